This is an optimization exercise on Yosys and OpenROAD, whose aim is small area, not a production implementation.
Where RTL was checked, it was by simulation tests only, not by an equivalence proof against the original.
Runs are listed by start time; runs that overlapped did not see each other's results, and the first one shown may already differ from the original design.
Not every run is shown, and edits may drop behaviour that the tests do not exercise.
No functional check of the RTL was part of runs 2 and 6.
Power and IR drop assume default switching activity.

[design/flow/config.mk]
export PLATFORM = sky130hd
export DESIGN_NAME = GraphicDriver
export DESIGN_NICKNAME = GraphicDriver
export VERILOG_FILES = /design/flow/design.v
export SDC_FILE = /design/flow/constraint.sdc
export NUM_CORES = 4
export LEC_CHECK = 0
export CAP_MARGIN = 20
export CORE_MARGIN = 2
export CORE_UTILIZATION = 25
export SLEW_MARGIN = 20
[design/flow/constraint.sdc]
create_clock -name core_clock -period 8.0 [get_ports {clk}]
set_input_delay 1.6000 -clock core_clock [delete_from_list [all_inputs] [get_ports {clk}]]
set_output_delay 1.6000 -clock core_clock [all_outputs]
set_load 0.01 [all_outputs]
[design/flow/design.v]
module altera_up_avalon_video_vga_timing (
	clk,
	reset,
	red_to_vga_display,
	green_to_vga_display,
	blue_to_vga_display,
	color_select,
	read_enable,
	end_of_active_frame,
	end_of_frame,
	vga_blank,					 
	vga_c_sync,					 
	vga_h_sync,					 
	vga_v_sync,					 
	vga_data_enable,			 
	vga_red,						 
	vga_green,	 				 
	vga_blue,	   			 
	vga_color_data	   		 
);
parameter CW								= 9;
parameter H_ACTIVE 						= 640;
parameter H_FRONT_PORCH					=  16;
parameter H_SYNC							=  96;
parameter H_BACK_PORCH 					=  48;
parameter H_TOTAL 						= 800;
parameter V_ACTIVE 						= 480;
parameter V_FRONT_PORCH					=  10;
parameter V_SYNC							=   2;
parameter V_BACK_PORCH 					=  33;
parameter V_TOTAL							= 525;
parameter PW								= 10;			 
parameter PIXEL_COUNTER_INCREMENT	= 10'h001;
parameter LW								= 10;			 
parameter LINE_COUNTER_INCREMENT		= 10'h001;
input						clk;
input						reset;
input			[CW: 0]	red_to_vga_display;
input			[CW: 0]	green_to_vga_display;
input			[CW: 0]	blue_to_vga_display;
input			[ 3: 0]	color_select;
output					read_enable;
output reg				end_of_active_frame;
output reg				end_of_frame;
output reg				vga_blank;			 
output reg				vga_c_sync;			 
output reg				vga_h_sync;			 
output reg				vga_v_sync;			 
output reg				vga_data_enable;	 
output reg	[CW: 0]	vga_red;				 
output reg	[CW: 0]	vga_green;			 
output reg	[CW: 0]	vga_blue;  	 		 
output reg	[CW: 0]	vga_color_data;	 
reg			[PW:1]	pixel_counter;
reg			[LW:1]	line_counter;
reg						early_hsync_pulse;
reg						early_vsync_pulse;
reg						hsync_pulse;
reg						vsync_pulse;
reg						csync_pulse;
reg						hblanking_pulse;
reg						vblanking_pulse;
reg						blanking_pulse;
always @ (posedge clk)
begin
	if (reset)
	begin
		vga_c_sync			<= 1'b1;
		vga_blank			<= 1'b1;
		vga_h_sync			<= 1'b1;
		vga_v_sync			<= 1'b1;
		vga_red				<= {(CW + 1){1'b0}};
		vga_green			<= {(CW + 1){1'b0}};
		vga_blue				<= {(CW + 1){1'b0}};
		vga_color_data		<= {(CW + 1){1'b0}};
	end
	else
	begin
		vga_blank			<= ~blanking_pulse;
		vga_c_sync			<= ~csync_pulse;
		vga_h_sync			<= ~hsync_pulse;
		vga_v_sync			<= ~vsync_pulse;
		vga_data_enable	<= ~blanking_pulse;
		if (blanking_pulse)
		begin
			vga_red			<= {(CW + 1){1'b0}};
			vga_green		<= {(CW + 1){1'b0}};
			vga_blue			<= {(CW + 1){1'b0}};
			vga_color_data	<= {(CW + 1){1'b0}};
		end
		else
		begin
			vga_red			<= red_to_vga_display;
			vga_green		<= green_to_vga_display;
			vga_blue			<= blue_to_vga_display;
			vga_color_data	<= ({(CW + 1){color_select[0]}} & red_to_vga_display) |
									({(CW + 1){color_select[1]}} & green_to_vga_display) |
									({(CW + 1){color_select[2]}} & blue_to_vga_display);
		end
	end
end
always @ (posedge clk)
begin
	if (reset)
	begin
		pixel_counter	<= H_TOTAL - 3;  
		line_counter	<= V_TOTAL - 1;  
	end
	else
	begin
		if (pixel_counter == (H_TOTAL - 1))
		begin
			pixel_counter <= {PW{1'b0}};
			if (line_counter == (V_TOTAL - 1))
				line_counter <= {LW{1'b0}};
			else
				line_counter <= line_counter + LINE_COUNTER_INCREMENT;
		end
		else 
			pixel_counter <= pixel_counter + PIXEL_COUNTER_INCREMENT;
	end
end
always @ (posedge clk) 
begin
	if (reset)
	begin
		end_of_active_frame <= 1'b0;
		end_of_frame		<= 1'b0;
	end
	else
	begin
		if ((line_counter == (V_ACTIVE - 1)) &&
			(pixel_counter == (H_ACTIVE - 2)))
			end_of_active_frame <= 1'b1;
		else
			end_of_active_frame <= 1'b0;
		if ((line_counter == (V_TOTAL - 1)) && 
			(pixel_counter == (H_TOTAL - 2)))
			end_of_frame <= 1'b1;
		else
			end_of_frame <= 1'b0;
	end
end
always @ (posedge clk) 
begin
	if (reset)
	begin
		early_hsync_pulse <= 1'b0;
		early_vsync_pulse <= 1'b0;
		hsync_pulse <= 1'b0;
		vsync_pulse <= 1'b0;
		csync_pulse	<= 1'b0;
	end
	else
	begin
		if (pixel_counter == (H_ACTIVE + H_FRONT_PORCH - 2))
			early_hsync_pulse <= 1'b1;	
		else if (pixel_counter == (H_TOTAL - H_BACK_PORCH - 2))
			early_hsync_pulse <= 1'b0;	
		if ((line_counter == (V_ACTIVE + V_FRONT_PORCH - 1)) && 
				(pixel_counter == (H_TOTAL - 2)))
			early_vsync_pulse <= 1'b1;
		else if ((line_counter == (V_TOTAL - V_BACK_PORCH - 1)) && 
				(pixel_counter == (H_TOTAL - 2)))
			early_vsync_pulse <= 1'b0;
		hsync_pulse <= early_hsync_pulse;
		vsync_pulse <= early_vsync_pulse;
		csync_pulse <= early_hsync_pulse ^ early_vsync_pulse;
	end
end
always @ (posedge clk) 
begin
	if (reset)
	begin
		hblanking_pulse	<= 1'b1;
		vblanking_pulse	<= 1'b1;
		blanking_pulse	<= 1'b1;
	end
	else
	begin
		if (pixel_counter == (H_ACTIVE - 2))
			hblanking_pulse	<= 1'b1;
		else if (pixel_counter == (H_TOTAL - 2))
			hblanking_pulse	<= 1'b0;
		if ((line_counter == (V_ACTIVE - 1)) &&
				(pixel_counter == (H_TOTAL - 2))) 
			vblanking_pulse	<= 1'b1;
		else if ((line_counter == (V_TOTAL - 1)) &&
				(pixel_counter == (H_TOTAL - 2))) 
			vblanking_pulse	<= 1'b0;
		blanking_pulse		<= hblanking_pulse | vblanking_pulse;
	end
end
assign read_enable = ~blanking_pulse;
endmodule
module video_driver
	#(parameter WIDTH = 640, parameter HEIGHT = 480)
	(CLOCK_50, reset, x, y, r, g, b, VGA_R, VGA_G, VGA_B, VGA_BLANK_N, VGA_CLK, VGA_HS, VGA_SYNC_N, VGA_VS); 
	input CLOCK_50;
	input reset;
	output reg [9:0] x;
	output reg [8:0] y;
	input [7:0] r, g, b;
	output [7:0] VGA_R;
	output [7:0] VGA_G;
	output [7:0] VGA_B;
	output VGA_BLANK_N;
	output VGA_CLK;
	output VGA_HS;
	output VGA_SYNC_N;
	output VGA_VS;
	localparam integer X_BLOCK = 640 / WIDTH;
	localparam integer Y_BLOCK = 480 / HEIGHT;
	localparam integer BLOCK = X_BLOCK < Y_BLOCK ? X_BLOCK : Y_BLOCK;
	localparam integer X_SPAN = WIDTH * BLOCK;
	localparam integer Y_SPAN = HEIGHT * BLOCK;
	localparam integer X_START = (640 - X_SPAN) / 2;
	localparam integer Y_START = (480 - Y_SPAN) / 2;
	localparam integer X_STOP = X_START + X_SPAN;
	localparam integer Y_STOP = Y_START + Y_SPAN;
	localparam integer BLOCK_STOP = BLOCK - 1;
	wire read_enable;
	wire end_of_active_frame;
	wire end_of_frame;
	wire vga_blank;
	wire vga_c_sync;
	wire vga_h_sync;
	wire vga_v_sync;
	wire vga_data_enable;
	reg read_enable_last;
	reg [9:0] xt;
	reg [8:0] yt;
	reg [9:0] xd;
	reg [8:0] yd;
	always @(posedge CLOCK_50) begin
		if(reset) begin
			xt <= 0;
			yt <= 0;
			xd <= 0;
			yd <= 0;
			x <= 0;
			y <= 0;
			read_enable_last <= 1'b0;
		end else begin
			read_enable_last <= read_enable;
			if(read_enable) begin
				xt <= xt + 1'b1;
				if(xt >= X_START && xt < X_STOP) begin
					if(xd == BLOCK_STOP) begin
						xd <= 10'b0;
						x <= x + 1'b1;
					end else begin
						xd <= xd + 1'b1;
					end
				end else begin
					xd <= 10'b0;
					x <= 10'b0;
				end
			end else begin
				xt <= 10'b0;
				xd <= 10'b0;
				x <= 10'b0;
			end
			if(end_of_active_frame) begin
				yt <= 9'b111111111;
				yd <= 9'b0;
				y <= 9'b0;
			end else begin
				if(read_enable_last & ~read_enable) begin
					yt <= yt + 1'b1;
					if(yt >= Y_START && yt < Y_STOP) begin
						if(yd == BLOCK_STOP) begin
							yd <= 9'b0;
							y <= y + 1'b1;
						end else begin
							yd <= yd + 1'b1;
						end
					end else begin
						yd <= 9'b0;
						y <= 9'b0;
					end
				end
			end
		end
	end
	assign VGA_BLANK_N = vga_blank;
	assign VGA_CLK = 1'b0;
	assign VGA_HS = vga_h_sync;
	assign VGA_SYNC_N = 1'b0;
	assign VGA_VS = vga_v_sync;
	reg [7:0] rout, gout, bout;
	always @(posedge CLOCK_50) begin
		if(xt >= X_START && xt < X_STOP && yt >= Y_START && yt < Y_STOP) begin
			rout <= r;
			gout <= g;
			bout <= b;
		end else begin
			rout <= 8'b0;
			gout <= 8'b0;
			bout <= 8'b0;
		end
	end
	altera_up_avalon_video_vga_timing video (
		.clk(CLOCK_50),
		.reset,
		.red_to_vga_display({rout,2'b00}),
		.green_to_vga_display({gout,2'b00}),
		.blue_to_vga_display({bout,2'b00}),
		.color_select(4'b1111),
		.read_enable,
		.end_of_active_frame,
		.end_of_frame,
		.vga_blank,					 
		.vga_c_sync,				 
		.vga_h_sync,				 
		.vga_v_sync,				 
		.vga_data_enable,			 
		.vga_red(VGA_R),			 
		.vga_green(VGA_G),	 	 
		.vga_blue(VGA_B),	   	 
		.vga_color_data()	   	 
	);
endmodule
module user_input(pressed, clk, button);
   output reg pressed;
	input clk, button;
   reg ps;
	reg ns;
	parameter off = 1'b0, on = 1'b1;
	always @(*)
	   case(ps)
		   off: if (button) ns = on;
			     else ns = off;
			on: if (button) ns = on;
			    else ns = off;
			default ns = off;
		endcase	
	always @(posedge clk) begin
	   pressed <= (~ps & button);
	   ps <= ns;
	end
endmodule
module pikachu(clk, rst, x, y, r, g, b, x0, y0, chosen);
	input clk, rst, chosen;
	input [9:0] x, x0;
	input [8:0] y, y0;
	output reg [7:0] r, g, b;
	parameter scale = 11;
	always @(posedge clk) begin
		if(chosen) begin
			if(x <= x0 + 10'b0011001000 & x > x0 & y <= y0 + 9'b011001000 & y > y0) begin
				if(y > y0 & y <= y0 + scale) begin
					if((x > x0 + scale*2 & x <= x0 + scale*4) | (x > x0 + 11*scale & x <= x0 + 13*scale)) begin
						r <= 8'b00001111;
						g <= 8'b00001111;
						b <= 8'b00001111;
					end else begin 
						r <= 8'b11111111;
						g <= 8'b11111111;
						b <= 8'b11111111;
					end
				end else if(y > y0 + scale & y <= y0 + scale*2) begin
					if((x > x0 + scale*2 & x <= x0 + 3*scale) | (x > x0 + scale*4 & x <= x0 + 5*scale) | 
							(x > x0 + 10*scale & x <= x0 + 11*scale) | (x > x0 + 12*scale & x <= x0 + 13*scale)) begin
						r <= 8'b00001111;  
						g <= 8'b00001111;
						b <= 8'b00001111;
					end else if((x > x0 + 3*scale & x <= x0 + scale*4) | (x > x0 + 11*scale & x <= x0 + 12*scale)) begin
						r <= 8'b11111111;  
						g <= 8'b11111111;
						b <= 8'b00000000;
					end else begin 
						r <= 8'b11111111;
						g <= 8'b11111111;
						b <= 8'b11111111;
					end 
				end else if(y > y0 + scale*2 & y <= y0 + 3*scale) begin
					if((x <= x0 + 3*scale) | (x > x0 + 5*scale & x <= x0 + 10*scale) | (x > x0 + 12*scale & x <= x0 + 13*scale)) begin
						r <= 8'b00001111;  
						g <= 8'b00001111;
						b <= 8'b00001111;
					end else if((x > x0 + 3*scale & x <= x0 + 5*scale) | (x > x0 + 10*scale & x <= x0 + 12*scale)) begin
						r <= 8'b11111111;  
						g <= 8'b11111111;
						b <= 8'b00000000;
					end else begin 
						r <= 8'b11111111;
						g <= 8'b11111111;
						b <= 8'b11111111;
					end
				end else if(y > y0 + 3*scale & y <= y0 + scale*4) begin
					if((x <= x0 + scale) | (x > x0 + scale*2 & x <= x0+ scale*4) | (x > x0 + 11*scale & x <= x0 + 12*scale)) begin
						r <= 8'b00001111;  
						g <= 8'b00001111;
						b <= 8'b00001111;
					end else if((x > x0 + scale & x <= x0 + scale*2) | (x > x0 + scale*4 & x <= x0 + 11*scale)) begin 
						r <= 8'b11111111;  
						g <= 8'b11111111;
						b <= 8'b00000000;
					end else begin 
						r <= 8'b11111111;
						g <= 8'b11111111;
						b <= 8'b11111111;
					end
				end else if(y > y0 + scale*4 & y <= y0 + 5*scale) begin
					if((x <= x0 + scale) | (x > x0 + 3*scale & x <= x0 + scale*4) | (x > x0 + 5*scale & x <= x0 + 6*scale) | 
							(x > x0 + 9*scale & x <= x0 + 10*scale) | (x > x0 + 11*scale & x <= x0 + 12*scale)) begin
						r <= 8'b00001111;  
						g <= 8'b00001111;
						b <= 8'b00001111;
					end else if((x > x0 + scale & x <= x0 + 3*scale) | (x > x0 + scale*4 & x <= x0 + 5*scale) | (x > x0 + 6*scale & x <= x0 + 9*scale) |
										(x > x0 + 10*scale & x <= x0 + 11*scale)) begin
						r <= 8'b11111111;  
						g <= 8'b11111111;
						b <= 8'b00000000;		
					end else begin 
						r <= 8'b11111111;
						g <= 8'b11111111;
						b <= 8'b11111111;
					end 
				end else if(y > y0 + 5*scale & y <= y0 + 6*scale) begin
					if((x > x0 + scale & x <= x0 + scale*4) | (x > x0 + 7*scale & x <= x0 + 8*scale) | (x > x0 + 11*scale & x <= x0 + 13*scale)) begin
						r <= 8'b00001111;
						g <= 8'b00001111;
						b <= 8'b00001111;
					end else if ((x > x0 + scale*4 & x <= x0 + 7*scale) | (x > x0 + 8*scale & x <= x0 + 11*scale)) begin
						r <= 8'b11111111;
						g <= 8'b11111111;
						b <= 8'b00000000;
					end else begin 
						r <= 8'b11111111;
						g <= 8'b11111111;
						b <= 8'b11111111;
					end
				end else if(y > y0 + 6*scale & y <= y0 + 7*scale) begin
					if((x > x0 + scale*2 & x <= x0 + 3*scale) | (x > x0 + 6*scale & x <= x0 + 9*scale) | (x > x0 + 12*scale & x <= x0 + 13*scale)) begin
						r <= 8'b00001111;
						g <= 8'b00001111;
						b <= 8'b00001111;
					end else if ((x > x0 + 3*scale & x <= x0 + scale*4) | (x > x0 + 5*scale & x <= x0 + 6*scale) | (x > x0 + 9*scale & x <= x0 + 10*scale) | (x > x0 + 11*scale & x <= x0 + 12*scale)) begin
						r <= 8'b11111111;
						g <= 8'b11111111;
						b <= 8'b00000000;
					end else if ((x > x0 + scale*4 & x <= x0 + 5*scale) | (x > x0 + 10*scale & x <= x0 + 11*scale)) begin
						r <= 8'b11111111;  
						g <= 8'b00000000;
						b <= 8'b00000000;
					end else begin 
						r <= 8'b11111111;
						g <= 8'b11111111;
						b <= 8'b11111111;
					end
				end else if(y > y0 + 7*scale & y <= y0 + 8*scale) begin
					if((x > x0 + scale*2 & x <= x0 + 3*scale) | (x > x0 + 12*scale & x <= x0 + 13*scale)) begin
						r <= 8'b00001111;
						g <= 8'b00001111;
						b <= 8'b00001111;
					end else if (x > x0 + 3*scale & x <= x0 + 12*scale) begin
						r <= 8'b11111111;
						g <= 8'b11111111;
						b <= 8'b00000000;
					end else begin 
						r <= 8'b11111111;
						g <= 8'b11111111;
						b <= 8'b11111111;
					end
				end else if(y > y0 + 8*scale & y <= y0 + 9*scale) begin
					if((x > x0 + scale*2 & x <= x0 + 3*scale) | (x > x0 + 5*scale & x <= x0 + 6*scale) | (x > x0 + 9*scale & x <= x0 + 10*scale) | (x > x0 + 12*scale & x <= x0 + 13*scale)) begin
						r <= 8'b00001111;
						g <= 8'b00001111;
						b <= 8'b00001111;
					end else if ((x > x0 + 3*scale & x <= x0 + 5*scale) | (x > x0 + 6*scale & x <= x0 + 9*scale) | (x > x0 + 10*scale & x <= x0 + 12*scale)) begin
						r <= 8'b11111111;
						g <= 8'b11111111;
						b <= 8'b00000000;
					end else begin 
						r <= 8'b11111111;
						g <= 8'b11111111;
						b <= 8'b11111111;
					end
				end else if(y > y0 + 9*scale & y <= y0 + 10*scale) begin
					if((x > x0 + scale*2 & x <= x0 + 3*scale) | (x > x0 + scale*4 & x <= x0 + 6*scale) | (x > x0 + 9*scale & x <= x0 + 11*scale) | (x > x0 + 12*scale & x <= x0 + 13*scale)) begin
						r <= 8'b00001111;
						g <= 8'b00001111;
						b <= 8'b00001111;
					end else if ((x > x0 + 3*scale & x <= x0 + scale*4) | (x > x0 + 6*scale & x <= x0 + 9*scale) | (x > x0 + 11*scale & x <= x0 + 12*scale)) begin
						r <= 8'b11111111;
						g <= 8'b11111111;
						b <= 8'b00000000;
					end else begin 
						r <= 8'b11111111;
						g <= 8'b11111111;
						b <= 8'b11111111;
					end
				end else if(y > y0 + 10*scale & y <= y0 + 11*scale) begin
					if((x > x0 + scale*2 & x <= x0 + 3*scale) | (x > x0 + 12*scale & x <= x0 + 13*scale)) begin
						r <= 8'b00001111;
						g <= 8'b00001111;
						b <= 8'b00001111;
					end else if (x > x0 + 3*scale & x <= x0 + 12*scale) begin
						r <= 8'b11111111;
						g <= 8'b11111111;
						b <= 8'b00000000;
					end else begin 
						r <= 8'b11111111;
						g <= 8'b11111111;
						b <= 8'b11111111;
					end
				end else if(y > y0 + 11*scale & y <= y0 + 12*scale) begin
					if((x > x0 + 3*scale & x <= x0 +scale*4) | (x > x0 + 6*scale & x <= x0 + 9*scale) | (x > x0 + 11*scale & x <= x0 + 12*scale)) begin
						r <= 8'b00001111;
						g <= 8'b00001111;
						b <= 8'b00001111;
					end else if ((x > x0 + scale*4 & x <= x0 + 6*scale) | (x > x0 + 9*scale & x <= x0 + 11*scale)) begin
						r <= 8'b11111111;
						g <= 8'b11111111;
						b <= 8'b00000000;
					end else begin 
						r <= 8'b11111111;
						g <= 8'b11111111;
						b <= 8'b11111111;
					end
				end else if(y > y0 + 12*scale & y <= y0 + 13*scale) begin
					if((x > x0 + scale*4 & x <= x0 + 6*scale) | (x > x0 + 9*scale & x <= x0 + 11*scale)) begin
						r <= 8'b00001111;
						g <= 8'b00001111;
						b <= 8'b00001111;
					end else begin 
						r <= 8'b11111111;
						g <= 8'b11111111;
						b <= 8'b11111111;
					end 
				end 
			end 
		end else begin 
			r <= 8'b11111111;
			g <= 8'b11111111;
			b <= 8'b11111111;
		end
	end 
endmodule 
module mushroom(clk, rst, x, y, r, g, b, x0, y0, chosen);
	input clk, rst, chosen;
	input [9:0] x, x0;
	input [8:0] y, y0;
	output reg [7:0] r, g, b;
	parameter scale = 8;
	always @(posedge clk) begin
		if(chosen) begin
			if(x <= x0 + 10'b0011001000 & x > x0 & y <= y0 + 9'b011001000 & y > y0) begin
				if(y > y0 & y <= y0 + scale) begin
					if(x > x0 + 5*scale & x <= x0 + 11*scale) begin
						r <= 8'b00001111;
						g <= 8'b00001111;
						b <= 8'b00001111;
					end else begin
						r <= 8'b11111111;
						g <= 8'b11111111;
						b <= 8'b11111111;
					end
				end else if (y > y0 + scale & y <= y0 + 2*scale) begin
					if((x > x0 + 3*scale & x <= x0 + 6*scale) | (x > x0 + 10*scale & x <= x0 + 13*scale)) begin
						r <= 8'b00001111;
						g <= 8'b00001111;
						b <= 8'b00001111;
					end else if (x > x0 + 7*scale & x <= x0 + 9*scale) begin
						r <= 8'b00001111;
						g <= 8'b10011001;
						b <= 8'b00001111;
					end else begin
						r <= 8'b11111111;
						g <= 8'b11111111;
						b <= 8'b11111111;
					end
				end else if (y > y0 + 2*scale & y <= y0 + 3*scale) begin
					if((x > x0 + 2*scale & x <= x0 + 4*scale) | (x > x0 + 12*scale & x <= x0 + 14*scale)) begin
						r <= 8'b00001111;
						g <= 8'b00001111;
						b <= 8'b00001111;
					end else if (x > x0 + 7*scale & x <= x0 + 9*scale) begin
						r <= 8'b00001111;
						g <= 8'b10011001;
						b <= 8'b00001111;
					end else begin
						r <= 8'b11111111;
						g <= 8'b11111111;
						b <= 8'b11111111;
					end
				end else if (y > y0 + 3*scale & y <= y0 + 4*scale) begin
					if((x > x0 + scale & x <= x0 + 3*scale) | (x > x0 + 13*scale & x <= x0 + 15*scale)) begin
						r <= 8'b00001111;
						g <= 8'b00001111;
						b <= 8'b00001111;
					end else if ((x > x0 + 3*scale & x <= x0 + 4*scale) | (x > x0 + 6*scale & x <= x0 + 10*scale) | (x > x0 + 12*scale & x <= x0 + 13*scale)) begin
						r <= 8'b00001111;
						g <= 8'b10011001;
						b <= 8'b00001111;
					end else begin
						r <= 8'b11111111;
						g <= 8'b11111111;
						b <= 8'b11111111;
					end
				end else if (y > y0 + 4*scale & y <= y0 + 5*scale) begin
					if((x > x0 + scale & x <= x0 + 2*scale) | (x > x0 + 14*scale & x <= x0 + 15*scale)) begin
						r <= 8'b00001111;
						g <= 8'b00001111;
						b <= 8'b00001111;
					end else if (x > x0 + 3*scale & x <= x0 + 13*scale) begin
						r <= 8'b00001111;
						g <= 8'b10011001;
						b <= 8'b00001111;
					end else begin
						r <= 8'b11111111;
						g <= 8'b11111111;
						b <= 8'b11111111;
					end
				end else if (y > y0 + 5*scale & y <= y0 + 6*scale) begin
					if((x > x0 & x <= x0 + 2*scale) | (x > x0 + 14*scale & x <= x0 + 16*scale)) begin
						r <= 8'b00001111;
						g <= 8'b00001111;
						b <= 8'b00001111;
					end else if ((x > x0 + 4*scale & x <= x0 + 6*scale) | (x > x0 + 10*scale & x <= x0 + 12*scale)) begin
						r <= 8'b00001111;
						g <= 8'b10011001;
						b <= 8'b00001111;
					end else begin
						r <= 8'b11111111;
						g <= 8'b11111111;
						b <= 8'b11111111;
					end
				end else if (y > y0 + 6*scale & y <= y0 + 9*scale) begin
					if((x > x0 & x <= x0 + 1*scale) | (x > x0 + 15*scale & x <= x0 + 16*scale)) begin
						r <= 8'b00001111;
						g <= 8'b00001111;
						b <= 8'b00001111;
					end else if ((x > x0 + 4*scale & x <= x0 + 5*scale) | (x > x0 + 11*scale & x <= x0 + 12*scale)) begin
						r <= 8'b00001111;
						g <= 8'b10011001;
						b <= 8'b00001111;
					end else begin
						r <= 8'b11111111;
						g <= 8'b11111111;
						b <= 8'b11111111;
					end
				end else if (y > y0 + 9*scale & y <= y0 + 10*scale) begin
					if((x > x0 & x <= x0 + 1*scale) | (x > x0 + 15*scale & x <= x0 + 16*scale)) begin
						r <= 8'b00001111;
						g <= 8'b00001111;
						b <= 8'b00001111;
					end else if ((x > x0 + scale & x <= x0 + 6*scale) | (x > x0 + 10*scale & x <= x0 + 15*scale)) begin
						r <= 8'b00001111;
						g <= 8'b10011001;
						b <= 8'b00001111;
					end else begin
						r <= 8'b11111111;
						g <= 8'b11111111;
						b <= 8'b11111111;
					end
				end else if (y > y0 + 10*scale & y <= y0 + 11*scale) begin
					if((x > x0 & x <= x0 + 1*scale) | (x > x0 + 3*scale & x <= x0 + 13*scale) | (x > x0 + 15*scale & x <= x0 + 16*scale)) begin
						r <= 8'b00001111;
						g <= 8'b00001111;
						b <= 8'b00001111;
					end else if ((x > x0 + scale & x <= x0 + 3*scale) | (x > x0 + 13*scale & x <= x0 + 15*scale)) begin
						r <= 8'b00001111;
						g <= 8'b10011001;
						b <= 8'b00001111;
					end else begin
						r <= 8'b11111111;
						g <= 8'b11111111;
						b <= 8'b11111111;
					end
				end else if (y > y0 + 11*scale & y <= y0 + 12*scale) begin
					if((x > x0 & x <= x0 + 4*scale) | (x > x0 + 6*scale & x <= x0 + 7*scale) | (x > x0 + 9*scale & x <= x0 + 10*scale) | (x > x0 + 12*scale & x <= x0 + 16*scale)) begin
						r <= 8'b00001111;
						g <= 8'b00001111;
						b <= 8'b00001111;
					end else if ((x > x0 + 4*scale & x <= x0 + 6*scale) | (x > x0 + 7*scale & x <= x0 + 9*scale) | (x > x0 + 10*scale & x <= x0 + 12*scale)) begin
						r <= 8'b11111111;  
						g <= 8'b11101101;
						b <= 8'b11001100;
					end else begin
						r <= 8'b11111111;
						g <= 8'b11111111;
						b <= 8'b11111111;
					end
				end else if (y > y0 + 12*scale & y <= y0 + 13*scale) begin
					if((x > x0 + scale & x <= x0 + 3*scale) | (x > x0 + 6*scale & x <= x0 + 7*scale) | (x > x0 + 9*scale & x <= x0 + 10*scale) | (x > x0 + 13*scale & x <= x0 + 15*scale)) begin
						r <= 8'b00001111;
						g <= 8'b00001111;
						b <= 8'b00001111;
					end else if ((x > x0 + 3*scale & x <= x0 + 6*scale) | (x > x0 + 7*scale & x <= x0 + 9*scale) | (x > x0 + 10*scale & x <= x0 + 13*scale)) begin
						r <= 8'b11111111;  
						g <= 8'b11101101;
						b <= 8'b11001100;
					end else begin
						r <= 8'b11111111;
						g <= 8'b11111111;
						b <= 8'b11111111;
					end
				end else if (y > y0 + 13*scale & y <= y0 + 14*scale) begin
					if((x > x0 + 2*scale & x <= x0 + 3*scale) | (x > x0 + 13*scale & x <= x0 + 14*scale)) begin
						r <= 8'b00001111;
						g <= 8'b00001111;
						b <= 8'b00001111;
					end else if (x > x0 + 3*scale & x <= x0 + 13*scale) begin
						r <= 8'b11111111;  
						g <= 8'b11101101;
						b <= 8'b11001100;
					end else begin
						r <= 8'b11111111;
						g <= 8'b11111111;
						b <= 8'b11111111;
					end
				end else if (y > y0 + 14*scale & y <= y0 + 15*scale) begin
					if((x > x0 + 2*scale & x <= x0 + 4*scale) | (x > x0 + 12*scale & x <= x0 + 14*scale)) begin
						r <= 8'b00001111;
						g <= 8'b00001111;
						b <= 8'b00001111;
					end else if (x > x0 + 4*scale & x <= x0 + 12*scale) begin
						r <= 8'b11111111;  
						g <= 8'b11101101;
						b <= 8'b11001100;
					end else begin
						r <= 8'b11111111;
						g <= 8'b11111111;
						b <= 8'b11111111;
					end
				end else if (y > y0 + 15*scale & y <= y0 + 16*scale) begin
					if(x > x0 + 3*scale & x <= x0 + 13*scale) begin
						r <= 8'b00001111;
						g <= 8'b00001111;
						b <= 8'b00001111;
					end else begin
						r <= 8'b11111111;
						g <= 8'b11111111;
						b <= 8'b11111111;
					end
				end
			end 
		end else begin
			r <= 8'b11111111;
			g <= 8'b11111111;
			b <= 8'b11111111;
		end
	end 
endmodule 
module kirby(clk, rst, x, y, r, g, b, x0, y0, chosen);
	input clk, rst, chosen;
	input [9:0] x, x0;
	input [8:0] y, y0;
	output reg [7:0] r, g, b;
	parameter scale = 8;
always @(posedge clk) begin
		if(chosen) begin
			if(x <= x0 + 10'b0011001000 & x > x0 & y <= y0 + 9'b011001000 & y > y0) begin
				if(y > y0 & y <= y0 + scale) begin
					if((x > x0 + 2*scale & x <= x0 + 4*scale) | (x > x0 + 5*scale & x <= x0 + 10*scale)) begin
						r <= 8'b00001111;
						g <= 8'b00001111;
						b <= 8'b00001111;
					end else begin
						r <= 8'b11111111;
						g <= 8'b11111111;
						b <= 8'b11111111;
					end
				end else if (y > y0 + scale & y <= y0 + 2*scale) begin
					if((x > x0 + 1*scale & x <= x0 + 2*scale) | (x > x0 + 4*scale & x <= x0 + 5*scale) | (x > x0 + 10*scale & x <= x0 + 12*scale)) begin
						r <= 8'b00001111;
						g <= 8'b00001111;
						b <= 8'b00001111;
					end else if ((x > x0 + 2*scale & x <= x0 + 4*scale) | (x > x0 + 5*scale & x <= x0 + 10*scale)) begin
						r <= 8'b11111111;
						g <= 8'b00110011;
						b <= 8'b00110011;
					end else begin
						r <= 8'b11111111;
						g <= 8'b11111111;
						b <= 8'b11111111;
					end
				end else if (y > y0 + 2*scale & y <= y0 + 3*scale) begin
					if((x > x0 & x <= x0 + scale) | (x > x0 + 3*scale & x <= x0 + 4*scale) | (x > x0 + 12*scale & x <= x0 + 13*scale)) begin
						r <= 8'b00001111;
						g <= 8'b00001111;
						b <= 8'b00001111;
					end else if ((x > x0 + scale & x <= x0 + 3*scale) | (x > x0 + 4*scale & x <= x0 + 12*scale)) begin
						r <= 8'b11111111;
						g <= 8'b00110011;
						b <= 8'b00110011;
					end else begin
						r <= 8'b11111111;
						g <= 8'b11111111;
						b <= 8'b11111111;
					end
				end else if (y > y0 + 3*scale & y <= y0 + 5*scale) begin
					if((x > x0 & x <= x0 + scale) | (x > x0 + 6*scale & x <= x0 + 7*scale) | (x > x0 + 8*scale & x <= x0 + 9*scale) | (x > x0 + 13*scale & x <= x0 + 14*scale)) begin
						r <= 8'b00001111;
						g <= 8'b00001111;
						b <= 8'b00001111;
					end else if ((x > x0 + scale & x <= x0 + 6*scale) | (x > x0 + 7*scale & x <= x0 + 8*scale) | (x > x0 + 9*scale & x <= x0 + 13*scale)) begin
						r <= 8'b11111111;
						g <= 8'b00110011;
						b <= 8'b00110011;
					end else begin
						r <= 8'b11111111;
						g <= 8'b11111111;
						b <= 8'b11111111;
					end
				end else if (y > y0 + 5*scale & y <= y0 + 6*scale) begin
					if((x > x0 & x <= x0 + scale) | (x > x0 + 6*scale & x <= x0 + 7*scale) | (x > x0 + 8*scale & x <= x0 + 9*scale) | (x > x0 + 14*scale & x <= x0 + 15*scale)) begin
						r <= 8'b00001111;
						g <= 8'b00001111;
						b <= 8'b00001111;
					end else if ((x > x0 + scale & x <= x0 + 6*scale) | (x > x0 + 7*scale & x <= x0 + 8*scale) | (x > x0 + 9*scale & x <= x0 + 14*scale)) begin
						r <= 8'b11111111;
						g <= 8'b00110011;
						b <= 8'b00110011;
					end else begin
						r <= 8'b11111111;
						g <= 8'b11111111;
						b <= 8'b11111111;
					end
				end else if (y > y0 + 6*scale & y <= y0 + 7*scale) begin
					if((x > x0 & x <= x0 + scale) | (x > x0 + 15*scale & x <= x0 + 16*scale)) begin
						r <= 8'b00001111;
						g <= 8'b00001111;
						b <= 8'b00001111;
					end else if ((x > x0 + scale & x <= x0 + 4*scale) | (x > x0 + 6*scale & x <= x0 + 9*scale) | (x > x0 + 11*scale & x <= x0 + 15*scale)) begin
						r <= 8'b11111111;
						g <= 8'b00110011;
						b <= 8'b00110011;
					end else if ((x > x0 + 4*scale & x <= x0 + 6*scale) | (x > x0 + 9*scale & x <= x0 + 11*scale)) begin
						r <= 8'b11111111;
						g <= 8'b00001111;
						b <= 8'b00001111;
					end else begin
						r <= 8'b11111111;
						g <= 8'b11111111;
						b <= 8'b11111111;
					end
				end else if (y > y0 + 7*scale & y <= y0 + 8*scale) begin
					if((x > x0 & x <= x0 + scale) | (x > x0 + 7*scale & x <= x0 + 8*scale) | (x > x0 + 15*scale & x <= x0 + 16*scale)) begin
						r <= 8'b00001111;
						g <= 8'b00001111;
						b <= 8'b00001111;
					end else if ((x > x0 + scale & x <= x0 + 7*scale) | (x > x0 + 8*scale & x <= x0 + 15*scale)) begin
						r <= 8'b11111111;
						g <= 8'b00110011;
						b <= 8'b00110011;
					end else begin
						r <= 8'b11111111;
						g <= 8'b11111111;
						b <= 8'b11111111;
					end
				end else if (y > y0 + 8*scale & y <= y0 + 9*scale) begin
					if((x > x0 + scale & x <= x0 + 2*scale) | (x > x0 + 7*scale & x <= x0 + 8*scale) | (x > x0 + 15*scale & x <= x0 + 16*scale)) begin
						r <= 8'b00001111;
						g <= 8'b00001111;
						b <= 8'b00001111;
					end else if ((x > x0 + 2*scale & x <= x0 + 7*scale) | (x > x0 + 8*scale & x <= x0 + 15*scale)) begin
						r <= 8'b11111111;
						g <= 8'b00110011;
						b <= 8'b00110011;
					end else begin
						r <= 8'b11111111;
						g <= 8'b11111111;
						b <= 8'b11111111;
					end
				end else if (y > y0 + 9*scale & y <= y0 + 10*scale) begin
					if((x > x0 + scale & x <= x0 + 2*scale) | (x > x0 + 12*scale & x <= x0 + 15*scale)) begin
						r <= 8'b00001111;
						g <= 8'b00001111;
						b <= 8'b00001111;
					end else if (x > x0 + 2*scale & x <= x0 + 12*scale) begin
						r <= 8'b11111111;
						g <= 8'b00110011;
						b <= 8'b00110011;
					end else begin
						r <= 8'b11111111;
						g <= 8'b11111111;
						b <= 8'b11111111;
					end	
				end else if (y > y0 + 10*scale & y <= y0 + 11*scale) begin
					if((x > x0 + scale & x <= x0 + 2*scale) | (x > x0 + 11*scale & x <= x0 + 12*scale) | (x > x0 + 15*scale & x <= x0 + 16*scale)) begin
						r <= 8'b00001111;
						g <= 8'b00001111;
						b <= 8'b00001111;
					end else if (x > x0 + 2*scale & x <= x0 + 11*scale) begin
						r <= 8'b11111111;
						g <= 8'b00110011;
						b <= 8'b00110011;
					end else if (x > x0 + 12*scale & x <= x0 + 15*scale) begin
						r <= 8'b11111111;
						g <= 8'b00001111;
						b <= 8'b00001111;
					end else begin
						r <= 8'b11111111;
						g <= 8'b11111111;
						b <= 8'b11111111;
					end	
				end else if (y > y0 + 11*scale & y <= y0 + 12*scale) begin
					if((x > x0 + 2*scale & x <= x0 + 3*scale) | (x > x0 + 10*scale & x <= x0 + 11*scale) | (x > x0 + 15*scale & x <= x0 + 16*scale)) begin
						r <= 8'b00001111;
						g <= 8'b00001111;
						b <= 8'b00001111;
					end else if (x > x0 + 3*scale & x <= x0 + 10*scale) begin
						r <= 8'b11111111;
						g <= 8'b00110011;
						b <= 8'b00110011;
					end else if (x > x0 + 11*scale & x <= x0 + 15*scale) begin
						r <= 8'b11111111;
						g <= 8'b00001111;
						b <= 8'b00001111;
					end else begin
						r <= 8'b11111111;
						g <= 8'b11111111;
						b <= 8'b11111111;
					end				
				end else if (y > y0 + 12*scale & y <= y0 + 13*scale) begin
					if((x > x0 + 2*scale & x <= x0 + 4*scale) | (x > x0 + 10*scale & x <= x0 + 11*scale) | (x > x0 + 15*scale & x <= x0 + 16*scale)) begin
						r <= 8'b00001111;
						g <= 8'b00001111;
						b <= 8'b00001111;
					end else if (x > x0 + 4*scale & x <= x0 + 10*scale) begin
						r <= 8'b11111111;
						g <= 8'b00110011;
						b <= 8'b00110011;
					end else if (x > x0 + 11*scale & x <= x0 + 15*scale) begin
						r <= 8'b11111111;
						g <= 8'b00001111;
						b <= 8'b00001111;
					end else begin
						r <= 8'b11111111;
						g <= 8'b11111111;
						b <= 8'b11111111;
					end		
				end else if (y > y0 + 13*scale & y <= y0 + 14*scale) begin
					if((x > x0 + scale & x <= x0 + 2*scale) | (x > x0 + 4*scale & x <= x0 + 6*scale) | (x > x0 + 9*scale & x <= x0 + 10*scale) | (x > x0 + 14*scale & x <= x0 + 15*scale)) begin
						r <= 8'b00001111;
						g <= 8'b00001111;
						b <= 8'b00001111;
					end else if (x > x0 + 6*scale & x <= x0 + 9*scale) begin
						r <= 8'b11111111;
						g <= 8'b00110011;
						b <= 8'b00110011;
					end else if ((x > x0 + 2*scale & x <= x0 + 4*scale) | (x > x0 + 10*scale & x <= x0 + 14*scale)) begin
						r <= 8'b11111111;
						g <= 8'b00001111;
						b <= 8'b00001111;
					end else begin
						r <= 8'b11111111;
						g <= 8'b11111111;
						b <= 8'b11111111;
					end	
				end else if (y > y0 + 14*scale & y <= y0 + 15*scale) begin
					if((x > x0 & x <= x0 + scale) | (x > x0 + 6*scale & x <= x0 + 11*scale) | (x > x0 + 13*scale & x <= x0 + 14*scale)) begin
						r <= 8'b00001111;
						g <= 8'b00001111;
						b <= 8'b00001111;
					end else if ((x > x0 + scale & x <= x0 + 6*scale) | (x > x0 + 11*scale & x <= x0 + 13*scale)) begin
						r <= 8'b11111111;
						g <= 8'b00001111;
						b <= 8'b00001111;
					end else begin
						r <= 8'b11111111;
						g <= 8'b11111111;
						b <= 8'b11111111;
					end	
				end else if (y > y0 + 15*scale & y <= y0 + 16*scale) begin
					if((x > x0 + scale & x <= x0 + 7*scale) | (x > x0 + 10*scale & x <= x0 + 13*scale)) begin
						r <= 8'b00001111;
						g <= 8'b00001111;
						b <= 8'b00001111;
					end else begin
						r <= 8'b11111111;
						g <= 8'b11111111;
						b <= 8'b11111111;
					end	
				end
			end 
		end else begin
			r <= 8'b11111111;
			g <= 8'b11111111;
			b <= 8'b11111111;
		end
	end 
endmodule 
module squirtle(clk, rst, x, y, r, g, b, x0, y0, chosen);
	input clk, rst, chosen;
	input [9:0] x, x0;
	input [8:0] y, y0;
	output reg [7:0] r, g, b;
	parameter scale = 6;
always @(posedge clk) begin
		if(chosen) begin
			if(x <= x0 + 10'b0011001000 & x > x0 & y <= y0 + 9'b011001000 & y > y0) begin
				if(y > y0 & y <= y0 + scale) begin
					if((x > x0 + 2*scale & x <= x0 + 5*scale) | (x > x0 + 14*scale & x <= x0 + 18*scale)) begin
						r <= 8'b00001111;
						g <= 8'b00001111;
						b <= 8'b00001111;
					end else begin
						r <= 8'b11111111;
						g <= 8'b11111111;
						b <= 8'b11111111;
					end
				end else if (y > y0 + scale & y <= y0 + 2*scale) begin
					if((x > x0 + 1*scale & x <= x0 + 2*scale) | (x > x0 + 5*scale & x <= x0 + 6*scale) | (x > x0 + 12*scale & x <= x0 + 14*scale) | (x > x0 + 18*scale & x <= x0 + 19*scale)) begin
						r <= 8'b00001111;
						g <= 8'b00001111;
						b <= 8'b00001111;
					end else if ((x > x0 + 2*scale & x <= x0 + 5*scale) | (x > x0 + 14*scale & x <= x0 + 18*scale)) begin
						r <= 8'b00000000;
						g <= 8'b11111111;
						b <= 8'b11111111;
					end else begin
						r <= 8'b11111111;
						g <= 8'b11111111;
						b <= 8'b11111111;
					end
				end else if (y > y0 + 2*scale & y <= y0 + 3*scale) begin
					if((x > x0 & x <= x0 + scale) | (x > x0 + 6*scale & x <= x0 + 7*scale) | (x > x0 + 10*scale & x <= x0 + 12*scale) | (x > x0 + 19*scale & x <= x0 + 20*scale)) begin
						r <= 8'b00001111;
						g <= 8'b00001111;
						b <= 8'b00001111;
					end else if ((x > x0 + scale & x <= x0 + 6*scale) | (x > x0 + 12*scale & x <= x0 + 19*scale)) begin
						r <= 8'b00000000;
						g <= 8'b11111111;
						b <= 8'b11111111;
					end else begin
						r <= 8'b11111111;
						g <= 8'b11111111;
						b <= 8'b11111111;
					end
				end else if (y > y0 + 3*scale & y <= y0 + 4*scale) begin
					if((x > x0 & x <= x0 + scale) | (x > x0 + 2*scale & x <= x0 + 3*scale) | (x > x0 + 6*scale & x <= x0 + 7*scale) | (x > x0 + 8*scale & x <= x0 + 10*scale) | (x > x0 + 11*scale & x <= x0 + 12*scale) | (x > x0 + 19*scale & x <= x0 + 20*scale)) begin
						r <= 8'b00001111;
						g <= 8'b00001111;
						b <= 8'b00001111;
					end else if ((x > x0 + scale & x <= x0 + 2*scale) | (x > x0 + 3*scale & x <= x0 + 6*scale) | (x > x0 + 12*scale & x <= x0 + 19*scale)) begin
						r <= 8'b00000000;
						g <= 8'b11111111;
						b <= 8'b11111111;
					end else if (x > x0 + 10*scale & x <= x0 + 11*scale) begin
						r <= 8'b11111111;  
						g <= 8'b11001100;
						b <= 8'b00000000;
					end else begin
						r <= 8'b11111111;
						g <= 8'b11111111;
						b <= 8'b11111111;
					end
				end else if (y > y0 + 4*scale & y <= y0 + 5*scale) begin
					if((x > x0 & x <= x0 + scale) | (x > x0 + 3*scale & x <= x0 + 4*scale) | (x > x0 + 7*scale & x <= x0 + 8*scale) | (x > x0 + 20*scale & x <= x0 + 21*scale)) begin
						r <= 8'b00001111;
						g <= 8'b00001111;
						b <= 8'b00001111;
					end else if ((x > x0 + scale & x <= x0 + 3*scale) | (x > x0 + 4*scale & x <= x0 + 7*scale) | (x > x0 + 11*scale & x <= x0 + 19*scale)) begin
						r <= 8'b00000000;
						g <= 8'b11111111;
						b <= 8'b11111111;
					end else if ((x > x0 + 8*scale & x <= x0 + 11*scale) | (x > x0 + 19*scale & x <= x0 + 20*scale)) begin
						r <= 8'b11111111;  
						g <= 8'b11001100;
						b <= 8'b00000000;
					end else begin
						r <= 8'b11111111;
						g <= 8'b11111111;
						b <= 8'b11111111;
					end
				end else if (y > y0 + 5*scale & y <= y0 + 6*scale) begin
					if((x > x0 + scale & x <= x0 + 2*scale) | (x > x0 + 3*scale & x <= x0 + 4*scale) | (x > x0 + 6*scale & x <= x0 + 7*scale) | (x > x0 + 20*scale & x <= x0 + 21*scale)) begin
						r <= 8'b00001111;
						g <= 8'b00001111;
						b <= 8'b00001111;
					end else if ((x > x0 + 2*scale & x <= x0 + 3*scale) | (x > x0 + 4*scale & x <= x0 + 6*scale) | (x > x0 + 10*scale & x <= x0 + 14*scale) | (x > x0 + 16*scale & x <= x0 + 20*scale)) begin
						r <= 8'b00000000;
						g <= 8'b11111111;
						b <= 8'b11111111;
					end else if ((x > x0 + 7*scale & x <= x0 + 10*scale) | (x > x0 + 14*scale & x <= x0 + 15*scale)) begin
						r <= 8'b11111111;  
						g <= 8'b11001100;
						b <= 8'b00000000;
					end else begin
						r <= 8'b11111111;
						g <= 8'b11111111;
						b <= 8'b11111111;
					end
				end else if (y > y0 + 6*scale & y <= y0 + 7*scale) begin
					if((x > x0 + 2*scale & x <= x0 + 5*scale) | (x > x0 + 6*scale & x <= x0 + 7*scale) | (x > x0 + 15*scale & x <= x0 + 16*scale) | (x > x0 + 20*scale & x <= x0 + 21*scale)) begin
						r <= 8'b00001111;
						g <= 8'b00001111;
						b <= 8'b00001111;
					end else if ((x > x0 + 5*scale & x <= x0 + 6*scale) | (x > x0 + 10*scale & x <= x0 + 14*scale) | (x > x0 + 16*scale & x <= x0 + 20*scale)) begin
						r <= 8'b00000000;
						g <= 8'b11111111;
						b <= 8'b11111111;
					end else if ((x > x0 + 7*scale & x <= x0 + 10*scale) | (x > x0 + 14*scale & x <= x0 + 15*scale)) begin
						r <= 8'b11111111;  
						g <= 8'b11001100;
						b <= 8'b00000000;
					end else begin
						r <= 8'b11111111;
						g <= 8'b11111111;
						b <= 8'b11111111;
					end
				end else if (y > y0 + 7*scale & y <= y0 + 8*scale) begin
					if((x > x0 + 4*scale & x <= x0 +6*scale) | (x > x0 + 10*scale & x <= x0 + 11*scale) | (x > x0 + 15*scale & x <= x0 + 16*scale) | (x > x0 + 19*scale & x <= x0 + 20*scale)) begin
						r <= 8'b00001111;
						g <= 8'b00001111;
						b <= 8'b00001111;
					end else if ((x > x0 + 9*scale & x <= x0 + 10*scale) | (x > x0 + 11*scale & x <= x0 + 14*scale) | (x > x0 + 16*scale & x <= x0 + 19*scale)) begin
						r <= 8'b00000000;
						g <= 8'b11111111;
						b <= 8'b11111111;
					end else if ((x > x0 + 6*scale & x <= x0 + 9*scale) | (x > x0 + 14*scale & x <= x0 + 15*scale)) begin
						r <= 8'b11111111;  
						g <= 8'b11001100;
						b <= 8'b00000000;
					end else begin
						r <= 8'b11111111;
						g <= 8'b11111111;
						b <= 8'b11111111;
					end
				end else if (y > y0 + 8*scale & y <= y0 + 9*scale) begin
					if((x > x0 + 5*scale & x <= x0 + 6*scale) | (x > x0 + 11*scale & x <= x0 + 13*scale) | (x > x0 + 17*scale & x <= x0 + 19*scale)) begin
						r <= 8'b00001111;
						g <= 8'b00001111;
						b <= 8'b00001111;
					end else if ((x > x0 + 8*scale & x <= x0 + 11*scale) | (x > x0 + 13*scale & x <= x0 +17*scale)) begin
						r <= 8'b00000000;
						g <= 8'b11111111;
						b <= 8'b11111111;
					end else if (x > x0 + 6*scale & x <= x0 + 8*scale) begin
						r <= 8'b11111111;  
						g <= 8'b11001100;
						b <= 8'b00000000;
					end else begin
						r <= 8'b11111111;
						g <= 8'b11111111;
						b <= 8'b11111111;
					end
				end else if (y > y0 + 9*scale & y <= y0 + 10*scale) begin
					if((x > x0 + 5*scale & x <= x0 + 6*scale) | (x > x0 + 13*scale & x <= x0 + 17*scale) | (x > x0 + 18*scale & x <= x0 + 19*scale)) begin
						r <= 8'b00001111;
						g <= 8'b00001111;
						b <= 8'b00001111;
					end else if ((x > x0 + 8*scale & x <= x0 + 13*scale) | (x > x0 + 17*scale & x <= x0 +18*scale)) begin
						r <= 8'b00000000;
						g <= 8'b11111111;
						b <= 8'b11111111;
					end else if (x > x0 + 6*scale & x <= x0 + 8*scale) begin
						r <= 8'b11111111;  
						g <= 8'b11001100;
						b <= 8'b00000000;
					end else begin
						r <= 8'b11111111;
						g <= 8'b11111111;
						b <= 8'b11111111;
					end
				end else if (y > y0 + 10*scale & y <= y0 + 11*scale) begin
					if((x > x0 + 5*scale & x <= x0 + 6*scale) | (x > x0 + 9*scale & x <= x0 + 10*scale) | (x > x0 + 13*scale & x <= x0 + 15*scale) | (x > x0 + 17*scale & x <= x0 + 18*scale)) begin
						r <= 8'b00001111;
						g <= 8'b00001111;
						b <= 8'b00001111;
					end else if ((x > x0 + 8*scale & x <= x0 + 9*scale) | (x > x0 + 10*scale & x <= x0 +13*scale)) begin
						r <= 8'b00000000;
						g <= 8'b11111111;
						b <= 8'b11111111;
					end else if (x > x0 + 6*scale & x <= x0 + 8*scale) begin
						r <= 8'b11111111;  
						g <= 8'b11001100;
						b <= 8'b00000000;
					end else if (x > x0 + 15*scale & x <= x0 + 17*scale) begin
						r <= 8'b11111111;
						g <= 8'b11111111;
						b <= 8'b00000000;
					end else begin
						r <= 8'b11111111;
						g <= 8'b11111111;
						b <= 8'b11111111;
					end
				end else if (y > y0 + 11*scale & y <= y0 + 12*scale) begin
					if((x > x0 + 5*scale & x <= x0 + 6*scale) | (x > x0 + 9*scale & x <= x0 + 13*scale) | (x > x0 + 16*scale & x <= x0 + 17*scale)) begin
						r <= 8'b00001111;
						g <= 8'b00001111;
						b <= 8'b00001111;
					end else if ((x > x0 + 8*scale & x <= x0 + 9*scale)) begin
						r <= 8'b00000000;
						g <= 8'b11111111;
						b <= 8'b11111111;
					end else if (x > x0 + 6*scale & x <= x0 + 8*scale) begin
						r <= 8'b11111111;  
						g <= 8'b11001100;
						b <= 8'b00000000;
					end else if (x > x0 + 13*scale & x <= x0 + 16*scale) begin
						r <= 8'b11111111;
						g <= 8'b11111111;
						b <= 8'b00000000;
					end else begin
						r <= 8'b11111111;
						g <= 8'b11111111;
						b <= 8'b11111111;
					end
				end else if (y > y0 + 12*scale & y <= y0 + 13*scale) begin
					if((x > x0 + 6*scale & x <= x0 + 7*scale) | (x > x0 + 8*scale & x <= x0 + 9*scale) | (x > x0 + 14*scale & x <= x0 + 16*scale) | (x > x0 + 17*scale & x <= x0 + 18*scale)) begin
						r <= 8'b00001111;
						g <= 8'b00001111;
						b <= 8'b00001111;
					end else if ((x > x0 + 7*scale & x <= x0 + 8*scale) | (x > x0 + 16*scale & x <= x0 + 17*scale)) begin
						r <= 8'b00000000;
						g <= 8'b11111111;
						b <= 8'b11111111;
					end else if (x > x0 + 9*scale & x <= x0 + 14*scale) begin
						r <= 8'b11111111;
						g <= 8'b11111111;
						b <= 8'b00000000;
					end else begin
						r <= 8'b11111111;
						g <= 8'b11111111;
						b <= 8'b11111111;
					end
				end else if (y > y0 + 13*scale & y <= y0 + 14*scale) begin
					if((x > x0 + 6*scale & x <= x0 + 7*scale) | (x > x0 + 8*scale & x <= x0 + 9*scale) | (x > x0 + 12*scale & x <= x0 + 17*scale)) begin
						r <= 8'b00001111;
						g <= 8'b00001111;
						b <= 8'b00001111;
					end else if ((x > x0 + 7*scale & x <= x0 + 8*scale) | (x > x0 + 9*scale & x <= x0 + 10*scale)) begin
						r <= 8'b00000000;
						g <= 8'b11111111;
						b <= 8'b11111111;
					end else if (x > x0 + 10*scale & x <= x0 + 12*scale) begin
						r <= 8'b11111111;
						g <= 8'b11111111;
						b <= 8'b00000000;
					end else begin
						r <= 8'b11111111;
						g <= 8'b11111111;
						b <= 8'b11111111;
					end
				end else if (y > y0 + 14*scale & y <= y0 + 15*scale) begin
					if((x > x0 + 7*scale & x <= x0 + 9*scale) | (x > x0 + 10*scale & x <= x0 + 13*scale)) begin
						r <= 8'b00001111;
						g <= 8'b00001111;
						b <= 8'b00001111;
					end else if (x > x0 + 9*scale & x <= x0 + 10*scale) begin
						r <= 8'b00000000;
						g <= 8'b11111111;
						b <= 8'b11111111;
					end else begin
						r <= 8'b11111111;
						g <= 8'b11111111;
						b <= 8'b11111111;
					end
				end else if (y > y0 + 15*scale & y <= y0 + 16*scale) begin
					if((x > x0 + 7*scale & x <= x0 + 8*scale) | (x > x0 + 11*scale & x <= x0 + 12*scale)) begin
						r <= 8'b00001111;
						g <= 8'b00001111;
						b <= 8'b00001111;
					end else if (x > x0 + 8*scale & x <= x0 + 11*scale) begin
						r <= 8'b00000000;
						g <= 8'b11111111;
						b <= 8'b11111111;
					end else begin
						r <= 8'b11111111;
						g <= 8'b11111111;
						b <= 8'b11111111;
					end
				end else if (y > y0 + 16*scale & y <= y0 + 17*scale) begin
					if(x > x0 + 7*scale & x <= x0 + 12*scale) begin
						r <= 8'b00001111;
						g <= 8'b00001111;
						b <= 8'b00001111;
					end else begin
						r <= 8'b11111111;
						g <= 8'b11111111;
						b <= 8'b11111111;
					end	
				end
			end 
		end else begin
			r <= 8'b11111111;
			g <= 8'b11111111;
			b <= 8'b11111111;
		end
	end 
endmodule 
module hulk(clk, rst, x, y, r, g, b, x0, y0, chosen);
	input clk, rst, chosen;
	input [9:0] x, x0;
	input [8:0] y, y0;
	output reg [7:0] r, g, b;
	parameter scale = 6;
always @(posedge clk) begin
		if(chosen) begin
			if(x <= x0 + 10'b0011001000 & x > x0 & y <= y0 + 9'b011001000 & y > y0) begin
				if(y > y0 & y <= y0 + scale) begin
					if((x > x0 + 4*scale & x <= x0 + 12*scale)) begin
						r <= 8'b00001111;
						g <= 8'b00001111;
						b <= 8'b00001111;
					end else begin
						r <= 8'b11111111;
						g <= 8'b11111111;
						b <= 8'b11111111;
					end
				end else if (y > y0 + scale & y <= y0 + 2*scale) begin
					if((x > x0 + 3*scale & x <= x0 + 4*scale) | (x > x0 + 12*scale & x <= x0 + 13*scale)) begin
						r <= 8'b00001111;
						g <= 8'b00001111;
						b <= 8'b00001111;
					end else if ((x > x0 + 4*scale & x <= x0 + 12*scale)) begin
						r <= 8'b01000000;
						g <= 8'b01000000;
						b <= 8'b01000000;
					end else begin
						r <= 8'b11111111;
						g <= 8'b11111111;
						b <= 8'b11111111;
					end
				end else if (y > y0 + 2*scale & y <= y0 + 4*scale) begin
					if((x > x0 + 2*scale & x <= x0 + 3*scale) | (x > x0 + 13*scale & x <= x0 + 14*scale)) begin
						r <= 8'b00001111;
						g <= 8'b00001111;
						b <= 8'b00001111;
					end else if ((x > x0 + 3*scale & x <= x0 + 13*scale)) begin
						r <= 8'b01000000;
						g <= 8'b01000000;
						b <= 8'b01000000;
					end else begin
						r <= 8'b11111111;
						g <= 8'b11111111;
						b <= 8'b11111111;
					end
				end else if (y > y0 + 4*scale & y <= y0 + 5*scale) begin
					if((x > x0 + 2*scale & x <= x0 + 3*scale) | (x > x0 + 13*scale & x <= x0 + 14*scale)) begin
						r <= 8'b00001111;
						g <= 8'b00001111;
						b <= 8'b00001111;
					end else if ((x > x0 + 3*scale & x <= x0 + 4*scale) | (x > x0 + 10*scale & x <= x0 + 13*scale)) begin
						r <= 8'b01000000;
						g <= 8'b01000000;
						b <= 8'b01000000;
					end else if ((x > x0 + 4*scale & x <= x0 + 10*scale)) begin
						r <= 8'b00000000;
						g <= 8'b01100110;
						b <= 8'b00000000;
					end else begin
						r <= 8'b11111111;
						g <= 8'b11111111;
						b <= 8'b11111111;
					end
				end else if (y > y0 + 5*scale & y <= y0 + 6*scale) begin
					if((x > x0 + 2*scale & x <= x0 + 3*scale) | (x > x0 + 13*scale & x <= x0 + 14*scale)) begin
						r <= 8'b00001111;
						g <= 8'b00001111;
						b <= 8'b00001111;
					end else if ((x > x0 + 3*scale & x <= x0 + 4*scale) | (x > x0 + 11*scale & x <= x0 + 13*scale)) begin
						r <= 8'b01000000;
						g <= 8'b01000000;
						b <= 8'b01000000;
					end else if ((x > x0 + 4*scale & x <= x0 + 11*scale)) begin
						r <= 8'b00000000;
						g <= 8'b01100110;
						b <= 8'b00000000;
					end else begin
						r <= 8'b11111111;
						g <= 8'b11111111;
						b <= 8'b11111111;
					end
				end else if (y > y0 + 6*scale & y <= y0 + 7*scale) begin
					if((x > x0 + 2*scale & x <= x0 + 3*scale) | (x > x0 + 5*scale & x <= x0 + 6*scale) | (x > x0 + 9*scale & x <= x0 + 10*scale) | (x > x0 + 13*scale & x <= x0 + 14*scale)) begin
						r <= 8'b00001111;
						g <= 8'b00001111;
						b <= 8'b00001111;
					end else if ((x > x0 + 3*scale & x <= x0 + 4*scale) | (x > x0 + 11*scale & x <= x0 + 12*scale)) begin
						r <= 8'b01000000;
						g <= 8'b01000000;
						b <= 8'b01000000;
					end else if ((x > x0 + 4*scale & x <= x0 + 5*scale) | (x > x0 + 6*scale & x <= x0 + 9*scale) | (x > x0 + 10*scale & x <= x0 + 11*scale) | (x > x0 + 12*scale & x <= x0 + 13*scale)) begin
						r <= 8'b00000000;
						g <= 8'b01100110;
						b <= 8'b00000000;
					end else begin
						r <= 8'b11111111;
						g <= 8'b11111111;
						b <= 8'b11111111;
					end
				end else if (y > y0 + 7*scale & y <= y0 + 8*scale) begin
					if((x > x0 + 2*scale & x <= x0 + 3*scale) | (x > x0 + 13*scale & x <= x0 + 14*scale)) begin
						r <= 8'b00001111;
						g <= 8'b00001111;
						b <= 8'b00001111;
					end else if ((x > x0 + 3*scale & x <= x0 + 13*scale)) begin
						r <= 8'b00000000;
						g <= 8'b01100110;
						b <= 8'b00000000;
					end else begin
						r <= 8'b11111111;
						g <= 8'b11111111;
						b <= 8'b11111111;
					end
				end else if (y > y0 + 8*scale & y <= y0 + 9*scale) begin
					if((x > x0 + 2*scale & x <= x0 + 3*scale) | (x > x0 + 5*scale & x <= x0 + 10*scale) | (x > x0 + 13*scale & x <= x0 + 14*scale)) begin
						r <= 8'b00001111;
						g <= 8'b00001111;
						b <= 8'b00001111;
					end else if ((x > x0 + 3*scale & x <= x0 + 5*scale) | (x > x0 + 10*scale & x <= x0 + 13*scale)) begin
						r <= 8'b00000000;
						g <= 8'b01100110;
						b <= 8'b00000000;
					end else begin
						r <= 8'b11111111;
						g <= 8'b11111111;
						b <= 8'b11111111;
					end
				end else if (y > y0 + 9*scale & y <= y0 + 10*scale) begin
					if((x > x0 + 2*scale & x <= x0 + 3*scale) | (x > x0 + 13*scale & x <= x0 + 14*scale)) begin
						r <= 8'b00001111;
						g <= 8'b00001111;
						b <= 8'b00001111;
					end else if ((x > x0 + 3*scale & x <= x0 + 13*scale)) begin
						r <= 8'b00000000;
						g <= 8'b01100110;
						b <= 8'b00000000;
					end else begin
						r <= 8'b11111111;
						g <= 8'b11111111;
						b <= 8'b11111111;
					end	
				end else if (y > y0 + 10*scale & y <= y0 + 11*scale) begin
					if((x > x0 + 2*scale & x <= x0 + 4*scale) | (x > x0 + 12*scale & x <= x0 + 14*scale)) begin
						r <= 8'b00001111;
						g <= 8'b00001111;
						b <= 8'b00001111;
					end else if ((x > x0 + 4*scale & x <= x0 + 12*scale)) begin
						r <= 8'b00000000;
						g <= 8'b01100110;
						b <= 8'b00000000;
					end else begin
						r <= 8'b11111111;
						g <= 8'b11111111;
						b <= 8'b11111111;
					end	
				end else if (y > y0 + 11*scale & y <= y0 + 12*scale) begin
					if((x > x0 + 2*scale & x <= x0 + 3*scale) | (x > x0 + 4*scale & x <= x0 + 12*scale) | (x > x0 + 13*scale & x <= x0 + 14*scale)) begin
						r <= 8'b00001111;
						g <= 8'b00001111;
						b <= 8'b00001111;
					end else if ((x > x0 + 3*scale & x <= x0 + 4*scale) | (x > x0 + 12*scale & x <= x0 + 13*scale)) begin
						r <= 8'b00000000;
						g <= 8'b01100110;
						b <= 8'b00000000;
					end else begin
						r <= 8'b11111111;
						g <= 8'b11111111;
						b <= 8'b11111111;
					end
				end else if (y > y0 + 12*scale & y <= y0 + 13*scale) begin
					if((x > x0 + 1*scale & x <= x0 + 2*scale) | (x > x0 + 14*scale & x <= x0 + 15*scale)) begin
						r <= 8'b00001111;
						g <= 8'b00001111;
						b <= 8'b00001111;
					end else if ((x > x0 + 2*scale & x <= x0 + 14*scale)) begin
						r <= 8'b00000000;
						g <= 8'b01100110;
						b <= 8'b00000000;
					end else begin
						r <= 8'b11111111;
						g <= 8'b11111111;
						b <= 8'b11111111;
					end
				end else if (y > y0 + 13*scale & y <= y0 + 14*scale) begin
					if((x > x0 & x <= x0 + scale) | (x > x0 + 11*scale & x <= x0 + 12*scale) | (x > x0 + 15*scale & x <= x0 + 16*scale)) begin
						r <= 8'b00001111;
						g <= 8'b00001111;
						b <= 8'b00001111;
					end else if ((x > x0 + scale & x <= x0 + 11*scale) | (x > x0 + 12*scale & x <= x0 + 15*scale)) begin
						r <= 8'b00000000;
						g <= 8'b01100110;
						b <= 8'b00000000;
					end else begin
						r <= 8'b11111111;
						g <= 8'b11111111;
						b <= 8'b11111111;
					end
				end else if (y > y0 + 14*scale & y <= y0 + 15*scale) begin
					if((x > x0 & x <= x0 + scale) | (x > x0 + 3*scale & x <= x0 + 5*scale) | (x > x0 + 11*scale & x <= x0 + 13*scale) | (x > x0 + 15*scale & x <= x0 + 16*scale)) begin
						r <= 8'b00001111;
						g <= 8'b00001111;
						b <= 8'b00001111;
					end else if ((x > x0 + scale & x <= x0 + 3*scale) | (x > x0 + 5*scale & x <= x0 + 11*scale) | (x > x0 + 13*scale & x <= x0 + 15*scale)) begin
						r <= 8'b00000000;
						g <= 8'b01100110;
						b <= 8'b00000000;
					end else begin
						r <= 8'b11111111;
						g <= 8'b11111111;
						b <= 8'b11111111;
					end
				end else if (y > y0 + 15*scale & y <= y0 + 16*scale) begin
					if((x > x0 & x <= x0 + scale) | (x > x0 + 4*scale & x <= x0 + 5*scale) | (x > x0 + 11*scale & x <= x0 + 12*scale) | (x > x0 + 15*scale & x <= x0 + 16*scale)) begin
						r <= 8'b00001111;
						g <= 8'b00001111;
						b <= 8'b00001111;
					end else if ((x > x0 + scale & x <= x0 + 4*scale) | (x > x0 + 5*scale & x <= x0 + 11*scale) | (x > x0 + 12*scale & x <= x0 + 15*scale)) begin
						r <= 8'b00000000;
						g <= 8'b01100110;
						b <= 8'b00000000;
					end else begin
						r <= 8'b11111111;
						g <= 8'b11111111;
						b <= 8'b11111111;
					end
				end else if (y > y0 + 16*scale & y <= y0 + 17*scale) begin
					if((x > x0 & x <= x0 + scale) | (x > x0 + 4*scale & x <= x0 + 5*scale) | (x > x0 + 11*scale & x <= x0 + 12*scale) | (x > x0 + 15*scale & x <= x0 + 16*scale)) begin
						r <= 8'b00001111;
						g <= 8'b00001111;
						b <= 8'b00001111;
					end else if ((x > x0 + scale & x <= x0 + 4*scale) | (x > x0 + 12*scale & x <= x0 + 15*scale)) begin
						r <= 8'b00000000;
						g <= 8'b01100110;
						b <= 8'b00000000;
					end else if ((x > x0 + 5*scale & x <= x0 + 11*scale)) begin
						r <= 8'b00110011;
						g <= 8'b00110011;
						b <= 8'b11111111;
					end else begin
						r <= 8'b11111111;
						g <= 8'b11111111;
						b <= 8'b11111111;
					end	
				end else if (y > y0 + 17*scale & y <= y0 + 18*scale) begin
					if((x > x0 + scale & x <= x0 + 5*scale) | (x > x0 + 11*scale & x <= x0 + 15*scale)) begin
						r <= 8'b00001111;
						g <= 8'b00001111;
						b <= 8'b00001111;
					end else if ((x > x0 + 5*scale & x <= x0 + 11*scale)) begin
						r <= 8'b00110011;
						g <= 8'b00110011;
						b <= 8'b11111111;
					end else begin
						r <= 8'b11111111;
						g <= 8'b11111111;
						b <= 8'b11111111;
					end	
				end else if (y > y0 + 18*scale & y <= y0 + 19*scale) begin
					if((x > x0 + 4*scale & x <= x0 + 5*scale) | (x > x0 + 7*scale & x <= x0 + 9*scale) | (x > x0 + 11*scale & x <= x0 + 12*scale)) begin
						r <= 8'b00001111;
						g <= 8'b00001111;
						b <= 8'b00001111;
					end else if ((x > x0 + 5*scale & x <= x0 + 7*scale) | (x > x0 + 9*scale & x <= x0 + 11*scale)) begin
						r <= 8'b00110011;
						g <= 8'b00110011;
						b <= 8'b11111111;
					end else begin
						r <= 8'b11111111;
						g <= 8'b11111111;
						b <= 8'b11111111;
					end		
				end else if (y > y0 + 19*scale & y <= y0 + 20*scale) begin
					if((x > x0 + 4*scale & x <= x0 + 7*scale) | (x > x0 + 9*scale & x <= x0 + 12*scale)) begin
						r <= 8'b00001111;
						g <= 8'b00001111;
						b <= 8'b00001111;
					end else begin
						r <= 8'b11111111;
						g <= 8'b11111111;
						b <= 8'b11111111;
					end	
				end
			end 
		end else begin
			r <= 8'b11111111;
			g <= 8'b11111111;
			b <= 8'b11111111;
		end
	end 
endmodule 
module ironman(clk, rst, x, y, r, g, b, x0, y0, chosen);
	input clk, rst, chosen;
	input [9:0] x, x0;
	input [8:0] y, y0;
	output reg [7:0] r, g, b;
	parameter scale = 6;
always @(posedge clk) begin
		if(chosen) begin
			if(x <= x0 + 10'b0011001000 & x > x0 & y <= y0 + 9'b011001000 & y > y0) begin
				if(y > y0 & y <= y0 + scale) begin
					if((x > x0 + 11*scale & x <= x0 + 17*scale)) begin
						r <= 8'b00001111;
						g <= 8'b00001111;
						b <= 8'b00001111;
					end else begin
						r <= 8'b11111111;
						g <= 8'b11111111;
						b <= 8'b11111111;
					end
				end else if (y > y0 + scale & y <= y0 + 2*scale) begin
					if((x > x0 + 10*scale & x <= x0 + 11*scale) | (x > x0 + 17*scale & x <= x0 + 18*scale)) begin
						r <= 8'b00001111;
						g <= 8'b00001111;
						b <= 8'b00001111;
					end else if ((x > x0 + 11*scale & x <= x0 + 17*scale)) begin
						r <= 8'b11111111;
						g <= 8'b00000000;
						b <= 8'b00000000;
					end else begin
						r <= 8'b11111111;
						g <= 8'b11111111;
						b <= 8'b11111111;
					end
				end else if (y > y0 + 2*scale & y <= y0 + 3*scale) begin
					if((x > x0 + 9*scale & x <= x0 + 10*scale) | (x > x0 + 18*scale & x <= x0 + 19*scale)) begin
						r <= 8'b00001111;
						g <= 8'b00001111;
						b <= 8'b00001111;
					end else if ((x > x0 + 10*scale & x <= x0 + 13*scale) | (x > x0 + 16*scale & x <= x0 + 18*scale)) begin
						r <= 8'b11111111;
						g <= 8'b00000000;
						b <= 8'b00000000;
					end else if ((x > x0 + 13*scale & x <= x0 + 16*scale)) begin
						r <= 8'b11111111;
						g <= 8'b11111111;
						b <= 8'b00000000;
					end else begin
						r <= 8'b11111111;
						g <= 8'b11111111;
						b <= 8'b11111111;
					end
				end else if (y > y0 + 3*scale & y <= y0 + 4*scale) begin
					if((x > x0 + 9*scale & x <= x0 + 10*scale) | (x > x0 + 19*scale & x <= x0 + 20*scale)) begin
						r <= 8'b00001111;
						g <= 8'b00001111;
						b <= 8'b00001111;
					end else if ((x > x0 + 10*scale & x <= x0 + 13*scale) | (x > x0 + 16*scale & x <= x0 + 18*scale)) begin
						r <= 8'b11111111;
						g <= 8'b00000000;
						b <= 8'b00000000;
					end else if ((x > x0 + 13*scale & x <= x0 + 16*scale) | (x > x0 + 18*scale & x <= x0 + 19*scale)) begin
						r <= 8'b11111111;
						g <= 8'b11111111;
						b <= 8'b00000000;
					end else begin
						r <= 8'b11111111;
						g <= 8'b11111111;
						b <= 8'b11111111;
					end
				end else if (y > y0 + 4*scale & y <= y0 + 5*scale) begin
					if((x > x0 + 8*scale & x <= x0 + 9*scale) | (x > x0 + 19*scale & x <= x0 + 20*scale)) begin
						r <= 8'b00001111;
						g <= 8'b00001111;
						b <= 8'b00001111;
					end else if ((x > x0 + 9*scale & x <= x0 + 13*scale) | (x > x0 + 16*scale & x <= x0 + 18*scale)) begin
						r <= 8'b11111111;
						g <= 8'b00000000;
						b <= 8'b00000000;
					end else if ((x > x0 + 13*scale & x <= x0 + 16*scale) | (x > x0 + 18*scale & x <= x0 + 19*scale)) begin
						r <= 8'b11111111;
						g <= 8'b11111111;
						b <= 8'b00000000;
					end else begin
						r <= 8'b11111111;
						g <= 8'b11111111;
						b <= 8'b11111111;
					end
				end else if (y > y0 + 5*scale & y <= y0 + 6*scale) begin
					if((x > x0 + 6*scale & x <= x0 + 9*scale) | (x > x0 + 19*scale & x <= x0 + 20*scale)) begin
						r <= 8'b00001111;
						g <= 8'b00001111;
						b <= 8'b00001111;
					end else if ((x > x0 + 9*scale & x <= x0 + 12*scale)) begin
						r <= 8'b11111111;
						g <= 8'b00000000;
						b <= 8'b00000000;
					end else if ((x > x0 + 12*scale & x <= x0 + 19*scale)) begin
						r <= 8'b11111111;
						g <= 8'b11111111;
						b <= 8'b00000000;
					end else begin
						r <= 8'b11111111;
						g <= 8'b11111111;
						b <= 8'b11111111;
					end
				end else if (y > y0 + 6*scale & y <= y0 + 7*scale) begin
					if((x > x0 + 4*scale & x <= x0 + 6*scale) | (x > x0 + 8*scale & x <= x0 + 9*scale) | (x > x0 + 14*scale & x <= x0 + 16*scale) | (x > x0 + 17*scale & x <= x0 + 18*scale) | (x > x0 + 19*scale & x <= x0 + 20*scale) | (x > x0 + 26*scale & x <= x0 + 28*scale)) begin
						r <= 8'b00001111;
						g <= 8'b00001111;
						b <= 8'b00001111;
					end else if ((x > x0 + 7*scale & x <= x0 + 8*scale) | (x > x0 + 9*scale & x <= x0 + 12*scale)) begin
						r <= 8'b11111111;
						g <= 8'b00000000;
						b <= 8'b00000000;
					end else if ((x > x0 + 6*scale & x <= x0 + 7*scale) | (x > x0 + 12*scale & x <= x0 + 14*scale) | (x > x0 + 16*scale & x <= x0 + 17*scale) | (x > x0 + 18*scale & x <= x0 + 19*scale)) begin
						r <= 8'b11111111;
						g <= 8'b11111111;
						b <= 8'b00000000;
					end else begin
						r <= 8'b11111111;
						g <= 8'b11111111;
						b <= 8'b11111111;
					end
				end else if (y > y0 + 7*scale & y <= y0 + 8*scale) begin
					if((x > x0 + 3*scale & x <= x0 + 4*scale) | (x > x0 + 9*scale & x <= x0 + 10*scale) | (x > x0 + 19*scale & x <= x0 + 20*scale) | (x > x0 + 25*scale & x <= x0 + 26*scale) | (x > x0 + 28*scale & x <= x0 + 29*scale)) begin
						r <= 8'b00001111;
						g <= 8'b00001111;
						b <= 8'b00001111;
					end else if ((x > x0 + 7*scale & x <= x0 + 9*scale) | (x > x0 + 10*scale & x <= x0 + 12*scale) | (x > x0 + 26*scale & x <= x0 + 28*scale)) begin
						r <= 8'b11111111;
						g <= 8'b00000000;
						b <= 8'b00000000;
					end else if ((x > x0 + 4*scale & x <= x0 + 7*scale) | (x > x0 + 12*scale & x <= x0 + 19*scale)) begin
						r <= 8'b11111111;
						g <= 8'b11111111;
						b <= 8'b00000000;
					end else begin
						r <= 8'b11111111;
						g <= 8'b11111111;
						b <= 8'b11111111;
					end
				end else if (y > y0 + 8*scale & y <= y0 + 9*scale) begin
					if((x > x0 + 2*scale & x <= x0 + 3*scale) | (x > x0 + 9*scale & x <= x0 + 10*scale) | (x > x0 + 19*scale & x <= x0 + 25*scale) | (x > x0 + 28*scale & x <= x0 + 29*scale)) begin
						r <= 8'b00001111;
						g <= 8'b00001111;
						b <= 8'b00001111;
					end else if ((x > x0 + 3*scale & x <= x0 + 4*scale) | (x > x0 + 6*scale & x <= x0 + 9*scale) | (x > x0 + 10*scale & x <= x0 + 13*scale) | (x > x0 + 18*scale & x <= x0 + 19*scale) | (x > x0 + 25*scale & x <= x0 + 26*scale)) begin
						r <= 8'b11111111;
						g <= 8'b00000000;
						b <= 8'b00000000;
					end else if ((x > x0 + 4*scale & x <= x0 + 6*scale) | (x > x0 + 13*scale & x <= x0 + 18*scale)) begin
						r <= 8'b11111111;
						g <= 8'b11111111;
						b <= 8'b00000000;
					end else begin
						r <= 8'b11111111;
						g <= 8'b11111111;
						b <= 8'b11111111;
					end
				end else if (y > y0 + 9*scale & y <= y0 + 10*scale) begin
					if((x > x0 + 2*scale & x <= x0 + 3*scale) | (x > x0 + 7*scale & x <= x0 + 8*scale) | (x > x0 + 10*scale & x <= x0 + 11*scale) | (x > x0 + 14*scale & x <= x0 + 17*scale) | (x > x0 + 18*scale & x <= x0 + 20*scale) | (x > x0 + 22*scale & x <= x0 + 23*scale) | (x > x0 + 28*scale & x <= x0 + 29*scale)) begin
						r <= 8'b00001111;
						g <= 8'b00001111;
						b <= 8'b00001111;
					end else if ((x > x0 + 3*scale & x <= x0 + 7*scale) | (x > x0 + 8*scale & x <= x0 + 10*scale) | (x > x0 + 11*scale & x <= x0 + 13*scale) | (x > x0 + 23*scale & x <= x0 + 26*scale)) begin
						r <= 8'b11111111;
						g <= 8'b00000000;
						b <= 8'b00000000;
					end else if ((x > x0 + 13*scale & x <= x0 + 14*scale) | (x > x0 + 17*scale & x <= x0 + 18*scale) | (x > x0 + 20*scale & x <= x0 + 22*scale)) begin
						r <= 8'b11111111;
						g <= 8'b11111111;
						b <= 8'b00000000;
					end else begin
						r <= 8'b11111111;
						g <= 8'b11111111;
						b <= 8'b11111111;
					end
				end else if (y > y0 + 10*scale & y <= y0 + 11*scale) begin
					if((x > x0 + 2*scale & x <= x0 + 3*scale) | (x > x0 + 6*scale & x <= x0 + 7*scale) | (x > x0 + 8*scale & x <= x0 + 9*scale) | (x > x0 + 11*scale & x <= x0 + 12*scale) | (x > x0 + 17*scale & x <= x0 + 18*scale) | (x > x0 + 22*scale & x <= x0 + 23*scale) | (x > x0 + 28*scale & x <= x0 + 29*scale)) begin
						r <= 8'b00001111;
						g <= 8'b00001111;
						b <= 8'b00001111;
					end else if ((x > x0 + 3*scale & x <= x0 + 6*scale) | (x > x0 + 7*scale & x <= x0 + 8*scale) | (x > x0 + 9*scale & x <= x0 + 11*scale) | (x > x0 + 12*scale & x <= x0 + 13*scale) | (x > x0 + 18*scale & x <= x0 + 20*scale) | (x > x0 + 23*scale & x <= x0 + 26*scale)) begin
						r <= 8'b11111111;
						g <= 8'b00000000;
						b <= 8'b00000000;
					end else if ((x > x0 + 13*scale & x <= x0 + 17*scale) | (x > x0 + 20*scale & x <= x0 + 22*scale)) begin
						r <= 8'b11111111;
						g <= 8'b11111111;
						b <= 8'b00000000;
					end else begin
						r <= 8'b11111111;
						g <= 8'b11111111;
						b <= 8'b11111111;
					end
				end else if (y > y0 + 11*scale & y <= y0 + 12*scale) begin
					if((x > x0 + 3*scale & x <= x0 + 4*scale) | (x > x0 + 6*scale & x <= x0 + 7*scale) | (x > x0 + 9*scale & x <= x0 + 10*scale) | (x > x0 + 12*scale & x <= x0 + 17*scale) | (x > x0 + 22*scale & x <= x0 + 23*scale) | (x > x0 + 28*scale & x <= x0 + 29*scale)) begin
						r <= 8'b00001111;
						g <= 8'b00001111;
						b <= 8'b00001111;
					end else if ((x > x0 + 4*scale & x <= x0 + 6*scale) | (x > x0 + 7*scale & x <= x0 + 9*scale) | (x > x0 + 10*scale & x <= x0 + 12*scale) | (x > x0 + 17*scale & x <= x0 + 22*scale) | (x > x0 + 23*scale & x <= x0 + 28*scale)) begin
						r <= 8'b11111111;
						g <= 8'b00000000;
						b <= 8'b00000000;
					end else begin
						r <= 8'b11111111;
						g <= 8'b11111111;
						b <= 8'b11111111;
					end
				end else if (y > y0 + 12*scale & y <= y0 + 13*scale) begin
					if((x > x0 + 4*scale & x <= x0 + 5*scale) | (x > x0 + 9*scale & x <= x0 + 10*scale) | (x > x0 + 17*scale & x <= x0 + 28*scale)) begin
						r <= 8'b00001111;
						g <= 8'b00001111;
						b <= 8'b00001111;
					end else if ((x > x0 + 5*scale & x <= x0 + 9*scale) | (x > x0 + 10*scale & x <= x0 + 13*scale) | (x > x0 + 16*scale & x <= x0 + 17*scale)) begin
						r <= 8'b11111111;
						g <= 8'b00000000;
						b <= 8'b00000000;
					end else begin
						r <= 8'b11111111;
						g <= 8'b11111111;
						b <= 8'b11111111;
					end
				end else if (y > y0 + 13*scale & y <= y0 + 14*scale) begin
					if((x > x0 + 5*scale & x <= x0 + 6*scale) | (x > x0 + 8*scale & x <= x0 + 9*scale) | (x > x0 + 17*scale & x <= x0 + 18*scale)) begin
						r <= 8'b00001111;
						g <= 8'b00001111;
						b <= 8'b00001111;
					end else if ((x > x0 + 6*scale & x <= x0 + 8*scale) | (x > x0 + 9*scale & x <= x0 + 14*scale) | (x > x0 + 15*scale & x <= x0 + 17*scale)) begin
						r <= 8'b11111111;
						g <= 8'b00000000;
						b <= 8'b00000000;
					end else begin
						r <= 8'b11111111;
						g <= 8'b11111111;
						b <= 8'b11111111;
					end
				end else if (y > y0 + 14*scale & y <= y0 + 15*scale) begin
					if((x > x0 + 6*scale & x <= x0 + 8*scale) | (x > x0 + 16*scale & x <= x0 + 17*scale)) begin
						r <= 8'b00001111;
						g <= 8'b00001111;
						b <= 8'b00001111;
					end else if ((x > x0 + 8*scale & x <= x0 + 16*scale)) begin
						r <= 8'b11111111;
						g <= 8'b00000000;
						b <= 8'b00000000;
					end else begin
						r <= 8'b11111111;
						g <= 8'b11111111;
						b <= 8'b11111111;
					end
				end else if (y > y0 + 15*scale & y <= y0 + 16*scale) begin
					if((x > x0 + 8*scale & x <= x0 + 9*scale) | (x > x0 + 16*scale & x <= x0 + 17*scale)) begin
						r <= 8'b00001111;
						g <= 8'b00001111;
						b <= 8'b00001111;
					end else if ((x > x0 + 9*scale & x <= x0 + 16*scale)) begin
						r <= 8'b11111111;
						g <= 8'b00000000;
						b <= 8'b00000000;
					end else begin
						r <= 8'b11111111;
						g <= 8'b11111111;
						b <= 8'b11111111;
					end
				end else if (y > y0 + 16*scale & y <= y0 + 17*scale) begin
					if((x > x0 + 7*scale & x <= x0 + 8*scale) | (x > x0 + 16*scale & x <= x0 + 17*scale)) begin
						r <= 8'b00001111;
						g <= 8'b00001111;
						b <= 8'b00001111;
					end else if ((x > x0 + 9*scale & x <= x0 + 15*scale)) begin
						r <= 8'b11111111;
						g <= 8'b00000000;
						b <= 8'b00000000;
					end else if ((x > x0 + 8*scale & x <= x0 + 9*scale) | (x > x0 + 15*scale & x <= x0 + 16*scale)) begin
						r <= 8'b11111111;
						g <= 8'b11111111;
						b <= 8'b00000000;
					end else begin
						r <= 8'b11111111;
						g <= 8'b11111111;
						b <= 8'b11111111;
					end
				end else if (y > y0 + 17*scale & y <= y0 + 18*scale) begin
					if((x > x0 + 6*scale & x <= x0 + 7*scale) | (x > x0 + 17*scale & x <= x0 + 18*scale)) begin
						r <= 8'b00001111;
						g <= 8'b00001111;
						b <= 8'b00001111;
					end else if ((x > x0 + 10*scale & x <= x0 + 14*scale)) begin
						r <= 8'b11111111;
						g <= 8'b00000000;
						b <= 8'b00000000;
					end else if ((x > x0 + 7*scale & x <= x0 + 10*scale) | (x > x0 + 14*scale & x <= x0 + 17*scale)) begin
						r <= 8'b11111111;
						g <= 8'b11111111;
						b <= 8'b00000000;
					end else begin
						r <= 8'b11111111;
						g <= 8'b11111111;
						b <= 8'b11111111;
					end
				end else if (y > y0 + 18*scale & y <= y0 + 19*scale) begin
					if((x > x0 + 5*scale & x <= x0 + 6*scale) | (x > x0 + 11*scale & x <= x0 + 13*scale) | (x > x0 + 18*scale & x <= x0 + 19*scale)) begin
						r <= 8'b00001111;
						g <= 8'b00001111;
						b <= 8'b00001111;
					end else if ((x > x0 + 6*scale & x <= x0 + 7*scale) | (x > x0 + 16*scale & x <= x0 + 18*scale)) begin
						r <= 8'b11111111;
						g <= 8'b00000000;
						b <= 8'b00000000;
					end else if ((x > x0 + 7*scale & x <= x0 + 11*scale) | (x > x0 + 13*scale & x <= x0 + 16*scale)) begin
						r <= 8'b11111111;
						g <= 8'b11111111;
						b <= 8'b00000000;
					end else begin
						r <= 8'b11111111;
						g <= 8'b11111111;
						b <= 8'b11111111;
					end
				end else if (y > y0 + 19*scale & y <= y0 + 20*scale) begin
					if((x > x0 + 3*scale & x <= x0 + 5*scale) | (x > x0 + 10*scale & x <= x0 + 11*scale) | (x > x0 + 13*scale & x <= x0 + 14*scale) | (x > x0 + 18*scale & x <= x0 + 19*scale)) begin
						r <= 8'b00001111;
						g <= 8'b00001111;
						b <= 8'b00001111;
					end else if ((x > x0 + 5*scale & x <= x0 + 8*scale) | (x > x0 + 14*scale & x <= x0 + 18*scale)) begin
						r <= 8'b11111111;
						g <= 8'b00000000;
						b <= 8'b00000000;
					end else if ((x > x0 + 8*scale & x <= x0 + 10*scale)) begin
						r <= 8'b11111111;
						g <= 8'b11111111;
						b <= 8'b00000000;
					end else begin
						r <= 8'b11111111;
						g <= 8'b11111111;
						b <= 8'b11111111;
					end
				end else if (y > y0 + 20*scale & y <= y0 + 21*scale) begin
					if((x > x0 + 1*scale & x <= x0 + 3*scale) | (x > x0 + 9*scale & x <= x0 + 10*scale) | (x > x0 + 13*scale & x <= x0 + 14*scale) | (x > x0 + 17*scale & x <= x0 + 20*scale)) begin
						r <= 8'b00001111;
						g <= 8'b00001111;
						b <= 8'b00001111;
					end else if ((x > x0 + 3*scale & x <= x0 + 9*scale) | (x > x0 + 14*scale & x <= x0 + 17*scale)) begin
						r <= 8'b11111111;
						g <= 8'b00000000;
						b <= 8'b00000000;
					end else begin
						r <= 8'b11111111;
						g <= 8'b11111111;
						b <= 8'b11111111;
					end
				end else if (y > y0 + 21*scale & y <= y0 + 22*scale) begin
					if((x > x0 & x <= x0 + scale) | (x > x0 + 8*scale & x <= x0 + 9*scale) | (x > x0 + 12*scale & x <= x0 + 13*scale) | (x > x0 + 20*scale & x <= x0 + 21*scale)) begin
						r <= 8'b00001111;
						g <= 8'b00001111;
						b <= 8'b00001111;
					end else if ((x > x0 + scale & x <= x0 + 8*scale) | (x > x0 + 13*scale & x <= x0 + 20*scale)) begin
						r <= 8'b11111111;
						g <= 8'b00000000;
						b <= 8'b00000000;
					end else begin
						r <= 8'b11111111;
						g <= 8'b11111111;
						b <= 8'b11111111;
					end
				end else if (y > y0 + 22*scale & y <= y0 + 23*scale) begin
					if((x > x0 & x <= x0 + 9*scale) | (x > x0 + 12*scale & x <= x0 + 21*scale)) begin
						r <= 8'b00001111;
						g <= 8'b00001111;
						b <= 8'b00001111;
					end else begin
						r <= 8'b11111111;
						g <= 8'b11111111;
						b <= 8'b11111111;
					end
				end
			end 
		end else begin
			r <= 8'b11111111;
			g <= 8'b11111111;
			b <= 8'b11111111;
		end
	end 
endmodule 
module mp(clk, rst, x, y, r, g, b, x0, y0, magic);
	input clk, rst;
	input [9:0] x, x0;
	input [8:0] y, y0;
	input [9:0] magic;
	output reg [7:0] r, g, b;
	always @(posedge clk) begin
		if(x <= x0 + 10'b0011001000 & x > x0 & y <= y0 + 9'b011001000 & y > y0) begin
			if(y > y0 & y <= y0 + 2) begin
				if((x > x0 & x <= x0 + 124)) begin
					r <= 8'b00001111;
					g <= 8'b00001111;
					b <= 8'b00001111;
				end else begin 
					r <= 8'b11111111;
					g <= 8'b11111111;
					b <= 8'b11111111;
				end
			end else if(y > y0 + 2 & y <= y0 + 12) begin
				if((x > x0 & x <= x0 + 2) | (x > x0 + 122 & x <= x0 + 124)) begin
					r <= 8'b00001111;
					g <= 8'b00001111;
					b <= 8'b00001111;
				end else if (x > x0 + 2 & x <= x0 + magic) begin
					r <= 8'b00000000;
					g <= 8'b00000000;
					b <= 8'b11111111;
				end else begin			
					r <= 8'b11111111;
					g <= 8'b11111111;
					b <= 8'b11111111;
				end
			end else if(y > y0 + 12 & y <= y0 + 14) begin
				if((x > x0 & x <= x0 + 124)) begin
					r <= 8'b00001111;
					g <= 8'b00001111;
					b <= 8'b00001111;
				end else begin 
					r <= 8'b11111111;
					g <= 8'b11111111;
					b <= 8'b11111111;
				end
			end	
		end else begin 
			r <= 8'b11111111;
			g <= 8'b11111111;
			b <= 8'b11111111;
		end
	end 
endmodule 
module blood_bar(clk, rst, x, y, r, g, b, x0, y0, blood);
	input clk, rst;
	input [9:0] x, x0;
	input [8:0] y, y0;
	input [9:0] blood;
	output reg [7:0] r, g, b;
	always @(posedge clk) begin
		if(x <= x0 + 10'b0011001000 & x > x0 & y <= y0 + 9'b011001000 & y > y0) begin
			if(y > y0 & y <= y0 + 2) begin
				if((x > x0 & x <= x0 + 124)) begin
					r <= 8'b00001111;
					g <= 8'b00001111;
					b <= 8'b00001111;
				end else begin 
					r <= 8'b11111111;
					g <= 8'b11111111;
					b <= 8'b11111111;
				end
			end else if(y > y0 + 2 & y <= y0 + 12) begin
				if((x > x0 & x <= x0 + 2) | (x > x0 + 122 & x <= x0 + 124)) begin
					r <= 8'b00001111;
					g <= 8'b00001111;
					b <= 8'b00001111;
				end else if (x > x0 + 2 & x <= x0 + blood) begin
					r <= 8'b11111111;
					g <= 8'b00000000;
					b <= 8'b00000000;
				end else begin			
					r <= 8'b11111111;
					g <= 8'b11111111;
					b <= 8'b11111111;
				end
			end else if(y > y0 + 12 & y <= y0 + 14) begin
				if((x > x0 & x <= x0 + 124)) begin
					r <= 8'b00001111;
					g <= 8'b00001111;
					b <= 8'b00001111;
				end else begin 
					r <= 8'b11111111;
					g <= 8'b11111111;
					b <= 8'b11111111;
				end
			end	
		end else begin 
			r <= 8'b11111111;
			g <= 8'b11111111;
			b <= 8'b11111111;
		end
	end 
endmodule 
module Menu(clk, rst, x, y, r, g, b, x0, y0);
	input clk, rst;
	input [9:0] x, x0;
	input [8:0] y, y0;
	output reg [7:0] r, g, b;
	always @(posedge clk) begin
		if(x <= x0 + 10'b0011001000 & x > x0 & y <= y0 + 9'b011001000 & y > y0) begin
			if(y > y0 & y <= y0 + 2) begin
				if((x > x0 & x <= x0 + 179)) begin
					r <= 8'b00000000;
					g <= 8'b00000000;
					b <= 8'b00000000;
				end else begin 
					r <= 8'b11111111;
					g <= 8'b11111111;
					b <= 8'b11111111;
				end
			end else if(y > y0 + 2 & y <= y0 + 17) begin
				if((x > x0 & x <= x0 + 2) | (x > x0 + 177 & x <= x0 + 179)) begin
					r <= 8'b00000000;
					g <= 8'b00000000;
					b <= 8'b00000000;
				end else begin			
					r <= 8'b11111111;
					g <= 8'b11111111;
					b <= 8'b11111111;
				end
			end else if(y > y0 + 17 & y <= y0 + 42) begin
				if((x > x0 & x <= x0 + 2) | (x > x0 + 177 & x <= x0 + 179)) begin
					r <= 8'b00000000;
					g <= 8'b00000000;
					b <= 8'b00000000;
				end else if((x > x0 + 97 & x <= x0 + 122)) begin
					r <= 8'b11111111;
					g <= 8'b00000000;
					b <= 8'b00000000;
				end else if (x > x0 + 137 & x <= x0 + 162) begin
					r <= 8'b00000000;
					g <= 8'b00000000;
					b <= 8'b11111111;
				end else begin			
					r <= 8'b11111111;
					g <= 8'b11111111;
					b <= 8'b11111111;
				end
			end else if(y > y0 + 42 & y <= y0 + 57) begin
				if((x > x0 & x <= x0 + 2) | (x > x0 + 177 & x <= x0 + 179)) begin
					r <= 8'b00000000;
					g <= 8'b00000000;
					b <= 8'b00000000;
				end else begin			
					r <= 8'b11111111;
					g <= 8'b11111111;
					b <= 8'b11111111;
				end
			end else if(y > y0 + 57 & y <= y0 + 82) begin
				if((x > x0 & x <= x0 + 2) | (x > x0 + 177 & x <= x0 + 179)) begin
					r <= 8'b00000000;
					g <= 8'b00000000;
					b <= 8'b00000000;
				end else if((x > x0 + 17 & x <= x0 + 42)) begin
					r <= 8'b00101111;
					g <= 8'b00101111;
					b <= 8'b00101111;
				end else if((x > x0 + 57 & x <= x0 + 82)) begin
					r <= 8'b00011111;
					g <= 8'b00011111;
					b <= 8'b00011111;
				end else if((x > x0 + 97 & x <= x0 + 122)) begin
					r <= 8'b00010011;
					g <= 8'b00010011;
					b <= 8'b00010011;
				end else if((x > x0 + 137 & x <= x0 + 162)) begin
					r <= 8'b00001100;
					g <= 8'b00001100;
					b <= 8'b00001100;
				end else begin 
					r <= 8'b11111111;
					g <= 8'b11111111;
					b <= 8'b11111111;
				end
			end else if(y > y0 + 82 & y <= y0 + 97) begin
				if((x > x0 & x <= x0 + 2) | (x > x0 + 177 & x <= x0 + 179)) begin
					r <= 8'b00000000;
					g <= 8'b00000000;
					b <= 8'b00000000;
				end else begin 
					r <= 8'b11111111;
					g <= 8'b11111111;
					b <= 8'b11111111;
				end
			end else if(y > y0 + 97 & y <= y0 + 99) begin
				if((x > x0 & x <= x0 + 179)) begin
					r <= 8'b00000000;
					g <= 8'b00000000;
					b <= 8'b00000000;
				end else begin 
					r <= 8'b11111111;
					g <= 8'b11111111;
					b <= 8'b11111111;
				end
			end
		end else begin 
			r <= 8'b11111111;
			g <= 8'b11111111;
			b <= 8'b11111111;
		end
	end 
endmodule 
module pointer_locat(clk, rst, toLeft, toRight, x, y, enter, command);
	input clk, rst;
	input toLeft, toRight;
	output reg [9:0] x;
	output reg [8:0] y;
	input enter;
	output reg [5:0] command;
	parameter case_blood = 3'b000, case_magic = 3'b001, case_1 = 3'b010, case_2 = 3'b011,
					case_3 = 3'b100, case_4 = 3'b101;
	reg [3:0] ps, ns;
	always @ (*)
		case (ps)
			case_blood: if(toLeft & ~toRight & ~enter) begin
								ns = case_4;
								command = 6'b000000;
							end else if (toRight & ~toLeft & ~enter) begin 
								ns = case_magic;
								command = 6'b000000;
							end else if (~toRight & ~toLeft & enter) begin
								ns = case_blood;
								command = 6'b010000;
							end else begin
								ns = ps;
								command = 6'b000000;
							end
			case_magic: if(toLeft & ~toRight & ~enter) begin
								ns = case_blood;
								command = 6'b000000;
							end else if (toRight & ~toLeft & ~enter) begin 
								ns = case_1;
								command = 6'b000000;
							end else if (~toRight & ~toLeft & enter) begin
								ns = case_magic;
								command = 6'b100000;
							end else begin
								ns = ps;
								command = 6'b000000;
							end
			case_1: if(toLeft & ~toRight & ~enter) begin
							ns = case_magic;
							command = 6'b000000;
						end else if (toRight & ~toLeft & ~enter) begin 
							ns = case_2;
							command = 6'b000000;
						end else if (~toRight & ~toLeft & enter) begin
							ns = case_1;
							command = 6'b000001;
						end else begin
								ns = ps;
								command = 6'b000000;
						end
			case_2: if(toLeft & ~toRight & ~enter) begin
							ns = case_1;
							command = 6'b000000;
						end else if (toRight & ~toLeft & ~enter) begin 
							ns = case_3;
							command = 6'b000000;
						end else if (~toRight & ~toLeft & enter) begin
							ns = case_2;
							command = 6'b000010;
						end else begin
								ns = ps;
								command = 6'b000000;
						end
			case_3: if(toLeft & ~toRight & ~enter) begin
							ns = case_2;
							command = 6'b000000;
						end else if (toRight & ~toLeft & ~enter) begin 
							ns = case_4;
							command = 6'b000000;
						end else if (~toRight & ~toLeft & enter) begin
							ns = case_3;
							command = 6'b000100;
						end else begin
								ns = ps;
								command = 6'b000000;
						end
			case_4: if(toLeft & ~toRight & ~enter) begin
							ns = case_3;
							command = 6'b000000;
						end else if (toRight & ~toLeft & ~enter) begin 
							ns = case_blood;
							command = 6'b000000;
						end else if (~toRight & ~toLeft & enter) begin
							ns = case_4;
							command = 6'b001000;
						end else begin
								ns = ps;
								command = 6'b000000;
						end
			default begin
						ns = case_blood;
						command = 6'b000000;
					end
		endcase
	always @ (*)
		case (ps)
			case_blood: begin 
							x = 88;
							y = 22;
							end
			case_magic: begin 
							x = 128;
							y = 22;
							end
			case_1: begin 
							x = 8;
							y = 62;
							end				
			case_2: begin 
							x = 48;
							y = 62;
							end	
			case_3: begin 
							x = 88;
							y = 62;
							end
			case_4: begin 
							x = 128;
							y = 62;
							end
			default begin 
							x = 88;
							y = 22;
					end
		endcase
		always @(posedge clk)
			if (rst)
				ps <= case_blood;
			else 
				ps <= ns;
endmodule
module pointer(clk, rst, x, y, r, g, b, x0, y0);
	input clk, rst;
	input [9:0] x, x0;
	input [8:0] y, y0;
	output reg [7:0] r, g, b;
	parameter scale = 2;
	always @(posedge clk) begin
		if(x <= x0 + 10'b0000001000 & x > x0 & y <= y0 + 9'b000001110 & y > y0) begin
			if(y > y0 & y <= y0 + scale) begin
				if((x > x0 & x <= x0 + scale)) begin
					r <= 8'b11111111;
					g <= 8'b10011001;
					b <= 8'b11001100;
				end else begin 
					r <= 8'b11111111;
					g <= 8'b11111111;
					b <= 8'b11111111;
				end
			end else if(y > y0 + scale & y <= y0 + 2*scale) begin
				if((x > x0 & x <= x0 + 2*scale)) begin
					r <= 8'b11111111;
					g <= 8'b10011001;
					b <= 8'b11001100;
				end else begin 
					r <= 8'b11111111;
					g <= 8'b11111111;
					b <= 8'b11111111;
				end
			end else if(y > y0 + 2*scale & y <= y0 + 3*scale) begin
				if((x > x0 & x <= x0 + 3*scale)) begin
					r <= 8'b11111111;
					g <= 8'b10011001;
					b <= 8'b11001100;
				end else begin 
					r <= 8'b11111111;
					g <= 8'b11111111;
					b <= 8'b11111111;
				end
			end else if(y > y0 + 3*scale & y <= y0 + 4*scale) begin
				if((x > x0 & x <= x0 + 4*scale)) begin
					r <= 8'b11111111;
					g <= 8'b10011001;
					b <= 8'b11001100;
				end else begin 
					r <= 8'b11111111;
					g <= 8'b11111111;
					b <= 8'b11111111;
				end
			end else if(y > y0 + 4*scale & y <= y0 + 5*scale) begin
				if((x > x0 & x <= x0 + 3*scale)) begin
					r <= 8'b11111111;
					g <= 8'b10011001;
					b <= 8'b11001100;
				end else begin 
					r <= 8'b11111111;
					g <= 8'b11111111;
					b <= 8'b11111111;
				end
			end else if(y > y0 + 5*scale & y <= y0 + 6*scale) begin
				if((x > x0 & x <= x0 + 2*scale)) begin
					r <= 8'b11111111;
					g <= 8'b10011001;
					b <= 8'b11001100;
				end else begin 
					r <= 8'b11111111;
					g <= 8'b11111111;
					b <= 8'b11111111;
				end	
			end else if(y > y0 + 6*scale & y <= y0 + 7*scale) begin
				if((x > x0 & x <= x0 + scale)) begin
					r <= 8'b11111111;
					g <= 8'b10011001;
					b <= 8'b11001100;
				end else begin 
					r <= 8'b11111111;
					g <= 8'b11111111;
					b <= 8'b11111111;
				end
			end
		end else begin 
			r <= 8'b11111111;
			g <= 8'b11111111;
			b <= 8'b11111111;
		end
	end 
endmodule 
module pokeball(clk, rst, x, y, r, g, b, x0, y0, enable);
	input clk, rst, enable;
	input [9:0] x, x0;
	input [8:0] y, y0;
	output reg [7:0] r, g, b;
	always @(posedge clk) begin
		if(enable) begin
			if(x <= x0 + 10'b0000001110 & x > x0 & y <= y0 + 9'b000001110 & y > y0) begin
				if(y > y0 & y <= y0 + 1) begin
					if(x > x0 + 5 & x <= x0 + 9) begin
						r <= 8'b00001111;
						g <= 8'b00001111;
						b <= 8'b00001111;
					end else begin
						r <= 8'b11111111;
						g <= 8'b11111111;
						b <= 8'b11111111;
					end
				end else if (y > y0 + 1 & y <= y0 + 2) begin
					if((x > x0 + 3 & x <= x0 + 5) | (x > x0 + 10 & x <= x0 + 11)) begin
						r <= 8'b00001111;
						g <= 8'b00001111;
						b <= 8'b00001111;
					end else if (x > x0 + 5 & x <= x0 + 10) begin
						r <= 8'b11111111;
						g <= 8'b00000000;
						b <= 8'b00000000;
					end else begin
						r <= 8'b11111111;
						g <= 8'b11111111;
						b <= 8'b11111111;
					end
				end else if (y > y0 + 2 & y <= y0 + 3) begin
					if((x > x0 + 2 & x <= x0 + 3) | (x > x0 + 11 & x <= x0 + 12)) begin
						r <= 8'b00001111;
						g <= 8'b00001111;
						b <= 8'b00001111;
					end else if (x > x0 + 3 & x <= x0 + 11) begin
						r <= 8'b11111111;
						g <= 8'b00000000;
						b <= 8'b00000000;
					end else begin
						r <= 8'b11111111;
						g <= 8'b11111111;
						b <= 8'b11111111;
					end
				end else if (y > y0 + 3 & y <= y0 + 5) begin
					if((x > x0 + 1 & x <= x0 + 2) | (x > x0 + 12 & x <= x0 + 13)) begin
						r <= 8'b00001111;
						g <= 8'b00001111;
						b <= 8'b00001111;
					end else if (x > x0 + 2 & x <= x0 + 12) begin
						r <= 8'b11111111;
						g <= 8'b00000000;
						b <= 8'b00000000;
					end else begin
						r <= 8'b11111111;
						g <= 8'b11111111;
						b <= 8'b11111111;
					end
				end else if (y > y0 + 5 & y <= y0 + 6) begin
					if((x > x0 & x <= x0 + 1) | (x > x0 + 6 & x <= x0 + 8) | (x > x0 + 13 & x <= x0 + 14)) begin
						r <= 8'b00001111;
						g <= 8'b00001111;
						b <= 8'b00001111;
					end else if ((x > x0 + 1 & x <= x0 + 6) |  (x > x0 + 8 & x <= x0 + 13))begin
						r <= 8'b11111111;
						g <= 8'b00000000;
						b <= 8'b00000000;
					end else begin
						r <= 8'b11111111;
						g <= 8'b11111111;
						b <= 8'b11111111;
					end
				end else if (y > y0 + 6 & y <= y0 + 7) begin
					if((x > x0 & x <= x0 + 1) | (x > x0 + 5 & x <= x0 + 6) | (x > x0 + 8 & x <= x0 + 9) | (x > x0 + 13 & x <= x0 + 14)) begin
						r <= 8'b00001111;
						g <= 8'b00001111;
						b <= 8'b00001111;
					end else if ((x > x0 + 1 & x <= x0 + 5) |  (x > x0 + 9 & x <= x0 + 13))begin
						r <= 8'b11111111;
						g <= 8'b00000000;
						b <= 8'b00000000;
					end else begin
						r <= 8'b11111111;
						g <= 8'b11111111;
						b <= 8'b11111111;
					end
				end else if (y > y0 + 7 & y <= y0 + 8) begin
					if((x > x0 & x <= x0 + 6) | (x > x0 + 9 & x <= x0 + 14)) begin
						r <= 8'b00001111;
						g <= 8'b00001111;
						b <= 8'b00001111;
					end else begin
						r <= 8'b11111111;
						g <= 8'b11111111;
						b <= 8'b11111111;
					end
				end else if (y > y0 + 8 & y <= y0 + 9) begin
					if((x > x0 & x <= x0 + 1) | (x > x0 + 6 & x <= x0 + 8) | (x > x0 + 13 & x <= x0 + 14)) begin
						r <= 8'b00001111;
						g <= 8'b00001111;
						b <= 8'b00001111;
					end else begin
						r <= 8'b11111111;
						g <= 8'b11111111;
						b <= 8'b11111111;
					end
				end else if (y > y0 + 9 & y <= y0 + 11) begin
					if((x > x0 + 1 & x <= x0 + 2) | (x > x0 + 12 & x <= x0 + 13)) begin
						r <= 8'b00001111;
						g <= 8'b00001111;
						b <= 8'b00001111;
					end else begin
						r <= 8'b11111111;
						g <= 8'b11111111;
						b <= 8'b11111111;
					end
				end else if (y > y0 + 11 & y <= y0 + 12) begin
					if((x > x0 + 2 & x <= x0 + 3) | (x > x0 + 11 & x <= x0 + 12)) begin
						r <= 8'b00001111;
						g <= 8'b00001111;
						b <= 8'b00001111;
					end else begin
						r <= 8'b11111111;
						g <= 8'b11111111;
						b <= 8'b11111111;
					end
				end else if (y > y0 + 12 & y <= y0 + 13) begin
					if((x > x0 + 3 & x <= x0 + 5) | (x > x0 + 9 & x <= x0 + 11)) begin
						r <= 8'b00001111;
						g <= 8'b00001111;
						b <= 8'b00001111;
					end else begin
						r <= 8'b11111111;
						g <= 8'b11111111;
						b <= 8'b11111111;
					end
				end else if(y > y0 + 13& y <= y0 + 14) begin
					if(x > x0 + 5 & x <= x0 + 9) begin
						r <= 8'b00001111;
						g <= 8'b00001111;
						b <= 8'b00001111;
					end else begin
						r <= 8'b11111111;
						g <= 8'b11111111;
						b <= 8'b11111111;
					end
				end
			end else begin
				r <= 8'b11111111;
				g <= 8'b11111111;
				b <= 8'b11111111;
			end
		end else begin
			r <= 8'b11111111;
			g <= 8'b11111111;
			b <= 8'b11111111;
		end
	end 
endmodule 
module GraphicDriver(clk, reset, VGA_HS, VGA_VS, VGA_R, VGA_G, VGA_B, VGA_SYNC_N, VGA_BLANK_N, KEY, enable, getAttack, blood1, blood2, magic, life, command);
	input clk, reset, getAttack;
	input [3:0] KEY;
	input [11:0] enable;
	input [9:0] blood1, blood2, magic;
	input [2:0] life;
	output VGA_HS, VGA_VS;
	output VGA_BLANK_N;
	output VGA_SYNC_N;
	output [7:0] VGA_R, VGA_G, VGA_B;
	output [5:0] command;
	wire VGA_CLK;
	wire [9:0] x;
	wire [8:0] y;
	wire [7:0] r1, g1, b1, r2, g2, b2, r3, g3, b3, r4, g4, b4, r5, g5, b5, r6, g6, b6, r7, g7, b7, r8, g8, b8, 
					r9, g9, b9, r10, g10, b10, r11, g11, b11, r12, g12, b12, r13, g13, b13, r14, g14, b14, r15, g15, b15,
					r16, g16, b16, r17, g17, b17, r18, g18, b18, r19, g19, b19, r20, g20, b20;
	reg [7:0] r, g, b;
	wire pressed1, pressed2, pressed3;
	wire [9:0] point_x;
	wire [8:0] point_y;
	wire [7:0] offset = 8'd0;
	video_driver vd(clk, reset, x, y, r, g, b, VGA_R, VGA_G, VGA_B, VGA_BLANK_N, VGA_CLK, VGA_HS, VGA_SYNC_N, VGA_VS);
	user_input u1 (pressed1, clk, KEY[2]);
	user_input u2 (pressed2, clk, KEY[3]);
	user_input u3 (pressed3, clk, KEY[0]);
	pikachu p1(clk, reset, x, y, r1, g1, b1, 60 + offset, 275 - offset, enable[0]);
	mushroom m1(clk, reset, x, y, r3, g3, b3, 60 + offset, 275 - offset, enable[1]);
	kirby k1(clk, reset, x, y, r5, g5, b5, 60 + offset, 275 - offset, enable[2]);
	squirtle s1(clk, reset, x, y, r7, g7, b7, 60 + offset, 275 - offset, enable[3]);
	hulk h1(clk, reset, x, y, r9, g9, b9, 60 + offset, 275 - offset, enable[4]);
	ironman i1(clk, reset, x, y, r11, g11, b11, 60 + offset, 275 - offset, enable[5]);
	pikachu p2(clk, reset, x, y, r2, g2, b2, 380, 75, enable[6]);
	mushroom m2(clk, reset, x, y, r4, g4, b4, 380, 75, enable[7]);
	kirby k2(clk, reset, x, y, r6, g6, b6, 380, 75, enable[8]);
	squirtle s2(clk, reset, x, y, r8, g8, b8, 380, 75, enable[9]);
	hulk h2(clk, reset, x, y, r10, g10, b10, 380, 75, enable[10]);
	ironman i2(clk, reset, x, y, r12, g12, b12, 380, 75, enable[11]);
	mp mp(clk, reset, x, y, r13, g13, b13, 60, 244, magic);
	blood_bar bb1(clk, reset, x, y, r14, g14, b14, 380, 30, blood1);
	blood_bar bb2(clk, reset, x, y, r15, g15, b15, 60, 230, blood2);
	Menu m(clk, reset, x, y, r16, g16, b16, 350, 300);
	pointer_locat pl(clk, reset, pressed2, pressed1, point_x, point_y, ~KEY[0], command);
	pointer p(clk, reset, x, y, r17, g17, b17, 350 + point_x, 300 + point_y);
	pokeball pb1(clk, reset, x, y, r18, g18, b18, 362, 317, life[0]);
	pokeball pb2(clk, reset, x, y, r19, g19, b19, 386, 317, life[1]);
	pokeball pb3(clk, reset, x, y, r20, g20, b20, 410, 317, life[2]);
	always @(*) 
		if(getAttack) 
			r = 8'b11111111;
		else begin
			if(r1 > r2 & r3 > r2 & r4 > r2 & r5 > r2 & r6 > r2 & r7 > r2 & r8 > r2 & r9 > r2 & r10 > r2 & r11 > r2 & r12 > r2 & r13 > r2 & r14 > r2 & r15 > r2 & r16 > r2 & r17 > r2 & r18 > r2 & r19 > r2 & r20 > r2) 
				r = r2;
			else if(r2 > r1 & r3 > r1 & r4 > r1 & r5 > r1 & r6 > r1 & r7 > r1 & r8 > r1 & r9 > r1 & r10 > r1 & r11 > r1 & r12 > r1 & r13 > r1 & r14 > r1 & r15 > r1 & r16 > r1 & r17 > r1 & r18 > r1 & r19 > r1 & r20 > r1)
				r = r1;
			else if(r1 > r3 & r2 > r3 & r4 > r3 & r5 > r3 & r6 > r3 & r7 > r3 & r8 > r3 & r9 > r3 & r10 > r3 & r11 > r3 & r12 > r3 & r13 > r3 & r14 > r3 & r15 > r3 & r16 > r3 & r17 > r3 & r18 > r3 & r19 > r3 & r20 > r3)
				r = r3;
			else if(r1 > r4 & r2 > r4 & r3 > r4 & r5 > r4 & r6 > r4 & r7 > r4 & r8 > r4 & r9 > r4 & r10 > r4 & r11 > r4 & r12 > r4 & r13 > r4 & r14 > r4 & r15 > r4 & r16 > r4 & r17 > r4 & r18 > r4 & r19 > r4 & r20 > r4)
				r = r4;
			else if(r1 > r5 & r2 > r5 & r3 > r5 & r4 > r5 & r6 > r5 & r7 > r5 & r8 > r5 & r9 > r5 & r10 > r5 & r11 > r5 & r12 > r5 & r13 > r5 & r14 > r5 & r15 > r5 & r16 > r5 & r17 > r5 & r18 > r5 & r19 > r5 & r20 > r5)
				r = r5;
			else if(r1 > r6 & r2 > r6 & r3 > r6 & r4 > r6 & r5 > r6 & r7 > r6 & r8 > r6 & r9 > r6 & r10 > r6 & r11 > r6 & r12 > r6 & r13 > r6 & r14 > r6 & r15 > r6 & r16 > r6 & r17 > r6 & r18 > r6 & r19 > r6 & r20 > r6)
				r = r6;
			else if(r1 > r7 & r2 > r7 & r3 > r7 & r4 > r7 & r5 > r7 & r6 > r7 & r8 > r7 & r9 > r7 & r10 > r7 & r11 > r7 & r12 > r7 & r13 > r7 & r14 > r7 & r15 > r7 & r16 > r7 & r17 > r7 & r18 > r7 & r19 > r7 & r20 > r7)
				r = r7;
			else if(r1 > r8 & r2 > r8 & r3 > r8 & r4 > r8 & r5 > r8 & r6 > r8 & r7 > r8 & r9 > r8 & r10 > r8 & r11 > r8 & r12 > r8 & r13 > r8 & r14 > r8 & r15 > r8 & r16 > r8 & r17 > r8 & r18 > r8 & r19 > r8 & r20 > r8)
				r = r8;
			else if(r1 > r9 & r2 > r9 & r3 > r9 & r4 > r9 & r5 > r9 & r6 > r9 & r7 > r9 & r8 > r9 & r10 > r9 & r11 > r9 & r12 > r9 & r13 > r9 & r14 > r9 & r15 > r9 & r16 > r9 & r17 > r9 & r18 > r9 & r19 > r9 & r20 > r9)
				r = r9;
			else if(r1 > r10 & r2 > r10 & r3 > r10 & r4 > r10 & r5 > r10 & r6 > r10 & r7 > r10 & r8 > r10 & r9 > r10 & r11 > r10 & r12 > r10 & r13 > r10 & r14 > r10 & r15 > r10 & r16 > r10 & r17 > r10 & r18 > r10 & r19 > r10 & r20 > r10)
				r = r10;
			else if(r1 > r11 & r2 > r11 & r3 > r11 & r4 > r11 & r5 > r11 & r6 > r11 & r7 > r11 & r8 > r11 & r9 > r11 & r10 > r11 & r12 > r11 & r13 > r11 & r14 > r11 & r15 > r11 & r16 > r11 & r17 > r11 & r18 > r11 & r19 > r11 & r20 > r11)
				r = r11;
			else if(r1 > r12 & r2 > r12 & r3 > r12 & r4 > r12 & r5 > r12 & r6 > r12 & r7 > r12 & r8 > r12 & r9 > r12 & r10 > r12 & r11 > r12 & r13 > r12 & r14 > r12 & r15 > r12 & r16 > r12 & r17 > r12 & r18 > r12 & r19 > r12 & r20 > r12)
				r = r12;
			else if(r1 > r13 & r2 > r13 & r3 > r13 & r4 > r13 & r5 > r13 & r6 > r13 & r7 > r13 & r8 > r13 & r9 > r13 & r10 > r13 & r11 > r13 & r12 > r13 & r14 > r13 & r15 > r13 & r16 > r13 & r17 > r13 & r18 > r13 & r19 > r13 & r20 > r13)
				r = r13;
			else if(r1 > r14 & r2 > r14 & r3 > r14 & r4 > r14 & r5 > r14 & r6 > r14 & r7 > r14 & r8 > r14 & r9 > r14 & r10 > r14 & r11 > r14 & r12 > r14 & r13 > r14 & r15 > r14 & r16 > r14 & r17 > r14 & r18 > r14 & r19 > r14 & r20 > r14)
				r = r14;
			else if(r1 > r15 & r2 > r15 & r3 > r15 & r4 > r15 & r5 > r15 & r6 > r15 & r7 > r15 & r8 > r15 & r9 > r15 & r10 > r15 & r11 > r15 & r12 > r15 & r13 > r15 & r14 > r15 & r16 > r15 & r17 > r15 & r18 > r15 & r19 > r15 & r20 > r15)
				r = r15;
			else if(r1 > r16 & r2 > r16 & r3 > r16 & r4 > r16 & r5 > r16 & r6 > r16 & r7 > r16 & r8 > r16 & r9 > r16 & r10 > r16 & r11 > r16 & r12 > r16 & r13 > r16 & r14 > r16 & r15 > r16 & r17 > r16 & r18 > r16 & r19 > r16 & r20 > r16)
				r = r16;
			else if(r1 > r17 & r2 > r17 & r3 > r17 & r4 > r17 & r5 > r17 & r6 > r17 & r7 > r17 & r8 > r17 & r9 > r17 & r10 > r17 & r11 > r17 & r12 > r17 & r13 > r17 & r14 > r17 & r15 > r17 & r16 > r17 & r18 > r17 & r19 > r17 & r20 > r17)
				r = r17;
			else if(r1 > r18 & r2 > r18 & r3 > r18 & r4 > r18 & r5 > r18 & r6 > r18 & r7 > r18 & r8 > r18 & r9 > r18 & r10 > r18 & r11 > r18 & r12 > r18 & r13 > r18 & r14 > r18 & r15 > r18 & r16 > r18 & r17 > r18 & r19 > r18 & r20 > r18)
				r = r18;
			else if(r1 > r19 & r2 > r19 & r3 > r19 & r4 > r19 & r5 > r19 & r6 > r19 & r7 > r19 & r8 > r19 & r9 > r19 & r10 > r19 & r11 > r19 & r12 > r19 & r13 > r19 & r14 > r19 & r15 > r19 & r16 > r19 & r17 > r19 & r18 > r19 & r20 > r19)
				r = r19;
			else 
				r = r20;
		end
	always @(*) 
		if(getAttack) 
			g = 8'b00001111;
		else begin
			if(g1 > g2 & g3 > g2 & g4 > g2 & g5 > g2 & g6 > g2 & g7 > g2 & g8 > g2 & g9 > g2 & g10 > g2 & g11 > g2 & g12 > g2 & g13 > g2 & g14 > g2 & g15 > g2 & g16 > g2 & g17 > g2 & g18 > g2 & g19 > g2 & g20 > g2) 
				g = g2;
			else if(g2 > g1 & g3 > g1 & g4 > g1 & g5 > g1 & g6 > g1 & g7 > g1 & g8 > g1 & g9 > g1 & g10 > g1 & g11 > g1 & g12 > g1 & g13 > g1 & g14 > g1 & g15 > g1 & g16 > g1 & g17 > g1 & g18 > g1 & g19 > g1 & g20 > g1)
				g = g1;
			else if(g1 > g3 & g2 > g3 & g4 > g3 & g5 > g3 & g6 > g3 & g7 > g3 & g8 > g3 & g9 > g3 & g10 > g3 & g11 > g3 & g12 > g3 & g13 > g3 & g14 > g3 & g15 > g3 & g16 > g3 & g17 > g3 & g18 > g3 & g19 > g3 & g20 > g3)
				g = g3;
			else if(g1 > g4 & g2 > g4 & g3 > g4 & g5 > g4 & g6 > g4 & g7 > g4 & g8 > g4 & g9 > g4 & g10 > g4 & g11 > g4 & g12 > g4 & g13 > g4 & g14 > g4 & g15 > g4 & g16 > g4 & g17 > g4 & g18 > g4 & g19 > g4 & g20 > g4)
				g = g4;
			else if(g1 > g5 & g2 > g5 & g3 > g5 & g4 > g5 & g6 > g5 & g7 > g5 & g8 > g5 & g9 > g5 & g10 > g5 & g11 > g5 & g12 > g5 & g13 > g5 & g14 > g5 & g15 > g5 & g16 > g5 & g17 > g5 & g18 > g5 & g19 > g5 & g20 > g5)
				g = g5;
			else if(g1 > g6 & g2 > g6 & g3 > g6 & g4 > g6 & g5 > g6 & g7 > g6 & g8 > g6 & g9 > g6 & g10 > g6 & g11 > g6 & g12 > g6 & g13 > g6 & g14 > g6 & g15 > g6 & g16 > g6 & g17 > g6 & g18 > g6 & g19 > g6 & g20 > g6)
				g = g6;
			else if(g1 > g7 & g2 > g7 & g3 > g7 & g4 > g7 & g5 > g7 & g6 > g7 & g8 > g7 & g9 > g7 & g10 > g7 & g11 > g7 & g12 > g7 & g13 > g7 & g14 > g7 & g15 > g7 & g16 > g7 & g17 > g7 & g18 > g7 & g19 > g7 & g20 > g7)
				g = g7;
			else if(g1 > g8 & g2 > g8 & g3 > g8 & g4 > g8 & g5 > g8 & g6 > g8 & g7 > g8 & g9 > g8 & g10 > g8 & g11 > g8 & g12 > g8 & g13 > g8 & g14 > g8 & g15 > g8 & g16 > g8 & g17 > g8 & g18 > g8 & g19 > g8 & g20 > g8)
				g = g8;
			else if(g1 > g9 & g2 > g9 & g3 > g9 & g4 > g9 & g5 > g9 & g6 > g9 & g7 > g9 & g8 > g9 & g10 > g9 & g11 > g9 & g12 > g9 & g13 > g9 & g14 > g9 & g15 > g9 & g16 > g9 & g17 > g9 & g18 > g9 & g19 > g9 & g20 > g9)
				g = g9;
			else if(g1 > g10 & g2 > g10 & g3 > g10 & g4 > g10 & g5 > g10 & g6 > g10 & g7 > g10 & g8 > g10 & g9 > g10 & g11 > g10 & g12 > g10 & g13 > g10 & g14 > g10 & g15 > g10 & g16 > g10 & g17 > g10 & g18 > g10 & g19 > g10 & g20 > g10)
				g = g10;
			else if(g1 > g11 & g2 > g11 & g3 > g11 & g4 > g11 & g5 > g11 & g6 > g11 & g7 > g11 & g8 > g11 & g9 > g11 & g10 > g11 & g12 > g11 & g13 > g11 & g14 > g11 & g15 > g11 & g16 > g11 & g17 > g11 & g18 > g11 & g19 > g11 & g20 > g11)
				g = g11;
			else if(g1 > g12 & g2 > g12 & g3 > g12 & g4 > g12 & g5 > g12 & g6 > g12 & g7 > g12 & g8 > g12 & g9 > g12 & g10 > g12 & g11 > g12 & g13 > g12 & g14 > g12 & g15 > g12 & g16 > g12 & g17 > g12 & g18 > g12 & g19 > g12 & g20 > g12)
				g = g12;
			else if(g1 > g13 & g2 > g13 & g3 > g13 & g4 > g13 & g5 > g13 & g6 > g13 & g7 > g13 & g8 > g13 & g9 > g13 & g10 > g13 & g11 > g13 & g12 > g13 & g14 > g13 & g15 > g13 & g16 > g13 & g17 > g13 & g18 > g13 & g19 > g13 & g20 > g13)
				g = g13;
			else if(g1 > g14 & g2 > g14 & g3 > g14 & g4 > g14 & g5 > g14 & g6 > g14 & g7 > g14 & g8 > g14 & g9 > g14 & g10 > g14 & g11 > g14 & g12 > g14 & g13 > g14 & g15 > g14 & g16 > g14 & g17 > g14 & g18 > g14 & g19 > g14 & g20 > g14)
				g = g14;
			else if(g1 > g15 & g2 > g15 & g3 > g15 & g4 > g15 & g5 > g15 & g6 > g15 & g7 > g15 & g8 > g15 & g9 > g15 & g10 > g15 & g11 > g15 & g12 > g15 & g13 > g15 & g14 > g15 & g16 > g15 & g17 > g15 & g18 > g15 & g19 > g15 & g20 > g15)
				g = g15;
			else if(g1 > g16 & g2 > g16 & g3 > g16 & g4 > g16 & g5 > g16 & g6 > g16 & g7 > g16 & g8 > g16 & g9 > g16 & g10 > g16 & g11 > g16 & g12 > g16 & g13 > g16 & g14 > g16 & g15 > g16 & g17 > g16 & g18 > g16 & g19 > g16 & g20 > g16)
				g = g16;
			else if(g1 > g17 & g2 > g17 & g3 > g17 & g4 > g17 & g5 > g17 & g6 > g17 & g7 > g17 & g8 > g17 & g9 > g17 & g10 > g17 & g11 > g17 & g12 > g17 & g13 > g17 & g14 > g17 & g15 > g17 & g16 > g17 & g18 > g17 & g19 > g17 & g20 > g17)
				g = g17;
			else if(g1 > g18 & g2 > g18 & g3 > g18 & g4 > g18 & g5 > g18 & g6 > g18 & g7 > g18 & g8 > g18 & g9 > g18 & g10 > g18 & g11 > g18 & g12 > g18 & g13 > g18 & g14 > g18 & g15 > g18 & g16 > g18 & g17 > g18 & g19 > g18 & g20 > g18)
				g = g18;
			else if(g1 > g19 & g2 > g19 & g3 > g19 & g4 > g19 & g5 > g19 & g6 > g19 & g7 > g19 & g8 > g19 & g9 > g19 & g10 > g19 & g11 > g19 & g12 > g19 & g13 > g19 & g14 > g19 & g15 > g19 & g16 > g19 & g17 > g19 & g18 > g19 & g20 > g19)
				g = g19;
			else 
				g = g20;
		end
	always @(*) 
		if(getAttack) 
			b = 8'b00001111;
		else begin
			if(b1 > b2 & b3 > b2 & b4 > b2 & b5 > b2 & b6 > b2 & b7 > b2 & b8 > b2 & b9 > b2 & b10 > b2 & b11 > b2 & b12 > b2 & b13 > b2 & b14 > b2 & b15 > b2 & b16 > b2 & b17 > b2 & b18 > b2 & b19 > b2 & b20 > b2) 
				b = b2;
			else if(b2 > b1 & b3 > b1 & b4 > b1 & b5 > b1 & b6 > b1 & b7 > b1 & b8 > b1 & b9 > b1 & b10 > b1 & b11 > b1 & b12 > b1 & b13 > b1 & b14 > b1 & b15 > b1 & b16 > b1 & b17 > b1 & b18 > b1 & b19 > b1 & b20 > b1)
				b = b1;
			else if(b1 > b3 & b2 > b3 & b4 > b3 & b5 > b3 & b6 > b3 & b7 > b3 & b8 > b3 & b9 > b3 & b10 > b3 & b11 > b3 & b12 > b3 & b13 > b3 & b14 > b3 & b15 > b3 & b16 > b3 & b17 > b3 & b18 > b3 & b19 > b3 & b20 > b3)
				b = b3;
			else if(b1 > b4 & b2 > b4 & b3 > b4 & b5 > b4 & b6 > b4 & b7 > b4 & b8 > b4 & b9 > b4 & b10 > b4 & b11 > b4 & b12 > b4 & b13 > b4 & b14 > b4 & b15 > b4 & b16 > b4 & b17 > b4 & b18 > b4 & b19 > b4 & b20 > b4)
				b = b4;
			else if(b1 > b5 & b2 > b5 & b3 > b5 & b4 > b5 & b6 > b5 & b7 > b5 & b8 > b5 & b9 > b5 & b10 > b5 & b11 > b5 & b12 > b5 & b13 > b5 & b14 > b5 & b15 > b5 & b16 > b5 & b17 > b5 & b18 > b5 & b19 > b5 & b20 > b5)
				b = b5;
			else if(b1 > b6 & b2 > b6 & b3 > b6 & b4 > b6 & b5 > b6 & b7 > b6 & b8 > b6 & b9 > b6 & b10 > b6 & b11 > b6 & b12 > b6 & b13 > b6 & b14 > b6 & b15 > b6 & b16 > b6 & b17 > b6 & b18 > b6 & b19 > b6 & b20 > b6)
				b = b6;
			else if(b1 > b7 & b2 > b7 & b3 > b7 & b4 > b7 & b5 > b7 & b6 > b7 & b8 > b7 & b9 > b7 & b10 > b7 & b11 > b7 & b12 > b7 & b13 > b7 & b14 > b7 & b15 > b7 & b16 > b7 & b17 > b7 & b18 > b7 & b19 > b7 & b20 > b7)
				b = b7;
			else if(b1 > b8 & b2 > b8 & b3 > b8 & b4 > b8 & b5 > b8 & b6 > b8 & b7 > b8 & b9 > b8 & b10 > b8 & b11 > b8 & b12 > b8 & b13 > b8 & b14 > b8 & b15 > b8 & b16 > b8 & b17 > b8 & b18 > b8 & b19 > b8 & b20 > b8)
				b = b8;
			else if(b1 > b9 & b2 > b9 & b3 > b9 & b4 > b9 & b5 > b9 & b6 > b9 & b7 > b9 & b8 > b9 & b10 > b9 & b11 > b9 & b12 > b9 & b13 > b9 & b14 > b9 & b15 > b9 & b16 > b9 & b17 > b9 & b18 > b9 & b19 > b9 & b20 > b9)
				b = b9;
			else if(b1 > b10 & b2 > b10 & b3 > b10 & b4 > b10 & b5 > b10 & b6 > b10 & b7 > b10 & b8 > b10 & b9 > b10 & b11 > b10 & b12 > b10 & b13 > b10 & b14 > b10 & b15 > b10 & b16 > b10 & b17 > b10 & b18 > b10 & b19 > b10 & b20 > b10)
				b = b10;
			else if(b1 > b11 & b2 > b11 & b3 > b11 & b4 > b11 & b5 > b11 & b6 > b11 & b7 > b11 & b8 > b11 & b9 > b11 & b10 > b11 & b12 > b11 & b13 > b11 & b14 > b11 & b15 > b11 & b16 > b11 & b17 > b11 & b18 > b11 & b19 > b11 & b20 > b11)
				b = b11;
			else if(b1 > b12 & b2 > b12 & b3 > b12 & b4 > b12 & b5 > b12 & b6 > b12 & b7 > b12 & b8 > b12 & b9 > b12 & b10 > b12 & b11 > b12 & b13 > b12 & b14 > b12 & b15 > b12 & b16 > b12 & b17 > b12 & b18 > b12 & b19 > b12 & b20 > b12)
				b = b12;
			else if(b1 > b13 & b2 > b13 & b3 > b13 & b4 > b13 & b5 > b13 & b6 > b13 & b7 > b13 & b8 > b13 & b9 > b13 & b10 > b13 & b11 > b13 & b12 > b13 & b14 > b13 & b15 > b13 & b16 > b13 & b17 > b13 & b18 > b13 & b19 > b13 & b20 > b13)
				b = b13;
			else if(b1 > b14 & b2 > b14 & b3 > b14 & b4 > b14 & b5 > b14 & b6 > b14 & b7 > b14 & b8 > b14 & b9 > b14 & b10 > b14 & b11 > b14 & b12 > b14 & b13 > b14 & b15 > b14 & b16 > b14 & b17 > b14 & b18 > b14 & b19 > b14 & b20 > b14)
				b = b14;
			else if(b1 > b15 & b2 > b15 & b3 > b15 & b4 > b15 & b5 > b15 & b6 > b15 & b7 > b15 & b8 > b15 & b9 > b15 & b10 > b15 & b11 > b15 & b12 > b15 & b13 > b15 & b14 > b15 & b16 > b15 & b17 > b15 & b18 > b15 & b19 > b15 & b20 > b15)
				b = b15;
			else if(b1 > b16 & b2 > b16 & b3 > b16 & b4 > b16 & b5 > b16 & b6 > b16 & b7 > b16 & b8 > b16 & b9 > b16 & b10 > b16 & b11 > b16 & b12 > b16 & b13 > b16 & b14 > b16 & b15 > b16 & b17 > b16 & b18 > b16 & b19 > b16 & b20 > b16)
				b = b16;
			else if(b1 > b17 & b2 > b17 & b3 > b17 & b4 > b17 & b5 > b17 & b6 > b17 & b7 > b17 & b8 > b17 & b9 > b17 & b10 > b17 & b11 > b17 & b12 > b17 & b13 > b17 & b14 > b17 & b15 > b17 & b16 > b17 & b18 > b17 & b19 > b17 & b20 > b17)
				b = b17;
			else if(b1 > b18 & b2 > b18 & b3 > b18 & b4 > b18 & b5 > b18 & b6 > b18 & b7 > b18 & b8 > b18 & b9 > b18 & b10 > b18 & b11 > b18 & b12 > b18 & b13 > b18 & b14 > b18 & b15 > b18 & b16 > b18 & b17 > b18 & b19 > b18 & b20 > b18)
				b = b18;
			else if(b1 > b19 & b2 > b19 & b3 > b19 & b4 > b19 & b5 > b19 & b6 > b19 & b7 > b19 & b8 > b19 & b9 > b19 & b10 > b19 & b11 > b19 & b12 > b19 & b13 > b19 & b14 > b19 & b15 > b19 & b16 > b19 & b17 > b19 & b18 > b19 & b20 > b19)
				b = b19;
			else 
				b = b20;
		end
endmodule
[design/flow/run.sh]
#!/bin/bash
# synth_recipe.tcl (not shown) runs the flow's synth.tcl, then flattens the netlist and writes it again
# the make line also repeats each setting of config.mk as NAME=value (left out here)
make -C /OpenROAD-flow-scripts/flow DESIGN_CONFIG=/design/flow/config.mk WORK_HOME=/design/flow/orfs CLKGATE_MAP_FILE= SYNTH_SCRIPT=/design/flow/synth_recipe.tcl finish
==> notes.md, run 1 <==
# TYPE chip_impl_metric gauge
chip_impl_info{name="outcome",value="finished clean"} 1
chip_impl_info{name="synth.top_cells.by_area",value="sky130_fd_sc_hd__ha_1, sky130_fd_sc_hd__dfxtp_1, sky130_fd_sc_hd__a21oi_1"} 1
chip_impl_info{name="worstHoldPathType",value="reg -> reg"} 1
chip_impl_metric{name="worst-slew-pin-transition",unit="ns"} 1.289
chip_impl_metric{name="worstPathRequired",unit="ns"} 8.44
chip_impl_metric{name="avgSynthCellArea",unit="µm²"} 7.389
chip_impl_metric{name="wl",unit="µm"} 362600
chip_impl_metric{name="clk_pin_slew_worst_paths",unit="ns"} 0.06
chip_impl_metric{name="synth_largest_type_area_fraction",unit=""} 0.2768
chip_impl_metric{name="global_route.usage.total",unit=""} 0.2670
chip_impl_metric{name="synth_edf_count",unit=""} 0
chip_impl_metric{name="hold_buffers",unit=""} 0
chip_impl_info{name="critical_path_class",value="reg -> reg"} 1
chip_impl_metric{name="max_cap_viol_count",unit=""} 0
chip_impl_metric{name="drcViolationCount",unit=""} 0
chip_impl_metric{name="vias",unit=""} 76672
chip_impl_metric{name="antenna_found_initial",unit=""} 18
chip_impl_metric{name="reg2regPathDepth",unit=""} 11
chip_impl_info{name="cts_tree",value="done"} 1
chip_impl_info{name="critPathSlowestCell",value="sky130_fd_sc_hd__o21ai_1"} 1
chip_impl_metric{name="hpwl",unit="µm"} 280200
chip_impl_metric{name="holdPathStages",unit=""} 1
chip_impl_metric{name="cpPeakStageDelay",unit="ns"} 1.14
chip_impl_metric{name="largest_net_degree_at_the_start_of_global_routing",unit=""} 51
chip_impl_info{name="yosys_most_used_dff",value="sky130_fd_sc_hd__dfxtp_1"} 1
chip_impl_metric{name="floorplan.io_pins",unit=""} 86
chip_impl_info{name="setup.worst_path.end_class",value="flop"} 1
chip_impl_metric{name="global_route.overflow_total",unit=""} 0
chip_impl_metric{name="final-max-slew-violation-count",unit=""} 0
chip_impl_metric{name="worst-path-buf-inv",unit=""} 1
chip_impl_metric{name="route.detailed.vias_per_inst",unit=""} 6.340
chip_impl_metric{name="numPortBuffers",unit=""} 77
chip_impl_metric{name="critical_path.max_fanout",unit=""} 32
chip_impl_metric{name="synthesis.instances",unit=""} 8606
chip_impl_metric{name="post_route_cells_drive_above_1_share",unit=""} 0.06767
chip_impl_metric{name="seq_area_frac_synth",unit=""} 0.07366
chip_impl_metric{name="syn_area",unit="mm²"} 0.06359
chip_impl_metric{name="clock-sinks",unit=""} 234
chip_impl_metric{name="setup_viol",unit=""} 0
chip_impl_info{name="timing.critical_path.max_delay_family",value="compound AO/OA/AOI/OAI gates"} 1
chip_impl_metric{name="yosys_warnings",unit=""} 59
chip_impl_info{name="grt_setup_unrepaired",value="no"} 1
chip_impl_metric{name="1st_iter_drt_viols",unit=""} 10575
chip_impl_metric{name="post_cts.resized_instances",unit=""} 0
chip_impl_metric{name="first_pass_iters",unit=""} 10
chip_impl_metric{name="initial_utilization",unit=""} 0.2509
chip_impl_metric{name="final_min_period_over_clock_period",unit=""} 0.7306
chip_impl_metric{name="worst_rel_slew_slack",unit=""} 0.1296
chip_impl_metric{name="insertion_delay",unit="ns"} 0.65
chip_impl_metric{name="first_global_vias",unit=""} 70271
chip_impl_metric{name="final.fill_count",unit=""} 27980
chip_impl_metric{name="clock_tree.htree_level_count",unit=""} 2
chip_impl_metric{name="fmax",unit="MHz"} 171.1
chip_impl_metric{name="coreArea",unit="mm²"} 0.2535
chip_impl_info{name="cts-root-buf",value="sky130_fd_sc_hd__clkbuf_16"} 1
chip_impl_metric{name="cts_inserted_buffers",unit=""} 35
chip_impl_metric{name="rows",unit=""} 185
chip_impl_metric{name="postSynthRegisterBits",unit=""} 234
chip_impl_info{name="worstSetupStartpointType",value="flop"} 1
chip_impl_metric{name="post_cts.repair.setup_buffers",unit=""} 0
chip_impl_metric{name="design.die.area",unit="mm²"} 0.2584
chip_impl_metric{name="first_pass_grt_wire_length",unit="µm"} 512100
chip_impl_metric{name="cts_buffer_depth",unit=""} 3
chip_impl_metric{name="synth_async_sr_flop_share",unit=""} 0
chip_impl_info{name="critical_path.most_common_cell",value="sky130_fd_sc_hd__o21ai_1"} 1
chip_impl_metric{name="die_y",unit="µm"} 508.4
chip_impl_metric{name="ant_nets",unit=""} 0
chip_impl_metric{name="fin_worst_skew",unit="ns"} 0.05697
chip_impl_metric{name="nets",unit=""} 10153
chip_impl_metric{name="die_w",unit="µm"} 508.4
chip_impl_info{name="cell_type_with_the_highest_aggregate_area_in_the_netlist",value="sky130_fd_sc_hd__ha_1"} 1
chip_impl_metric{name="wire_per_inst",unit="µm"} 29.98
chip_impl_metric{name="synth_cell_types",unit=""} 137
chip_impl_metric{name="cp.arrival",unit="ns"} 6.29
chip_impl_metric{name="report.final.hold_viol_count",unit=""} 0
chip_impl_metric{name="critical_path_depth",unit=""} 11
chip_impl_info{name="path_cells",value="buf_4 -> nand4bb_1 -> o21ai_1 -> nand2_1 -> o21ai_0 -> or4_1 -> nor4_2 -> nor3_1 -> o21ai_1 -> a2111oi_0 -> a311oi_1"} 1
chip_impl_metric{name="timing.final.crit_period",unit="ns"} 5.845
chip_impl_metric{name="routabilityCongestion",unit=""} 1.078
chip_impl_metric{name="setup_total_negative_slack",unit="ns"} 0
chip_impl_metric{name="area_growth_syn_to_layout",unit="%"} 10.46
-- through the flow --
| stage | area (µm²) | utilization | instances | hold slack, ns | setup WS, ns |
|---|---|---|---|---|---|
| 2_1_floorplan | 63630 | - | 8615 | 0.3559 | 3.534 |
| 3_3_place_gp | 69000 | 0.2722 | 12022 | 0.3607 | 2.581 |
| 3_5_place_dp | 69000 | 0.2722 | 12022 | 0.3639 | 2.670 |
| 4_1_cts | 70170 | 0.2769 | 12084 | 0.3783 | 2.593 |
| 5_1_grt | 70240 | 0.2771 | 12090 | 0.3836 | 2.149 |
| 6_report | 70240 | 0.2771 | 12093 | 0.3788 | 2.155 |
-- path summary, 6_finish.rpt --
path | start | end | slack (ns)
max | vd.x[7]$_SDFFE_PP0P_ | s2.r[6]$_SDFFE_PN1P_ | 2.16
min | u2.ps$_DFF_P_ | u2.pressed$_DFF_P_ | 0.38
max reg2reg | vd.x[7]$_SDFFE_PP0P_ | s2.r[6]$_SDFFE_PN1P_ | 2.16
min reg2reg | u2.ps$_DFF_P_ | u2.pressed$_DFF_P_ | 0.38
-- routing by layer --
layer  up-vias  global-route usage  part of all wire
met5         -                   0           0.00026
met4        12              0.1638             0.077
met3      1335             0.07529              0.12
met2      5266              0.3936              0.40
met1     36202              0.3412              0.40
li1      33857                   -                 -
-- cells in the final DEF (no fill, tap or decap), drive strengths merged, types with 36 or more instances in the layout --
cell type / n
or3: 59
a221oi: 57
inv: 335
o211ai: 109
nor4: 170
a31oi: 122
o31ai: 54
and4: 39
nor2b: 226
xor2: 36
nand2b: 167
nand3: 397
nand4: 319
a211o: 36
and3: 127
a21o: 207
clkdlybuf4s50: 77
xnor2: 41
or4: 69
dfxtp: 234
ha: 1407
buf: 256
nor4b: 42
and2: 91
o2111ai: 38
a21oi: 684
o21a: 62
a32oi: 36
o221ai: 58
clkbuf: 43
a2111oi: 42
o22ai: 149
nand2: 662
a22oi: 79
o21ai: 499
nor2: 666
nor3: 242
or2: 71
a211oi: 112
-- cell type report --
| class | instances | area [µm²] | area share |
|---|---|---|---|
| antenna | 8 | 20.02 | 0.0002850 |
| clock buffer | 43 | 915.9 | 0.01304 |
| clock inverter | 19 | 254.0 | 0.003616 |
| inverter | 336 | 1261 | 0.01795 |
| multi-input combinational | 7754 | 56150 | 0.7993 |
| sequential | 234 | 4725 | 0.06726 |
| tap | 3366 | 4212 | 0.05996 |
| timing repair buffer | 333 | 2709 | 0.03856 |
-- synthesized netlist by cell type (148+ instances only) --
master                     instances
sky130_fd_sc_hd__nand4_1         317
sky130_fd_sc_hd__a21o_1          207
sky130_fd_sc_hd__ha_1           1407
sky130_fd_sc_hd__nor2b_1         226
sky130_fd_sc_hd__nand3_1         397
sky130_fd_sc_hd__inv_1           329
sky130_fd_sc_hd__nand2_1         659
sky130_fd_sc_hd__nor4_1          164
sky130_fd_sc_hd__dfxtp_1         234
sky130_fd_sc_hd__nand2b_1        167
sky130_fd_sc_hd__a21oi_1         673
sky130_fd_sc_hd__o22ai_1         148
sky130_fd_sc_hd__o21ai_0         463
sky130_fd_sc_hd__nor2_1          657
sky130_fd_sc_hd__nor3_1          224
-- worst register-to-register path: stages (launching register included) --
cell	delay, ns
sky130_fd_sc_hd__dfxtp_2	0.87
sky130_fd_sc_hd__buf_4	0.43
sky130_fd_sc_hd__nand4bb_1	0.61
sky130_fd_sc_hd__o21ai_1	1.14
sky130_fd_sc_hd__nand2_1	0.76
sky130_fd_sc_hd__o21ai_0	0.42
sky130_fd_sc_hd__or4_1	0.33
sky130_fd_sc_hd__nor4_2	0.10
sky130_fd_sc_hd__nor3_1	0.21
sky130_fd_sc_hd__o21ai_1	0.10
sky130_fd_sc_hd__a2111oi_0	0.58
sky130_fd_sc_hd__a311oi_1	0.11
-- kinds of logic (layout without fill, tap and decap cells) --
family,Yosys count,in the layout,share of synthesized area
xor+xnor,77,77,0.01060
fa+ha+maj,1407,1407,0.2768
compound gates,2698,2698,0.2868
flops,234,234,0.07366
mux,16,16,0.002558
buf+inv,627,731,0.04517
simple gates,3545,3545,0.3042
other cells,2,19,0.0001181
Power of run 1 is not shown: the default activity estimate is doubtful for this run.
## Run 2: large edit since run 1, in outline
design/flow/design.v: 2734 -> 4695 lines; modules unchanged: 0
  GraphicDriver: edited, 183 -> 4695 lines, shown in part
  removed: altera_up_avalon_video_vga_timing, video_driver, user_input, pikachu, mushroom, kirby, squirtle, hulk, ironman, mp, blood_bar, Menu, pointer_locat, pointer, pokeball
==> module GraphicDriver as of run 2, first 98 of 4695 lines <==
module GraphicDriver(clk, reset, VGA_HS, VGA_VS, VGA_R, VGA_G, VGA_B, VGA_SYNC_N, VGA_BLANK_N, KEY, enable, getAttack, blood1, blood2, magic, life, command);
  input clk;
  wire clk;
  input reset;
  wire reset;
  output VGA_HS;
  wire VGA_HS;
  output VGA_VS;
  wire VGA_VS;
  output [7:0] VGA_R;
  wire [7:0] VGA_R;
  output [7:0] VGA_G;
  wire [7:0] VGA_G;
  output [7:0] VGA_B;
  wire [7:0] VGA_B;
  output VGA_SYNC_N;
  wire VGA_SYNC_N;
  output VGA_BLANK_N;
  reg VGA_BLANK_N;
  input [3:0] KEY;
  wire [3:0] KEY;
  input [11:0] enable;
  wire [11:0] enable;
  input getAttack;
  wire getAttack;
  input [9:0] blood1;
  wire [9:0] blood1;
  input [9:0] blood2;
  wire [9:0] blood2;
  input [9:0] magic;
  wire [9:0] magic;
  input [2:0] life;
  wire [2:0] life;
  output [5:0] command;
  wire [5:0] command;
  wire [5:0] _0000_;
  wire [5:0] _0001_;
  wire [5:0] _0002_;
  wire _0003_;
  wire _0004_;
  wire _0005_;
  wire [3:0] _0006_;
  wire [2:0] _0007_;
  wire [3:0] _0008_;
  wire _0009_;
  wire _0010_;
  wire _0011_;
  wire _0012_;
  wire _0013_;
  wire _0014_;
  wire _0015_;
  wire _0016_;
  wire _0017_;
  wire _0018_;
  wire _0019_;
  wire _0020_;
  wire _0021_;
  wire _0022_;
  wire _0023_;
  wire _0024_;
  wire _0025_;
  wire _0026_;
  wire _0027_;
  wire _0028_;
  wire _0029_;
  wire _0030_;
  wire _0031_;
  wire _0032_;
  wire _0033_;
  wire _0034_;
  wire _0035_;
  wire _0036_;
  wire _0037_;
  wire _0038_;
  wire _0039_;
  wire _0040_;
  wire _0041_;
  wire _0042_;
  wire _0043_;
  wire _0044_;
  wire _0045_;
  wire _0046_;
  wire _0047_;
  wire _0048_;
  wire _0049_;
  wire _0050_;
  wire _0051_;
  wire _0052_;
  wire _0053_;
  wire _0054_;
  wire _0055_;
  wire _0056_;
  wire _0057_;
  wire _0058_;
  wire _0059_;
  wire _0060_;
  wire _0061_;
  wire _0062_;
--- a/design/flow/config.mk
+++ b/design/flow/config.mk
@@ -6,6 +6,7 @@
 export NUM_CORES = 4
 export LEC_CHECK = 0
+export ABC_AREA = 1
 export CAP_MARGIN = 20
 export CORE_MARGIN = 2
-export CORE_UTILIZATION = 25
+export CORE_UTILIZATION = 50
 export SLEW_MARGIN = 20
==> run 2 against run 1 <==
Still clean. Sequential cell count fell by 144. Cell count fell by 79%. First-iteration DRC count fell by 81%. Largest cell class unchanged. Highest routed layer is now met4.
==> notes.md, run 2 <==
# TYPE chip_impl_metric gauge
chip_impl_info{name="synth_top_family_by_area",value="simple AND/OR/NAND/NOR gates"} 1
chip_impl_metric{name="critical_path.max_fanout",unit=""} 15
chip_impl_info{name="worstSetupStartpointType",value="flop"} 1
chip_impl_metric{name="coreArea",unit="mm²"} 0.02354
chip_impl_info{name="critPathSlowestCell",value="sky130_fd_sc_hd__dfxtp_1"} 1
chip_impl_metric{name="simple_gate_share_of_the_synthesized_area",unit=""} 0.4684
chip_impl_metric{name="design.die.area",unit="mm²"} 0.02532
chip_impl_metric{name="number_of_inserted_diodes",unit=""} 0
chip_impl_metric{name="initial_utilization",unit=""} 0.5111
chip_impl_metric{name="synth_xor_area_frac",unit=""} 0.007072
chip_impl_metric{name="die_y",unit="µm"} 159.1
chip_impl_metric{name="leakagePower",unit="µW"} 0.007183
chip_impl_metric{name="final.fill_count",unit=""} 2323
chip_impl_metric{name="fmax",unit="MHz"} 131.8
chip_impl_metric{name="wl",unit="µm"} 53000
chip_impl_info{name="cts_tree",value="done"} 1
chip_impl_info{name="commonest_cells_after_routing_fill_and_taps_aside",value="sky130_fd_sc_hd__nand2_1, sky130_fd_sc_hd__nor2_1, sky130_fd_sc_hd__inv_1"} 1
chip_impl_metric{name="global_route.overflow_total",unit=""} 0
chip_impl_metric{name="setup_viol",unit=""} 0
chip_impl_metric{name="synth_largest_type_area_fraction",unit=""} 0.1750
chip_impl_metric{name="vias",unit=""} 15357
chip_impl_metric{name="synth_async_sr_flop_share",unit=""} 0
chip_impl_metric{name="placement.cell_area",unit="mm²"} 0.01325
chip_impl_metric{name="max_cap_viol_count",unit=""} 0
chip_impl_info{name="grt_setup_unrepaired",value="no"} 1
chip_impl_metric{name="die_w",unit="µm"} 159.1
chip_impl_metric{name="largest_net_degree_at_the_start_of_global_routing",unit=""} 23
chip_impl_info{name="synth.top_cells.by_count",value="sky130_fd_sc_hd__nand2_1, sky130_fd_sc_hd__nor2_1, sky130_fd_sc_hd__inv_1, sky130_fd_sc_hd__nand3_1, sky130_fd_sc_hd__o21ai_0"} 1
chip_impl_info{name="cell_type_with_the_highest_aggregate_area_in_the_netlist",value="sky130_fd_sc_hd__nand2_1"} 1
chip_impl_metric{name="cts_buffer_depth",unit=""} 2
chip_impl_info{name="layout.cells.most_common",value="sky130_fd_sc_hd__nand2_1"} 1
chip_impl_metric{name="insertion_delay",unit="ns"} 0.36
chip_impl_metric{name="report.final.hold_viol_count",unit=""} 0
chip_impl_metric{name="final-max-slew-violation-count",unit=""} 0
chip_impl_metric{name="post_route_cells_drive_above_1_share",unit=""} 0.1108
chip_impl_info{name="cts-root-buf",value="sky130_fd_sc_hd__clkbuf_16"} 1
chip_impl_metric{name="finish.instance_area",unit="mm²"} 0.01360
chip_impl_metric{name="floorplan.io_pins",unit=""} 86
chip_impl_metric{name="synthesis.instances",unit=""} 2095
chip_impl_info{name="setup.worst_path.end_class",value="flop"} 1
chip_impl_info{name="worstHoldPathType",value="reg -> reg"} 1
chip_impl_metric{name="final_min_period_over_clock_period",unit=""} 0.9485
chip_impl_metric{name="first_pass_grt_wire_length",unit="µm"} 79870
chip_impl_metric{name="hold_buffers",unit=""} 0
chip_impl_metric{name="numPortBuffers",unit=""} 77
chip_impl_metric{name="post-place-ws",unit="ns"} 0.4401
chip_impl_metric{name="fin_util",unit=""} 0.5777
chip_impl_metric{name="synth_adder_area_share",unit=""} 0.08091
chip_impl_info{name="outcome",value="finished clean"} 1
chip_impl_info{name="critical_path.most_common_cell",value="sky130_fd_sc_hd__ha_1"} 1
chip_impl_metric{name="yosys-mux-area-fraction",unit=""} 0
chip_impl_metric{name="postSynthRegisterBits",unit=""} 90
chip_impl_metric{name="ant_nets",unit=""} 0
chip_impl_metric{name="clk_pin_slew_worst_paths",unit="ns"} 0.07
chip_impl_metric{name="first_global_vias",unit=""} 14291
chip_impl_metric{name="synth_cell_types",unit=""} 78
chip_impl_metric{name="seq_area_frac_synth",unit=""} 0.1498
chip_impl_metric{name="area_growth_syn_to_layout",unit="%"} 13.04
chip_impl_metric{name="1st_iter_drt_viols",unit=""} 2038
chip_impl_metric{name="fin_worst_skew",unit="ns"} 0.01018
chip_impl_info{name="critical_path_class",value="reg -> reg"} 1
chip_impl_metric{name="clock-sinks",unit=""} 90
chip_impl_metric{name="cts_inserted_buffers",unit=""} 9
chip_impl_metric{name="yosys_warnings",unit=""} 1
chip_impl_metric{name="cp.arrival",unit="ns"} 7.84
chip_impl_metric{name="routabilityCongestion",unit=""} 1.055
chip_impl_metric{name="worstPathRequired",unit="ns"} 8.25
chip_impl_metric{name="global_route.usage.total",unit=""} 0.4017
chip_impl_metric{name="setup_total_negative_slack",unit="ns"} 0
chip_impl_metric{name="rows",unit=""} 56
chip_impl_metric{name="ir_worst_vdd",unit="mV"} 0.1495
chip_impl_info{name="yosys_most_used_dff",value="sky130_fd_sc_hd__dfxtp_1"} 1
chip_impl_metric{name="hpwl",unit="µm"} 43190
chip_impl_metric{name="avgSynthCellArea",unit="µm²"} 5.743
chip_impl_metric{name="timing.final.crit_period",unit="ns"} 7.588
chip_impl_info{name="synth.top_cells.by_area",value="sky130_fd_sc_hd__nand2_1, sky130_fd_sc_hd__dfxtp_1, sky130_fd_sc_hd__nor2_1"} 1
chip_impl_metric{name="wire_per_inst",unit="µm"} 21.09
chip_impl_metric{name="worst-slew-pin-transition",unit="ns"} 0.9529
chip_impl_metric{name="nets",unit=""} 2318
chip_impl_metric{name="synth_compound_gate_area_share",unit=""} 0.1688
chip_impl_metric{name="cpPeakStageDelay",unit="ns"} 0.38
chip_impl_metric{name="first_pass_iters",unit=""} 6
chip_impl_metric{name="drcViolationCount",unit=""} 0
chip_impl_metric{name="synth_edf_count",unit=""} 0
chip_impl_metric{name="timing.final.ws_setup",unit="ns"} 0.4123
chip_impl_metric{name="antenna_found_initial",unit=""} 0
chip_impl_metric{name="route.detailed.vias_per_inst",unit=""} 6.111
chip_impl_metric{name="power-per-cell-area",unit="mW/mm²"} 258.6
chip_impl_metric{name="clock_tree.htree_level_count",unit=""} 3
chip_impl_metric{name="syn_area",unit="mm²"} 0.01203
chip_impl_metric{name="worst_rel_slew_slack",unit=""} 0.3483
chip_impl_info{name="post-synth-top-count-cell",value="sky130_fd_sc_hd__nand2_1"} 1
[run 2: power breakdown]
part	internal [µW]	leakage [µW]	switching, µW
registers	465	0.000731	25.7
logic	666	0.00630	1900
clock network	252	0.000157	206
[run 2: path summary, 6_finish.rpt]
path / startpoint / endpoint / slack, ns / cells past startpoint
worst max-delay path: Y[3]$_SDFFE_PP1P_ / s1[0]$_SDFF_PP1_ / 0.41 / 48
worst min-delay path: k3_ps$_DFF_P_ / pressed2$_SDFF_PP0_ / 0.39 / 1
worst max register to register: Y[3]$_SDFFE_PP1P_ / s1[0]$_SDFF_PP1_ / 0.41 / 48
worst min register to register: k3_ps$_DFF_P_ / pressed2$_SDFF_PP0_ / 0.39 / 1
[run 2: metrics by stage]
stage,power [µW],instances,hold slack [ns]
4_1_cts,3381,2512,0.4000
3_3_place_gp,2924,2496,0.3722
6_report,3517,2513,0.3929
5_1_grt,3679,2513,0.4038
2_1_floorplan,2131,2101,0.3661
3_5_place_dp,2924,2496,0.3900
[run 2: cell families after synthesis]
kind of cell	count (synthesis)
flops	90
compound gates	337
other cells	1
fa+ha+maj	78
simple gates	1227
xor+xnor	8
buf+inv	354
[run 2: routing by layer]
layer	up-vias	part of all wire	GRT usage
met5	-	0	0
met4	0	0.082	0.2773
met3	279	0.11	0.08544
met2	1078	0.43	0.6316
met1	6933	0.38	0.4916
li1	7067	-	-
[run 2: cell type report]
class                      count  area (µm²)  share of cell area
tap                          319       399.1             0.02935
sequential                    90        1802              0.1325
clock buffer                   9       225.2             0.01656
timing repair buffer         130        1169             0.08592
inverter                     300        1130             0.08307
clock inverter                 7       95.09            0.006992
multi-input combinational   1658        8781              0.6456
[run 2: critical path, delay by kind of cell, from the launching register on]
family	cells	cell delay [ns]
buf+inv	7	0.69
fa+ha+maj	6	1.32
simple gates	30	4.05
compound gates	5	1.04
flops	1	0.38
[run 2: repair_timing]
action                                 CTS  global route
buffers inserted                         0             0
endpoints found under the hold margin    0             0
setup endpoints to repair                0            10
resized for setup                        0             7
## Run 3: large edit since run 2, in outline
design/flow/design.v: 4695 -> 4771 lines; modules unchanged: 0
  GraphicDriver: edited, 4695 -> 4771 lines, shown in part
==> module GraphicDriver, changes in run 3, first 90 of 4773 lines <==
@@ -34,13 +34,13 @@
   output [5:0] command;
   wire [5:0] command;
-  wire [5:0] _0000_;
-  wire [5:0] _0001_;
-  wire [5:0] _0002_;
-  wire _0003_;
-  wire _0004_;
-  wire _0005_;
-  wire [3:0] _0006_;
-  wire [2:0] _0007_;
-  wire [3:0] _0008_;
+  wire _0000_;
+  wire _0001_;
+  wire _0002_;
+  wire [3:0] _0003_;
+  wire [2:0] _0004_;
+  wire [3:0] _0005_;
+  wire _0006_;
+  wire _0007_;
+  wire _0008_;
   wire _0009_;
   wire _0010_;
@@ -2190,4 +2190,54 @@
   wire _2154_;
   wire _2155_;
+  wire _2156_;
+  wire _2157_;
+  wire _2158_;
+  wire _2159_;
+  wire _2160_;
+  wire _2161_;
+  wire _2162_;
+  wire _2163_;
+  wire _2164_;
+  wire _2165_;
+  wire _2166_;
+  wire _2167_;
+  wire _2168_;
+  wire _2169_;
+  wire _2170_;
+  wire _2171_;
+  wire _2172_;
+  wire _2173_;
+  wire _2174_;
+  wire _2175_;
+  wire _2176_;
+  wire _2177_;
+  wire _2178_;
+  wire _2179_;
+  wire _2180_;
+  wire _2181_;
+  wire _2182_;
+  wire _2183_;
+  wire _2184_;
+  wire _2185_;
+  wire _2186_;
+  wire _2187_;
+  wire _2188_;
+  wire _2189_;
+  wire _2190_;
+  wire _2191_;
+  wire _2192_;
+  wire _2193_;
+  wire _2194_;
+  wire _2195_;
+  wire _2196_;
+  wire _2197_;
+  wire _2198_;
+  wire _2199_;
+  wire _2200_;
+  wire _2201_;
+  wire _2202_;
+  wire _2203_;
+  wire _2204_;
+  wire _2205_;
   reg [9:0] X;
   wire [9:0] Xp1;
@@ -2227,2241 +2277,2275 @@
   reg [9:0] s1;
   reg [9:0] s2;
-  assign _1096_ = 4'h1 >> { Y[8], Y[9] };
-  assign _1107_ = 4'h1 >> Y[3:2];
-  assign _1118_ = 4'h2 >> { _1107_, Y[4] };
-  assign _1129_ = 4'h1 >> { Y[6], Y[7] };
-  assign _1140_ = 4'h4 >> { _1129_, Y[5] };
-  assign _1151_ = 4'h4 >> { _1140_, Y[9] };
-  assign _1162_ = 4'h4 >> { _1151_, _1118_ };
-  assign _1173_ = 4'h1 >> { _1162_, _1096_ };
-  assign _1183_ = 4'h8 >> Y[3:2];
==> run 3 against run 2 <==
Sequential cell count is 4 lower. Count of clock-buffer cells in the layout stayed put. Power is 2.6% lower. Clock power is 5.2% lower. Fmax is 0.67% higher. First-iteration DRC count is 17% higher. Cell count is 4.0% higher. Non-clock buffer count is 16 lower.
==> notes.md, run 3 <==
# TYPE chip_impl_metric gauge
chip_impl_metric{name="power",unit="µW"} 3425
chip_impl_metric{name="first_global_vias",unit=""} 14841
chip_impl_metric{name="numPortBuffers",unit=""} 77
chip_impl_metric{name="final.fill_count",unit=""} 2411
chip_impl_metric{name="leakagePower",unit="µW"} 0.007355
chip_impl_metric{name="ir_worst_vdd",unit="mV"} 0.1363
chip_impl_info{name="synth.top_cells.by_count",value="sky130_fd_sc_hd__nand2_1, sky130_fd_sc_hd__nor2_1, sky130_fd_sc_hd__inv_1, sky130_fd_sc_hd__nand3_1, sky130_fd_sc_hd__o21ai_0"} 1
chip_impl_metric{name="postSynthRegisterBits",unit=""} 86
chip_impl_info{name="synth.top_cells.by_area",value="sky130_fd_sc_hd__nand2_1, sky130_fd_sc_hd__dfxtp_1, sky130_fd_sc_hd__nor2_1"} 1
chip_impl_metric{name="floorplan.io_pins",unit=""} 86
chip_impl_metric{name="worst-slew-pin-transition",unit="ns"} 0.9122
chip_impl_metric{name="sw_frac_of_total",unit=""} 0.6184
chip_impl_metric{name="synth_largest_type_area_fraction",unit=""} 0.1894
chip_impl_metric{name="ant_nets",unit=""} 0
chip_impl_metric{name="global_route.overflow_total",unit=""} 0
chip_impl_metric{name="critical_path.max_fanout",unit=""} 17
chip_impl_metric{name="cts_buffer_depth",unit=""} 2
chip_impl_metric{name="p_clk_frac",unit=""} 0.127
chip_impl_info{name="critical_path.most_common_cell",value="sky130_fd_sc_hd__nand2_1"} 1
chip_impl_metric{name="max_cap_viol_count",unit=""} 0
chip_impl_metric{name="setup_total_negative_slack",unit="ns"} 0
chip_impl_metric{name="cpPeakStageDelay",unit="ns"} 0.50
chip_impl_info{name="grt_setup_unrepaired",value="no"} 1
chip_impl_info{name="cell_type_with_the_highest_aggregate_area_in_the_netlist",value="sky130_fd_sc_hd__nand2_1"} 1
chip_impl_metric{name="die_y",unit="µm"} 159.5
chip_impl_metric{name="drcViolationCount",unit=""} 0
chip_impl_metric{name="synth_cell_types",unit=""} 66
chip_impl_info{name="outcome",value="finished clean"} 1
chip_impl_info{name="post-synth-top-count-cell",value="sky130_fd_sc_hd__nand2_1"} 1
chip_impl_info{name="cts-root-buf",value="sky130_fd_sc_hd__clkbuf_16"} 1
chip_impl_metric{name="synth_async_sr_flop_share",unit=""} 0
chip_impl_metric{name="hpwl",unit="µm"} 42480
chip_impl_metric{name="nets",unit=""} 2396
chip_impl_metric{name="vias",unit=""} 16146
chip_impl_metric{name="final-max-slew-violation-count",unit=""} 0
chip_impl_metric{name="1st_iter_drt_viols",unit=""} 2385
chip_impl_metric{name="worst_rel_slew_slack",unit=""} 0.3854
chip_impl_metric{name="fin_util",unit=""} 0.5769
chip_impl_metric{name="cp.arrival",unit="ns"} 7.80
chip_impl_metric{name="combinationalPowerShare",unit=""} 0.735
chip_impl_metric{name="post_route_cells_drive_above_1_share",unit=""} 0.09812
chip_impl_metric{name="power.sequential.fraction",unit=""} 0.138
chip_impl_metric{name="post_cts.repair.setup_buffers",unit=""} 0
chip_impl_metric{name="synthesis.instances",unit=""} 2197
chip_impl_metric{name="avgSynthCellArea",unit="µm²"} 5.503
chip_impl_metric{name="wire_per_inst",unit="µm"} 20.00
chip_impl_metric{name="final_min_period_over_clock_period",unit=""} 0.9421
chip_impl_metric{name="worstPathRequired",unit="ns"} 8.26
chip_impl_metric{name="setup_viol",unit=""} 0
chip_impl_info{name="critical_path_class",value="reg -> reg"} 1
chip_impl_metric{name="clock_tree.htree_level_count",unit=""} 3
chip_impl_metric{name="cts_inserted_buffers",unit=""} 9
chip_impl_info{name="commonest_cells_after_routing_fill_and_taps_aside",value="sky130_fd_sc_hd__nand2_1, sky130_fd_sc_hd__nor2_1, sky130_fd_sc_hd__inv_1"} 1
chip_impl_info{name="yosys_most_used_dff",value="sky130_fd_sc_hd__dfxtp_1"} 1
chip_impl_metric{name="syn_area",unit="mm²"} 0.01209
chip_impl_metric{name="power_report.internal_total",unit="µW"} 1307
chip_impl_metric{name="wl",unit="µm"} 52250
chip_impl_metric{name="first_pass_grt_wire_length",unit="µm"} 79320
chip_impl_metric{name="clk_pin_slew_worst_paths",unit="ns"} 0.08
chip_impl_metric{name="netSwitchingPower",unit="µW"} 2118
chip_impl_metric{name="fin_worst_skew",unit="ns"} 0.01032
chip_impl_metric{name="seq_area_frac_synth",unit=""} 0.1424
chip_impl_metric{name="yosys_warnings",unit=""} 1
chip_impl_metric{name="first_pass_iters",unit=""} 8
chip_impl_metric{name="coreArea",unit="mm²"} 0.02361
chip_impl_info{name="worstSetupStartpointType",value="flop"} 1
chip_impl_metric{name="area_growth_syn_to_layout",unit="%"} 12.67
chip_impl_metric{name="routabilityCongestion",unit=""} 1.111
chip_impl_info{name="setup.worst_path.end_class",value="flop"} 1
chip_impl_metric{name="global_route.usage.total",unit=""} 0.3930
chip_impl_metric{name="clock-sinks",unit=""} 86
chip_impl_metric{name="insertion_delay",unit="ns"} 0.36
chip_impl_metric{name="largest_net_degree_at_the_start_of_global_routing",unit=""} 19
chip_impl_metric{name="route.detailed.vias_per_inst",unit=""} 6.179
chip_impl_metric{name="timing.final.crit_period",unit="ns"} 7.537
chip_impl_metric{name="synth_edf_count",unit=""} 0
chip_impl_info{name="worstHoldPathType",value="reg -> reg"} 1
chip_impl_info{name="layout.cells.most_common",value="sky130_fd_sc_hd__nand2_1"} 1
chip_impl_info{name="critPathSlowestCell",value="sky130_fd_sc_hd__ha_1"} 1
chip_impl_metric{name="power-per-cell-area",unit="mW/mm²"} 251.4
chip_impl_metric{name="initial_utilization",unit=""} 0.5120
chip_impl_metric{name="design.die.area",unit="mm²"} 0.02544
chip_impl_metric{name="report.final.hold_viol_count",unit=""} 0
chip_impl_metric{name="fmax",unit="MHz"} 132.7
chip_impl_metric{name="antenna_found_initial",unit=""} 0
chip_impl_info{name="cts_tree",value="done"} 1
chip_impl_metric{name="rows",unit=""} 56
chip_impl_metric{name="die_w",unit="µm"} 159.5
==> run 3: cell types whose count changed after synthesis, moves of 6 or more <==
| cell | delta |
|---|---|
| sky130_fd_sc_hd__ha_1 | -21 |
| sky130_fd_sc_hd__nand3_1 | -14 |
| sky130_fd_sc_hd__buf_4 | -12 |
| sky130_fd_sc_hd__o21ai_1 | +8 |
| sky130_fd_sc_hd__nor2_1 | +61 |
| sky130_fd_sc_hd__nor3_1 | +6 |
| sky130_fd_sc_hd__nand2_1 | +49 |
| sky130_fd_sc_hd__inv_1 | +29 |
| sky130_fd_sc_hd__o22ai_1 | +11 |
| sky130_fd_sc_hd__a21oi_1 | -17 |
| sky130_fd_sc_hd__nor4_1 | +7 |
| sky130_fd_sc_hd__inv_2 | +8 |
==> run 3: cells by family (layout without fill, tap and decap cells) <==
family / after synthesis / after routing / share of synthesized area
adders and majority gates: 56 / 56 / 0.05795
buffers and inverters: 372 / 462 / 0.1238
xor gates and xnor gates: 5 / 5 / 0.003622
DFF: 86 / 86 / 0.1424
AOI/OAI and AO/OA: 336 / 336 / 0.1685
and+or+nand+nor: 1341 / 1341 / 0.5035
other: 1 / 8 / 0.0003102
==> run 3: final cells by class <==
type,instances,area [µm²],area share
Tap cell,319,399.1,0.02930
Timing Repair Buffer,114,1049,0.07697
Inverter,332,1249,0.09167
Multi-Input combinational cell,1745,8900,0.6533
Clock buffer,9,225.2,0.01653
Antenna cell,1,2.502,0.0001837
Sequential cell,86,1722,0.1264
Clock inverter,7,76.32,0.005603
==> run 3: power groups by stage <==
stage	sequential [µW]	combinational, µW	clock (µW)
detailed placement	481	2360	0
CTS	471	2380	433
finish	472	2520	434
floorplan	471	1600	0
global route	475	2640	453
global placement	481	2360	0
==> run 3: timing repair <==
item | 4_1_cts | 5_1_grt
endpoints found under the setup margin | 0 | 1
hold buffers | 0 | 0
gates resized for setup | 0 | 1
==> run 3: critical path, delay by kind of cell (launching register included) <==
| family | cells | cell delay, ns |
|---|---|---|
| AO/OA/AOI/OAI | 3 | 0.27 |
| XOR/XNOR | 1 | 0.21 |
| adder cells (fa/ha/maj) | 2 | 0.74 |
| buffers and inverters | 7 | 0.85 |
| flip-flops | 1 | 0.41 |
| AND/OR/NAND/NOR | 32 | 4.89 |
==> run 3: through the flow <==
| step | cell area [µm²] | cells | hold slack (ns) | setup WS, ns |
|---|---|---|---|---|
| finish | 13620 | 2613 | 0.3896 | 0.4630 |
| global route | 13620 | 2612 | 0.4015 | 0.02285 |
| CTS | 13610 | 2612 | 0.3895 | 0.7031 |
| detailed placement | 13310 | 2596 | 0.3772 | 0.8403 |
| global placement | 13310 | 2596 | 0.3693 | 0.9525 |
| floorplan | 12110 | 2203 | 0.3661 | 2.275 |
==> run 3: path summary, 6_finish.rpt <==
path | startpoint | end | slack (ns) | cells past startpoint
max reg2reg | Y[4]$_SDFFE_PP0P_ | s1[7]$_SDFF_PP1_ | 0.46 | 45
max | Y[4]$_SDFFE_PP0P_ | s1[7]$_SDFF_PP1_ | 0.46 | 45
min | k2_ps$_DFF_P_ | pressed1$_SDFF_PP0_ | 0.39 | 1
min reg2reg | k2_ps$_DFF_P_ | pressed1$_SDFF_PP0_ | 0.39 | 1
==> run 3: layer usage <==
layer  global-route usage  up-vias  wire length [µm]
met5                    0        -                 0
met4               0.2198        0              3511
met3              0.09898      283              7164
met2               0.6173     1302             22060
met1               0.4908     7231             19510
li1                     -     7330                 -
==> run 4: changes to the inputs <==
==> design/flow/flow/run.sh (new file) <==
#!/bin/bash
# Own layout flow: the standard synthesis, then the combinational logic of its
# netlist is re-mapped for area (flip-flop cells and their names are kept),
# then the standard ORFS flow from floorplan on, with 1x port buffers.
# Every tool's output goes to a log file of its own in this folder.
set -euo pipefail
W=$PWD
R=$W/orfs/results/sky130hd/GraphicDriver/base
LIB=$FLOW_HOME/platforms/sky130hd/lib/sky130_fd_sc_hd__tt_025C_1v80.lib

# 1. standard synthesis
bash standard.sh synth > $W/log_1_standard_synth.log 2>&1
cp $R/1_2_yosys.v $W/std_1_2_yosys.v

# 2. re-map the combinational logic for area
DU=$(sed -n '/DONT_USE_CELLS += /,/^#/p' $FLOW_HOME/platforms/sky130hd/config.mk | grep -o 'sky130_fd_sc_hd__[a-z0-9_]*' | sed 's/^/-dont_use /' | tr '\n' ' ')
echo "strash; dch -f; amap; topo" > $W/remap.abc
cat > $W/remap.ys <<EOS
read_liberty -ignore_miss_func $LIB
read_verilog $W/std_1_2_yosys.v
hierarchy -top GraphicDriver
setattr -mod -set keep_hierarchy 1 sky130_fd_sc_hd__dfxtp_1
flatten
opt_clean -purge
abc -script $W/remap.abc -liberty $LIB $DU
opt_clean -purge
hilomap -singleton -hicell sky130_fd_sc_hd__conb_1 HI -locell sky130_fd_sc_hd__conb_1 LO
insbuf -buf sky130_fd_sc_hd__buf_4 A X
opt_clean -purge
select GraphicDriver
write_verilog -noattr -noexpr -selected $W/remapped.v
EOS
yosys -s $W/remap.ys > $W/log_2_remap.log 2>&1
cp $W/remapped.v $R/1_2_yosys.v
rm -f $R/1_synth.odb $R/1_synth.sdc
bash standard.sh synth > $W/log_3_synth_odb.log 2>&1

# 3. floorplan to final layout
bash standard.sh BUFFER_PORTS_ARGS="-buffer_cell sky130_fd_sc_hd__buf_1" finish > $W/log_4_finish.log 2>&1
==> design/flow/standard.sh (new file) <==
#!/bin/bash
# synth_recipe.tcl (not shown) runs the flow's synth.tcl, then flattens the netlist and writes it again
# the make line also repeats each setting of config.mk as NAME=value (left out here)
make -C /OpenROAD-flow-scripts/flow DESIGN_CONFIG=/design/flow/config.mk WORK_HOME=/design/flow/orfs CLKGATE_MAP_FILE= SYNTH_SCRIPT=/design/flow/synth_recipe.tcl "${@:-finish}"
removed: design/flow/run.sh
==> run 4 against run 3 <==
Cell count fell by 13%. Highest routed layer is now met5. The layout now fails its checks (setup timing). First-iteration DRC count up 4.3%. Critical path type unchanged. Sequential power decreased by 1%. Clock skew increased by 0.0031 ns. Largest cell class unchanged.
==> notes.md, run 4 <==
# TYPE chip_impl_metric gauge
chip_impl_metric{name="cpPeakStageDelay",unit="ns"} 0.45
chip_impl_metric{name="leakagePower",unit="µW"} 0.004536
chip_impl_metric{name="p_clk_frac",unit=""} 0.124
chip_impl_metric{name="clock_tree.htree_level_count",unit=""} 3
chip_impl_info{name="reg2reg_to",value="s1[2]$_SDFF_PP1_"} 1
chip_impl_metric{name="nets",unit=""} 2050
chip_impl_metric{name="setup_viol",unit=""} 2
chip_impl_metric{name="final-max-slew-violation-count",unit=""} 0
chip_impl_metric{name="first_pass_grt_wire_length",unit="µm"} 74490
chip_impl_metric{name="worstPathRequired",unit="ns"} 8.24
chip_impl_metric{name="hold_buffers",unit=""} 0
chip_impl_info{name="worstHoldPathType",value="reg -> reg"} 1
chip_impl_metric{name="ir_worst_vdd",unit="mV"} 0.2227
chip_impl_metric{name="dpl.cell_count",unit=""} 2234
chip_impl_info{name="worstSetupStartpointType",value="flop"} 1
chip_impl_metric{name="syn_area",unit="mm²"} 0.009737
chip_impl_metric{name="clock-sinks",unit=""} 86
chip_impl_metric{name="power.sequential.fraction",unit=""} 0.127
chip_impl_metric{name="critical_path.max_fanout",unit=""} 10
chip_impl_metric{name="power_report.internal_total",unit="µW"} 1584
chip_impl_metric{name="reg2regPathDepth",unit=""} 45
chip_impl_metric{name="sw_frac_of_total",unit=""} 0.5671
chip_impl_metric{name="route.detailed.vias_per_inst",unit=""} 6.725
chip_impl_metric{name="worst_rel_slew_slack",unit=""} 0.4540
chip_impl_metric{name="floorplan.io_pins",unit=""} 86
chip_impl_metric{name="global_route.overflow_total",unit=""} 0
chip_impl_metric{name="wl",unit="µm"} 50340
chip_impl_metric{name="cp.arrival",unit="ns"} 8.28
chip_impl_metric{name="combinationalPowerShare",unit=""} 0.749
chip_impl_info{name="worstSetupStartpoint",value="Y[6]$_SDFFE_PP0P_"} 1
chip_impl_info{name="critical_path.reg2reg.startpoint",value="Y[6]$_SDFFE_PP0P_"} 1
chip_impl_info{name="critPathSlowestCell",value="sky130_fd_sc_hd__or3_1"} 1
chip_impl_metric{name="synthesis.instances",unit=""} 1722
chip_impl_metric{name="power-per-cell-area",unit="mW/mm²"} 286.6
chip_impl_info{name="setup.worst_path.end_class",value="flop"} 1
chip_impl_metric{name="first_pass_iters",unit=""} 12
chip_impl_metric{name="ant_nets",unit=""} 0
chip_impl_metric{name="timing.final.crit_period",unit="ns"} 8.039
chip_impl_metric{name="numPortBuffers",unit=""} 77
chip_impl_metric{name="worst-slew-pin-transition",unit="ns"} 0.8115
chip_impl_info{name="holdCritStartpoint",value="k3_ps$_DFF_P_"} 1
chip_impl_info{name="outcome",value="failed layout checks"} 1
chip_impl_metric{name="yosys_warnings",unit=""} 1
chip_impl_metric{name="fin_worst_skew",unit="ns"} 0.01344
chip_impl_metric{name="vias",unit=""} 15252
chip_impl_info{name="check-failures",value="setup timing"} 1
chip_impl_metric{name="insertion_delay",unit="ns"} 0.36
chip_impl_info{name="cts-root-buf",value="sky130_fd_sc_hd__clkbuf_16"} 1
chip_impl_info{name="critical_path_class",value="reg -> reg"} 1
chip_impl_metric{name="rows",unit=""} 51
chip_impl_metric{name="first_global_vias",unit=""} 13610
chip_impl_metric{name="cts_buffer_depth",unit=""} 2
chip_impl_metric{name="final.fill_count",unit=""} 1785
chip_impl_metric{name="wire_per_inst",unit="µm"} 22.20
chip_impl_metric{name="post-place-ws",unit="ns"} -0.3333
chip_impl_metric{name="number_of_inserted_diodes",unit=""} 0
chip_impl_metric{name="largest_net_degree_at_the_start_of_global_routing",unit=""} 18
chip_impl_info{name="critPathCapture",value="s1[2]$_SDFF_PP1_"} 1
chip_impl_metric{name="antenna_found_initial",unit=""} 2
chip_impl_metric{name="clk_pin_slew_worst_paths",unit="ns"} 0.07
chip_impl_metric{name="netSwitchingPower",unit="µW"} 2075
chip_impl_info{name="layout.cells.most_common",value="sky130_fd_sc_hd__nor2_1"} 1
chip_impl_metric{name="post_route_cells_drive_above_1_share",unit=""} 0.1802
chip_impl_metric{name="initial_utilization",unit=""} 0.5053
chip_impl_metric{name="max_cap_viol_count",unit=""} 0
chip_impl_metric{name="global_route.usage.total",unit=""} 0.4708
chip_impl_info{name="cts_tree",value="done"} 1
chip_impl_metric{name="timing.final.ws_setup",unit="ns"} -0.03916
chip_impl_metric{name="drcViolationCount",unit=""} 0
chip_impl_metric{name="layout.cells.non_filler",unit=""} 2268
chip_impl_metric{name="routabilityCongestion",unit=""} 1.213
chip_impl_metric{name="die_w",unit="µm"} 143.6
chip_impl_metric{name="rrSetupSlack",unit="ns"} -0.04
chip_impl_metric{name="avgSynthCellArea",unit="µm²"} 5.654
chip_impl_metric{name="fin_util",unit=""} 0.6624
chip_impl_metric{name="cts_inserted_buffers",unit=""} 9
chip_impl_metric{name="report.final.hold_viol_count",unit=""} 0
chip_impl_metric{name="final_min_period_over_clock_period",unit=""} 1.005
chip_impl_metric{name="1st_iter_drt_viols",unit=""} 2487
chip_impl_metric{name="hpwl",unit="µm"} 38340
chip_impl_metric{name="design.die.area",unit="mm²"} 0.02061
chip_impl_metric{name="fmax",unit="MHz"} 124.4
chip_impl_metric{name="hold_slack",unit="ns"} 0.3888
chip_impl_metric{name="area_growth_syn_to_layout",unit="%"} 31.11
chip_impl_metric{name="die_y",unit="µm"} 143.6
chip_impl_info{name="commonest_cells_after_routing_fill_and_taps_aside",value="sky130_fd_sc_hd__nor2_1, sky130_fd_sc_hd__clkinv_1, sky130_fd_sc_hd__buf_4"} 1
chip_impl_metric{name="coreArea",unit="mm²"} 0.01927
run 4: timing repair:
action | CTS | global route
buffers inserted | 5 | 13
endpoints found under the setup margin | 9 | 10
cloned | 0 | 0
pin swaps | 1 | 21
resized for setup | 18 | 168
run 4: layout make-up:
class                   instances  area [µm²]  share of cell area
clock buffers                  10       239.0             0.01872
clock inverters                 6       72.57            0.005685
inverters                     235       899.6             0.07047
multi-input cells            1396        7751              0.6072
flip-flops and latches         86        1722              0.1349
well taps                     265       331.6             0.02597
repair buffers                270        1750              0.1371
run 4: routing by layer:
metal | part of all wire | track usage | vias up
met5 | 0.00026 | 0 | -
met2 | 0.42 | 0.7055 | 1394
li1 | - | - | 6685
met1 | 0.35 | 0.5644 | 6735
met3 | 0.15 | 0.1949 | 436
met4 | 0.083 | 0.2745 | 2
run 4: critical path: cells and delay by family, from the launching register on:
kind / cells / cell delay [ns]
AO/OA/AOI/OAI: 15 / 3.16
AND/OR/NAND/NOR: 21 / 3.15
buffers and inverters: 9 / 1.23
flip-flops: 1 / 0.36
run 4: through the flow:
| stage | TNS (ns) | instance area [µm²] | power [µW] |
|---|---|---|---|
| 6_report | -0.06424 | 12770 | 3659 |
| 5_1_grt | -3.311 | 12770 | 3775 |
| 4_1_cts | 0 | 12130 | 3161 |
| 3_5_place_dp | -1.404 | 11700 | 2671 |
| 3_3_place_gp | -0.1077 | 11700 | 2675 |
| 2_1_floorplan | 0 | 9831 | 1729 |
run 4: how the worst min path moves through the flow:
stage | cells past startpoint | slack (ns) | endpoint
2_1_floorplan | 1 | 0.37 | pressed1$_SDFF_PP0_
3_3_place_gp | 1 | 0.37 | pressed2$_SDFF_PP0_
3_5_place_dp | 1 | 0.38 | pressed1$_SDFF_PP0_
4_1_cts | 1 | 0.39 | pressed2$_SDFF_PP0_
5_1_grt | 1 | 0.42 | pressed2$_SDFF_PP0_
6_report | 1 | 0.39 | pressed2$_SDFF_PP0_
run 4: power by group through the flow:
stage / Combinational [µW] / Sequential, µW / Clock, µW
6_report: 2740 / 465 / 453
5_1_grt: 2840 / 467 / 464
4_1_cts: 2250 / 464 / 448
3_5_place_dp: 2200 / 473 / 0
3_3_place_gp: 2200 / 473 / 0
2_1_floorplan: 1250 / 477 / 0
==> run 5: changes to the inputs <==
--- a/design/flow/flow/run.sh
+++ b/design/flow/flow/run.sh
@@ -15,5 +15,5 @@
 # 2. re-map the combinational logic for area
 DU=$(sed -n '/DONT_USE_CELLS += /,/^#/p' $FLOW_HOME/platforms/sky130hd/config.mk | grep -o 'sky130_fd_sc_hd__[a-z0-9_]*' | sed 's/^/-dont_use /' | tr '\n' ' ')
-echo "strash; dch -f; amap; topo" > $W/remap.abc
+echo "strash; dch -f; amap; topo; buffer -c; upsize -c; dnsize -c" > $W/remap.abc
 cat > $W/remap.ys <<EOS
 read_liberty -ignore_miss_func $LIB
@@ -23,5 +23,5 @@
 flatten
 opt_clean -purge
-abc -script $W/remap.abc -liberty $LIB $DU
+abc -D 8000 -script $W/remap.abc -liberty $LIB $DU
 opt_clean -purge
 hilomap -singleton -hicell sky130_fd_sc_hd__conb_1 HI -locell sky130_fd_sc_hd__conb_1 LO
==> run 5 against run 4 <==
The run now finishes clean. Count of clock-buffer cells in the layout is the same. Highest routed layer is now met4. Power fell by 2.0%. Worst hold slack got worse by 0.0061 ns. Fmax up 3.2%. Non-clock buffer count increased by 74.
==> notes.md, run 5 <==
# TYPE chip_impl_metric gauge
chip_impl_info{name="critPathSlowestCell",value="sky130_fd_sc_hd__a2111oi_1"} 1
chip_impl_metric{name="numPortBuffers",unit=""} 77
chip_impl_metric{name="power-per-cell-area",unit="mW/mm²"} 268.7
chip_impl_metric{name="global_route.usage.total",unit=""} 0.4642
chip_impl_metric{name="power.sequential.fraction",unit=""} 0.131
chip_impl_metric{name="hold_slack",unit="ns"} 0.3827
chip_impl_metric{name="avgSynthCellArea",unit="µm²"} 5.943
chip_impl_metric{name="initial_utilization",unit=""} 0.5108
chip_impl_metric{name="fmax",unit="MHz"} 128.4
chip_impl_metric{name="fin_worst_skew",unit="ns"} 0.007458
chip_impl_metric{name="die_y",unit="µm"} 148.0
chip_impl_metric{name="first_pass_grt_wire_length",unit="µm"} 79360
chip_impl_metric{name="power",unit="µW"} 3587
chip_impl_metric{name="cts_buffer_depth",unit=""} 2
chip_impl_info{name="worstSetupStartpointType",value="flop"} 1
chip_impl_metric{name="max_cap_viol_count",unit=""} 0
chip_impl_metric{name="die_w",unit="µm"} 148.0
chip_impl_metric{name="cts_inserted_buffers",unit=""} 9
chip_impl_info{name="cts_tree",value="done"} 1
chip_impl_metric{name="p_clk_frac",unit=""} 0.115
chip_impl_info{name="cts-root-buf",value="sky130_fd_sc_hd__clkbuf_16"} 1
chip_impl_metric{name="syn_area",unit="mm²"} 0.01037
chip_impl_metric{name="final.fill_count",unit=""} 1807
chip_impl_metric{name="nets",unit=""} 2124
chip_impl_metric{name="report.final.hold_viol_count",unit=""} 0
chip_impl_metric{name="route.detailed.vias_per_inst",unit=""} 6.646
chip_impl_metric{name="synthesis.instances",unit=""} 1745
chip_impl_metric{name="wire_per_inst",unit="µm"} 22.27
chip_impl_metric{name="ir_worst_vdd",unit="mV"} 0.2300
chip_impl_metric{name="post_route_cells_drive_above_1_share",unit=""} 0.2123
chip_impl_metric{name="largest_net_degree_at_the_start_of_global_routing",unit=""} 17
chip_impl_metric{name="placement.cell_area",unit="mm²"} 0.01271
chip_impl_metric{name="cpPeakStageDelay",unit="ns"} 0.48
chip_impl_metric{name="clock-sinks",unit=""} 86
chip_impl_info{name="worstSetupStartpoint",value="Y[6]$_SDFFE_PP0P_"} 1
chip_impl_metric{name="area_growth_syn_to_layout",unit="%"} 28.74
chip_impl_metric{name="clk_pin_slew_worst_paths",unit="ns"} 0.07
chip_impl_metric{name="netSwitchingPower",unit="µW"} 2044
chip_impl_info{name="layout.cells.most_common",value="sky130_fd_sc_hd__nor2_1"} 1
chip_impl_info{name="critical_path.reg2reg.startpoint",value="Y[6]$_SDFFE_PP0P_"} 1
chip_impl_info{name="commonest_cells_after_routing_fill_and_taps_aside",value="sky130_fd_sc_hd__nor2_1, sky130_fd_sc_hd__buf_4, sky130_fd_sc_hd__inv_1"} 1
chip_impl_metric{name="worst_rel_slew_slack",unit=""} 0.3814
chip_impl_info{name="worstHoldPathType",value="reg -> reg"} 1
chip_impl_metric{name="first_pass_iters",unit=""} 10
chip_impl_metric{name="fin_util",unit=""} 0.6577
chip_impl_info{name="grt_setup_unrepaired",value="yes"} 1
chip_impl_info{name="outcome",value="finished clean"} 1
chip_impl_metric{name="global_route.overflow_total",unit=""} 0
chip_impl_metric{name="hpwl",unit="µm"} 41040
chip_impl_metric{name="power_report.internal_total",unit="µW"} 1543
chip_impl_metric{name="coreArea",unit="mm²"} 0.02030
chip_impl_metric{name="ant_nets",unit=""} 0
chip_impl_metric{name="drcViolationCount",unit=""} 0
chip_impl_metric{name="design.die.area",unit="mm²"} 0.02191
chip_impl_metric{name="floorplan.io_pins",unit=""} 86
chip_impl_metric{name="routabilityCongestion",unit=""} 1.139
chip_impl_metric{name="setup_viol",unit=""} 0
chip_impl_metric{name="clock_tree.htree_level_count",unit=""} 3
chip_impl_metric{name="insertion_delay",unit="ns"} 0.35
chip_impl_info{name="holdCritStartpoint",value="k3_ps$_DFF_P_"} 1
chip_impl_metric{name="yosys_warnings",unit=""} 1
chip_impl_info{name="critical_path_class",value="reg -> reg"} 1
chip_impl_metric{name="final-max-slew-violation-count",unit=""} 0
chip_impl_metric{name="worstPathRequired",unit="ns"} 8.23
chip_impl_metric{name="worst-slew-pin-transition",unit="ns"} 0.9217
chip_impl_metric{name="sw_frac_of_total",unit=""} 0.5697
chip_impl_metric{name="first_global_vias",unit=""} 14518
chip_impl_metric{name="leakagePower",unit="µW"} 0.005385
chip_impl_metric{name="antenna_found_initial",unit=""} 0
chip_impl_metric{name="combinationalPowerShare",unit=""} 0.754
chip_impl_metric{name="timing.final.crit_period",unit="ns"} 7.787
chip_impl_metric{name="finish.instance_area",unit="mm²"} 0.01335
chip_impl_info{name="setup.worst_path.end_class",value="flop"} 1
chip_impl_metric{name="final_min_period_over_clock_period",unit=""} 0.9734
chip_impl_metric{name="number_of_inserted_diodes",unit=""} 0
chip_impl_metric{name="critical_path.max_fanout",unit=""} 13
chip_impl_info{name="critical_path.most_common_cell",value="sky130_fd_sc_hd__nor2_4"} 1
chip_impl_metric{name="wl",unit="µm"} 52270
chip_impl_metric{name="hold_buffers",unit=""} 0
chip_impl_metric{name="1st_iter_drt_viols",unit=""} 2665
chip_impl_metric{name="vias",unit=""} 15598
chip_impl_metric{name="cp.arrival",unit="ns"} 8.02
chip_impl_metric{name="rows",unit=""} 52
==> run 5: repair_timing <==
item,4_1_cts,5_1_grt
setup buffers,0,13
endpoints found under the setup margin,0,10
gates resized for setup,0,56
==> run 5: final timing paths <==
check,end,slack (ns),cells past startpoint
setup / recovery,s1[0]$_SDFF_PP1_,0.21,49
hold / removal,pressed2$_SDFF_PP0_,0.38,1
setup reg to reg,s1[0]$_SDFF_PP1_,0.21,49
hold reg to reg,pressed2$_SDFF_PP0_,0.38,1
==> run 5: worst max-delay path, delay by kind of cell, from the launching register on <==
family | cells | cell delay [ns]
AOI/OAI and AO/OA | 15 | 2.54
buffers and inverters | 10 | 1.26
and+or+nand+nor | 24 | 3.51
DFF | 1 | 0.35
==> run 5: final cells by class <==
cell class                      instances  area (µm²)  area share
Multi-Input combinational cell       1396        7764      0.5815
Timing Repair Buffer                  344        2306      0.1727
Sequential cell                        86        1724      0.1291
Inverter                              235       924.6     0.06926
Tap cell                              270       337.8     0.02530
Clock buffer                           10       239.0     0.01790
Clock inverter                          6       55.05    0.004124
==> run 5: power by group through the flow <==
stage	clock network (µW)	logic (µW)	registers [µW]
global route	421	2830	472
finish	413	2700	470
CTS	409	2440	468
floorplan	0	1450	478
global placement	0	2430	477
detailed placement	0	2430	478
==> run 5: per-stage QoR <==
step,worst slack [ns],TNS (ns),cells
floorplan,1.179,0,1751
global placement,0.4113,0,2318
detailed placement,0.1848,0,2318
CTS,0.006058,0,2334
global route,-0.06364,-0.1856,2347
finish,0.2126,0,2347
==> run 5: per-layer routing <==
metal / vias up / routed length (µm) / track usage
li1: 6806 / - / -
met5: - / 0 / 0
met3: 434 / 7797 / 0.1373
met2: 1460 / 21970 / 0.7220
met4: 0 / 4589 / 0.2895
met1: 6898 / 17920 / 0.5618
--- run 6: outline of the changes from run 5 ---
design/flow/design.v: 4771 -> 4623 lines; modules unchanged: 0
  GraphicDriver: edited, 4771 -> 4623 lines, shown in part
==> module GraphicDriver as of run 6, first 99 of 4623 lines <==
module GraphicDriver(clk, reset, VGA_HS, VGA_VS, VGA_R, VGA_G, VGA_B, VGA_SYNC_N, VGA_BLANK_N, KEY, enable, getAttack, blood1, blood2, magic, life, command);
  input clk;
  wire clk;
  input reset;
  wire reset;
  output VGA_HS;
  wire VGA_HS;
  output VGA_VS;
  wire VGA_VS;
  output [7:0] VGA_R;
  wire [7:0] VGA_R;
  output [7:0] VGA_G;
  wire [7:0] VGA_G;
  output [7:0] VGA_B;
  wire [7:0] VGA_B;
  output VGA_SYNC_N;
  wire VGA_SYNC_N;
  output VGA_BLANK_N;
  reg VGA_BLANK_N;
  input [3:0] KEY;
  wire [3:0] KEY;
  input [11:0] enable;
  wire [11:0] enable;
  input getAttack;
  wire getAttack;
  input [9:0] blood1;
  wire [9:0] blood1;
  input [9:0] blood2;
  wire [9:0] blood2;
  input [9:0] magic;
  wire [9:0] magic;
  input [2:0] life;
  wire [2:0] life;
  output [5:0] command;
  wire [5:0] command;
  wire _0000_;
  wire _0001_;
  wire _0002_;
  wire [3:0] _0003_;
  wire [2:0] _0004_;
  wire [3:0] _0005_;
  wire _0006_;
  wire _0007_;
  wire _0008_;
  wire _0009_;
  wire _0010_;
  wire _0011_;
  wire _0012_;
  wire _0013_;
  wire _0014_;
  wire _0015_;
  wire _0016_;
  wire _0017_;
  wire _0018_;
  wire _0019_;
  wire _0020_;
  wire _0021_;
  wire _0022_;
  wire _0023_;
  wire _0024_;
  wire _0025_;
  wire _0026_;
  wire _0027_;
  wire _0028_;
  wire _0029_;
  wire _0030_;
  wire _0031_;
  wire _0032_;
  wire _0033_;
  wire _0034_;
  wire _0035_;
  wire _0036_;
  wire _0037_;
  wire _0038_;
  wire _0039_;
  wire _0040_;
  wire _0041_;
  wire _0042_;
  wire _0043_;
  wire _0044_;
  wire _0045_;
  wire _0046_;
  wire _0047_;
  wire _0048_;
  wire _0049_;
  wire _0050_;
  wire _0051_;
  wire _0052_;
  wire _0053_;
  wire _0054_;
  wire _0055_;
  wire _0056_;
  wire _0057_;
  wire _0058_;
  wire _0059_;
  wire _0060_;
  wire _0061_;
  wire _0062_;
  wire _0063_;
--- a/design/flow/config.mk
+++ b/design/flow/config.mk
@@ -10,3 +10,4 @@
 export CORE_MARGIN = 2
 export CORE_UTILIZATION = 50
+export GPL_TIMING_DRIVEN = 0
 export SLEW_MARGIN = 20
==> run 6 against run 5 <==
Now fails the layout checks on setup timing. Synthesized cell count shrank 5.0%. Routed wire length down 6.1%. Area after synthesis down 5.6%. Die area is 5.5% lower. Largest cell class unchanged. Highest routed layer is now met5.
==> notes.md, run 6 <==
# TYPE chip_impl_metric gauge
chip_impl_metric{name="final_min_period_over_clock_period",unit=""} 1.031
chip_impl_metric{name="worst-slew-pin-transition",unit="ns"} 1.130
chip_impl_metric{name="die_y",unit="µm"} 143.9
chip_impl_metric{name="critical_path.max_fanout",unit=""} 7
chip_impl_metric{name="numPortBuffers",unit=""} 77
chip_impl_metric{name="setup_total_negative_slack",unit="ns"} -1.387
chip_impl_info{name="check-failures",value="setup timing"} 1
chip_impl_metric{name="fin_worst_skew",unit="ns"} 0.009743
chip_impl_metric{name="nets",unit=""} 1890
chip_impl_metric{name="initial_utilization",unit=""} 0.5062
chip_impl_info{name="layout.cells.most_common",value="sky130_fd_sc_hd__nor2_1"} 1
chip_impl_metric{name="coreArea",unit="mm²"} 0.01933
chip_impl_info{name="worstSetupStartpoint",value="X[1]$_SDFF_PP0_"} 1
chip_impl_metric{name="first_global_vias",unit=""} 13124
chip_impl_info{name="worstHoldPathType",value="reg -> reg"} 1
chip_impl_info{name="critical_path_class",value="reg -> reg"} 1
chip_impl_metric{name="design.die.area",unit="mm²"} 0.02071
chip_impl_metric{name="rrSetupSlack",unit="ns"} -0.24
chip_impl_metric{name="cts_buffer_depth",unit=""} 2
chip_impl_metric{name="clock_tree.htree_level_count",unit=""} 3
chip_impl_metric{name="report.final.hold_viol_count",unit=""} 0
chip_impl_metric{name="drcViolationCount",unit=""} 0
chip_impl_metric{name="worstPathRequired",unit="ns"} 8.28
chip_impl_metric{name="number_of_inserted_diodes",unit=""} 0
chip_impl_metric{name="global_route.usage.total",unit=""} 0.4593
chip_impl_metric{name="ir_worst_vdd",unit="mV"} 0.1982
chip_impl_metric{name="max_cap_viol_count",unit=""} 0
chip_impl_metric{name="area_growth_syn_to_layout",unit="%"} 26.90
chip_impl_info{name="commonest_cells_after_routing_fill_and_taps_aside",value="sky130_fd_sc_hd__nor2_1, sky130_fd_sc_hd__inv_1, sky130_fd_sc_hd__nand2_1"} 1
chip_impl_metric{name="insertion_delay",unit="ns"} 0.35
chip_impl_metric{name="critical_path_depth",unit=""} 51
chip_impl_metric{name="avgSynthCellArea",unit="µm²"} 5.907
chip_impl_metric{name="largest_net_degree_at_the_start_of_global_routing",unit=""} 19
chip_impl_metric{name="hpwl",unit="µm"} 35470
chip_impl_metric{name="power",unit="µW"} 3416
chip_impl_metric{name="clock-sinks",unit=""} 86
chip_impl_metric{name="first_pass_grt_wire_length",unit="µm"} 72970
chip_impl_info{name="critPathCapture",value="s1[0]$_SDFF_PP1_"} 1
chip_impl_metric{name="power-per-cell-area",unit="mW/mm²"} 275.0
chip_impl_metric{name="post_route_cells_drive_above_1_share",unit=""} 0.2073
chip_impl_metric{name="yosys_warnings",unit=""} 1
chip_impl_metric{name="first_pass_iters",unit=""} 12
chip_impl_metric{name="setup_viol",unit=""} 7
chip_impl_info{name="cts_tree",value="done"} 1
chip_impl_metric{name="worst_rel_slew_slack",unit=""} 0.2394
chip_impl_metric{name="fmax",unit="MHz"} 121.3
chip_impl_metric{name="die_w",unit="µm"} 143.9
chip_impl_metric{name="timing.final.ws_setup",unit="ns"} -0.2449
chip_impl_info{name="outcome",value="failed layout checks"} 1
chip_impl_metric{name="vias",unit=""} 14565
chip_impl_info{name="critPathSlowestCell",value="sky130_fd_sc_hd__or4_4"} 1
chip_impl_metric{name="1st_iter_drt_viols",unit=""} 2842
chip_impl_metric{name="antenna_found_initial",unit=""} 1
chip_impl_metric{name="global_route.overflow_total",unit=""} 0
chip_impl_metric{name="cpPeakStageDelay",unit="ns"} 0.49
chip_impl_metric{name="wire_per_inst",unit="µm"} 23.28
chip_impl_metric{name="syn_area",unit="mm²"} 0.009788
chip_impl_info{name="cts-root-buf",value="sky130_fd_sc_hd__clkbuf_16"} 1
chip_impl_info{name="worstSetupStartpointType",value="flop"} 1
chip_impl_metric{name="synthesis.instances",unit=""} 1657
chip_impl_metric{name="placement.cell_area",unit="mm²"} 0.01043
chip_impl_metric{name="cp.arrival",unit="ns"} 8.52
chip_impl_info{name="setup.worst_path.end_class",value="flop"} 1
chip_impl_metric{name="clk_pin_slew_worst_paths",unit="ns"} 0.07
chip_impl_info{name="timing.critical_path.max_delay_family",value="simple AND/OR/NAND/NOR gates"} 1
chip_impl_metric{name="rows",unit=""} 51
chip_impl_metric{name="finish.instance_area",unit="mm²"} 0.01242
chip_impl_metric{name="routabilityCongestion",unit=""} 1.120
chip_impl_metric{name="hold_buffers",unit=""} 0
chip_impl_metric{name="worst-path-buf-inv",unit=""} 11
chip_impl_metric{name="hold_slack",unit="ns"} 0.3931
chip_impl_metric{name="leakagePower",unit="µW"} 0.004639
chip_impl_metric{name="floorplan.io_pins",unit=""} 86
chip_impl_metric{name="cts_inserted_buffers",unit=""} 9
chip_impl_metric{name="final-max-slew-violation-count",unit=""} 0
chip_impl_info{name="reg2reg_to",value="s1[0]$_SDFF_PP1_"} 1
chip_impl_metric{name="reg2regPathDepth",unit=""} 51
chip_impl_metric{name="timing.final.crit_period",unit="ns"} 8.245
chip_impl_metric{name="post-place-ws",unit="ns"} -1.753
chip_impl_metric{name="ant_nets",unit=""} 0
chip_impl_info{name="critical_path.reg2reg.startpoint",value="X[1]$_SDFF_PP0_"} 1
chip_impl_metric{name="route.detailed.vias_per_inst",unit=""} 6.909
chip_impl_info{name="grt_setup_unrepaired",value="yes"} 1
chip_impl_metric{name="wl",unit="µm"} 49070
-- run 6: worst min-delay path by stage --
stage                          end           from  slack (ns)  depth (start not counted)
6_report       pressed1$_SDFF_PP0_  k2_ps$_DFF_P_        0.39                          1
4_1_cts        pressed1$_SDFF_PP0_  k2_ps$_DFF_P_        0.40                          1
3_3_place_gp   pressed2$_SDFF_PP0_  k3_ps$_DFF_P_        0.37                          1
3_5_place_dp   pressed1$_SDFF_PP0_  k2_ps$_DFF_P_        0.38                          1
5_1_grt        pressed1$_SDFF_PP0_  k2_ps$_DFF_P_        0.41                          1
2_1_floorplan  pressed1$_SDFF_PP0_  k2_ps$_DFF_P_        0.37                          1
-- run 6: timing repair --
item	in CTS	in global routing
setup buffers	41	45
pin swaps	31	40
setup endpoints to repair	10	10
resized for setup	128	129
-- run 6: layout make-up --
cell class	count	area [µm²]
well taps	265	331.6
repair buffers	164	947.2
plain buffers	31	173.9
fillers	1655	6914
clock buffers	9	225.2
multi-input cells	1315	8009
clock inverters	7	71.32
flip-flops and latches	86	1755
inverters	231	907.1
-- run 6: power by group --
part / internal, µW / leakage (µW) / switching, µW
logic: 812 / 0.00379 / 1730
registers: 441 / 0.000704 / 24.0
clock network: 220 / 0.000146 / 192
-- run 6: worst reg2reg max path, delay by kind of cell, from the launching register on --
kind | cells | cell delay, ns
AO/OA/AOI/OAI | 15 | 2.62
AND/OR/NAND/NOR | 25 | 3.68
flip-flops | 1 | 0.38
buffers and inverters | 11 | 1.48
-- run 6: routing by layer --
layer | wire length (µm) | part of all wire | GRT usage
met1 | 17400 | 0.35 | 0.5670
met2 | 20150 | 0.41 | 0.6852
met3 | 7542 | 0.15 | 0.1819
met4 | 3920 | 0.080 | 0.2446
met5 | 51 | 0.0010 | 0
-- run 6: stage by stage --
| step | utilization | cells |
|---|---|---|
| 2_1_floorplan | - | 1663 |
| 3_3_place_gp | 0.5395 | 2005 |
| 3_5_place_dp | 0.5395 | 2005 |
| 4_1_cts | 0.5979 | 2062 |
| 5_1_grt | 0.6424 | 2108 |
| 6_report | 0.6424 | 2108 |
## Run 7: large edit since run 6, in outline
design/flow/design.v: 4623 -> 4617 lines; modules unchanged: 0
  GraphicDriver: edited, 4623 -> 4617 lines, shown in part
==> module GraphicDriver as of run 7, first 99 of 4617 lines <==
module GraphicDriver(clk, reset, VGA_HS, VGA_VS, VGA_R, VGA_G, VGA_B, VGA_SYNC_N, VGA_BLANK_N, KEY, enable, getAttack, blood1, blood2, magic, life, command);
  input clk;
  wire clk;
  input reset;
  wire reset;
  output VGA_HS;
  wire VGA_HS;
  output VGA_VS;
  wire VGA_VS;
  output [7:0] VGA_R;
  wire [7:0] VGA_R;
  output [7:0] VGA_G;
  wire [7:0] VGA_G;
  output [7:0] VGA_B;
  wire [7:0] VGA_B;
  output VGA_SYNC_N;
  wire VGA_SYNC_N;
  output VGA_BLANK_N;
  reg VGA_BLANK_N;
  input [3:0] KEY;
  wire [3:0] KEY;
  input [11:0] enable;
  wire [11:0] enable;
  input getAttack;
  wire getAttack;
  input [9:0] blood1;
  wire [9:0] blood1;
  input [9:0] blood2;
  wire [9:0] blood2;
  input [9:0] magic;
  wire [9:0] magic;
  input [2:0] life;
  wire [2:0] life;
  output [5:0] command;
  wire [5:0] command;
  wire _0000_;
  wire _0001_;
  wire _0002_;
  wire [3:0] _0003_;
  wire [2:0] _0004_;
  wire [3:0] _0005_;
  wire _0006_;
  wire _0007_;
  wire _0008_;
  wire _0009_;
  wire _0010_;
  wire _0011_;
  wire _0012_;
  wire _0013_;
  wire _0014_;
  wire _0015_;
  wire _0016_;
  wire _0017_;
  wire _0018_;
  wire _0019_;
  wire _0020_;
  wire _0021_;
  wire _0022_;
  wire _0023_;
  wire _0024_;
  wire _0025_;
  wire _0026_;
  wire _0027_;
  wire _0028_;
  wire _0029_;
  wire _0030_;
  wire _0031_;
  wire _0032_;
  wire _0033_;
  wire _0034_;
  wire _0035_;
  wire _0036_;
  wire _0037_;
  wire _0038_;
  wire _0039_;
  wire _0040_;
  wire _0041_;
  wire _0042_;
  wire _0043_;
  wire _0044_;
  wire _0045_;
  wire _0046_;
  wire _0047_;
  wire _0048_;
  wire _0049_;
  wire _0050_;
  wire _0051_;
  wire _0052_;
  wire _0053_;
  wire _0054_;
  wire _0055_;
  wire _0056_;
  wire _0057_;
  wire _0058_;
  wire _0059_;
  wire _0060_;
  wire _0061_;
  wire _0062_;
  wire _0063_;
--- a/design/flow/flow/run.sh
+++ b/design/flow/flow/run.sh
@@ -15,5 +15,5 @@
 # 2. re-map the combinational logic for area
 DU=$(sed -n '/DONT_USE_CELLS += /,/^#/p' $FLOW_HOME/platforms/sky130hd/config.mk | grep -o 'sky130_fd_sc_hd__[a-z0-9_]*' | sed 's/^/-dont_use /' | tr '\n' ' ')
-echo "strash; dch -f; amap; topo; buffer -c; upsize -c; dnsize -c" > $W/remap.abc
+cp $W/flow/remap.abc $W/remap.abc
 cat > $W/remap.ys <<EOS
 read_liberty -ignore_miss_func $LIB
==> design/flow/flow/remap.abc (new file) <==
strash; balance; dch -f; map -D 5500; topo; buffer -c; upsize -c; dnsize -c
--- a/design/flow/config.mk
+++ b/design/flow/config.mk
@@ -11,3 +11,4 @@
 export CORE_UTILIZATION = 50
 export GPL_TIMING_DRIVEN = 0
+export SETUP_SLACK_MARGIN = 0.3
 export SLEW_MARGIN = 20
==> run 7 against run 6 <==
Register-to-register slack gained 0.68 ns. Now clean on timing, DRC and antenna. Global-route usage shrank 3.5 points. Highest routed layer is now met4. Critical endpoint is now s1[3]$_SDFF_PP0_. Synthesized cell count grew 11%.
==> notes.md, run 7 <==
# TYPE chip_impl_metric gauge
chip_impl_metric{name="cts_buffer_depth",unit=""} 2
chip_impl_metric{name="post_route_cells_drive_above_1_share",unit=""} 0.1292
chip_impl_metric{name="first_pass_grt_wire_length",unit="µm"} 72240
chip_impl_metric{name="critical_path.max_fanout",unit=""} 10
chip_impl_metric{name="avgSynthCellArea",unit="µm²"} 5.728
chip_impl_metric{name="coreArea",unit="mm²"} 0.02082
chip_impl_metric{name="design.die.area",unit="mm²"} 0.02221
chip_impl_info{name="worstSetupStartpointType",value="flop"} 1
chip_impl_metric{name="drcViolationCount",unit=""} 0
chip_impl_info{name="layout.cells.most_common",value="sky130_fd_sc_hd__nor2_1"} 1
chip_impl_metric{name="cts_inserted_buffers",unit=""} 9
chip_impl_metric{name="first_pass_iters",unit=""} 9
chip_impl_metric{name="largest_net_degree_at_the_start_of_global_routing",unit=""} 19
chip_impl_metric{name="clock-sinks",unit=""} 86
chip_impl_metric{name="ant_nets",unit=""} 0
chip_impl_metric{name="numPortBuffers",unit=""} 77
chip_impl_info{name="setup.worst_path.end_class",value="flop"} 1
chip_impl_metric{name="area_growth_syn_to_layout",unit="%"} 12.03
chip_impl_metric{name="syn_area",unit="mm²"} 0.01052
chip_impl_metric{name="1st_iter_drt_viols",unit=""} 2492
chip_impl_metric{name="rows",unit=""} 53
chip_impl_info{name="critical_path_class",value="reg -> reg"} 1
chip_impl_metric{name="wire_per_inst",unit="µm"} 22.10
chip_impl_metric{name="max_cap_viol_count",unit=""} 0
chip_impl_metric{name="antenna_found_initial",unit=""} 0
chip_impl_info{name="cts-root-buf",value="sky130_fd_sc_hd__clkbuf_16"} 1
chip_impl_metric{name="ir_worst_vdd",unit="mV"} 0.1557
chip_impl_metric{name="insertion_delay",unit="ns"} 0.35
chip_impl_info{name="outcome",value="finished clean"} 1
chip_impl_metric{name="wl",unit="µm"} 49170
chip_impl_metric{name="nets",unit=""} 1997
chip_impl_metric{name="worstPathRequired",unit="ns"} 8.24
chip_impl_info{name="critPathSlowestCell",value="sky130_fd_sc_hd__nor2_1"} 1
chip_impl_metric{name="final_min_period_over_clock_period",unit=""} 0.9457
chip_impl_metric{name="fmax",unit="MHz"} 132.2
chip_impl_metric{name="vias",unit=""} 14546
chip_impl_metric{name="synthesis.instances",unit=""} 1836
chip_impl_metric{name="report.final.hold_viol_count",unit=""} 0
chip_impl_metric{name="final-max-slew-violation-count",unit=""} 0
chip_impl_metric{name="cp.arrival",unit="ns"} 7.81
chip_impl_metric{name="hold_buffers",unit=""} 0
chip_impl_metric{name="hpwl",unit="µm"} 38450
chip_impl_metric{name="worst_rel_slew_slack",unit=""} 0.2215
chip_impl_metric{name="route.detailed.vias_per_inst",unit=""} 6.538
chip_impl_info{name="cts_tree",value="done"} 1
chip_impl_metric{name="clk_pin_slew_worst_paths",unit="ns"} 0.07
chip_impl_metric{name="cpPeakStageDelay",unit="ns"} 0.66
chip_impl_metric{name="worst-slew-pin-transition",unit="ns"} 1.159
chip_impl_metric{name="floorplan.io_pins",unit=""} 86
chip_impl_metric{name="setup_viol",unit=""} 0
chip_impl_metric{name="power-per-cell-area",unit="mW/mm²"} 218.5
chip_impl_info{name="grt_setup_unrepaired",value="yes"} 1
chip_impl_metric{name="global_route.overflow_total",unit=""} 0
chip_impl_metric{name="rrSetupSlack",unit="ns"} 0.43
chip_impl_metric{name="hold_slack",unit="ns"} 0.3851
chip_impl_metric{name="initial_utilization",unit=""} 0.5050
chip_impl_metric{name="yosys_warnings",unit=""} 1
chip_impl_metric{name="leakagePower",unit="µW"} 0.005024
chip_impl_metric{name="fin_worst_skew",unit="ns"} 0.01337
chip_impl_metric{name="timing.final.crit_period",unit="ns"} 7.565
chip_impl_info{name="worstHoldPathType",value="reg -> reg"} 1
chip_impl_info{name="commonest_cells_after_routing_fill_and_taps_aside",value="sky130_fd_sc_hd__nor2_1, sky130_fd_sc_hd__inv_1, sky130_fd_sc_hd__nand2_1"} 1
chip_impl_metric{name="number_of_inserted_diodes",unit=""} 0
chip_impl_metric{name="power",unit="µW"} 2575
chip_impl_metric{name="routabilityCongestion",unit=""} 1.147
chip_impl_metric{name="die_w",unit="µm"} 149.0
chip_impl_metric{name="global_route.usage.total",unit=""} 0.4247
chip_impl_metric{name="clock_tree.htree_level_count",unit=""} 3
chip_impl_metric{name="die_y",unit="µm"} 149.0
chip_impl_metric{name="setup_total_negative_slack",unit="ns"} 0
chip_impl_metric{name="first_global_vias",unit=""} 12902
run 7: worst paths after layout:
path,from,end,cells after the start
setup / recovery,Y[2]$_SDFFE_PP1P_,s1[3]$_SDFF_PP0_,43
hold / removal,k3_ps$_DFF_P_,pressed2$_SDFF_PP0_,1
setup reg to reg,Y[2]$_SDFFE_PP1P_,s1[3]$_SDFF_PP0_,43
hold reg to reg,k3_ps$_DFF_P_,pressed2$_SDFF_PP0_,1
run 7: metrics by stage:
step / worst slack [ns] / area, µm² / cells / util
floorplan: 2.328 / 10540 / 1842 / -
global placement: 0.07731 / 11170 / 2194 / 0.5365
detailed placement: 0.2202 / 11180 / 2194 / 0.5370
CTS: 0.3375 / 11540 / 2210 / 0.5540
global route: 0.2160 / 11780 / 2225 / 0.5658
finish: 0.4346 / 11780 / 2225 / 0.5658
run 7: final cells by class:
cell class	instances	area [µm²]
Sequential cell	86	1735
Buffer	22	137.6
Inverter	328	1272
Timing Repair Buffer	92	401.6
Clock inverter	7	127.6
Clock buffer	9	225.2
Multi-Input combinational cell	1406	7537
Tap cell	275	344.1
Fill cell	2099	9041
run 7: per-layer routing:
metal  up-vias  global-route usage  wire length, µm
met1      6485              0.5292            18120
met4         0              0.2600             4006
met2      1256              0.6435            20190
met5         -                   0                0
met3       342              0.1266             6846
li1       6463                   -                -
run 7: timing repair:
action / in CTS / in global routing
pin swaps: 0 / 3
resized for setup: 1 / 40
endpoints found under the setup margin: 8 / 10
setup buffers: 0 / 15
run 7: worst max-delay path: cells and delay by family (launching register included):
family                    cells  cell delay [ns]
DFF                           1             0.47
AOI/OAI and AO/OA            13             2.36
buffers and inverters         9             0.99
and+or+nand+nor              20             3.41
xor gates and xnor gates      1             0.20
run 7: power breakdown:
part           leakage [µW]  switching, µW  internal (µW)  total (µW)
logic               0.00415           1200            399        1600
registers          0.000699           24.0            443         467
clock network      0.000173            197            311         508
==> run 8: changes to the inputs <==
==> design/flow/flow/remap.abc (replaced) <==
strash; balance; dch -f; map -D 4500; topo; buffer -c; upsize -c; dnsize -c
--- a/design/flow/config.mk
+++ b/design/flow/config.mk
@@ -11,4 +11,4 @@
 export CORE_UTILIZATION = 50
 export GPL_TIMING_DRIVEN = 0
-export SETUP_SLACK_MARGIN = 0.3
+export SETUP_SLACK_MARGIN = 0.2
 export SLEW_MARGIN = 20
==> run 8 against run 7 <==
First-iteration DRC count up 2.7%. Cell count is 0.90% lower. Setup slack better by 0.10 ns. Die area up 0.15%. Critical endpoint is now s1[0]$_SDFF_PP1_. Largest power group unchanged. Utilization is 1.1 points lower. Sequential cell count unchanged. Global-route usage grew 1.7 points. Sequential power increased by 1%. Sequential share of layout area increased by 0.25 points. Worst hold slack worse by 0.0017 ns. Combinational power down 7%.
==> notes.md, run 8 <==
# TYPE chip_impl_metric gauge
chip_impl_metric{name="rows",unit=""} 53
chip_impl_metric{name="holdPathStages",unit=""} 1
chip_impl_metric{name="fmax",unit="MHz"} 134.0
chip_impl_metric{name="worst_rel_slew_slack",unit=""} 0.1603
chip_impl_metric{name="routabilityCongestion",unit=""} 1.069
chip_impl_metric{name="power-per-cell-area",unit="mW/mm²"} 208.7
chip_impl_metric{name="cts_inserted_buffers",unit=""} 9
chip_impl_metric{name="reg2regPathDepth",unit=""} 34
chip_impl_metric{name="antenna_found_initial",unit=""} 1
chip_impl_metric{name="wl",unit="µm"} 50500
chip_impl_metric{name="drcViolationCount",unit=""} 0
chip_impl_metric{name="design.die.area",unit="mm²"} 0.02224
chip_impl_metric{name="worstPathRequired",unit="ns"} 8.19
chip_impl_metric{name="critical_path.max_fanout",unit=""} 10
chip_impl_metric{name="number_of_inserted_diodes",unit=""} 0
chip_impl_metric{name="first_pass_iters",unit=""} 9
chip_impl_metric{name="largest_net_degree_at_the_start_of_global_routing",unit=""} 18
chip_impl_metric{name="fin_worst_skew",unit="ns"} 0.007415
chip_impl_metric{name="report.final.hold_viol_count",unit=""} 0
chip_impl_metric{name="nets",unit=""} 1977
chip_impl_metric{name="ir_worst_vdd",unit="mV"} 0.1278
chip_impl_metric{name="finish.instance_area",unit="mm²"} 0.01154
chip_impl_metric{name="numPortBuffers",unit=""} 77
chip_impl_metric{name="route.detailed.vias_per_inst",unit=""} 6.593
chip_impl_metric{name="cpPeakStageDelay",unit="ns"} 0.61
chip_impl_metric{name="initial_utilization",unit=""} 0.5058
chip_impl_metric{name="hold_buffers",unit=""} 0
chip_impl_metric{name="1st_iter_drt_viols",unit=""} 2560
chip_impl_metric{name="area_growth_syn_to_layout",unit="%"} 9.599
chip_impl_metric{name="syn_area",unit="mm²"} 0.01053
chip_impl_metric{name="vias",unit=""} 14537
chip_impl_metric{name="die_w",unit="µm"} 149.1
chip_impl_metric{name="cp.arrival",unit="ns"} 7.65
chip_impl_info{name="cts_tree",value="done"} 1
chip_impl_info{name="critPathSlowestCell",value="sky130_fd_sc_hd__dfxtp_1"} 1
chip_impl_metric{name="max_cap_viol_count",unit=""} 0
chip_impl_metric{name="clock_tree.htree_level_count",unit=""} 3
chip_impl_metric{name="clock-sinks",unit=""} 86
chip_impl_info{name="commonest_cells_after_routing_fill_and_taps_aside",value="sky130_fd_sc_hd__nor2_1, sky130_fd_sc_hd__nand2_1, sky130_fd_sc_hd__inv_1"} 1
chip_impl_metric{name="floorplan.io_pins",unit=""} 86
chip_impl_metric{name="global_route.overflow_total",unit=""} 0
chip_impl_metric{name="setup_total_negative_slack",unit="ns"} 0
chip_impl_metric{name="leakagePower",unit="µW"} 0.005077
chip_impl_metric{name="setup_viol",unit=""} 0
chip_impl_info{name="layout.cells.most_common",value="sky130_fd_sc_hd__nor2_1"} 1
chip_impl_info{name="critical_path.most_common_cell",value="sky130_fd_sc_hd__nand2_1"} 1
chip_impl_metric{name="global_route.usage.total",unit=""} 0.4416
chip_impl_metric{name="post_route_cells_drive_above_1_share",unit=""} 0.1062
chip_impl_info{name="outcome",value="finished clean"} 1
chip_impl_metric{name="insertion_delay",unit="ns"} 0.36
chip_impl_metric{name="synthesis.instances",unit=""} 1831
chip_impl_metric{name="first_global_vias",unit=""} 13239
chip_impl_metric{name="die_y",unit="µm"} 149.1
chip_impl_metric{name="placement.cell_area",unit="mm²"} 0.01120
chip_impl_info{name="setup.worst_path.end_class",value="flop"} 1
chip_impl_info{name="cts-root-buf",value="sky130_fd_sc_hd__clkbuf_16"} 1
chip_impl_metric{name="hpwl",unit="µm"} 39300
chip_impl_metric{name="ant_nets",unit=""} 0
chip_impl_metric{name="yosys_warnings",unit=""} 1
chip_impl_metric{name="avgSynthCellArea",unit="µm²"} 5.752
chip_impl_metric{name="first_pass_grt_wire_length",unit="µm"} 75000
chip_impl_info{name="critical_path_class",value="reg -> reg"} 1
chip_impl_metric{name="worst-slew-pin-transition",unit="ns"} 1.255
chip_impl_info{name="worstHoldPathType",value="reg -> reg"} 1
chip_impl_info{name="worstSetupStartpointType",value="flop"} 1
chip_impl_metric{name="clk_pin_slew_worst_paths",unit="ns"} 0.07
chip_impl_metric{name="final-max-slew-violation-count",unit=""} 0
chip_impl_metric{name="post_cts.repair.setup_buffers",unit=""} 0
chip_impl_metric{name="coreArea",unit="mm²"} 0.02082
chip_impl_metric{name="final_min_period_over_clock_period",unit=""} 0.9330
chip_impl_info{name="grt_setup_unrepaired",value="no"} 1
chip_impl_metric{name="cts_buffer_depth",unit=""} 2
chip_impl_metric{name="wire_per_inst",unit="µm"} 22.90
chip_impl_metric{name="timing.final.crit_period",unit="ns"} 7.464
## run 8: routing by layer
| metal | GRT usage | up-vias | wire (µm) | part of all wire |
|---|---|---|---|---|
| li1 | - | 6422 | - | - |
| met1 | 0.5534 | 6470 | 18300 | 0.36 |
| met2 | 0.6823 | 1307 | 21170 | 0.42 |
| met3 | 0.1083 | 338 | 6952 | 0.14 |
| met4 | 0.2714 | 0 | 4081 | 0.081 |
| met5 | 0 | - | 0 | 0 |
## run 8: final cells by class
| cell class | instances | area (µm²) |
|---|---|---|
| Fill cell | 2081 | 9279 |
| Multi-Input combinational cell | 1417 | 7535 |
| Sequential cell | 86 | 1729 |
| Inverter | 308 | 1166 |
| Tap cell | 275 | 344.1 |
| Timing Repair Buffer | 77 | 289.0 |
| Clock buffer | 9 | 225.2 |
| Buffer | 26 | 168.9 |
| Clock inverter | 7 | 86.33 |
## run 8: through the flow
step	instances	utilization	setup slack, ns	hold WS (ns)	total power (µW)
final	2205	0.5544	0.5357	0.3834	2409
after global routing	2205	0.5544	0.2265	0.4052	2467
after CTS	2205	0.5528	0.4476	0.3839	2298
after detailed placement	2189	0.5378	0.4908	0.3745	1858
after global placement	2189	0.5373	0.4696	0.3707	1875
after floorplan	1837	-	2.708	0.3661	1411
## run 8: final timing paths
| path | startpoint | slack [ns] | endpoint |
|---|---|---|---|
| worst max-delay path | Y[3]$_SDFFE_PP1P_ | 0.54 | s1[0]$_SDFF_PP1_ |
| worst min-delay path | k3_ps$_DFF_P_ | 0.38 | pressed2$_SDFF_PP0_ |
| worst max register to register | Y[3]$_SDFFE_PP1P_ | 0.54 | s1[0]$_SDFF_PP1_ |
| worst min register to register | k3_ps$_DFF_P_ | 0.38 | pressed2$_SDFF_PP0_ |
## run 8: timing repair
item,in CTS,in global routing
setup endpoints to repair,0,10
resized for setup,0,10
hold endpoints to repair,0,0
## run 8: power by group
group	total (µW)	switching, µW	leakage (µW)	internal, µW
clock network	447	198	0.000150	249
registers	474	31.1	0.000699	443
logic	1490	1140	0.00423	351
total	2410	1370	0.00508	1040
## run 8: worst max-delay path: cells and delay by family (launching register included)
| kind | cells | cell delay, ns |
|---|---|---|
| buffers and inverters | 7 | 1.73 |
| flip-flops | 1 | 0.61 |
| AO/OA/AOI/OAI | 14 | 2.93 |
| AND/OR/NAND/NOR | 13 | 2.00 |
## Run 9: large edit since run 8, in outline
design/flow/design.v: 4617 -> 4247 lines; modules unchanged: 0
  GraphicDriver: edited, 4617 -> 4247 lines, shown in part
==> module GraphicDriver as of run 9, first 99 of 4247 lines <==
module GraphicDriver(clk, reset, VGA_HS, VGA_VS, VGA_R, VGA_G, VGA_B, VGA_SYNC_N, VGA_BLANK_N, KEY, enable, getAttack, blood1, blood2, magic, life, command);
  input clk;
  wire clk;
  input reset;
  wire reset;
  output VGA_HS;
  wire VGA_HS;
  output VGA_VS;
  wire VGA_VS;
  output [7:0] VGA_R;
  wire [7:0] VGA_R;
  output [7:0] VGA_G;
  wire [7:0] VGA_G;
  output [7:0] VGA_B;
  wire [7:0] VGA_B;
  output VGA_SYNC_N;
  wire VGA_SYNC_N;
  output VGA_BLANK_N;
  reg VGA_BLANK_N;
  input [3:0] KEY;
  wire [3:0] KEY;
  input [11:0] enable;
  wire [11:0] enable;
  input getAttack;
  wire getAttack;
  input [9:0] blood1;
  wire [9:0] blood1;
  input [9:0] blood2;
  wire [9:0] blood2;
  input [9:0] magic;
  wire [9:0] magic;
  input [2:0] life;
  wire [2:0] life;
  output [5:0] command;
  wire [5:0] command;
  wire _0000_;
  wire _0001_;
  wire _0002_;
  wire [3:0] _0003_;
  wire [2:0] _0004_;
  wire [3:0] _0005_;
  wire _0006_;
  wire _0007_;
  wire _0008_;
  wire _0009_;
  wire _0010_;
  wire _0011_;
  wire _0012_;
  wire _0013_;
  wire _0014_;
  wire _0015_;
  wire _0016_;
  wire _0017_;
  wire _0018_;
  wire _0019_;
  wire _0020_;
  wire _0021_;
  wire _0022_;
  wire _0023_;
  wire _0024_;
  wire _0025_;
  wire _0026_;
  wire _0027_;
  wire _0028_;
  wire _0029_;
  wire _0030_;
  wire _0031_;
  wire _0032_;
  wire _0033_;
  wire _0034_;
  wire _0035_;
  wire _0036_;
  wire _0037_;
  wire _0038_;
  wire _0039_;
  wire _0040_;
  wire _0041_;
  wire _0042_;
  wire _0043_;
  wire _0044_;
  wire _0045_;
  wire _0046_;
  wire _0047_;
  wire _0048_;
  wire _0049_;
  wire _0050_;
  wire _0051_;
  wire _0052_;
  wire _0053_;
  wire _0054_;
  wire _0055_;
  wire _0056_;
  wire _0057_;
  wire _0058_;
  wire _0059_;
  wire _0060_;
  wire _0061_;
  wire _0062_;
  wire _0063_;
==> run 9 against run 8 <==
Setup slack worse by 0.016 ns. Sequential share of layout area up 0.68 points. Area after synthesis down 4.6%. First-iteration DRC count down 25%. Design area down 4.7%. Count of clock-buffer cells in the layout unchanged. Global-route usage down 1.4 points. Routed wire length down 7.1%. Via count down 9.2%. Critical path depth unchanged. Combinational power down 28%. Die area down 4.5%. Largest cell class unchanged. Highest routed layer unchanged.
==> notes.md, run 9 <==
# TYPE chip_impl_metric gauge
chip_impl_metric{name="clock-sinks",unit=""} 86
chip_impl_metric{name="post_cts.repair.setup_buffers",unit=""} 0
chip_impl_metric{name="setup_viol",unit=""} 0
chip_impl_metric{name="timing.final.ws_setup",unit="ns"} 0.5197
chip_impl_metric{name="p_clk_frac",unit=""} 0.220
chip_impl_metric{name="global_route.usage.total",unit=""} 0.4276
chip_impl_metric{name="global_route.overflow_total",unit=""} 0
chip_impl_metric{name="floorplan.io_pins",unit=""} 86
chip_impl_metric{name="coreArea",unit="mm²"} 0.01959
chip_impl_metric{name="final-max-slew-violation-count",unit=""} 0
chip_impl_metric{name="clk_pin_slew_worst_paths",unit="ns"} 0.08
chip_impl_info{name="critical_path.reg2reg.startpoint",value="X[5]$_SDFF_PP0_"} 1
chip_impl_metric{name="max_cap_viol_count",unit=""} 0
chip_impl_metric{name="syn_area",unit="mm²"} 0.01005
chip_impl_info{name="grt_setup_unrepaired",value="no"} 1
chip_impl_info{name="cts_tree",value="done"} 1
chip_impl_metric{name="cpPeakStageDelay",unit="ns"} 0.89
chip_impl_metric{name="die_w",unit="µm"} 145.8
chip_impl_info{name="reg2reg_to",value="s1[3]$_SDFF_PN0_"} 1
chip_impl_metric{name="cp.arrival",unit="ns"} 7.70
chip_impl_metric{name="post_cts.resized_instances",unit=""} 0
chip_impl_metric{name="ant_nets",unit=""} 0
chip_impl_info{name="commonest_cells_after_routing_fill_and_taps_aside",value="sky130_fd_sc_hd__nor2_1, sky130_fd_sc_hd__nand2_1, sky130_fd_sc_hd__inv_1"} 1
chip_impl_metric{name="final.fill_count",unit=""} 1959
chip_impl_metric{name="leakagePower",unit="µW"} 0.004767
chip_impl_info{name="worstHoldPathType",value="reg -> reg"} 1
chip_impl_metric{name="final_min_period_over_clock_period",unit=""} 0.9350
chip_impl_metric{name="nets",unit=""} 1861
chip_impl_info{name="critical_path_class",value="reg -> reg"} 1
chip_impl_metric{name="first_global_vias",unit=""} 12151
chip_impl_metric{name="power_report.internal_total",unit="µW"} 927.3
chip_impl_metric{name="drcViolationCount",unit=""} 0
chip_impl_metric{name="numPortBuffers",unit=""} 77
chip_impl_metric{name="first_pass_grt_wire_length",unit="µm"} 70540
chip_impl_metric{name="combinationalPowerShare",unit=""} 0.543
chip_impl_metric{name="area_growth_syn_to_layout",unit="%"} 9.438
chip_impl_metric{name="ir_worst_vdd",unit="mV"} 0.1286
chip_impl_metric{name="wl",unit="µm"} 46910
chip_impl_info{name="setup.worst_path.end_class",value="flop"} 1
chip_impl_metric{name="layout.cells.non_filler",unit=""} 2079
chip_impl_metric{name="sw_frac_of_total",unit=""} 0.5278
chip_impl_metric{name="first_pass_iters",unit=""} 7
chip_impl_metric{name="vias",unit=""} 13205
chip_impl_metric{name="wire_per_inst",unit="µm"} 22.57
chip_impl_metric{name="yosys_warnings",unit=""} 1
chip_impl_metric{name="fin_worst_skew",unit="ns"} 0.01615
chip_impl_metric{name="cts_buffer_depth",unit=""} 2
chip_impl_metric{name="timing.final.crit_period",unit="ns"} 7.480
chip_impl_metric{name="route.detailed.vias_per_inst",unit=""} 6.352
chip_impl_metric{name="cts_inserted_buffers",unit=""} 9
chip_impl_metric{name="worstPathRequired",unit="ns"} 8.22
chip_impl_metric{name="initial_utilization",unit=""} 0.5129
chip_impl_metric{name="setup_total_negative_slack",unit="ns"} 0
chip_impl_info{name="outcome",value="finished clean"} 1
chip_impl_metric{name="placement.cell_area",unit="mm²"} 0.01070
chip_impl_metric{name="avgSynthCellArea",unit="µm²"} 5.859
chip_impl_metric{name="hpwl",unit="µm"} 36850
chip_impl_metric{name="reg2regPathDepth",unit=""} 34
chip_impl_metric{name="rows",unit=""} 51
chip_impl_metric{name="clock_tree.htree_level_count",unit=""} 3
chip_impl_info{name="worstSetupStartpoint",value="X[5]$_SDFF_PP0_"} 1
chip_impl_metric{name="1st_iter_drt_viols",unit=""} 1924
chip_impl_metric{name="fmax",unit="MHz"} 133.7
chip_impl_info{name="layout.cells.most_common",value="sky130_fd_sc_hd__nor2_1"} 1
chip_impl_metric{name="power.sequential.fraction",unit=""} 0.236
chip_impl_info{name="cts-root-buf",value="sky130_fd_sc_hd__clkbuf_16"} 1
chip_impl_metric{name="dpl.cell_count",unit=""} 2063
chip_impl_metric{name="post_route_cells_drive_above_1_share",unit=""} 0.1058
chip_impl_metric{name="netSwitchingPower",unit="µW"} 1037
chip_impl_metric{name="design.die.area",unit="mm²"} 0.02125
chip_impl_metric{name="worst-slew-pin-transition",unit="ns"} 1.201
chip_impl_metric{name="number_of_inserted_diodes",unit=""} 0
chip_impl_metric{name="synthesis.instances",unit=""} 1715
chip_impl_metric{name="power-per-cell-area",unit="mW/mm²"} 178.6
chip_impl_metric{name="post-place-ws",unit="ns"} 1.065
chip_impl_metric{name="routabilityCongestion",unit=""} 1.075
chip_impl_metric{name="largest_net_degree_at_the_start_of_global_routing",unit=""} 19
chip_impl_info{name="critical_path.most_common_cell",value="sky130_fd_sc_hd__nand2_1"} 1
chip_impl_metric{name="insertion_delay",unit="ns"} 0.35
chip_impl_info{name="worstSetupStartpointType",value="flop"} 1
chip_impl_metric{name="rrSetupSlack",unit="ns"} 0.52
chip_impl_metric{name="hold_buffers",unit=""} 0
chip_impl_metric{name="critical_path.max_fanout",unit=""} 18
chip_impl_metric{name="die_y",unit="µm"} 145.8
chip_impl_metric{name="antenna_found_initial",unit=""} 0
chip_impl_info{name="critPathSlowestCell",value="sky130_fd_sc_hd__dfxtp_1"} 1
chip_impl_info{name="critPathCapture",value="s1[3]$_SDFF_PN0_"} 1
chip_impl_metric{name="finish.instance_area",unit="mm²"} 0.01100
chip_impl_metric{name="report.final.hold_viol_count",unit=""} 0
chip_impl_metric{name="worst_rel_slew_slack",unit=""} 0.1963
[run 9: cell count changes in the layout (fill, tap and decap cells not counted), sizes merged, moves of 5 or more]
cell    delta
nand4     -14
nor2      -40
o211ai     -5
o21ai     -13
a21oi     +18
nand2      -9
nor4       -7
clkinv     +8
inv       -18
or2        -6
a22oi      -6
a31oi      -9
[run 9: critical path, delay by kind of cell (launching register included)]
family	cells	cell delay (ns)
AO/OA/AOI/OAI	9	1.71
buffers and inverters	5	0.78
AND/OR/NAND/NOR	20	3.94
flip-flops	1	0.89
[run 9: power by group through the flow]
stage          Combinational (µW)  Clock, µW  Sequential (µW)
6_report                     1070        432              464
2_1_floorplan                 681          0              466
3_3_place_gp                 1010          0              473
3_5_place_dp                  998          0              473
5_1_grt                      1120        449              465
4_1_cts                      1000        433              463
[run 9: area by class of cell]
type                       instances  area (µm²)  area share
multi-input combinational       1318        7062      0.6422
sequential                        86        1722      0.1566
inverter                         296        1152      0.1048
tap                              265       331.6     0.03015
timing repair buffer              77       289.0     0.02628
clock buffer                       9       225.2     0.02048
buffer                            21       141.4     0.01286
clock inverter                     7       73.82    0.006713
[run 9: metal layers]
metal,global-route usage,routed length (µm),share of wire
met5,0,0,0
met4,0.2868,4123,0.088
met3,0.1129,5925,0.13
met2,0.6601,19660,0.42
met1,0.5221,17210,0.37
[run 9: worst min-delay path by stage]
stage / from / endpoint / slack (ns) / depth (start not counted)
final: k2_ps$_DFF_P_ / pressed1$_SDFF_PP0_ / 0.40 / 1
after CTS: k3_ps$_DFF_P_ / pressed2$_SDFF_PP0_ / 0.40 / 1
after detailed placement: k3_ps$_DFF_P_ / pressed2$_SDFF_PP0_ / 0.39 / 1
after floorplan: k2_ps$_DFF_P_ / pressed1$_SDFF_PP0_ / 0.37 / 1
after global placement: k3_ps$_DFF_P_ / pressed2$_SDFF_PP0_ / 0.37 / 1
after global routing: k3_ps$_DFF_P_ / pressed2$_SDFF_PP0_ / 0.42 / 1
[run 9: stage by stage]
| stage | utilization | hold slack (ns) | power [µW] |
|---|---|---|---|
| global route | 0.5613 | 0.4174 | 2030 |
| CTS | 0.5613 | 0.3983 | 1899 |
| detailed placement | 0.5461 | 0.3890 | 1471 |
| floorplan | - | 0.3661 | 1147 |
| global placement | 0.5458 | 0.3714 | 1482 |
| finish | 0.5613 | 0.3960 | 1964 |
==> run 10: changes to the inputs <==
--- a/design/flow/config.mk
+++ b/design/flow/config.mk
@@ -9,6 +9,6 @@
 export CAP_MARGIN = 20
 export CORE_MARGIN = 2
-export CORE_UTILIZATION = 50
+export CORE_UTILIZATION = 55
 export GPL_TIMING_DRIVEN = 0
-export SETUP_SLACK_MARGIN = 0.2
+export SETUP_SLACK_MARGIN = 0.05
 export SLEW_MARGIN = 20
==> run 10 against run 9 <==
Fmax fell by 1.2%. Utilization increased by 4.9 points. Die area fell by 8.9%. Combinational power is essentially flat. Register-to-register slack got worse by 0.09 ns. Clock skew is essentially flat. Via count grew 2.7%. Sequential share of layout area is 0.080 points higher. Clock power increased by 2%. Critical path depth down 7. Area after synthesis unchanged. Sequential cell count is the same. Critical path type unchanged. Critical endpoint unchanged. Highest routed layer is now met5.
==> notes.md, run 10 <==
# TYPE chip_impl_metric gauge
chip_impl_info{name="commonest_cells_after_routing_fill_and_taps_aside",value="sky130_fd_sc_hd__nor2_1, sky130_fd_sc_hd__nand2_1, sky130_fd_sc_hd__inv_1"} 1
chip_impl_metric{name="first_pass_iters",unit=""} 8
chip_impl_metric{name="route.detailed.vias_per_inst",unit=""} 6.635
chip_impl_metric{name="clk_pin_slew_worst_paths",unit="ns"} 0.08
chip_impl_metric{name="routabilityCongestion",unit=""} 1.113
chip_impl_info{name="critical_path_class",value="reg -> reg"} 1
chip_impl_metric{name="die_w",unit="µm"} 139.2
chip_impl_info{name="cts-root-buf",value="sky130_fd_sc_hd__clkbuf_16"} 1
chip_impl_metric{name="ir_worst_vdd",unit="mV"} 0.1233
chip_impl_metric{name="setup_viol",unit=""} 0
chip_impl_metric{name="ant_nets",unit=""} 0
chip_impl_info{name="grt_setup_unrepaired",value="no"} 1
chip_impl_info{name="worstHoldPathType",value="reg -> reg"} 1
chip_impl_metric{name="cp.arrival",unit="ns"} 7.78
chip_impl_metric{name="coreArea",unit="mm²"} 0.01796
chip_impl_metric{name="antenna_found_initial",unit=""} 1
chip_impl_metric{name="design.die.area",unit="mm²"} 0.01937
chip_impl_metric{name="first_global_vias",unit=""} 12418
chip_impl_metric{name="leakagePower",unit="µW"} 0.004769
chip_impl_metric{name="hold_buffers",unit=""} 0
chip_impl_metric{name="worstPathRequired",unit="ns"} 8.21
chip_impl_metric{name="initial_utilization",unit=""} 0.5594
chip_impl_metric{name="area_growth_syn_to_layout",unit="%"} 9.040
chip_impl_info{name="setup.worst_path.end_class",value="flop"} 1
chip_impl_metric{name="final_min_period_over_clock_period",unit=""} 0.9459
chip_impl_metric{name="clock_tree.htree_level_count",unit=""} 3
chip_impl_metric{name="1st_iter_drt_viols",unit=""} 2244
chip_impl_metric{name="setup_total_negative_slack",unit="ns"} 0
chip_impl_info{name="cts_tree",value="done"} 1
chip_impl_metric{name="multiInputGateArea",unit="mm²"} 0.007062
chip_impl_metric{name="nets",unit=""} 1861
chip_impl_metric{name="clock-sinks",unit=""} 86
chip_impl_metric{name="avgSynthCellArea",unit="µm²"} 5.859
chip_impl_metric{name="fin_util",unit=""} 0.6099
chip_impl_info{name="layout.cells.most_common",value="sky130_fd_sc_hd__nor2_1"} 1
chip_impl_metric{name="wl",unit="µm"} 47980
chip_impl_metric{name="synthesis.instances",unit=""} 1715
chip_impl_metric{name="syn_area",unit="mm²"} 0.01005
chip_impl_metric{name="cts_buffer_depth",unit=""} 2
chip_impl_metric{name="vias",unit=""} 13555
chip_impl_metric{name="die_y",unit="µm"} 139.2
chip_impl_metric{name="final-max-slew-violation-count",unit=""} 0
chip_impl_metric{name="hpwl",unit="µm"} 36610
chip_impl_metric{name="fmax",unit="MHz"} 132.1
chip_impl_info{name="outcome",value="finished clean"} 1
chip_impl_metric{name="max_cap_viol_count",unit=""} 0
chip_impl_metric{name="cts_inserted_buffers",unit=""} 9
chip_impl_metric{name="yosys_warnings",unit=""} 1
chip_impl_metric{name="global_route.overflow_total",unit=""} 0
chip_impl_metric{name="critical_path.max_fanout",unit=""} 9
chip_impl_info{name="worstSetupStartpointType",value="flop"} 1
chip_impl_metric{name="fin_worst_skew",unit="ns"} 0.01568
chip_impl_metric{name="layout.area.seq",unit="mm²"} 0.001724
chip_impl_metric{name="report.final.hold_viol_count",unit=""} 0
chip_impl_metric{name="rows",unit=""} 49
chip_impl_metric{name="insertion_delay",unit="ns"} 0.35
chip_impl_metric{name="wire_per_inst",unit="µm"} 23.48
chip_impl_metric{name="timing.final.crit_period",unit="ns"} 7.567
chip_impl_metric{name="floorplan.io_pins",unit=""} 86
chip_impl_metric{name="global_route.usage.total",unit=""} 0.4779
chip_impl_metric{name="final.fill_count",unit=""} 1738
chip_impl_metric{name="worst_rel_slew_slack",unit=""} 0.2666
chip_impl_metric{name="drcViolationCount",unit=""} 0
chip_impl_metric{name="worst-slew-pin-transition",unit="ns"} 1.093
chip_impl_metric{name="power-per-cell-area",unit="mW/mm²"} 182.1
chip_impl_metric{name="numPortBuffers",unit=""} 77
chip_impl_metric{name="first_pass_grt_wire_length",unit="µm"} 71840
chip_impl_metric{name="number_of_inserted_diodes",unit=""} 0
chip_impl_metric{name="largest_net_degree_at_the_start_of_global_routing",unit=""} 19
chip_impl_metric{name="post_route_cells_drive_above_1_share",unit=""} 0.1069
==> run 10: final timing paths <==
| check | from | endpoint | slack [ns] | cells past startpoint |
|---|---|---|---|---|
| worst max-delay path | X[2]$_SDFF_PP1_ | s1[3]$_SDFF_PN0_ | 0.43 | 27 |
| worst min-delay path | k3_ps$_DFF_P_ | pressed2$_SDFF_PP0_ | 0.37 | 1 |
| worst max register to register | X[2]$_SDFF_PP1_ | s1[3]$_SDFF_PN0_ | 0.43 | 27 |
| worst min register to register | k3_ps$_DFF_P_ | pressed2$_SDFF_PP0_ | 0.37 | 1 |
==> run 10: critical path, cell delays in order, from the launching register on <==
cell	delay, ns
sky130_fd_sc_hd__dfxtp_1	0.55
sky130_fd_sc_hd__inv_6	0.09
sky130_fd_sc_hd__nor2_1	0.21
sky130_fd_sc_hd__nor2_1	0.07
sky130_fd_sc_hd__nor2_1	0.82
sky130_fd_sc_hd__clkinv_1	0.78
sky130_fd_sc_hd__nor2_1	0.77
sky130_fd_sc_hd__nor2_1	0.19
sky130_fd_sc_hd__a21oi_1	0.21
sky130_fd_sc_hd__a21oi_2	0.17
sky130_fd_sc_hd__xor2_1	0.18
sky130_fd_sc_hd__o22ai_1	0.18
sky130_fd_sc_hd__nand2_2	0.18
sky130_fd_sc_hd__xor2_2	0.38
sky130_fd_sc_hd__o2111ai_2	0.20
sky130_fd_sc_hd__a2111oi_4	0.51
sky130_fd_sc_hd__nand3_1	0.25
sky130_fd_sc_hd__nand2_1	0.12
sky130_fd_sc_hd__o21ai_1	0.14
sky130_fd_sc_hd__nand3_1	0.17
sky130_fd_sc_hd__nand2_1	0.13
sky130_fd_sc_hd__inv_2	0.09
sky130_fd_sc_hd__nand2_1	0.07
sky130_fd_sc_hd__o21ai_0	0.33
sky130_fd_sc_hd__nand2_1	0.11
sky130_fd_sc_hd__nand2_1	0.10
sky130_fd_sc_hd__a31oi_1	0.09
sky130_fd_sc_hd__o41ai_1	0.33
==> run 10: report_power, final <==
group	switching [µW]	internal, µW	total [µW]
Combinational	824	267	1090
Clock	217	222	439
Sequential	26.4	439	465
Total	1070	928	2000
==> run 10: what timing repair did <==
item / CTS / global route
setup buffers: 0 / 0
endpoints found under the setup margin: 0 / 1
gates resized for setup: 0 / 2
hold endpoints to repair: 0 / 0
==> run 10: layout make-up <==
cell class                 count  share of cell area
buffer                        21             0.01290
tap                          229             0.02615
multi-input combinational   1318              0.6445
timing repair buffer          77             0.02638
clock inverter                 7            0.006966
clock buffer                   9             0.02055
sequential                    86              0.1574
inverter                     296              0.1052
==> run 10: routing by layer <==
metal	wire [µm]	up-vias	track usage
li1	-	5987	-
met1	16580	6035	0.5632
met2	19900	1187	0.7293
met3	6906	344	0.1550
met4	4577	2	0.3472
met5	7	-	0
==> run 10: metrics by stage <==
| step | hold WS, ns | std cells | setup slack (ns) | total power [µW] | area, µm² |
|---|---|---|---|---|---|
| 6_report | 0.3735 | 2043 | 0.4326 | 1995 | 10960 |
| 5_1_grt | 0.3911 | 2043 | 0.1159 | 2037 | 10960 |
| 4_1_cts | 0.3745 | 2043 | 1.025 | 1894 | 10950 |
| 3_5_place_dp | 0.3707 | 2027 | 1.082 | 1472 | 10650 |
| 3_3_place_gp | 0.3704 | 2027 | 1.034 | 1477 | 10650 |
| 2_1_floorplan | 0.3661 | 1721 | 2.992 | 1147 | 10070 |
==> run 11: changes to the inputs <==
==> design/flow/flow/remap.abc (replaced) <==
strash; balance; dch -f; map -D 4500 -a; topo; buffer -c; upsize -c; dnsize -c
--- a/design/flow/config.mk
+++ b/design/flow/config.mk
@@ -9,6 +9,6 @@
 export CAP_MARGIN = 20
 export CORE_MARGIN = 2
-export CORE_UTILIZATION = 55
+export CORE_UTILIZATION = 50
 export GPL_TIMING_DRIVEN = 0
-export SETUP_SLACK_MARGIN = 0.05
+export SETUP_SLACK_MARGIN = 0.2
 export SLEW_MARGIN = 20
==> run 11 against run 10 <==
Clock skew decreased by 0.0035 ns. Critical path depth increased by 7. Highest routed layer unchanged. Routed wire length shrank 3.8%.
==> notes.md, run 11 <==
# TYPE chip_impl_metric gauge
chip_impl_metric{name="die_w",unit="µm"} 145.3
chip_impl_info{name="worstSetupStartpointType",value="flop"} 1
chip_impl_metric{name="cts_inserted_buffers",unit=""} 9
chip_impl_metric{name="p_clk_frac",unit=""} 0.220
chip_impl_metric{name="synthesis.instances",unit=""} 1727
chip_impl_metric{name="clk_pin_slew_worst_paths",unit="ns"} 0.08
chip_impl_metric{name="design.die.area",unit="mm²"} 0.02110
chip_impl_metric{name="vias",unit=""} 13172
chip_impl_metric{name="cp.arrival",unit="ns"} 7.67
chip_impl_info{name="cts-root-buf",value="sky130_fd_sc_hd__clkbuf_16"} 1
chip_impl_metric{name="reg2regPathDepth",unit=""} 34
chip_impl_metric{name="numPortBuffers",unit=""} 77
chip_impl_metric{name="timing.final.ws_setup",unit="ns"} 0.5194
chip_impl_metric{name="largest_net_degree_at_the_start_of_global_routing",unit=""} 20
chip_impl_metric{name="floorplan.io_pins",unit=""} 86
chip_impl_metric{name="initial_utilization",unit=""} 0.5110
chip_impl_metric{name="wire_per_inst",unit="µm"} 22.06
chip_impl_metric{name="final-max-slew-violation-count",unit=""} 0
chip_impl_metric{name="clock-sinks",unit=""} 86
chip_impl_metric{name="ir_worst_vdd",unit="mV"} 0.1031
chip_impl_metric{name="hpwl",unit="µm"} 36430
chip_impl_info{name="outcome",value="finished clean"} 1
chip_impl_metric{name="leakagePower",unit="µW"} 0.004748
chip_impl_info{name="critical_path_class",value="reg -> reg"} 1
chip_impl_info{name="setup.worst_path.end_class",value="flop"} 1
chip_impl_metric{name="die_y",unit="µm"} 145.3
chip_impl_info{name="timing.critical_path.max_delay_family",value="simple AND/OR/NAND/NOR gates"} 1
chip_impl_metric{name="holdPathStages",unit=""} 1
chip_impl_metric{name="route.detailed.vias_per_inst",unit=""} 6.296
chip_impl_metric{name="rows",unit=""} 51
chip_impl_metric{name="setup_total_negative_slack",unit="ns"} 0
chip_impl_metric{name="critical_path.max_fanout",unit=""} 8
chip_impl_info{name="layout.cells.most_common",value="sky130_fd_sc_hd__nor2_1"} 1
chip_impl_metric{name="final.fill_count",unit=""} 2025
chip_impl_metric{name="yosys_warnings",unit=""} 1
chip_impl_info{name="grt_setup_unrepaired",value="no"} 1
chip_impl_metric{name="post_route_cells_drive_above_1_share",unit=""} 0.1106
chip_impl_metric{name="critical_path_depth",unit=""} 34
chip_impl_metric{name="coreArea",unit="mm²"} 0.01953
chip_impl_info{name="worstHoldPathType",value="reg -> reg"} 1
chip_impl_metric{name="nets",unit=""} 1874
chip_impl_info{name="critPathCapture",value="s1[3]$_SDFF_PN0_"} 1
chip_impl_metric{name="max_cap_viol_count",unit=""} 0
chip_impl_info{name="worstSetupStartpoint",value="X[2]$_SDFF_PP1_"} 1
chip_impl_metric{name="wl",unit="µm"} 46150
chip_impl_metric{name="netSwitchingPower",unit="µW"} 990.1
chip_impl_metric{name="power",unit="µW"} 1896
chip_impl_info{name="critical_path.reg2reg.startpoint",value="X[2]$_SDFF_PP1_"} 1
chip_impl_metric{name="power_report.internal_total",unit="µW"} 905.8
chip_impl_metric{name="drcViolationCount",unit=""} 0
chip_impl_metric{name="worstPathRequired",unit="ns"} 8.19
chip_impl_metric{name="worst_rel_slew_slack",unit=""} 0.2290
chip_impl_info{name="critical_path.most_common_cell",value="sky130_fd_sc_hd__nand2_1"} 1
chip_impl_metric{name="combinationalPowerShare",unit=""} 0.534
chip_impl_info{name="commonest_cells_after_routing_fill_and_taps_aside",value="sky130_fd_sc_hd__nor2_1, sky130_fd_sc_hd__inv_1, sky130_fd_sc_hd__nand2_1"} 1
chip_impl_info{name="critPathSlowestCell",value="sky130_fd_sc_hd__dfxtp_1"} 1
chip_impl_metric{name="power.sequential.fraction",unit=""} 0.246
chip_impl_metric{name="fin_worst_skew",unit="ns"} 0.01214
chip_impl_metric{name="1st_iter_drt_viols",unit=""} 1884
chip_impl_metric{name="antenna_found_initial",unit=""} 1
chip_impl_metric{name="fmax",unit="MHz"} 133.7
chip_impl_info{name="cts_tree",value="done"} 1
chip_impl_metric{name="global_route.overflow_total",unit=""} 0
chip_impl_metric{name="power-per-cell-area",unit="mW/mm²"} 173.1
chip_impl_metric{name="global_route.usage.total",unit=""} 0.4222
chip_impl_metric{name="number_of_inserted_diodes",unit=""} 0
chip_impl_metric{name="sw_frac_of_total",unit=""} 0.5222
chip_impl_metric{name="area_growth_syn_to_layout",unit="%"} 9.757
chip_impl_metric{name="report.final.hold_viol_count",unit=""} 0
chip_impl_metric{name="ant_nets",unit=""} 0
chip_impl_metric{name="first_pass_grt_wire_length",unit="µm"} 69270
chip_impl_metric{name="routabilityCongestion",unit=""} 1.095
chip_impl_metric{name="first_pass_iters",unit=""} 6
chip_impl_metric{name="setup_viol",unit=""} 0
chip_impl_metric{name="first_global_vias",unit=""} 12073
chip_impl_metric{name="cts_buffer_depth",unit=""} 2
chip_impl_metric{name="worst-path-buf-inv",unit=""} 5
chip_impl_metric{name="avgSynthCellArea",unit="µm²"} 5.777
chip_impl_info{name="reg2reg_to",value="s1[3]$_SDFF_PN0_"} 1
chip_impl_metric{name="worst-slew-pin-transition",unit="ns"} 1.152
chip_impl_metric{name="post_cts.repair.setup_buffers",unit=""} 0
chip_impl_metric{name="insertion_delay",unit="ns"} 0.35
chip_impl_metric{name="syn_area",unit="mm²"} 0.009977
chip_impl_metric{name="cpPeakStageDelay",unit="ns"} 0.53
chip_impl_metric{name="rrSetupSlack",unit="ns"} 0.52
chip_impl_metric{name="post-place-ws",unit="ns"} 0.7250
chip_impl_metric{name="clock_tree.htree_level_count",unit=""} 3
chip_impl_metric{name="timing.final.crit_period",unit="ns"} 7.481
chip_impl_metric{name="final_min_period_over_clock_period",unit=""} 0.9351
run 11: stage by stage:
stage	instances	area (µm²)	util	hold slack [ns]
finish	2092	10950	0.5608	0.3830
global route	2092	10950	0.5608	0.3861
CTS	2092	10930	0.5599	0.3834
detailed placement	2076	10640	0.5447	0.3735
global placement	2075	10620	0.5439	0.3706
floorplan	1733	10000	-	0.3661
run 11: power by group through the flow:
stage | clock network [µW] | logic (µW) | registers [µW]
after global routing | 439 | 1060 | 467
after global placement | 0 | 946 | 475
after detailed placement | 0 | 944 | 474
after floorplan | 0 | 639 | 466
final | 417 | 1010 | 466
after CTS | 417 | 948 | 464
run 11: what timing repair did:
item	in CTS	in global routing
setup endpoints to repair	0	9
gates resized for setup	0	5
hold buffers	0	0
run 11: cell type report:
cell class | count | area, µm² | area share
plain buffers | 20 | 128.9 | 0.01177
clock buffers | 9 | 225.2 | 0.02057
clock inverters | 7 | 72.57 | 0.006627
inverters | 312 | 1211 | 0.1106
multi-input cells | 1315 | 6958 | 0.6354
flip-flops and latches | 86 | 1724 | 0.1574
well taps | 265 | 331.6 | 0.03028
repair buffers | 78 | 299.0 | 0.02731
run 11: worst register-to-register path: cells and delay by family (launching register included):
kind	cells	cell delay, ns
DFF	1	0.53
AOI/OAI and AO/OA	9	1.91
buffers and inverters	5	0.93
xor gates and xnor gates	2	0.34
and+or+nand+nor	18	3.64
run 11: layer usage:
layer  vias up  wire length (µm)  global-route usage
met1      5854             17230              0.5251
met2      1036             19010              0.6398
met5         -                11                   0
li1       6000                 -                   -
met3       280              5937              0.1107
met4         2              3960              0.2833
run 11: how the worst min path moves through the flow:
stage	from	to	slack [ns]
finish	k2_ps$_DFF_P_	pressed1$_SDFF_PP0_	0.38
floorplan	k2_ps$_DFF_P_	pressed1$_SDFF_PP0_	0.37
detailed placement	k2_ps$_DFF_P_	pressed1$_SDFF_PP0_	0.37
CTS	k2_ps$_DFF_P_	pressed1$_SDFF_PP0_	0.38
global placement	k3_ps$_DFF_P_	pressed2$_SDFF_PP0_	0.37
global route	k2_ps$_DFF_P_	pressed1$_SDFF_PP0_	0.39
==> run 12: changes to the inputs <==
==> design/flow/flow/remap.abc (replaced) <==
strash; balance; dch -f; map -D 4500; topo; buffer -c; upsize -c; dnsize -c
--- a/design/flow/config.mk
+++ b/design/flow/config.mk
@@ -10,4 +10,5 @@
 export CORE_MARGIN = 2
 export CORE_UTILIZATION = 50
+export CTS_BUF_LIST = sky130_fd_sc_hd__clkbuf_8
 export GPL_TIMING_DRIVEN = 0
 export SETUP_SLACK_MARGIN = 0.2
==> run 12 against run 11 <==
Still clean. Setup slack worse by 0.033 ns. Design area down 0.50%. Sequential cell count unchanged. Count of clock-buffer cells in the layout unchanged. Non-clock buffer count unchanged. Die area up 0.70%. Combinational power up 6%. Clock power down 22%. Clock skew up 0.016 ns. Highest routed layer is now met4.
==> notes.md, run 12 <==
# TYPE chip_impl_metric gauge
chip_impl_info{name="outcome",value="finished clean"} 1
chip_impl_metric{name="post_cts.repair.setup_buffers",unit=""} 0
chip_impl_metric{name="clock-sinks",unit=""} 86
chip_impl_metric{name="power",unit="µW"} 1859
chip_impl_metric{name="drcViolationCount",unit=""} 0
chip_impl_metric{name="timing.final.crit_period",unit="ns"} 7.514
chip_impl_metric{name="numPortBuffers",unit=""} 77
chip_impl_metric{name="design.die.area",unit="mm²"} 0.02125
chip_impl_metric{name="global_route.usage.total",unit=""} 0.4281
chip_impl_metric{name="clk_pin_slew_worst_paths",unit="ns"} 0.12
chip_impl_metric{name="largest_net_degree_at_the_start_of_global_routing",unit=""} 19
chip_impl_metric{name="synthesis.instances",unit=""} 1715
chip_impl_metric{name="multiInputGateArea",unit="mm²"} 0.007062
chip_impl_metric{name="routabilityCongestion",unit=""} 1.075
chip_impl_metric{name="insertion_delay",unit="ns"} 0.39
chip_impl_metric{name="worstPathRequired",unit="ns"} 8.25
chip_impl_metric{name="final-max-slew-violation-count",unit=""} 0
chip_impl_metric{name="fin_worst_skew",unit="ns"} 0.02768
chip_impl_info{name="cts_tree",value="done"} 1
chip_impl_metric{name="syn_area",unit="mm²"} 0.01005
chip_impl_metric{name="ir_worst_vdd",unit="mV"} 0.09649
chip_impl_metric{name="power-per-cell-area",unit="mW/mm²"} 170.6
chip_impl_metric{name="cts_inserted_buffers",unit=""} 9
chip_impl_metric{name="route.detailed.vias_per_inst",unit=""} 6.363
chip_impl_metric{name="die_w",unit="µm"} 145.8
chip_impl_metric{name="1st_iter_drt_viols",unit=""} 1945
chip_impl_info{name="cts-root-buf",value="sky130_fd_sc_hd__clkbuf_8"} 1
chip_impl_info{name="critical_path.reg2reg.startpoint",value="X[5]$_SDFF_PP0_"} 1
chip_impl_metric{name="final_min_period_over_clock_period",unit=""} 0.9392
chip_impl_info{name="holdCritStartpoint",value="k2_ps$_DFF_P_"} 1
chip_impl_info{name="worstHoldPathType",value="reg -> reg"} 1
chip_impl_metric{name="critical_path.max_fanout",unit=""} 18
chip_impl_metric{name="global_route.overflow_total",unit=""} 0
chip_impl_metric{name="post_route_cells_drive_above_1_share",unit=""} 0.1058
chip_impl_info{name="critPathSlowestCell",value="sky130_fd_sc_hd__dfxtp_1"} 1
chip_impl_metric{name="coreArea",unit="mm²"} 0.01959
chip_impl_metric{name="worst-slew-pin-transition",unit="ns"} 1.179
chip_impl_metric{name="report.final.hold_viol_count",unit=""} 0
chip_impl_metric{name="first_pass_iters",unit=""} 6
chip_impl_metric{name="post_cts.resized_instances",unit=""} 0
chip_impl_info{name="worstSetupStartpointType",value="flop"} 1
chip_impl_info{name="timing.critical_path.max_delay_family",value="simple AND/OR/NAND/NOR gates"} 1
chip_impl_info{name="worstSetupStartpoint",value="X[5]$_SDFF_PP0_"} 1
chip_impl_metric{name="fmax",unit="MHz"} 133.1
chip_impl_metric{name="nets",unit=""} 1861
chip_impl_metric{name="area_growth_syn_to_layout",unit="%"} 8.429
chip_impl_info{name="grt_setup_unrepaired",value="no"} 1
chip_impl_metric{name="vias",unit=""} 13228
chip_impl_metric{name="layout.area.seq",unit="mm²"} 0.001722
chip_impl_metric{name="first_global_vias",unit=""} 12116
chip_impl_metric{name="wl",unit="µm"} 46910
chip_impl_metric{name="final.fill_count",unit=""} 1980
chip_impl_metric{name="cts_buffer_depth",unit=""} 2
chip_impl_metric{name="setup_total_negative_slack",unit="ns"} 0
chip_impl_metric{name="leakagePower",unit="µW"} 0.004721
chip_impl_metric{name="fin_util",unit=""} 0.5562
chip_impl_metric{name="worst-path-buf-inv",unit=""} 5
chip_impl_info{name="critical_path_class",value="reg -> reg"} 1
chip_impl_info{name="commonest_cells_after_routing_fill_and_taps_aside",value="sky130_fd_sc_hd__nor2_1, sky130_fd_sc_hd__nand2_1, sky130_fd_sc_hd__inv_1"} 1
chip_impl_metric{name="placement.cell_area",unit="mm²"} 0.01070
chip_impl_metric{name="floorplan.io_pins",unit=""} 86
chip_impl_metric{name="wire_per_inst",unit="µm"} 22.57
chip_impl_metric{name="rows",unit=""} 51
chip_impl_metric{name="cpPeakStageDelay",unit="ns"} 0.93
chip_impl_metric{name="cp.arrival",unit="ns"} 7.77
chip_impl_metric{name="die_y",unit="µm"} 145.8
chip_impl_metric{name="max_cap_viol_count",unit=""} 0
chip_impl_metric{name="first_pass_grt_wire_length",unit="µm"} 70550
chip_impl_metric{name="initial_utilization",unit=""} 0.5129
chip_impl_metric{name="ant_nets",unit=""} 0
chip_impl_metric{name="antenna_found_initial",unit=""} 0
chip_impl_metric{name="clock_tree.htree_level_count",unit=""} 3
chip_impl_metric{name="worst_rel_slew_slack",unit=""} 0.2111
chip_impl_info{name="critical_path.most_common_cell",value="sky130_fd_sc_hd__nand2_1"} 1
chip_impl_metric{name="finish.instance_area",unit="mm²"} 0.01090
chip_impl_metric{name="hold_buffers",unit=""} 0
chip_impl_info{name="setup.worst_path.end_class",value="flop"} 1
chip_impl_metric{name="setup_viol",unit=""} 0
chip_impl_metric{name="avgSynthCellArea",unit="µm²"} 5.859
chip_impl_metric{name="yosys_warnings",unit=""} 1
chip_impl_metric{name="hpwl",unit="µm"} 36850
chip_impl_metric{name="number_of_inserted_diodes",unit=""} 0
chip_impl_info{name="layout.cells.most_common",value="sky130_fd_sc_hd__nor2_1"} 1
-- run 12: path summary, 6_finish.rpt --
check / to / slack [ns] / depth (start not counted)
max: s1[3]$_SDFF_PN0_ / 0.49 / 34
min: pressed1$_SDFF_PP0_ / 0.40 / 1
max reg2reg: s1[3]$_SDFF_PN0_ / 0.49 / 34
min reg2reg: pressed1$_SDFF_PP0_ / 0.40 / 1
-- run 12: final cells by class --
class	count	share of cell area
clock buffer	9	0.01137
sequential	86	0.1580
timing repair buffer	77	0.02653
inverter	296	0.1058
multi-input combinational	1318	0.6481
tap	265	0.03043
buffer	21	0.01298
clock inverter	7	0.006775
-- run 12: power by group --
group	switching (µW)	internal, µW	leakage [µW]	total [µW]
Combinational	802	267	0.00392	1070
Clock	201	123	0.000101	325
Sequential	25.4	439	0.000699	464
Total	1030	829	0.00472	1860
-- run 12: per-stage QoR --
stage | hold slack (ns) | setup WS, ns | std cells
floorplan | 0.3661 | 2.992 | 1721
global placement | 0.3714 | 0.9502 | 2063
detailed placement | 0.3890 | 1.065 | 2063
CTS | 0.4033 | 0.9603 | 2079
global route | 0.4213 | 0.2535 | 2079
finish | 0.4001 | 0.4860 | 2079
-- run 12: per-layer routing --
layer | routed length (µm) | vias to the layer above | part of all wire | global-route usage
met1 | 17200 | 5892 | 0.37 | 0.5200
met2 | 19820 | 1059 | 0.42 | 0.6639
met4 | 4034 | 0 | 0.086 | 0.2819
met5 | 0 | - | 0 | 0
li1 | - | 5983 | - | -
met3 | 5851 | 294 | 0.12 | 0.1166
==> run 13: changes to the inputs <==
==> design/flow/flow/remap.abc (replaced) <==
strash; balance; dch -f; map -D 4500 -a; topo; buffer -c; upsize -c; dnsize -c
==> run 13 against run 12 <==
Still clean on timing, DRC and antenna. Setup slack worse by 0.012 ns. First-iteration DRC count is 1.3% lower. Register-to-register slack hardly changed. Critical path type unchanged. Largest power group unchanged. Highest routed layer is now met5.
==> notes.md, run 13 <==
# TYPE chip_impl_metric gauge
chip_impl_metric{name="number_of_inserted_diodes",unit=""} 0
chip_impl_info{name="cts_tree",value="done"} 1
chip_impl_info{name="setup.worst_path.end_class",value="flop"} 1
chip_impl_metric{name="ant_nets",unit=""} 0
chip_impl_metric{name="cts_inserted_buffers",unit=""} 9
chip_impl_metric{name="avgSynthCellArea",unit="µm²"} 5.777
chip_impl_metric{name="power-per-cell-area",unit="mW/mm²"} 164.9
chip_impl_metric{name="final.fill_count",unit=""} 2041
chip_impl_metric{name="ir_worst_vdd",unit="mV"} 0.1034
chip_impl_metric{name="initial_utilization",unit=""} 0.5110
chip_impl_info{name="critical_path.most_common_cell",value="sky130_fd_sc_hd__nand2_1"} 1
chip_impl_metric{name="fin_util",unit=""} 0.5556
chip_impl_metric{name="floorplan.io_pins",unit=""} 86
chip_impl_metric{name="drcViolationCount",unit=""} 0
chip_impl_metric{name="hold_buffers",unit=""} 0
chip_impl_metric{name="wl",unit="µm"} 46120
chip_impl_metric{name="worstPathRequired",unit="ns"} 8.22
chip_impl_metric{name="final-max-slew-violation-count",unit=""} 0
chip_impl_metric{name="timing.final.ws_setup",unit="ns"} 0.4737
chip_impl_metric{name="rows",unit=""} 51
chip_impl_metric{name="use_met1",unit=""} 0.5295
chip_impl_metric{name="cts_buffer_depth",unit=""} 2
chip_impl_metric{name="syn_area",unit="mm²"} 0.009977
chip_impl_metric{name="fmax",unit="MHz"} 132.9
chip_impl_metric{name="worst-slew-pin-transition",unit="ns"} 1.191
chip_impl_metric{name="route.detailed.vias_per_inst",unit=""} 6.304
chip_impl_info{name="layout.cells.most_common",value="sky130_fd_sc_hd__nor2_1"} 1
chip_impl_info{name="critical_path_class",value="reg -> reg"} 1
chip_impl_metric{name="final_min_period_over_clock_period",unit=""} 0.9408
chip_impl_metric{name="first_global_vias",unit=""} 12058
chip_impl_info{name="cts-root-buf",value="sky130_fd_sc_hd__clkbuf_8"} 1
chip_impl_metric{name="synthesis.instances",unit=""} 1727
chip_impl_info{name="worstSetupStartpointType",value="flop"} 1
chip_impl_metric{name="cp.arrival",unit="ns"} 7.74
chip_impl_info{name="outcome",value="finished clean"} 1
chip_impl_metric{name="dpl.cell_count",unit=""} 2076
chip_impl_metric{name="post_route_cells_drive_above_1_share",unit=""} 0.1106
chip_impl_metric{name="setup_viol",unit=""} 0
chip_impl_metric{name="yosys_warnings",unit=""} 1
chip_impl_metric{name="worst_rel_slew_slack",unit=""} 0.2029
chip_impl_metric{name="insertion_delay",unit="ns"} 0.38
chip_impl_metric{name="largest_net_degree_at_the_start_of_global_routing",unit=""} 20
chip_impl_metric{name="met2_capacity_usage_during_global_routing",unit=""} 0.6346
chip_impl_info{name="worstHoldPathType",value="reg -> reg"} 1
chip_impl_metric{name="met3_usage",unit=""} 0.1123
chip_impl_metric{name="global_route.usage.total",unit=""} 0.4225
chip_impl_metric{name="first_pass_grt_wire_length",unit="µm"} 69320
chip_impl_metric{name="cpPeakStageDelay",unit="ns"} 0.55
chip_impl_metric{name="routabilityCongestion",unit=""} 1.095
chip_impl_info{name="critPathSlowestCell",value="sky130_fd_sc_hd__dfxtp_1"} 1
chip_impl_metric{name="clock_tree.htree_level_count",unit=""} 3
chip_impl_metric{name="design.die.area",unit="mm²"} 0.02110
chip_impl_metric{name="first_pass_iters",unit=""} 13
chip_impl_metric{name="vias",unit=""} 13189
chip_impl_metric{name="clock-sinks",unit=""} 86
chip_impl_metric{name="leakagePower",unit="µW"} 0.004702
chip_impl_metric{name="timing.final.crit_period",unit="ns"} 7.526
chip_impl_metric{name="nets",unit=""} 1874
chip_impl_metric{name="hold_slack",unit="ns"} 0.3870
chip_impl_metric{name="post-place-ws",unit="ns"} 0.7250
chip_impl_metric{name="hpwl",unit="µm"} 36430
chip_impl_info{name="busiest_layer",value="met2"} 1
chip_impl_metric{name="setup_total_negative_slack",unit="ns"} 0
chip_impl_metric{name="coreArea",unit="mm²"} 0.01953
chip_impl_info{name="grt_setup_unrepaired",value="no"} 1
chip_impl_metric{name="area_growth_syn_to_layout",unit="%"} 8.741
chip_impl_metric{name="1st_iter_drt_viols",unit=""} 1920
chip_impl_info{name="commonest_cells_after_routing_fill_and_taps_aside",value="sky130_fd_sc_hd__nor2_1, sky130_fd_sc_hd__inv_1, sky130_fd_sc_hd__nand2_1"} 1
chip_impl_metric{name="clk_pin_slew_worst_paths",unit="ns"} 0.11
chip_impl_metric{name="die_w",unit="µm"} 145.3
chip_impl_metric{name="die_y",unit="µm"} 145.3
chip_impl_metric{name="critical_path.max_fanout",unit=""} 8
chip_impl_metric{name="fin_worst_skew",unit="ns"} 0.01745
chip_impl_metric{name="wire_per_inst",unit="µm"} 22.05
chip_impl_metric{name="numPortBuffers",unit=""} 77
chip_impl_metric{name="post_cts.resized_instances",unit=""} 0
chip_impl_metric{name="global_route.overflow_total",unit=""} 0
chip_impl_metric{name="layout.cells.non_filler",unit=""} 2092
chip_impl_metric{name="antenna_found_initial",unit=""} 1
chip_impl_metric{name="report.final.hold_viol_count",unit=""} 0
chip_impl_metric{name="max_cap_viol_count",unit=""} 0
chip_impl_metric{name="post_cts.repair.setup_buffers",unit=""} 0
==> run 13: area by class of cell <==
class                           count  area [µm²]  share of cell area
Tap cell                          265       331.6             0.03056
Sequential cell                    86        1724              0.1589
Buffer                             20       128.9             0.01188
Timing Repair Buffer               78       299.0             0.02756
Multi-Input combinational cell   1315        6958              0.6413
Clock inverter                      7       72.57            0.006689
Clock buffer                        9       123.9             0.01142
Inverter                          312        1211              0.1116
==> run 13: power by group <==
part,switching [µW],internal (µW)
clock,183,122
combinational,772,246
sequential,26.5,439
==> run 13: layer usage <==
metal,vias to the layer above,wire [µm],part of all wire
li1,6018,-,-
met1,5832,17400,0.38
met2,1065,18940,0.41
met3,272,5872,0.13
met4,2,3891,0.084
met5,-,11,0.00024
==> run 13: path summary, 6_finish.rpt <==
| path | start | to | slack (ns) | depth (start not counted) |
|---|---|---|---|---|
| setup / recovery | X[2]$_SDFF_PP1_ | s1[3]$_SDFF_PN0_ | 0.47 | 34 |
| hold / removal | k2_ps$_DFF_P_ | pressed1$_SDFF_PP0_ | 0.39 | 1 |
| setup reg to reg | X[2]$_SDFF_PP1_ | s1[3]$_SDFF_PN0_ | 0.47 | 34 |
| hold reg to reg | k2_ps$_DFF_P_ | pressed1$_SDFF_PP0_ | 0.39 | 1 |
==> run 13: critical path: cells and delay by family (launching register included) <==
family / cells / cell delay [ns]
XOR/XNOR: 2 / 0.34
AO/OA/AOI/OAI: 9 / 1.92
AND/OR/NAND/NOR: 18 / 3.60
flip-flops: 1 / 0.55
buffers and inverters: 5 / 0.94
==> run 13: per-stage QoR <==
stage,total power (µW),cell area (µm²)
3_3_place_gp,1421,10620
2_1_floorplan,1105,10000
3_5_place_dp,1418,10640
4_1_cts,1720,10830
6_report,1789,10850
5_1_grt,1854,10850

[what the ideal ports hide]
The results above use ideal ports. As a check the final layouts listed here were re-extracted and re-timed, cells and wires unchanged. Step 1 sets driving cells, clkbuf_16 on the clock port and buf_2 on the other inputs (assumed; they add their load-dependent delay and slew). Step 2 also shifts input and output timing later by t, the mid clock arrival at the registers, as if the neighbouring blocks saw the same clock. Slacks: no drivers / after step 1 / after step 2; pairs: no drivers / after step 1.
run | shift t [ns] | setup WS [ns] | pins driven straight from the clock port
run 1 | 0.708 | 2.155 / 2.155 / 2.155 | 1
run 2 | 0.397 | 0.412 / 0.412 / 0.412 | 1
run 3 | 0.399 | 0.463 / 0.463 / 0.463 | 1
run 4 | 0.396 | -0.039 / -0.039 / -0.039 | 1
run 5 | 0.392 | 0.213 / 0.213 / 0.213 | 1
run 6 | 0.384 | -0.245 / -0.245 / -0.245 | 1
run 7 | 0.389 | 0.435 / 0.435 / 0.435 | 1
run 8 | 0.395 | 0.536 / 0.536 / 0.536 | 1
run 9 | 0.387 | 0.520 / 0.520 / 0.520 | 1
run 10 | 0.392 | 0.433 / 0.433 / 0.433 | 1
run 11 | 0.392 | 0.519 / 0.519 / 0.519 | 1
run 12 | 0.415 | 0.486 / 0.486 / 0.486 | 1
run 13 | 0.409 | 0.474 / 0.474 / 0.474 | 1
